From an optimization exercise on the open Yosys and OpenROAD flow, aimed at small area; shortcuts taken in it are not production practice.
The RTL was checked by simulation tests, not by an equivalence proof against the original design.
The runs stand in the order in which they began. Some may have run side by side, so a run need not build on the results above it, and the first need not be the original design.
The series may have gaps, and a smaller design here may also do less where the tests do not look.
In runs 15 to 22 the design's own scripts or RTL, not TritonCTS, make the clock network.
The flow treats the clock pin as an ideal source. Dropping or thinning the clock tree relies on that and would not hold on a real chip.

### flow/design.v
module bcd_binario (
    input  logic [7:0] bcd,  
    output logic [3:0] bin   
);
    logic [4:0] decenas; 
    always_comb begin
        unique case (bcd [7:4])
                4'b0001 : decenas = 4'b1010;
                default : decenas = 4'b0000;
            endcase
        bin = bcd [3:0] + decenas;
    end
endmodule
module debounce (
    input  logic clk,
    input  logic rst,            
    input  logic key,            
    output logic key_pressed     
);
    parameter int N = 6;
    logic [N-1:0] reg_sat, reg_next;
    logic SAMPLE1, SAMPLE2;
    logic reg_reset;
    logic reg_add;
    logic key_stable;
    assign reg_reset = (SAMPLE1 ^ SAMPLE2);
    assign reg_add   = ~reg_sat[N-1];
    always_comb begin
        case ({reg_reset, reg_add})
            2'b00: reg_next = reg_sat;           
            2'b01: reg_next = reg_sat + 1'b1;    
            default: reg_next = {N{1'b0}};       
        endcase
    end
    always_ff @(posedge clk or negedge rst) begin
        if (!rst) begin
            SAMPLE1     <= 1'b1;
            SAMPLE2     <= 1'b1;
            reg_sat     <= '0;
            key_stable  <= 1'b1;   
            key_pressed <= 1'b1;   
        end else begin
            SAMPLE1 <= key;
            SAMPLE2 <= SAMPLE1;
            reg_sat <= reg_next;
            if (reg_sat[N-1]) begin
                key_stable <= SAMPLE2;
            end
            key_pressed <= key_stable ? 1'b1 : 1'b0;
        end
    end
endmodule
module display_bin_hex (
    input  logic [3:0] switch,
    output logic [6:0] seven  
);
    always_comb begin
        seven = 7'b1111111;
        case (switch)
            4'b0000: seven = 7'b0000001;  
            4'b0001: seven = 7'b1001111;  
            4'b0010: seven = 7'b0010010;  
            4'b0011: seven = 7'b0000110;  
            4'b0100: seven = 7'b1001100;  
            4'b0101: seven = 7'b0100100;  
            4'b0110: seven = 7'b0100000;  
            4'b0111: seven = 7'b0001111;  
            4'b1000: seven = 7'b0000000;  
            4'b1001: seven = 7'b0000100;  
            4'b1010: seven = 7'b0001000;  
            4'b1011: seven = 7'b1100000;  
            4'b1100: seven = 7'b0110001;  
            4'b1101: seven = 7'b1000010;  
            4'b1111: seven = 7'b1111111;  
            default: seven = 7'b1111111;  
        endcase
    end
endmodule
module display_7seg  (
    input  logic        clk,
    input  logic        rst,        
    input  logic [15:0] digito,     
    output logic [3:0]  anodo,      
    output logic [6:0]  seven
);
    logic [15:0] contador;
    logic [1:0]  anodo_selec;
    logic        phase;         
    logic [3:0]  data;
    logic [6:0]  seven_next;
    always_ff @(posedge clk or negedge rst) begin
        if (!rst) begin
            contador    <= 0;
            anodo_selec <= 0;
            phase       <= 1'b0;
        end else begin
            if (contador == 16'd11) begin
                contador <= 0;
                phase    <= ~phase;           
                if (phase == 1'b0) begin
                    anodo_selec <= anodo_selec + 1'b1;
                end
            end else begin
                contador <= contador + 1'b1;
            end
        end
    end
    always_ff @(posedge clk or negedge rst) begin
        if (!rst) begin
            data <= 4'd0;
        end else begin
            case (anodo_selec)
                2'b00: data <= digito[3:0];
                2'b01: data <= digito[7:4];
                2'b10: data <= digito[11:8];
                2'b11: data <= digito[15:12];
            endcase
        end
    end
    display_bin_hex u_display_bin_hex (
        .switch(data),
        .seven (seven_next)    
    );
    always_ff @(posedge clk or negedge rst) begin
        if (!rst) begin
            seven <= 7'b111_1111;  
        end else begin
            seven <= seven_next;
        end
    end
    always_ff @(posedge clk or negedge rst) begin
        if (!rst) begin
            anodo <= 4'b1111;           
        end else begin
            if (phase == 1'b0) begin
                anodo <= 4'b1111;
            end else begin
                case (anodo_selec)
                    2'b00: anodo <= 4'b1110;  
                    2'b01: anodo <= 4'b1101;  
                    2'b10: anodo <= 4'b1011;  
                    2'b11: anodo <= 4'b0111;  
                endcase
            end
        end
    end
endmodule
module teclado #(
    parameter int SCAN_DIV = 54   
)(
    input  logic clk,
    input  logic rst,            
    input  logic [3:0] filas,
    output logic [3:0] columnas,
    output logic [3:0] boton
);
    logic [1:0] contador;
    logic [$clog2(SCAN_DIV)-1:0] scan_col;
    always_ff @(posedge clk or negedge rst) begin
      if (!rst) begin
        contador <= 0;
        scan_col <= 0;
        columnas <= 4'b0111;
        boton    <= 4'b1111;
      end else begin
        if (scan_col == SCAN_DIV-1) begin
            scan_col <= 0;
            contador <= (contador == 3) ? 0: contador + 1;
        end else begin
            scan_col <= scan_col + 1;
        end        
        case(contador)
            0: columnas <= 4'b0111;
            1: columnas <= 4'b1011;
            2: columnas <= 4'b1101;
            3: columnas <= 4'b1110;
        endcase
        boton <= 4'b1111;
        case(columnas)
            4'b0111:begin
                if(filas == 4'b0111) boton <= 4'b0001;  
                if(filas == 4'b1011) boton <= 4'b0100;  
                if(filas == 4'b1101) boton <= 4'b0111;  
                if(filas == 4'b1110) boton <= 4'b1101;  
            end
            4'b1011:begin
                if(filas == 4'b0111) boton <= 4'b0010;  
                if(filas == 4'b1011) boton <= 4'b0101;  
                if(filas == 4'b1101) boton <= 4'b1000;  
                if(filas == 4'b1110) boton <= 4'b0000;  
            end
            4'b1101:begin
                if(filas == 4'b0111) boton <= 4'b0011;  
                if(filas == 4'b1011) boton <= 4'b0110;  
                if(filas == 4'b1101) boton <= 4'b1001;  
                if(filas == 4'b1110) boton <= 4'b1110;  
            end
            4'b1110:begin
                if(filas == 4'b0111) boton <= 4'b1010;  
                if(filas == 4'b1011) boton <= 4'b1011;  
                if(filas == 4'b1101) boton <= 4'b1100;  
                if(filas == 4'b1110) boton <= 4'b1101;  
            end
            default: boton <= 4'b1111;
        endcase
      end
    end
endmodule
module operacion #(
    parameter int SCAN_DIV = 500
)(
    input   logic       clk,
    input   logic       rst,
    input   logic [3:0] dividendo,
    input   logic [3:0] divisor,
    output  logic [3:0] cociente,
    output  logic [3:0] resto
);
    logic [$clog2(SCAN_DIV)-1:0] scan_div;
    logic [1:0] contador;
    logic [3:0] a_reg;  
    logic [3:0] b_reg;  
    logic [3:0] r_reg;  
    logic [3:0] q_reg;  
    logic [3:0] r_fin;  
    logic        [3:0] r_next;
    logic signed [4:0] d_next;  
    always_comb begin
        a_reg  = dividendo;
        b_reg  = divisor;
        r_next = (contador == 0) ? {3'b000, a_reg[3]}            
                                 : {r_reg[2:0], a_reg[3 - contador]};                
        d_next = $signed({1'b0, r_next}) - $signed({1'b0, b_reg});  
    end
    always_ff @(posedge clk or negedge rst) begin
        if (!rst) begin
            scan_div  <= 0;
            contador  <= 0;
            r_reg     <= 4'b0000;
            q_reg     <= 4'b0000;
            r_fin     <= 4'b0000;
        end else begin
            if (scan_div == SCAN_DIV-1) begin
            if (d_next < 0) begin
                q_reg[3 - contador] <= 1'b0;
                r_reg               <= r_next;
                if (contador == 3) r_fin <= r_next;
            end else begin
                q_reg[3 - contador] <= 1'b1;
                r_reg               <= d_next[3:0];
                if (contador == 3) r_fin <= d_next[3:0];
            end
            scan_div <= 0;
            contador <= (contador == 3) ? 0: contador + 1;
            end else begin
                scan_div <= scan_div + 1;
            end
        end
    end
    assign cociente = q_reg;
    assign resto    = r_fin;
endmodule
module top #(
    parameter int WAIT_CYCLES = 600,
    parameter int OP_CYCLES   = 400
)(
    input  logic       clk,    
    input  logic       rst,    
    output logic [3:0] anodo,  
    output logic [6:0] seven,  
    output logic [3:0] col,    
    input  logic [3:0] fil     
);
    logic [3:0] filas_debounce;
    logic [3:0] boton_press;
    debounce f0 (.clk(clk), .rst(rst), .key(fil[0]), .key_pressed(filas_debounce[0]));
    debounce f1 (.clk(clk), .rst(rst), .key(fil[1]), .key_pressed(filas_debounce[1]));
    debounce f2 (.clk(clk), .rst(rst), .key(fil[2]), .key_pressed(filas_debounce[2]));
    debounce f3 (.clk(clk), .rst(rst), .key(fil[3]), .key_pressed(filas_debounce[3]));
    teclado teclado_inst (
        .clk      (clk),
        .rst      (rst),
        .filas    (filas_debounce),
        .columnas (col),
        .boton    (boton_press)
    );
    logic [3:0] key_prev1;
    logic [3:0] key_prev2;
    logic       key_down;
    always_ff @(posedge clk or negedge rst) begin
        if (!rst) begin
            key_prev1 <= 4'b1111;
            key_prev2 <= 4'b1111;
            key_down  <= 1'b0;
        end else begin
            key_down  <= (key_prev2 == 4'b1111) &&
                         (key_prev1 == 4'b1111) &&
                         (boton_press != 4'b1111);
            key_prev2 <= key_prev1;
            key_prev1 <= boton_press;
        end
    end
    typedef enum logic [1:0] {
        STATE_INPUT_A,    
        STATE_INPUT_B,    
        STATE_WAIT,       
        STATE_OPERACION   
    } operation_state_t;
    operation_state_t current_state, next_state;
    operation_state_t prev_state;    
    logic [3:0] A0, A1;  
    logic [3:0] B0, B1;  
    localparam int WAIT_CNT_WIDTH = $clog2(WAIT_CYCLES);
    logic [WAIT_CNT_WIDTH-1:0] wait_cnt;
    logic                      wait_done;
    assign wait_done = (wait_cnt == WAIT_CYCLES-1);
    logic [3:0] a_bin, b_bin;
    logic [3:0] q_bcd, r_bcd;           
    bcd_binario dividendo (.bcd ({A1, A0}), .bin (a_bin));
    bcd_binario divisor   (.bcd ({B1, B0}), .bin (b_bin));
    operacion #(.SCAN_DIV(4)) divisor_inst (
        .clk       (clk),
        .rst       (rst),
        .dividendo (a_bin),
        .divisor   (b_bin),
        .cociente  (q_bcd),
        .resto     (r_bcd)
    );
    logic [3:0] Q_LATCH, R_LATCH;
    logic       op_latched;    
    localparam int OP_CNT_WIDTH = $clog2(OP_CYCLES);
    logic [OP_CNT_WIDTH-1:0] op_cnt;
    logic                    op_done;
    assign op_done = (op_cnt == OP_CYCLES-1);
    always_ff @(posedge clk or negedge rst) begin
        if (!rst) begin
            current_state <= STATE_INPUT_A;
            prev_state    <= STATE_INPUT_A;
            A0 <= 4'b1111; A1 <= 4'b1111;
            B0 <= 4'b1111; B1 <= 4'b1111;
            wait_cnt   <= '0;
            op_cnt     <= '0;
            op_latched <= 1'b0;
            Q_LATCH    <= 4'b1111;
            R_LATCH    <= 4'b1111;
        end else begin
            current_state <= next_state;
            case (current_state)
                STATE_WAIT: begin
                    if (!wait_done)
                        wait_cnt <= wait_cnt + 1;
                    else
                        wait_cnt <= '0;
                end
                default: begin
                    wait_cnt <= '0;
                end
            endcase
            if (current_state == STATE_OPERACION) begin
                if (!op_done) begin
                    op_cnt <= op_cnt + 1;
                end else begin
                    op_cnt <= op_cnt;
                    if (!op_latched) begin
                        Q_LATCH    <= q_bcd;
                        R_LATCH    <= r_bcd;
                        op_latched <= 1'b1;
                    end
                end
            end else begin
                op_cnt     <= '0;
                op_latched <= 1'b0;
            end
            if (key_down) begin
                unique case (current_state)
                    STATE_INPUT_A,
                    STATE_INPUT_B: begin
                        unique case (boton_press)
                            4'b1101: begin
                                A0 <= 4'b1111; A1 <= 4'b1111;
                                B0 <= 4'b1111; B1 <= 4'b1111;
                                prev_state <= STATE_INPUT_A;
                                op_latched <= 1'b0;
                                Q_LATCH    <= 4'b1111;
                                R_LATCH    <= 4'b1111;
                            end
                            4'b1110: begin
                                if (current_state == STATE_INPUT_A)
                                    prev_state <= STATE_INPUT_B;      
                                else
                                    prev_state <= STATE_OPERACION;    
                            end
                            default: begin
                                if (current_state == STATE_INPUT_A) begin
                                    A1 <= A0;
                                    A0 <= boton_press;
                                    prev_state <= STATE_INPUT_A;
                                end else begin
                                    B1 <= B0;
                                    B0 <= boton_press;
                                    prev_state <= STATE_INPUT_B;
                                end
                            end
                        endcase
                    end
                    STATE_OPERACION: begin
                        if (boton_press == 4'b1101) begin  
                            A0 <= 4'b1111; A1 <= 4'b1111;
                            B0 <= 4'b1111; B1 <= 4'b1111;
                            prev_state <= STATE_INPUT_A;
                            op_latched <= 1'b0;
                            Q_LATCH    <= 4'b1111;
                            R_LATCH    <= 4'b1111;
                        end
                    end
                    default: begin
                    end
                endcase
            end
        end
    end
    always_comb begin
        next_state = current_state;
        case (current_state)
            STATE_INPUT_A,
            STATE_INPUT_B: begin
                if (key_down)
                    next_state = STATE_WAIT;
            end
            STATE_WAIT: begin
                if (wait_done)
                    next_state = prev_state;
            end
            STATE_OPERACION: begin
                if (key_down && (boton_press == 4'b1101))
                    next_state = STATE_WAIT;
            end
            default: begin
                next_state = STATE_INPUT_A;
            end
        endcase
    end
    logic [15:0]      display_data;
    operation_state_t display_state;
    always_comb begin
        if (current_state == STATE_WAIT)
            display_state = prev_state;
        else
            display_state = current_state;
        display_data = 16'hFFFF;
        unique case (display_state)
            STATE_INPUT_A:
                display_data = {4'b1010, 4'b1111, A1, A0};
            STATE_INPUT_B:
                display_data = {4'b1011, 4'b1111, B1, B0};
            STATE_OPERACION:
                display_data = {a_bin, Q_LATCH, b_bin, R_LATCH};
            default:
                display_data = 16'hFFFF;
        endcase
    end
    display_7seg display (
        .clk   (clk),
        .rst   (rst),
        .digito(display_data),
        .anodo (anodo),
        .seven (seven)
    );
endmodule
### flow/run.sh
#!/bin/bash
# synth_recipe.tcl (not shown) runs the flow's synth.tcl, then flattens the netlist and writes it again
# the make line also repeats each setting of config.mk as NAME=value (left out here)
make -C /OpenROAD-flow-scripts/flow DESIGN_CONFIG=/design/flow/config.mk WORK_HOME=/design/flow/orfs CLKGATE_MAP_FILE= SYNTH_SCRIPT=/design/flow/synth_recipe.tcl finish
### flow/config.mk
export PLATFORM = sky130hd
export DESIGN_NAME = top
export DESIGN_NICKNAME = top
export VERILOG_FILES = /design/flow/design.v
export SDC_FILE = /design/flow/constraint.sdc
export NUM_CORES = 4
export LEC_CHECK = 0
export CAP_MARGIN = 20
export CORE_MARGIN = 2
export CORE_UTILIZATION = 40
export SLEW_MARGIN = 20
### flow/constraint.sdc
create_clock -name core_clock -period 6.0 [get_ports {clk}]
set_input_delay 1.2000 -clock core_clock [delete_from_list [all_inputs] [get_ports {clk}]]
set_output_delay 1.2000 -clock core_clock [all_outputs]
set_load 0.01 [all_outputs]
==> results of run 1 <==
[metal layers]
metal | share of wire (%) | global-route usage, % | wire length [µm]
met5 | 0 | 0 | 0
met4 | 2.0 | 5.74 | 316
met3 | 3.5 | 3.98 | 541
met2 | 47 | 24.6 | 7270
met1 | 47 | 20.5 | 7350
[through the flow]
| step | util [%] | cell area (µm²) | cells | hold WS [ns] |
|---|---|---|---|---|
| finish | 46.2 | 9010 | 1040 | 0.367 |
| global route | 46.2 | 9010 | 1040 | 0.374 |
| CTS | 46.1 | 9010 | 1040 | 0.368 |
| detailed placement | 43.2 | 8440 | 1008 | 0.357 |
| global placement | 43.2 | 8440 | 1008 | 0.355 |
| floorplan | - | 8000 | 745 | 0.352 |
[layout make-up]
class                   count  area (µm²)
repair buffers             21         211
fillers                  1830       10500
clock inverters            15         150
inverters                  28         105
clock buffers              17         425
flip-flops and latches    162        4140
well taps                 265         332
multi-input cells         532        3650
[cell usage in the layout, fill, tap and decap left out, types with 29 or more instances in the layout]
| cell type | synthesis | final |
|---|---|---|
| sky130_fd_sc_hd__dfrtp_1 | 96 | 96 |
| sky130_fd_sc_hd__nor2_1 | 81 | 81 |
| sky130_fd_sc_hd__dfstp_2 | 66 | 66 |
| sky130_fd_sc_hd__nand2_1 | 53 | 53 |
| sky130_fd_sc_hd__a21oi_1 | 40 | 40 |
| sky130_fd_sc_hd__ha_1 | 40 | 40 |
| sky130_fd_sc_hd__nand3_1 | 33 | 33 |
| sky130_fd_sc_hd__xnor2_1 | 30 | 30 |
| sky130_fd_sc_hd__o21ai_0 | 29 | 29 |
[final timing paths]
path,start,to
min reg2reg,f1.key_stable,f1.key_pressed
max,A1[0],divisor_inst.r_fin[1]
min,f1.key_stable,f1.key_pressed
max in group asynchronous,rst,f1.key_stable
min in group asynchronous,rst,f1.reg_sat[4]
max reg2reg,A1[0],divisor_inst.r_fin[1]
[critical path, stage by stage (launching register included)]
cell and delay (ns):
sky130_fd_sc_hd__dfstp_2 0.54, sky130_fd_sc_hd__nor4b_2 0.31, sky130_fd_sc_hd__ha_1 0.22, sky130_fd_sc_hd__ha_1 0.16, sky130_fd_sc_hd__xor2_1 0.19, sky130_fd_sc_hd__xnor2_1 0.18, sky130_fd_sc_hd__o22a_1 0.21, sky130_fd_sc_hd__ha_1 0.20
sky130_fd_sc_hd__fa_1 0.23, sky130_fd_sc_hd__nor2b_1 0.06, sky130_fd_sc_hd__o21ai_0 0.22, sky130_fd_sc_hd__nor2b_1 0.50, sky130_fd_sc_hd__mux2_2 0.41, sky130_fd_sc_hd__o21ai_0 0.15
[cells by family after synthesis]
group | count (synthesis)
simple gates | 260
fa+ha+maj | 41
buf+inv | 51
mux | 38
compound gates | 135
xor+xnor | 58
flops | 162
==> run notes, run 1 <==
- The main combinational cell family by area after synthesis is simple AND/OR/NAND/NOR gates.
- The clock latency on the worst-skew pair is 0.43 ns.
- During synthesis, Yosys emitted a total of 7 warnings.
- The initial antenna violation count is 0.
- Counting instances, the worst hold path has a depth of 0.
- Synthesis produced a netlist whose cell count is 745.
- Counting the buffers created by CTS gives 17.
- The slack of the worst reg-to-reg path is around 2.3 ns.
- The total overflow left after global routing is 0.
- The worst setup path is launched from a flip-flop.
- Yosys mapped a number of flops with a built-in enable equal to 0.
- Once routing completed, OpenROAD measured the worst setup slack at approximately 2.3 ns.
- The number of H-tree levels is 4.
- Cells with a size suffix above 1 make up between 10% and 20% of the layout.
- Max-cap violations in this run came to 0.
- Once the floorplan was initialized, standard cells occupied between 40% and 50% of the core.
- Buffers added to address setup during post-CTS repair amount to 0.
- The number of pins exceeding their max-slew limit in the final report is 0.
- The largest registers in the layout are display.contador: 16 flops, wait_cnt: 10 flops, op_cnt: 9 flops.
- The transition time of the tightest slew-check pin is between 0.9 and 1 ns.
- Across the routed clock network, the largest skew measured is between 0.009 and 0.01 ns.
- The final critical path takes up between 60% and 70% of the cycle.
- Before CTS, the worst setup slack after placement is between 2 and 2.5 ns.
- The placed wire-length estimate is 10600 µm.
- The final total negative setup slack is 0 ns.
- The average instance in the mapped netlist occupies about 11 µm².
- display.contador holds more flip-flops than any other register.
- The number of gates resized after CTS was 0.
- The detail route stage leaves a number of antenna-violating nets equal to 0.
- The maximum number of pins on one net before global-route repair is roughly 130.
- The area share of and/or/nand/nor cells after synthesis is between 10% and 20%.
- STA puts the critical path data required time at between 6 and 7 ns.
- The final routed wire length divided by cell count is ~15 µm.
- The first-pass GRT wire length is 27100 µm.
- The most frequently used cell type in the post-synthesis netlist is sky130_fd_sc_hd__dfrtp_1.
- Global routing consumed, over all layers together, between 10% and 20% of the routing resources.
- CTS saw between 150 and 200 sinks.
- The share of synthesized cell area in full adder, half adder and majority cells is under 10%.
- Sorting the synthesized cells by how often they occur yields 96 x sky130_fd_sc_hd__dfrtp_1, 81 x sky130_fd_sc_hd__nor2_1, 66 x sky130_fd_sc_hd__dfstp_2.
- In this run, synthesis produced a sequential element count of 162.
- The path type of the worst setup path is reg -> reg.
- After detailed routing, the number of vias per cell comes to 5.30.
- The smallest clock period supported by the final layout is computed as ~3.7 ns.
- The net count after synthesis is ~800.
- Along the worst path, the maximum fanout reaches 8.
- The number of cell rows is 51.
- The die height is between 100 and 150 µm.
- The post-cts hold buffer count is 0.
- Measured along the x axis, the die boundary spans 145 µm.
- After the first detailed-routing iteration, the DRC count stood at 296.
- The tightest slew margin relative to the limit is 35.8%.
- Setup repair after global routing left no endpoint under its margin.
- The routability congestion estimate from global placement is ~0.86.
- In the synthesized netlist, mux cells make up about 5.1% of the area.
- The run finished with no timing, DRC or antenna violations.
- The worst setup path is captured at a flip-flop.
- The final hold violation count is 0.
- The number of cells on the worst reg-to-reg path is 13.
- TritonCTS built the clock tree.
- The first detailed-routing pass took 4 iterations.
- After synthesis, the netlist uses 64 different library cells.
- The synthesized-area fraction occupied by ao, oa, aoi and oai cells is approximately 11%.
- The quantity of I/O buffers inserted on ports is 20.
- After synthesis, the cell types taking the most area are sky130_fd_sc_hd__dfrtp_1 30%, sky130_fd_sc_hd__dfstp_2 22%, sky130_fd_sc_hd__ha_1 6.3%.
- Summing the areas of all xor and xnor instances in the mapped netlist gives roughly 6.4% of the synthesized area.
- Summed over its instances, the top area cell type makes up a little under a third of the synthesized netlist area.
- The predominant post-synthesis flop cell is sky130_fd_sc_hd__dfrtp_1.
- The routed layout has about 5500 vias.
- The routed design has between 15000 and 20000 µm of wire.
- The region available for standard cell placement spans 19500 µm².
- In this run the cell area of the synthesized design comes to around 8000 µm².
- The arrival time reported for the critical path endpoint is slightly above 4 ns.
- In this run the worst hold path is classified as reg -> reg.
- For this run, design rule violations remaining after detail routing come to 0.
- The root buffer cell is sky130_fd_sc_hd__clkbuf_16.
- The I/O pin total is 21.
- In this run the deepest clock path goes through 2 buffers.
- The sequential share of the synthesized area is between 50% and 60%.
- The highest clock rate is about 0.27 GHz.
- After the last flow step, the layout net total stands at 809.
- The number of global-route vias before repair is between 5000 and 6000.
- Setup violations remaining at the end of the flow were counted as 0.
- 0 antenna diodes ended up in the layout.
- The die covers between 20000 and 25000 µm².
- The clock transition at the registers of the reported paths is 0.07 ns.
- The area growth from synthesis to layout is 12.7%.
- Of all flip-flops after synthesis, the portion carrying an async set or reset was between 90% and 100%.
- The register with the most flip-flops in the layout has 16 of them.
- The most area-hungry cell type in the Yosys netlist is sky130_fd_sc_hd__dfrtp_1.
Power of run 1 is not shown: the default activity estimate is doubtful for this run.
==> inputs of run 2 (changes only) <==
==> flow/design.v (replaced) <==
module bcd_binario (
    input  logic [7:0] bcd,  
    output logic [3:0] bin
);
    assign bin = bcd[3:0] + ((bcd[7:4] == 4'b0001) ? 4'b1010 : 4'b0000);
endmodule
module debounce (
    input  logic clk,
    input  logic rst,           
    input  logic key,           
    output logic key_stable     
);
    logic       s1, s2;
    logic [5:0] cnt;            
    always_ff @(posedge clk or negedge rst) begin
        if (!rst) begin
            s1         <= 1'b1;
            s2         <= 1'b1;
            cnt        <= '0;
            key_stable <= 1'b1;
        end else begin
            s1 <= key;
            s2 <= s1;
            if (s1 ^ s2)      cnt <= '0;
            else if (!cnt[5]) cnt <= cnt + 1'b1;
            if (cnt[5]) key_stable <= s2;
        end
    end
endmodule
module display_bin_hex (
    input  logic [3:0] switch,
    output logic [6:0] seven  
);
    always_comb begin
        case (switch)
            4'b0000: seven = 7'b0000001;  
            4'b0001: seven = 7'b1001111;  
            4'b0010: seven = 7'b0010010;  
            4'b0011: seven = 7'b0000110;  
            4'b0100: seven = 7'b1001100;  
            4'b0101: seven = 7'b0100100;  
            4'b0110: seven = 7'b0100000;  
            4'b0111: seven = 7'b0001111;  
            4'b1000: seven = 7'b0000000;  
            4'b1001: seven = 7'b0000100;  
            4'b1010: seven = 7'b0001000;  
            4'b1011: seven = 7'b1100000;  
            4'b1100: seven = 7'b0110001;  
            4'b1101: seven = 7'b1000010;  
            default: seven = 7'b1111111;  
        endcase
    end
endmodule
module display_7seg (
    input  logic       clk,
    input  logic       rst,
    input  logic [3:0] digit,     
    output logic [6:0] seven
);
    logic [3:0] d1, d2;
    always_ff @(posedge clk or negedge rst) begin
        if (!rst) begin
            d1 <= 4'd0;
            d2 <= 4'b1111;    
        end else begin
            d1 <= digit;
            d2 <= d1;
        end
    end
    display_bin_hex u_display_bin_hex (.switch(d2), .seven(seven));
endmodule
module teclado (
    input  logic       clk,
    input  logic       rst,
    input  logic [3:0] filas,      
    input  logic [1:0] col_idx,    
    output logic [3:0] boton
);
    logic       rv;
    logic [1:0] ri;
    always_ff @(posedge clk or negedge rst) begin
        if (!rst) begin
            rv    <= 1'b0;
            ri    <= 2'd0;
            boton <= 4'b1111;
        end else begin
            rv    <= (filas == 4'b0111) | (filas == 4'b1011) |
                     (filas == 4'b1101) | (filas == 4'b1110);
            ri[1] <= filas[3] & filas[2];
            ri[0] <= (filas[3] & filas[2]) ? ~filas[0] : filas[3];
            if (!rv) boton <= 4'b1111;
            else case ({col_idx, ri})
                4'b00_00: boton <= 4'b0001;  
                4'b00_01: boton <= 4'b0100;  
                4'b00_10: boton <= 4'b0111;  
                4'b00_11: boton <= 4'b1101;  
                4'b01_00: boton <= 4'b0010;  
                4'b01_01: boton <= 4'b0101;  
                4'b01_10: boton <= 4'b1000;  
                4'b01_11: boton <= 4'b0000;  
                4'b10_00: boton <= 4'b0011;  
                4'b10_01: boton <= 4'b0110;  
                4'b10_10: boton <= 4'b1001;  
                4'b10_11: boton <= 4'b1110;  
                4'b11_00: boton <= 4'b1010;  
                4'b11_01: boton <= 4'b1011;  
                4'b11_10: boton <= 4'b1100;  
                4'b11_11: boton <= 4'b1101;  
            endcase
        end
    end
endmodule
module operacion (
    input  logic [3:0] dividendo,
    input  logic [3:0] divisor,
    output logic [3:0] cociente,
    output logic [3:0] resto
);
    always_comb begin
        logic [3:0] r;
        logic [4:0] d;
        r = 4'd0;
        for (int i = 3; i >= 0; i--) begin
            r = {r[2:0], dividendo[i]};
            d = {1'b0, r} - {1'b0, divisor};
            cociente[i] = ~d[4];
            if (!d[4]) r = d[3:0];
        end
        resto = r;
    end
endmodule
module top (
    input  logic       clk,    
    input  logic       rst,    
    output logic [3:0] anodo,  
    output logic [6:0] seven,  
    output logic [3:0] col,    
    input  logic [3:0] fil     
);
    logic [2:0] m6;
    logic       p2;
    logic [3:0] m9;
    logic [1:0] sel_d;
    logic       nph_d;      
    logic [1:0] cc;
    logic       e6, e12, e54;
    assign e6  = (m6 == 3'd5);
    assign e12 = e6 & p2;
    assign e54 = e6 & (m9 == 4'd8);
    always_ff @(posedge clk or negedge rst) begin
        if (!rst) begin
            m6    <= 3'd7;
            p2    <= 1'b0;
            m9    <= 4'd0;
            sel_d <= 2'd0;
            nph_d <= 1'b1;
            cc    <= 2'd0;
        end else begin
            m6 <= e6 ? 3'd0 : m6 + 3'd1;
            if (e6) begin
                p2 <= ~p2;
                m9 <= (m9 == 4'd8) ? 4'd0 : m9 + 4'd1;
            end
            if (e12) {sel_d, nph_d} <= {sel_d, nph_d} + 3'd1;
            if (e54) cc <= cc + 2'd1;
        end
    end
    always_comb begin
        case (cc)
            2'd0: col = 4'b0111;
            2'd1: col = 4'b1011;
            2'd2: col = 4'b1101;
            2'd3: col = 4'b1110;
        endcase
        anodo = 4'b1111;
        if (!nph_d) anodo[sel_d] = 1'b0;
    end
    logic [1:0] sel;
    assign sel = sel_d + {1'b0, e12 & nph_d};
    logic [3:0] filas;
    logic [3:0] boton;
    debounce f0 (.clk(clk), .rst(rst), .key(fil[0]), .key_stable(filas[0]));
    debounce f1 (.clk(clk), .rst(rst), .key(fil[1]), .key_stable(filas[1]));
    debounce f2 (.clk(clk), .rst(rst), .key(fil[2]), .key_stable(filas[2]));
    debounce f3 (.clk(clk), .rst(rst), .key(fil[3]), .key_stable(filas[3]));
    teclado teclado_inst (
        .clk(clk), .rst(rst), .filas(filas), .col_idx(cc), .boton(boton)
    );
    logic n1, n2, key_down;
    always_ff @(posedge clk or negedge rst) begin
        if (!rst) begin
            n1       <= 1'b1;
            n2       <= 1'b1;
            key_down <= 1'b0;
        end else begin
            key_down <= n2 & n1 & (boton != 4'b1111);
            n2       <= n1;
            n1       <= (boton == 4'b1111);
        end
    end
    localparam logic [1:0] S_A = 2'd0, S_B = 2'd1, S_OP = 2'd2;
    logic [1:0] tgt;
    logic       w;
    logic [9:0] cnt;
    logic       cnt_end;
    assign cnt_end = &cnt;
    logic [3:0] P1, P0;
    logic [3:0] a_bin;     
    logic [3:0] p_bin;
    bcd_binario conv (.bcd({P1, P0}), .bin(p_bin));
    logic is_star, is_hash, go_wait;
    assign is_star = (boton == 4'b1101);
    assign is_hash = (boton == 4'b1110);
    assign go_wait = key_down & ~w & ((tgt != S_OP) | is_star);
    always_ff @(posedge clk or negedge rst) begin
        if (!rst) begin
            tgt <= S_A;
            w   <= 1'b0;
            P1  <= 4'b1111;
            P0  <= 4'b1111;
        end else begin
            if (go_wait) begin
                w <= 1'b1;
                if (is_star) begin
                    tgt <= S_A;
                    P1  <= 4'b1111;
                    P0  <= 4'b1111;
                end else if (is_hash) begin
                    if (tgt == S_A) begin
                        tgt <= S_B;
                        P1  <= 4'b1111;
                        P0  <= 4'b1111;
                    end else begin
                        tgt <= S_OP;
                    end
                end else begin
                    P1 <= P0;
                    P0 <= boton;
                end
            end else if (w & cnt_end) begin
                w <= 1'b0;
            end
        end
    end
    always_ff @(posedge clk) begin
        if (go_wait)
            cnt <= 10'd424;
        else if (w & cnt_end)
            cnt <= 10'd623;
        else if (!cnt_end)
            cnt <= cnt + 10'd1;
        if (go_wait & is_hash & (tgt == S_A))
            a_bin <= p_bin;
    end
    logic [3:0] q, r;
    logic       shown;
    operacion div (.dividendo(a_bin), .divisor(p_bin), .cociente(q), .resto(r));
    assign shown = ~w & cnt_end;
    logic [3:0] digit;
    always_comb begin
        if (tgt == S_OP) begin
            case (sel)
                2'd0: digit = shown ? r : 4'b1111;
                2'd1: digit = p_bin;
                2'd2: digit = shown ? q : 4'b1111;
                2'd3: digit = a_bin;
            endcase
        end else begin
            case (sel)
                2'd0: digit = P0;
                2'd1: digit = P1;
                2'd2: digit = 4'b1111;
                2'd3: digit = {3'b101, tgt[0]};
            endcase
        end
    end
    display_7seg display (.clk(clk), .rst(rst), .digit(digit), .seven(seven));
endmodule
==> run 2 against run 1 <==
Against the previous run:
- utilization up 0.57 points
- register-to-register slack worse by 2.0 ns
- critical path depth up 9
- synthesized cell count down 35%
- largest cell class is now multi-input combinational cells
- synthesized area down 38%
- still clean on timing, DRC and antenna
==> run notes, run 2 <==
- The run finished with no timing, DRC or antenna violations.
- The number of antenna-violating nets in the routed design is 0 (unchanged).
- The number of warnings issued by yosys came to 6 (-1).
- In the post-synthesis netlist, the biggest area contributors are sky130_fd_sc_hd__dfrtp_1 22%, sky130_fd_sc_hd__dfstp_2 18%, sky130_fd_sc_hd__ha_1 7.6%.
- The number of cell rows is 40 (-22%).
- The number of distinct library cells after synthesis was 59 (-7.8%).
- The worst setup skew after layout was 0.00822 ns (-0.00167 ns).
- The transition time of the tightest slew-check pin came to 0.951 ns (-0.0118 ns).
- The kind of cell with the highest combined delay on the critical path is compound AO/OA/AOI/OAI gates.
- The final period utilization is 95.3% (+34 points).
- The cell area after synthesis was 4930 µm² (-38%).
- The starting density of the core was 41.0% (+0.089 points).
- The number of buffer and inverter instances along the worst setup path is 0 (unchanged).
- The number of inserted diodes was 0 (unchanged).
- The die area came to 13200 µm² (-37%).
- The clock tree from TritonCTS is yes.
- The highest clock rate came to 0.175 GHz (-36%).
- The total global routing overflow was 0 (unchanged).
- The arrival time reported for the critical path endpoint is 5.93 ns (+1.90 ns).
- The synthesized area per cell is 10.1 µm² (-5.7%).
- The number of buffers inserted by post-CTS setup repair came to 0 (unchanged).
- The depth of the worst register-to-register path is 22 (+9).
- The layout net count came to 550 (-32%).
- The number of gates resized after cts is 0 (unchanged).
- The path type of the worst setup path is reg -> reg.
- The maximum cell stage delay along the critical path came to 0.55 ns (about the same).
- The number of pins exceeding their max-slew limit in the final report came to 0 (unchanged).
- The total detailed-routing wirelength is 8800 µm (-43%).
- The via count normalized by instance count is 5.27 (-0.55%).
- The hold-critical path depth was 0 (unchanged).
- The number of clock sinks is 92 (-43%).
- The worst-path cell with the longest stage delay is sky130_fd_sc_hd__dfstp_2.
- The share of flip-flops with an asynchronous set or reset came to 84.8% (-15 points).
- The number of storage elements in the synthesis netlist is 92 (-43%).
- The sequential share of the synthesized area is 47.0% (-4.8 points).
- The number of enable-type register cells in the synthesized netlist is 4 (+4).
- The predominant post-synthesis flop cell is sky130_fd_sc_hd__dfrtp_1.
- The placed wire-length estimate came to 6190 µm (-41%).
- In the synthesized netlist, the cells that appear most often are 50 x sky130_fd_sc_hd__nor2_1, 44 x sky130_fd_sc_hd__dfrtp_1, 43 x sky130_fd_sc_hd__nand2_1.
- The required time reported for the critical path endpoint is 6.21 ns (-0.13 ns).
- The maximum number of pins on one net before global-route repair is 79 (-37%).
- The biggest fanout along the worst timing path came to 4 (-4).
- The gate count of the mapped netlist is 487 (-35%).
- The first-pass GRT wire length is 15300 µm (-44%).
- The final total negative setup slack is 0 ns (unchanged).
- The I/O pin total is 21 (unchanged).
- The type of element launching the critical path is a flip-flop.
- The final routed wire length divided by cell count is 13.3 µm (-11%).
- The quantity of I/O buffers inserted on ports is 20 (unchanged).
- The CTS buffer count is 9 (-8).
- The final critical path time including I/O delays and setup is 5.72 ns (+2.03 ns).
- The total of endpoints with negative setup slack in the final report is 0 (unchanged).
- The worst setup path is captured at a flip-flop.
- The net count after synthesis was 526 (-34%).
- The count of max-cap constraint violations is 0 (unchanged).
- The number of global-route vias before repair is 3353 (-41%).
- The path class of the tightest hold or removal check is reg -> reg.
- The register with the most flip-flops is cnt.
- The commonest non-fill, non-tap cell in the layout is sky130_fd_sc_hd__nor2_1.
- The maximum number of buffers from clock root to sink is 2 (unchanged).
- The most area-hungry cell type in the Yosys netlist is sky130_fd_sc_hd__dfrtp_1.
- The clock transition at the registers of the reported paths is 0.07 ns (about the same).
- Traced cell by cell, the critical path runs through nor4b_4 > ha_1 > ha_1 > xnor2_1 > xor2_2 > nand3_1 > nand2_1 > o21ai_0 > fa_1 > a21oi_1 > or3_1 > o21bai_1 > fa_1 > a21o_1 > a21oi_2 > mux2_2 > ha_1 > a21o_1 > a21o_1 > a21oi_1 > a22oi_1 > o41a_1.
- The tree is rooted in a sky130_fd_sc_hd__clkbuf_16.
- From synthesis to final layout, the design area changed by 13.9%.
- The routability congestion estimate from global placement came to 0.848 (-1.3%).
- The initial antenna violation count is 0 (unchanged).
- Setup repair after global routing left no endpoint under its margin.
- The horizontal extent of the die was 115 µm (-21%).
- The proportion of netlist area held by the largest area contributor came to 22.3% (-7.7 points).
- The floorplan core area is 12000 µm² (-38%).
- The post-cts hold buffer count came to 0 (unchanged).
- In the layout the commonest cells are 50 x sky130_fd_sc_hd__nor2_1, 44 x sky130_fd_sc_hd__dfrtp_1, 43 x sky130_fd_sc_hd__nand2_1, 34 x sky130_fd_sc_hd__dfstp_2, 30 x sky130_fd_sc_hd__ha_1.
- The clock latency on the worst-skew pair is 0.33 ns (-0.10 ns).
- The overall track demand over capacity in global routing is 14.2% (-1.3 points).
- The number of H-tree levels is 3 (-1).
- The most frequently used cell type in the post-synthesis netlist is sky130_fd_sc_hd__nor2_1.
- The final hold violation count is 0 (unchanged).
- The critical path depth in cells is 22 (+9).
- The count of TritonRoute iterations in the first routing pass is 4 (unchanged).
- The number of flip-flops in the largest register came to 10 (-6).
- The die height is 115 µm (-21%).
- The tightest slew margin relative to the limit is 36.6% (+0.78 points).
- The proportion of layout cells with a drive suffix above 1 is 15.1% (-0.85 points).
- The DRC violations left came to 0 (unchanged).
- The number of vias in the routed layout is 3490 (-37%).
- The count of routing violations after the opening detailed-route iteration is 161 (-46%).
==> run 2: cell types whose count changed after synthesis, sizes merged, moves of 11 or more <==
cell / change
nand3: -19
a21oi: -20
mux2i: -13
dfstp: -32
xor2: -11
dfrtp: -52
xnor2: -13
nor2: -31
nor2b: -12
==> run 2: logic make-up after synthesis <==
kind of cell    synth area share [%]
simple gates                    16.3
compound gates                  13.6
flops                           47.0
buf+inv                         2.97
xor+xnor                        6.19
fa+ha+maj                       8.83
mux                             5.18
==> run 2: path summary, 6_finish.rpt <==
path	from	end	slack, ns
worst max-delay path	P1[0]	display.d1[1]	0.28
worst min-delay path	display.d1[1]	display.d2[1]	0.35
worst max register to register	P1[0]	display.d1[1]	0.28
worst min register to register	display.d1[1]	display.d2[1]	0.35
max in group asynchronous	rst	m9[2]	4.37
min in group asynchronous	rst	f2.cnt[1]	1.01
==> run 2: per-layer routing <==
metal / vias to the layer above / share of wire, % / global-route usage [%] / wire length, µm
met5: - / 0 / 0 / 0
met4: 0 / 2.2 / 6.27 / 190
met3: 18 / 2.3 / 1.95 / 206
met2: 53 / 47 / 22.6 / 4100
met1: 1666 / 49 / 19.4 / 4300
li1: 1753 / - / - / -
==> run 2: area by class of cell <==
| type | instances | area (µm²) |
|---|---|---|
| flip-flops and latches | 92 | 2310 |
| well taps | 147 | 184 |
| clock buffers | 9 | 225 |
| clock inverters | 6 | 65.1 |
| fillers | 1108 | 6400 |
| repair buffers | 24 | 228 |
| inverters | 27 | 104 |
| multi-input cells | 357 | 2490 |
==> run 2: metrics by stage <==
step | setup WS (ns) | instance area (µm²) | instances | utilization (%) | hold WS (ns)
after floorplan | 0.230 | 4930 | 487 | - | 0.333
after global placement | 0.446 | 5300 | 647 | 44.1 | 0.346
after detailed placement | 0.250 | 5300 | 647 | 44.2 | 0.337
after CTS | 0.211 | 5590 | 662 | 46.6 | 0.354
after global routing | 0.0140 | 5610 | 662 | 46.7 | 0.363
final | 0.285 | 5610 | 662 | 46.7 | 0.353
Power of run 2 is not shown: the default activity estimate is doubtful for this run.
==> inputs of run 3 (changes only) <==
--- a/flow/config.mk
+++ b/flow/config.mk
@@ -5,6 +5,7 @@
 export SDC_FILE = /design/flow/constraint.sdc
 export NUM_CORES = 4
 export LEC_CHECK = 0
+export ABC_AREA = 1
 export CAP_MARGIN = 20
 export CORE_MARGIN = 2
 export CORE_UTILIZATION = 40
==> run 3 against run 2 <==
Against the previous run:
- critical path depth up 6
- sequential cell count did not move
- cell count grew 19%
- critical path type unchanged
- register-to-register slack better by 0.31 ns
- die area up 0.66%
- via count rose by 8.6%
- still clean on timing, DRC and antenna
- sequential share of layout area decreased by 0.51 points
- clock-buffer cell count increased by 3
- worst hold slack lost 0.00092 ns
==> run notes, run 3 <==
- The run finished with no timing, DRC or antenna violations.
- The gate count of the mapped netlist is 586 (+20%).
- The net count after synthesis came to 625 (+19%).
- The commonest non-fill, non-tap cell in the layout is sky130_fd_sc_hd__inv_1.
- The final critical path time including I/O delays and setup is 5.40 ns (-0.312 ns).
- The tightest slew margin relative to the limit was 36.8% (+0.17 points).
- The clock latency on the worst-skew pair came to 0.34 ns (about the same).
- The start of the worst register-to-register path is P1[2].
- The total detailed-routing wirelength is 8860 µm (+0.62%).
- The initial antenna violation count was 0 (unchanged).
- The routability congestion estimate from global placement is 0.830 (-2.1%).
- The placed wire-length estimate was 6560 µm (+6.0%).
- The maximum number of pins on one net before global-route repair is 79 (unchanged).
- Ranked by total cell area, the synthesized netlist is headed by sky130_fd_sc_hd__dfrtp_1 22%, sky130_fd_sc_hd__dfstp_2 18%, sky130_fd_sc_hd__inv_1 8.0%.
- The number of pins exceeding their max-slew limit in the final report is 0 (unchanged).
- The number of clock sinks is 92 (unchanged).
- Clock tree synthesis selected as its root buffer the cell sky130_fd_sc_hd__clkbuf_16.
- The depth of the worst register-to-register path is 28 (+27%).
- The die area is 13300 µm² (+0.66%).
- By instance count, the cell type seen most on the critical path is sky130_fd_sc_hd__nand2_1.
- The placed standard-cell area is 5350 µm² (+0.85%).
- The critical path launch point is P1[2].
- After synthesis, the most frequently instantiated cells are 106 x sky130_fd_sc_hd__inv_1, 104 x sky130_fd_sc_hd__nand2_1, 52 x sky130_fd_sc_hd__nor2_1.
- The clock transition at the registers of the reported paths came to 0.07 ns (about the same).
- The worst setup skew after layout is 0.0101 ns (+0.00184 ns).
- The sequential share of the synthesized area is 46.6% (-0.32 points).
- The proportion of netlist area held by the largest area contributor is 22.2% (-0.15 points).
- The final routed wire length divided by cell count is 11.3 µm (-15%).
- The register with the most flip-flops in the final layout is cnt.
- The number of inserted diodes was 0 (unchanged).
- The maximum number of buffers from clock root to sink is 2 (unchanged).
- The horizontal extent of the die is 115 µm (+0.33%).
- The CTS buffer count is 9 (unchanged).
- The most frequently used cell type in the post-synthesis netlist is sky130_fd_sc_hd__inv_1.
- The number of buffer and inverter instances along the worst setup path came to 5 (+5).
- Among all stages on the critical path, the largest delay is contributed by sky130_fd_sc_hd__dfstp_2.
- The die height is 115 µm (+0.33%).
- The number of cell rows is 40 (unchanged).
- The final design area excluding fillers is 5680 µm² (+1.2%).
- The number of enable-type register cells in the synthesized netlist was 4 (unchanged).
- The predominant post-synthesis flop cell is sky130_fd_sc_hd__dfrtp_1.
- The final total negative setup slack is 0 ns (unchanged).
- The total global routing overflow is 0 (unchanged).
- The floorplan core area is 12100 µm² (+0.42%).
- The quantity of I/O buffers inserted on ports is 20 (unchanged).
- The via count normalized by instance count is 4.82 (-8.5%).
- The arrival time reported for the critical path endpoint was 5.64 ns (-0.29 ns).
- The number of flip-flops in the largest register was 10 (unchanged).
- The critical path depth in cells is 28 (+27%).
- The number of antenna-violating nets in the routed design came to 0 (unchanged).
- The number of storage elements in the synthesis netlist is 92 (unchanged).
- The transition time of the tightest slew-check pin is 0.949 ns (-0.00261 ns).
- The DRC violations left is 0 (unchanged).
- The post-cts hold buffer count is 0 (unchanged).
- The path type of the worst setup path is reg -> reg.
- The maximum cell stage delay along the critical path was 0.54 ns (about the same).
- The highest clock rate was 0.185 GHz (+5.8%).
- The number of distinct library cells after synthesis was 45 (-24%).
- The share of flip-flops with an asynchronous set or reset came to 84.8% (unchanged).
- The total of endpoints with negative setup slack in the final report was 0 (unchanged).
- The first-pass GRT wire length is 16000 µm (+5.0%).
- The most area-hungry cell type in the Yosys netlist is sky130_fd_sc_hd__dfrtp_1.
- Among cell families on the critical path, the largest total delay comes from adder cells.
- The overall track demand over capacity in global routing is 14.9% (+0.70 points).
- The class of the tightest hold or removal check is reg -> reg.
- The number of vias in the routed layout was 3790 (+8.6%).
- The count of routing violations after the opening detailed-route iteration came to 132 (-18%).
- The biggest fanout along the worst timing path came to 7 (+3).
- The share of the core filled with cells is 47.1% (+0.39 points).
- The proportion of layout cells with a drive suffix above 1 is 11.2% (-4.0 points).
- The synthesis-to-finish area growth is 14.5%.
- The slack of the worst reg-to-reg path came to 0.60 ns (+0.31 ns).
- The I/O pin total is 21 (unchanged).
- Setup repair after global routing left no endpoint under its margin.
- The final period utilization is 90.1% (-5.2 points).
- The count of TritonRoute iterations in the first routing pass is 4 (unchanged).
- The final hold violation count is 0 (unchanged).
- The required time reported for the critical path endpoint is 6.24 ns (+0.03 ns).
- The endpoint of the most critical register-to-register path is display.d1[0].
- The worst setup path is captured at a flip-flop.
- The number of warnings issued by yosys is 6 (unchanged).
- In the layout the commonest cells are 106 x sky130_fd_sc_hd__inv_1, 104 x sky130_fd_sc_hd__nand2_1, 52 x sky130_fd_sc_hd__nor2_1, 45 x sky130_fd_sc_hd__o21ai_0, 44 x sky130_fd_sc_hd__dfrtp_1.
- The synthesized area per cell is 8.47 µm² (-16%).
- The starting density of the core is 41.2% (+0.11 points).
- The layout net count came to 652 (+19%).
- The cell area after synthesis is 4960 µm² (+0.69%).
- The number of H-tree levels is 3 (unchanged).
- The critical path ends at display.d1[0].
- STA classifies the critical path startpoint as a flip-flop.
- The number of global-route vias before repair is 3828 (+14%).
- TritonCTS built the clock tree.
- The count of max-cap constraint violations was 0 (unchanged).
==> run 3: worst min-delay path by stage <==
stage	from	endpoint	slack [ns]	cells past startpoint
3_5_place_dp	display.d1[3]	display.d2[3]	0.34	0
3_3_place_gp	display.d1[3]	display.d2[3]	0.34	0
2_1_floorplan	display.d1[0]	display.d2[0]	0.33	0
6_report	display.d1[3]	display.d2[3]	0.35	0
4_1_cts	display.d1[3]	display.d2[3]	0.36	0
5_1_grt	display.d1[3]	display.d2[3]	0.36	0
==> run 3: routing by layer <==
metal | GRT usage (%) | vias up | part of all wire (%)
li1 | - | 1976 | -
met1 | 18.0 | 1768 | 46
met2 | 26.2 | 34 | 49
met3 | 2.21 | 12 | 2.4
met4 | 6.75 | 0 | 1.9
met5 | 0 | - | 0
==> run 3: layout make-up <==
cell class,instances,area (µm²)
fillers,1156,6380
flip-flops and latches,92,2310
multi-input cells,380,2220
inverters,110,415
clock buffers,12,267
well taps,168,210
repair buffers,20,198
clock inverters,4,55.1
==> run 3: logic make-up after synthesis <==
family | share of synthesized area [%]
xor+xnor | 2.47
buf+inv | 8.82
flops | 46.6
simple gates | 19.5
compound gates | 13.8
fa+ha+maj | 8.77
==> run 3: worst reg2reg max path, delay by kind of cell, from the launching register on <==
kind	cells	cell delay, ns
AND/OR/NAND/NOR	13	1.17
AO/OA/AOI/OAI	5	1.19
flip-flops	1	0.54
adder cells (fa/ha/maj)	5	1.92
buffers and inverters	5	0.50
==> run 3: timing repair <==
| action | 4_1_cts | 5_1_grt |
|---|---|---|
| gates resized for setup | 0 | 2 |
| setup endpoints to repair | 0 | 4 |
| buffers inserted | 0 | 0 |
==> run 3: metrics by stage <==
step	cells	setup WS (ns)	hold slack (ns)
2_1_floorplan	586	1.05	0.333
3_3_place_gp	770	0.692	0.340
3_5_place_dp	770	0.354	0.339
4_1_cts	786	0.315	0.355
5_1_grt	786	0.0676	0.358
6_report	786	0.597	0.352
Power of run 3 is not shown: the default activity estimate is doubtful for this run.
==> inputs of run 4 (changes only) <==
--- a/flow/config.mk
+++ b/flow/config.mk
@@ -5,8 +5,10 @@
 export SDC_FILE = /design/flow/constraint.sdc
 export NUM_CORES = 4
 export LEC_CHECK = 0
-export ABC_AREA = 1
 export CAP_MARGIN = 20
 export CORE_MARGIN = 2
 export CORE_UTILIZATION = 40
+export CTS_BUF_LIST = sky130_fd_sc_hd__clkbuf_8
+export CTS_CLUSTER_DIAMETER = 100
+export CTS_CLUSTER_SIZE = 40
 export SLEW_MARGIN = 20
==> run 4 against run 3 <==
Against the previous run:
- routed wire length shrank 2.0%
- sequential share of layout area grew 1.3 points
- utilization shrank 1.3 points
- critical endpoint is now display.d1[1]
- highest routed layer unchanged
==> run notes, run 4 <==
- The depth of the worst register-to-register path was 22 (-21%).
- The critical path ends at display.d1[1].
- The register with the most flip-flops is cnt.
- The biggest fanout along the worst timing path is 4 (-3).
- The via count normalized by instance count is 5.25 (+9.0%).
- The post-cts hold buffer count is 0 (unchanged).
- The number of vias in the routed layout was 3478 (-8.2%).
- The final design area excluding fillers is 5500 µm² (-3.1%).
- The synthesized area per cell came to 10.1 µm² (+20%).
- The critical path launch point is P1[0].
- The number of H-tree levels is 3 (unchanged).
- The CTS buffer count is 9 (unchanged).
- The number of flip-flops in the largest register came to 10 (unchanged).
- The run finished with no timing, DRC or antenna violations.
- The most frequently used cell type in the post-synthesis netlist is sky130_fd_sc_hd__nor2_1.
- The share of the core filled with cells is 45.8% (-1.3 points).
- The placed standard-cell area is 5300 µm² (-0.84%).
- The number of global-route vias before repair is 3341 (-13%).
- The final period utilization is 95.3% (+5.2 points).
- The slack of the worst reg-to-reg path was 0.28 ns (-0.31 ns).
- The routability congestion estimate from global placement is 0.848 (+2.2%).
- The most area-hungry cell type in the Yosys netlist is sky130_fd_sc_hd__dfrtp_1.
- The highest clock rate is 0.175 GHz (-5.5%).
- The number of storage elements in the synthesis netlist came to 92 (unchanged).
- The clock transition at the registers of the reported paths is 0.09 ns (+0.02 ns).
- The net count after synthesis was 526 (-16%).
- The total detailed-routing wirelength is 8680 µm (-2.0%).
- The number of distinct library cells after synthesis is 59 (+31%).
- STA classifies the critical path endpoint as a flip-flop.
- The placed wire-length estimate is 6190 µm (-5.7%).
- The smallest hold slack came to 0.359 ns (+0.00753 ns).
- The initial antenna violation count came to 0 (unchanged).
- The number of buffer and inverter instances along the worst setup path is 0 (-5).
- The die height is 115 µm (-0.33%).
- The share of flip-flops with an asynchronous set or reset is 84.8% (unchanged).
- The I/O pin total is 21 (unchanged).
- The path type of the worst setup path is reg -> reg.
- The number of cell rows is 40 (unchanged).
- The die area came to 13200 µm² (-0.66%).
- The first-pass GRT wire length was 15100 µm (-5.7%).
- The floorplan core area is 12000 µm² (-0.42%).
- The number of enable-type register cells in the synthesized netlist is 4 (unchanged).
- The startpoint identified for the worst register-to-register timing path is P1[0].
- The final hold violation count came to 0 (unchanged).
- The class of the tightest hold or removal check is reg -> reg.
- The clock tree from TritonCTS is yes.
- The quantity of I/O buffers inserted on ports is 20 (unchanged).
- In the post-synthesis netlist, the biggest area contributors are sky130_fd_sc_hd__dfrtp_1 22%, sky130_fd_sc_hd__dfstp_2 18%, sky130_fd_sc_hd__ha_1 7.6%.
- The layout net count was 550 (-16%).
- Compared with the post-synthesis result, the final layout area differs by 11.6%.
- In the layout the commonest cells are 50 x sky130_fd_sc_hd__nor2_1, 44 x sky130_fd_sc_hd__dfrtp_1, 43 x sky130_fd_sc_hd__nand2_1, 34 x sky130_fd_sc_hd__dfstp_2, 30 x sky130_fd_sc_hd__ha_1.
- The number of clock sinks came to 92 (unchanged).
- The gate count of the mapped netlist was 487 (-17%).
- The starting density of the core is 41.0% (-0.11 points).
- The tightest slew margin relative to the limit came to 28.7% (-8.0 points).
- The kind of cell with the highest combined delay along the critical path is compound AO/OA/AOI/OAI gates.
- The overall track demand over capacity in global routing was 14.1% (-0.82 points).
- The maximum cell stage delay along the critical path came to 0.56 ns (+0.02 ns).
- The required time reported for the critical path endpoint is 6.24 ns (about the same).
- The cell sitting at the root of the clock tree is a sky130_fd_sc_hd__clkbuf_8.
- The count of TritonRoute iterations in the first routing pass is 4 (unchanged).
- The most used flip-flop cell after synthesis is sky130_fd_sc_hd__dfrtp_1.
- Leaving out fill and tap cells, the most frequent cell in the layout is sky130_fd_sc_hd__nor2_1.
- The endpoint identified for the worst register-to-register timing path is display.d1[1].
- Counting instances in the post-synthesis netlist gives the leading cell types as 50 x sky130_fd_sc_hd__nor2_1, 44 x sky130_fd_sc_hd__dfrtp_1, 43 x sky130_fd_sc_hd__nand2_1.
- The clock latency on the worst-skew pair is 0.35 ns (about the same).
- The slowest stage of the critical path belongs to the cell sky130_fd_sc_hd__dfstp_2.
- The total of endpoints with negative setup slack in the final report was 0 (unchanged).
- Walking the worst path, the cells encountered are nor4b_4 > ha_1 > ha_1 > xnor2_1 > xor2_2 > nand3_1 > nand2_1 > o21ai_0 > fa_1 > a21oi_1 > or3_1 > o21bai_1 > fa_1 > a21o_1 > a21oi_2 > mux2_2 > ha_1 > a21o_1 > a21o_1 > a21oi_1 > a22oi_1 > o41a_1.
- The maximum number of pins on one net before global-route repair was 79 (unchanged).
- The DRC violations left came to 0 (unchanged).
- The cell area after synthesis was 4930 µm² (-0.68%).
- The worst setup skew after layout was 0.0125 ns (+0.00240 ns).
- The number of buffers inserted by post-CTS setup repair is 0 (unchanged).
- The arrival time reported for the critical path endpoint came to 5.95 ns (+0.31 ns).
- The proportion of netlist area held by the largest area contributor was 22.3% (+0.15 points).
- The final critical path time including I/O delays and setup was 5.72 ns (+0.313 ns).
- The number of inserted diodes is 0 (unchanged).
- The horizontal extent of the die was 115 µm (-0.33%).
- The maximum number of buffers from clock root to sink came to 2 (unchanged).
- The number of antenna-violating nets in the routed design came to 0 (unchanged).
- The transition time of the tightest slew-check pin came to 1.07 ns (+0.117 ns).
- The number of pins exceeding their max-slew limit in the final report came to 0 (unchanged).
- The final routed wire length divided by cell count is 13.1 µm (+16%).
- The sequential share of the synthesized area was 47.0% (+0.32 points).
- The critical path depth in cells was 22 (-21%).
- The number of warnings issued by yosys came to 6 (unchanged).
- The total global routing overflow is 0 (unchanged).
- The proportion of layout cells with a drive suffix above 1 is 15.0% (+3.8 points).
- STA classifies the critical path startpoint as a flip-flop.
- The count of max-cap constraint violations is 0 (unchanged).
- The count of routing violations after the opening detailed-route iteration is 181 (+37%).
run 4: changes by cell type after synthesis, sizes merged, moves of 6 or more:
cell   change
and3       +7
mux2      +10
a21oi      -9
xor2       +9
a31oi      +6
nand2     -61
nand3     -17
inv       -82
nor2b     +16
nor3      -10
o21ai     -20
xnor2     +11
mux2i     +12
run 4: cell families (layout without fill, tap and decap cells):
family | after synthesis | after routing | share of synthesized area, %
AOI/OAI and AO/OA | 102 | 102 | 13.6
buffers and inverters | 38 | 66 | 2.97
adders and majority gates | 33 | 33 | 8.83
xor gates and xnor gates | 34 | 34 | 6.19
DFF | 92 | 92 | 47.0
and+or+nand+nor | 165 | 165 | 16.3
muxes | 23 | 23 | 5.18
run 4: cell type report:
cell class	instances	area [µm²]
clock buffers	9	124
clock inverters	6	65.1
fillers	1114	6510
inverters	27	104
multi-input cells	357	2480
flip-flops and latches	92	2310
well taps	147	184
repair buffers	24	228
run 4: through the flow:
stage                     std cells  setup TNS (ns)  setup WS (ns)
after global placement          647               0          0.446
after CTS                       662               0          0.205
final                           662               0          0.284
after floorplan                 487               0          0.230
after detailed placement        647               0          0.250
after global routing            662        -0.00536       -0.00536
run 4: what timing repair did:
item / in CTS / in global routing
hold endpoints to repair: 0 / 0
resized for setup: 0 / 3
setup endpoints to repair: 0 / 4
run 4: worst register-to-register path, delay by kind of cell (launching register included):
| family | cells | cell delay (ns) |
|---|---|---|
| xor+xnor | 2 | 0.34 |
| simple gates | 4 | 0.68 |
| compound gates | 10 | 1.99 |
| flops | 1 | 0.56 |
| mux | 1 | 0.37 |
| fa+ha+maj | 5 | 1.65 |
run 4: per-layer routing:
metal,GRT usage (%),up-vias,wire length (µm)
li1,-,1748,-
met1,19.2,1654,4170
met2,22.4,64,4100
met3,2.11,12,253
met4,6.18,0,145
met5,0,-,0
run 4: how the worst min path moves through the flow:
stage                       start            end  slack [ns]  cells after the start
floorplan           display.d1[0]  display.d2[0]        0.33                      0
finish              display.d1[1]  display.d2[1]        0.36                      0
global placement    display.d1[0]  display.d2[0]        0.35                      0
global route        display.d1[1]  display.d2[1]        0.37                      0
detailed placement  display.d1[1]  display.d2[1]        0.34                      0
CTS                 display.d1[1]  display.d2[1]        0.36                      0
Power of run 4 is not shown: the default activity estimate is doubtful for this run.
==> inputs of run 5 (changes only) <==
--- a/flow/design.v
+++ b/flow/design.v
@@ -11,19 +11,21 @@
     output logic key_stable     
 );
     logic       s1, s2;
-    logic [5:0] cnt;            
+    logic [5:0] cnt;
+    logic       fb, sat;
+    assign fb  = cnt[0] ^ ~(cnt[5] | (cnt[2] & cnt[1]));
+    assign sat = cnt[5] & cnt[4] & cnt[2];
     always_ff @(posedge clk or negedge rst) begin
         if (!rst) begin
             s1         <= 1'b1;
             s2         <= 1'b1;
-            cnt        <= '0;
+            cnt        <= 6'h20;
             key_stable <= 1'b1;
         end else begin
             s1 <= key;
             s2 <= s1;
-            if (s1 ^ s2)      cnt <= '0;
-            else if (!cnt[5]) cnt <= cnt + 1'b1;
-            if (cnt[5]) key_stable <= s2;
+            cnt <= (s1 ^ s2) ? 6'h20 : {cnt[4:0], fb};
+            if (sat) key_stable <= s2;
         end
     end
 endmodule
@@ -202,8 +204,10 @@
     logic [1:0] tgt;
     logic       w;
     logic [9:0] cnt;
-    logic       cnt_end;
-    assign cnt_end = &cnt;
+    logic       cnt_hi9, cnt_end, cnt_fb;
+    assign cnt_hi9 = &cnt[8:0];
+    assign cnt_end = cnt_hi9 & cnt[9];
+    assign cnt_fb  = ~(cnt[9] ^ cnt[6]) | cnt_hi9;
     logic [3:0] P1, P0;
     logic [3:0] a_bin;     
     logic [3:0] p_bin;
@@ -244,11 +248,11 @@
     end
     always_ff @(posedge clk) begin
         if (go_wait)
-            cnt <= 10'd424;
+            cnt <= 10'h2b6;
         else if (w & cnt_end)
-            cnt <= 10'd623;
-        else if (!cnt_end)
-            cnt <= cnt + 10'd1;
+            cnt <= 10'h25c;
+        else
+            cnt <= {cnt[8:0], cnt_fb};
         if (go_wait & is_hash & (tgt == S_A))
             a_bin <= p_bin;
     end
--- a/flow/config.mk
+++ b/flow/config.mk
@@ -9,6 +9,4 @@
 export CORE_MARGIN = 2
 export CORE_UTILIZATION = 40
 export CTS_BUF_LIST = sky130_fd_sc_hd__clkbuf_8
-export CTS_CLUSTER_DIAMETER = 100
-export CTS_CLUSTER_SIZE = 40
 export SLEW_MARGIN = 20
==> run 5 against run 4 <==
Against the previous run:
- non-clock buffer count stayed put
- final area is 4.1% lower
- die area is 6.0% lower
- synthesized cell count is 10% lower
- clock skew is 0.0043 ns lower
- first-iteration DRC count is 8.3% higher
- setup slack better by 0.031 ns
- sequential cell count stayed put
- routed wire length is 11% lower
- utilization is 0.61 points higher
- largest cell class is now registers
==> run notes, run 5 <==
- The run finished with no timing, DRC or antenna violations.
- The number of pins exceeding their max-slew limit in the final report was 0 (unchanged).
- The met1 capacity usage during global routing is 16.8% (-2.4 points).
- The total area of sequential cells is 2320 µm² (+0.22%).
- The overall track demand over capacity in global routing is 13.0% (-1.0 points).
- The slack of the worst reg-to-reg path is 0.31 ns (+0.03 ns).
- The global-route layer with the greatest usage is met2.
- The number of flip-flops in the largest register is 10 (unchanged).
- The proportion of layout cells with a drive suffix above 1 is 19.0% (+4.1 points).
- In the layout the commonest cells are 45 x sky130_fd_sc_hd__nand2_1, 40 x sky130_fd_sc_hd__dfrtp_1, 38 x sky130_fd_sc_hd__dfstp_2, 26 x sky130_fd_sc_hd__inv_1, 26 x sky130_fd_sc_hd__ha_1.
- The number of warnings issued by yosys is 6 (unchanged).
- The final period utilization is 94.8% (-0.51 points).
- The gate count of the mapped netlist was 437 (-10%).
- In the post-synthesis netlist, the biggest area contributors are sky130_fd_sc_hd__dfrtp_1 22%, sky130_fd_sc_hd__dfstp_2 22%, sky130_fd_sc_hd__ha_1 7.0%.
- The count of max-cap constraint violations is 0 (unchanged).
- The endpoint of the most critical register-to-register path is display.d1[1].
- The total detailed-routing wirelength is 7750 µm (-11%).
- The slowest stage of the critical path belongs to the cell sky130_fd_sc_hd__dfstp_2.
- The cell that appears most often on the critical path is sky130_fd_sc_hd__ha_1.
- The biggest fanout along the worst timing path is 7 (+3).
- The synthesized area per cell is 10.6 µm² (+4.5%).
- The critical path launch point is P1[0].
- The number of H-tree levels is 3 (unchanged).
- The sequential share of the synthesized area is 50.2% (+3.2 points).
- The global-route track usage on met3 is 3.21% (+1.1 points).
- The number of inserted diodes was 0 (unchanged).
- The tightest slew margin relative to the limit is 34.2% (+5.5 points).
- The number of storage elements in the synthesis netlist is 92 (unchanged).
- The start of the worst register-to-register path is P1[0].
- The area of combinational cells with multiple inputs was 2220 µm² (-11%).
- The die area is 12400 µm² (-6.0%).
- The type of element launching the critical path is a flip-flop.
- The post-cts hold buffer count is 0 (unchanged).
- The final critical path time including I/O delays and setup is 5.69 ns (-0.0306 ns).
- The cell area after synthesis is 4620 µm² (-6.2%).
- The total global routing overflow is 0 (unchanged).
- The I/O pin total is 21 (unchanged).
- The number of distinct library cells after synthesis is 57 (-3.4%).
- Summed over all instances, the cell type with the most area after synthesis is sky130_fd_sc_hd__dfrtp_1.
- The most used flip-flop cell after synthesis is sky130_fd_sc_hd__dfrtp_1.
- The number of cell rows is 39 (-2.5%).
- The worst-case hold path end point is display.d2[1].
- The number of global-route vias before repair came to 3084 (-7.7%).
- The smallest hold slack is 0.361 ns (+0.00131 ns).
- The final routed wire length divided by cell count is 12.7 µm (-3.3%).
- The critical path is of the reg -> reg type.
- The number of inserted filler cells in the final layout is 1081 (-3.0%).
- The number of cells in the finished layout apart from fillers is 611 (-7.7%).
- The final hold violation count is 0 (unchanged).
- sky130_fd_sc_hd__nand2_1 is the most common cell in the netlist.
- The class of the tightest hold or removal check is reg -> reg.
- The quantity of I/O buffers inserted on ports is 20 (unchanged).
- The critical path goes through nor4b_4 > ha_1 > ha_1 > xnor2_1 > xor2_2 > inv_2 > nor2_4 > mux2i_1 > fa_1 > a21oi_2 > or3b_2 > a21oi_1 > or2_1 > ha_1 > a21o_1 > a21o_1 > o311ai_4 > ha_1 > nor2b_1 > o21ai_1 > and2_2 > mux2_2 > a21oi_1.
- The register with the most flip-flops is cnt.
- The number of antenna-violating nets in the routed design is 0 (unchanged).
- The net count after synthesis was 472 (-10%).
- The maximum number of buffers from clock root to sink is 2 (unchanged).
- The placed wire-length estimate was 5480 µm (-11%).
- The floorplan core area is 11400 µm² (-5.3%).
- Leaving out fill and tap cells, the most frequent cell in the layout is sky130_fd_sc_hd__nand2_1.
- By count the netlist is led by 45 x sky130_fd_sc_hd__nand2_1, 40 x sky130_fd_sc_hd__dfrtp_1, 38 x sky130_fd_sc_hd__dfstp_2.
- The layout net count is 498 (-9.5%).
- The CTS buffer count was 9 (unchanged).
- The total instance count after detailed placement is 594 (-8.2%).
- The number of clock sinks came to 92 (unchanged).
- The required time reported for the critical path endpoint is 6.28 ns (+0.04 ns).
- The tree is rooted in a sky130_fd_sc_hd__clkbuf_8.
- The final total negative setup slack is 0 ns (unchanged).
- From synthesis to final layout, the design area changed by 14.2%.
- The count of routing violations after the opening detailed-route iteration is 196 (+8.3%).
- The clock transition at the registers of the reported paths came to 0.10 ns (about the same).
- The setup slack after placement is 0.0266 ns (-0.223 ns).
- The DRC violations left came to 0 (unchanged).
- The met2 layer usage reported by global route came to 22.5% (+0.13 points).
- The clock latency on the worst-skew pair is 0.35 ns (about the same).
- The start point of the worst min-delay path is display.d1[1].
- The proportion of netlist area held by the largest area contributor is 21.7% (-0.68 points).
- The first-pass GRT wire length is 13700 µm (-9.4%).
- The worst setup path is captured at a flip-flop.
- The hold-critical path depth came to 0 (unchanged).
- The highest clock rate is 0.176 GHz (+0.54%).
- The maximum cell stage delay along the critical path came to 0.56 ns (about the same).
- The maximum number of pins on one net before global-route repair is 79 (unchanged).
- The clock tree from TritonCTS is yes.
- The depth of the worst register-to-register path is 23 (+4.5%).
- The slack of the critical path was 0.315 ns (+0.0306 ns).
- The share of flip-flops with an asynchronous set or reset is 84.8% (unchanged).
- The worst setup skew after layout came to 0.00818 ns (-0.00427 ns).
- The total of endpoints with negative setup slack in the final report was 0 (unchanged).
- The number of enable-type register cells in the synthesized netlist is 4 (unchanged).
- The routability congestion estimate from global placement is 0.871 (+2.7%).
- The starting density of the core is 40.7% (-0.38 points).
- The initial antenna violation count is 0 (unchanged).
- The die height is 112 µm (-3.1%).
- The via count normalized by instance count is 5.12 (-2.5%).
- The arrival time reported for the critical path endpoint is 5.97 ns (+0.02 ns).
- The transition time of the tightest slew-check pin is 0.979 ns (-0.0861 ns).
- The number of vias in the routed layout came to 3129 (-10%).
- The count of TritonRoute iterations in the first routing pass was 4 (unchanged).
- The horizontal extent of the die is 112 µm (-3.1%).
-- run 5: worst max path at each step --
stage,to,cells after the start
global placement,display.d1[1],23
finish,display.d1[1],23
floorplan,display.d1[1],23
global route,display.d1[0],24
detailed placement,display.d1[1],23
CTS,display.d1[1],23
-- run 5: layout make-up --
cell class,count,share of cell area [%]
Clock buffer,9,2.35
Clock inverter,7,2.11
Inverter,27,1.92
Multi-Input combinational cell,309,42.0
Sequential cell,92,43.9
Tap cell,143,3.39
Timing Repair Buffer,24,4.31
-- run 5: logic make-up (layout without fill, tap and decap cells) --
kind of cell	Yosys count	after routing	synth area share, %
DFF	92	92	50.2
muxes	18	18	4.44
xor gates and xnor gates	23	23	4.68
adders and majority gates	29	29	8.34
AOI/OAI and AO/OA	91	91	12.6
buffers and inverters	36	67	2.95
and+or+nand+nor	148	148	16.8
-- run 5: worst max-delay path: cells and delay by family (launching register included) --
| family | cells | cell delay [ns] |
|---|---|---|
| AND/OR/NAND/NOR | 6 | 1.35 |
| AO/OA/AOI/OAI | 7 | 1.43 |
| flip-flops | 1 | 0.56 |
| XOR/XNOR | 2 | 0.35 |
| buffers and inverters | 1 | 0.10 |
| multiplexers | 2 | 0.46 |
| adder cells (fa/ha/maj) | 5 | 1.37 |
-- run 5: through the flow --
step	util (%)	instance area, µm²
CTS	46.0	5240
finish	46.4	5280
floorplan	-	4620
global route	46.4	5280
detailed placement	43.9	4990
global placement	43.9	4990
-- run 5: routing by layer --
layer,vias up,wire length [µm]
met3,2,239
li1,1561,-
met2,49,3790
met5,-,0
met1,1517,3690
met4,0,24
-- run 5: what timing repair did --
item,in CTS,in global routing
gates resized for setup,1,8
pin swaps,0,1
setup endpoints to repair,1,4
gates cloned,0,0
buffers inserted,0,1
Power of run 5 is not shown: the default activity estimate is doubtful for this run.
==> inputs of run 6 (changes only) <==
--- a/flow/config.mk
+++ b/flow/config.mk
@@ -7,6 +7,6 @@
 export LEC_CHECK = 0
 export CAP_MARGIN = 20
 export CORE_MARGIN = 2
-export CORE_UTILIZATION = 40
+export CORE_UTILIZATION = 65
 export CTS_BUF_LIST = sky130_fd_sc_hd__clkbuf_8
 export SLEW_MARGIN = 20
==> run 6 against run 5 <==
Against the previous run:
- setup slack worse by 0.060 ns
- global-route usage rose by 9.2 points
- synthesized cell count did not move
- utilization rose by 29 points
- routed wire length is 2.6% higher
- final area is 1.8% lower
- non-clock buffer count is the same
- critical endpoint is now display.d1[0]
==> run notes, run 6 <==
- The overall track demand over capacity in global routing is 22.2% (+9.2 points).
- The final routed wire length divided by cell count is 14.1 µm (+11%).
- The number of global-route vias before repair is 2986 (-3.2%).
- The number of cell rows came to 30 (-23%).
- The maximum cell stage delay along the critical path came to 0.55 ns (about the same).
- The flow ran to the end and the layout has no timing, DRC or antenna violations.
- The share of flip-flops with an asynchronous set or reset is 84.8% (unchanged).
- The root buffer cell chosen for the clock tree is sky130_fd_sc_hd__clkbuf_8.
- The number of warnings issued by yosys is 6 (unchanged).
- The final total negative setup slack is 0 ns (unchanged).
- The sequential share of the synthesized area is 50.2% (unchanged).
- The post-cts hold buffer count is 0 (unchanged).
- The commonest non-fill, non-tap cell in the layout is sky130_fd_sc_hd__nand2_1.
- In the synthesized netlist, the cells that appear most often are 45 x sky130_fd_sc_hd__nand2_1, 40 x sky130_fd_sc_hd__dfrtp_1, 38 x sky130_fd_sc_hd__dfstp_2.
- Traced cell by cell, the critical path runs through nor4b_4 > ha_2 > ha_1 > xnor2_1 > xor2_2 > inv_2 > nor2_2 > mux2i_1 > fa_1 > a21oi_1 > or3b_2 > a21oi_2 > or2_1 > ha_1 > a21o_1 > a21o_1 > a21oi_2 > inv_1 > fa_1 > nor2b_1 > o21ai_1 > and2_2 > a311oi_1 > o31ai_1.
- The initial antenna violation count came to 0 (unchanged).
- The first-pass GRT wire length is 13400 µm (-2.2%).
- The number of clock sinks is 92 (unchanged).
- The number of pins exceeding their max-slew limit in the final report is 0 (unchanged).
- The library cells used most frequently in the layout, excluding fill and tap cells, are 45 x sky130_fd_sc_hd__nand2_1, 40 x sky130_fd_sc_hd__dfrtp_1, 38 x sky130_fd_sc_hd__dfstp_2, 26 x sky130_fd_sc_hd__inv_1.
- The worst setup skew after layout was 0.0126 ns (+0.00444 ns).
- The arrival time reported for the critical path endpoint is 5.97 ns (about the same).
- The count of max-cap constraint violations is 0 (unchanged).
- The tightest min-delay check is of the reg -> reg type.
- The maximum number of pins on one net before global-route repair came to 79 (unchanged).
- The count of routing violations after the opening detailed-route iteration is 121 (-38%).
- The starting density of the core is 67.7% (+27 points).
- The clock transition at the registers of the reported paths was 0.09 ns (about the same).
- The routability congestion estimate from global placement is 0.912 (+4.8%).
- The I/O pin total is 21 (unchanged).
- The die height is 88.3 µm (-21%).
- The transition time of the tightest slew-check pin came to 0.999 ns (+0.0197 ns).
- The share of the core filled with cells is 75.8% (+29 points).
- The clock latency on the worst-skew pair is 0.36 ns (about the same).
- The net count after synthesis is 472 (unchanged).
- The via count normalized by instance count is 5.58 (+8.9%).
- TritonCTS built the clock tree.
- The final hold violation count is 0 (unchanged).
- The number of distinct library cells after synthesis is 57 (unchanged).
- The largest individual stage delay along the critical path comes from the cell sky130_fd_sc_hd__dfstp_2.
- The final critical path time including I/O delays and setup is 5.75 ns (+0.0596 ns).
- Ranked by total cell area, the synthesized netlist is headed by sky130_fd_sc_hd__dfrtp_1 22%, sky130_fd_sc_hd__dfstp_2 22%, sky130_fd_sc_hd__ha_1 7.0%.
- The placed standard-cell area is 4930 µm² (-1.2%).
- The maximum number of buffers from clock root to sink is 2 (unchanged).
- The element type at the critical path end is a flip-flop.
- The floorplan core area is 6830 µm² (-40%).
- The die area is 7800 µm² (-37%).
- The total global routing overflow is 0 (unchanged).
- The worst setup path is launched from a flip-flop.
- The most common cell in the synthesized netlist is sky130_fd_sc_hd__nand2_1.
- The final design area excluding fillers was 5180 µm² (-1.8%).
- The layout net count is 498 (unchanged).
- The horizontal extent of the die is 88.3 µm (-21%).
- The number of enable-type register cells in the synthesized netlist is 4 (unchanged).
- The highest clock rate is 0.174 GHz (-1.0%).
- The kind of cell with the highest combined delay on the critical path is adder cells.
- The most area-hungry cell type in the Yosys netlist is sky130_fd_sc_hd__dfrtp_1.
- The cell area after synthesis came to 4620 µm² (unchanged).
- The required time reported for the critical path endpoint was 6.22 ns (-0.06 ns).
- The quantity of I/O buffers inserted on ports is 20 (unchanged).
- The placed wire-length estimate is 5590 µm (+1.9%).
- The proportion of layout cells with a drive suffix above 1 is 19.2% (+0.21 points).
- The final period utilization is 95.8% (+0.99 points).
- The synthesis-to-finish area growth is 12.1%.
- The total detailed-routing wirelength is 7950 µm (+2.6%).
- The count of TritonRoute iterations in the first routing pass was 4 (unchanged).
- The number of antenna-violating nets in the routed design is 0 (unchanged).
- For this run, the leading register cell type out of synthesis is sky130_fd_sc_hd__dfrtp_1.
- The path type of the worst setup path is reg -> reg.
- The number of storage elements in the synthesis netlist is 92 (unchanged).
- The tightest slew margin relative to the limit is 32.9% (-1.3 points).
- The number of buffer and inverter instances along the worst setup path is 2 (+1).
- The number of flip-flops in the largest register was 10 (unchanged).
- The number of vias in the routed layout is 3146 (+0.54%).
- The biggest fanout along the worst timing path is 7 (unchanged).
- The number of inserted diodes is 0 (unchanged).
- The CTS buffer count is 9 (unchanged).
- The proportion of netlist area held by the largest area contributor is 21.7% (unchanged).
- The synthesized area per cell came to 10.6 µm² (unchanged).
- The area of combinational cells with multiple inputs is 2220 µm² (+0.17%).
- Counting flops per register, the top entry is cnt.
- The DRC violations left came to 0 (unchanged).
- The gate count of the mapped netlist is 437 (unchanged).
- The total area of sequential cells is 2320 µm² (unchanged).
- The number of H-tree levels is 3 (unchanged).
- The number of inserted filler cells in the final layout is 489 (-55%).
- The total of endpoints with negative setup slack in the final report is 0 (unchanged).
run 6: cell counts after synthesis:
No cell type changed its count.
run 6: timing repair:
item                       in CTS  in global routing
cloned                          0                  0
resized for setup               1                  8
setup endpoints to repair       1                  4
buffers inserted                0                  1
run 6: metal layers:
| layer | vias up | part of all wire (%) | global-route usage (%) |
|---|---|---|---|
| li1 | 1564 | - | - |
| met1 | 1511 | 45 | 28.3 |
| met2 | 62 | 50 | 37.9 |
| met3 | 9 | 3.9 | 5.22 |
| met4 | 0 | 1.0 | 6.89 |
| met5 | - | 0 | 0 |
run 6: cells by family (layout without fill, tap and decap cells):
kind of cell             Yosys count  in the layout  synth area share [%]
multiplexers                      18             18                  4.44
flip-flops                        92             92                  50.2
AO/OA/AOI/OAI                     91             91                  12.6
adder cells (fa/ha/maj)           29             29                  8.34
buffers and inverters             36             67                  2.95
XOR/XNOR                          23             23                  4.68
AND/OR/NAND/NOR                  148            148                  16.8
run 6: cell type report:
| cell class | count | area share (%) |
|---|---|---|
| Timing Repair Buffer | 24 | 4.40 |
| Clock buffer | 9 | 2.39 |
| Tap cell | 96 | 2.32 |
| Sequential cell | 92 | 44.8 |
| Clock inverter | 7 | 1.33 |
| Inverter | 27 | 1.96 |
| Multi-Input combinational cell | 309 | 42.8 |
run 6: worst paths after layout:
check                                endpoint     startpoint  depth (start not counted)  slack (ns)
min in group asynchronous       display.d1[3]            rst                          1        0.98
worst min register to register  display.d2[2]  display.d1[2]                          0        0.36
max in group asynchronous           f3.cnt[0]            rst                          1        4.40
worst min-delay path            display.d2[2]  display.d1[2]                          0        0.36
worst max-delay path            display.d1[0]          P1[0]                         24        0.25
worst max register to register  display.d1[0]          P1[0]                         24        0.25
run 6: stage by stage:
step	cells	setup WS (ns)	hold WS, ns
CTS	563	0.0696	0.359
floorplan	437	0.300	0.333
global route	564	-0.0705	0.368
detailed placement	547	0.00710	0.337
global placement	547	0.266	0.350
finish	564	0.255	0.358
Power of run 6 is not shown: the default activity estimate is doubtful for this run.
==> inputs of run 7 (changes only) <==
--- a/flow/design.v
+++ b/flow/design.v
@@ -215,7 +215,7 @@
     logic is_star, is_hash, go_wait;
     assign is_star = (boton == 4'b1101);
     assign is_hash = (boton == 4'b1110);
-    assign go_wait = key_down & ~w & ((tgt != S_OP) | is_star);
+    assign go_wait = key_down & ~w & (~tgt[1] | is_star);
     always_ff @(posedge clk or negedge rst) begin
         if (!rst) begin
             tgt <= S_A;
@@ -230,12 +230,13 @@
                     P1  <= 4'b1111;
                     P0  <= 4'b1111;
                 end else if (is_hash) begin
-                    if (tgt == S_A) begin
+                    if (~tgt[0]) begin
                         tgt <= S_B;
                         P1  <= 4'b1111;
                         P0  <= 4'b1111;
                     end else begin
                         tgt <= S_OP;
+                        P1  <= p_bin;
                     end
                 end else begin
                     P1 <= P0;
@@ -253,30 +254,24 @@
             cnt <= 10'h25c;
         else
             cnt <= {cnt[8:0], cnt_fb};
-        if (go_wait & is_hash & (tgt == S_A))
+        if (tgt == S_A)    
             a_bin <= p_bin;
     end
     logic [3:0] q, r;
     logic       shown;
-    operacion div (.dividendo(a_bin), .divisor(p_bin), .cociente(q), .resto(r));
+    operacion div (.dividendo(a_bin), .divisor(P1), .cociente(q), .resto(r));
     assign shown = ~w & cnt_end;
+    logic       op, res;
     logic [3:0] digit;
-    always_comb begin
-        if (tgt == S_OP) begin
-            case (sel)
-                2'd0: digit = shown ? r : 4'b1111;
-                2'd1: digit = p_bin;
-                2'd2: digit = shown ? q : 4'b1111;
-                2'd3: digit = a_bin;
-            endcase
-        end else begin
-            case (sel)
-                2'd0: digit = P0;
-                2'd1: digit = P1;
-                2'd2: digit = 4'b1111;
-                2'd3: digit = {3'b101, tgt[0]};
-            endcase
-        end
+    assign op  = tgt[1];
+    assign res = op & shown;
+    always_comb begin
+        case (sel)
+            2'd0: digit = res ? r : (op ? 4'b1111 : P0);
+            2'd1: digit = P1;
+            2'd2: digit = res ? q : 4'b1111;
+            2'd3: digit = op ? a_bin : {3'b101, tgt[0]};
+        endcase
     end
     display_7seg display (.clk(clk), .rst(rst), .digit(digit), .seven(seven));
 endmodule
==> flow/flow/run.sh (new file) <==
#!/bin/bash
# Standard ORFS flow, synthesis without adder cells and with ABC's area script.
bash standard.sh ADDER_MAP_FILE= ABC_AREA=1 SYNTH_OPERATIONS_ARGS=-nofsm finish > standard_run.log 2>&1
==> flow/standard.sh (new file) <==
#!/bin/bash
# synth_recipe.tcl (not shown) runs the flow's synth.tcl, then flattens the netlist and writes it again
# the make line also repeats each setting of config.mk as NAME=value (left out here)
make -C /OpenROAD-flow-scripts/flow DESIGN_CONFIG=/design/flow/config.mk WORK_HOME=/design/flow/orfs CLKGATE_MAP_FILE= SYNTH_SCRIPT=/design/flow/synth_recipe.tcl "${@:-finish}"
--- a/flow/config.mk
+++ b/flow/config.mk
@@ -7,6 +7,6 @@
 export LEC_CHECK = 0
 export CAP_MARGIN = 20
 export CORE_MARGIN = 2
-export CORE_UTILIZATION = 65
+export CORE_UTILIZATION = 40
 export CTS_BUF_LIST = sky130_fd_sc_hd__clkbuf_8
 export SLEW_MARGIN = 20
removed: flow/run.sh
==> run 7 against run 6 <==
Against the previous run:
- utilization decreased by 29 points
- first-iteration DRC count increased by 55%
- final area decreased by 7.4%
- synthesized area decreased by 8.3%
- clock skew decreased by 0.0015 ns
- die area increased by 47%
- cell count increased by 15%
- critical endpoint is now seven[5]
- critical path depth decreased by 19
==> run notes, run 7 <==
- The run finished with no timing, DRC or antenna violations.
- Leaving out fill and tap cells, the most frequent cells in the layout are 80 x sky130_fd_sc_hd__inv_1, 76 x sky130_fd_sc_hd__nand2_1, 66 x sky130_fd_sc_hd__nor2_1, 40 x sky130_fd_sc_hd__dfrtp_1, 38 x sky130_fd_sc_hd__dfstp_2.
- By area the synthesized netlist is led by sky130_fd_sc_hd__dfrtp_1 24%, sky130_fd_sc_hd__dfstp_2 24%, sky130_fd_sc_hd__inv_1 7.1%.
- The die height is 107 µm (+21%).
- After synthesis, the most frequently instantiated cells are 80 x sky130_fd_sc_hd__inv_1, 76 x sky130_fd_sc_hd__nand2_1, 66 x sky130_fd_sc_hd__nor2_1.
- The count of routing violations after the opening detailed-route iteration is 187 (+55%).
- The post-cts hold buffer count is 0 (unchanged).
- The share of the core filled with cells is 46.5% (-29 points).
- Leaving out fill and tap cells, the most frequent cell in the layout is sky130_fd_sc_hd__inv_1.
- The worst setup skew after layout was 0.0111 ns (-0.00150 ns).
- The number of cell rows is 37 (+23%).
- The DRC violations left is 0 (unchanged).
- The final design area excluding fillers is 4800 µm² (-7.4%).
- The clock latency on the worst-skew pair is 0.37 ns (about the same).
- The final routed wire length divided by cell count is 11.6 µm (-17%).
- The count of TritonRoute iterations in the first routing pass came to 4 (unchanged).
- The number of flip-flops in the largest register was 10 (unchanged).
- The number of antenna-violating nets in the routed design is 0 (unchanged).
- The number of distinct library cells after synthesis is 43 (-25%).
- The final total negative setup slack is 0 ns (unchanged).
- The proportion of netlist area held by the largest area contributor is 23.6% (+2.0 points).
- The final hold violation count was 0 (unchanged).
- The starting density of the core is 41.1% (-27 points).
- CTS placed an instance of sky130_fd_sc_hd__clkbuf_8 at the clock tree root.
- The synthesized area per cell is 8.81 µm² (-17%).
- The I/O pin total is 21 (unchanged).
- More flip-flops sit in one register than any other, and that register is cnt.
- The die area is 11400 µm² (+47%).
- The biggest fanout along the worst timing path is 6 (-1).
- The CTS buffer count came to 9 (unchanged).
- The synthesis-to-finish area growth is 13.2%.
- The number of H-tree levels is 3 (unchanged).
- The first-pass GRT wire length is 13500 µm (+0.98%).
- The number of buffers inserted by post-CTS setup repair was 0 (unchanged).
- The overall track demand over capacity in global routing was 14.9% (-7.3 points).
- The met1 layer wirelength in the final routing was 3640 µm (+2.4%).
- The number of gates resized after cts is 0 (-1).
- The path type of the worst setup path is reg -> out.
- The cell family contributing the most delay on the critical path is buffers and inverters.
- The highest clock rate is 0.307 GHz (+76%).
- The final critical path time including I/O delays and setup is 3.26 ns (-2.49 ns).
- In the synthesized netlist the dominant register cell turns out to be sky130_fd_sc_hd__dfrtp_1.
- Setup repair after global routing left no endpoint under its margin.
- The total of endpoints with negative setup slack in the final report was 0 (unchanged).
- The sum of met3 wire segment lengths after detailed routing is 275 µm (-12%).
- The tightest slew margin relative to the limit is 38.5% (+5.6 points).
- The maximum cell stage delay along the critical path is 0.58 ns (+0.03 ns).
- The placed standard-cell area is 4600 µm² (-6.8%).
- The initial antenna violation count was 0 (unchanged).
- The number of vias in the routed layout is 3119 (-0.86%).
- The hold-critical path depth came to 0 (unchanged).
- The most numerous cell type found on the critical path is sky130_fd_sc_hd__inv_1.
- The number of warnings issued by yosys was 6 (unchanged).
- The floorplan core area was 10300 µm² (+51%).
- The total global routing overflow came to 0 (unchanged).
- The via count normalized by instance count is 4.79 (-14%).
- The number of inserted diodes is 0 (unchanged).
- The clock tree from TritonCTS is yes.
- The cell area after synthesis is 4240 µm² (-8.3%).
- sky130_fd_sc_hd__dfrtp_1 takes more of the synthesized area than any other cell.
- The number of global-route vias before repair came to 3119 (+4.5%).
- Traced cell by cell, the critical path runs through inv_1 > nor2_1 > inv_1 > o32ai_1 > clkdlybuf4s50_1.
- The depth of the worst register-to-register path is 17 (-29%).
- The sequential share of the synthesized area is 54.7% (+4.5 points).
- The gate count of the mapped netlist was 481 (+10%).
- The placed wire-length estimate is 5440 µm (-2.7%).
- The number of storage elements in the synthesis netlist came to 92 (unchanged).
- The final period utilization is 54.3% (-41 points).
- The share of flip-flops with an asynchronous set or reset is 84.8% (unchanged).
- The transition time of the tightest slew-check pin came to 0.922 ns (-0.0766 ns).
- The maximum number of pins on one net before global-route repair is 79 (unchanged).
- The type of element launching the critical path is a flip-flop.
- The clock transition at the registers of the reported paths came to 0.09 ns (about the same).
- The routability congestion estimate from global placement is 0.912 (about the same).
- The wire length on met2 came to 3530 µm (-12%).
- The number of clock sinks is 92 (unchanged).
- The detailed router used layers up to and including met4.
- The horizontal extent of the die is 107 µm (+21%).
- The number of buffer and inverter instances along the worst setup path is 3 (+1).
- The number of pins exceeding their max-slew limit in the final report is 0 (unchanged).
- The proportion of layout cells with a drive suffix above 1 is 17.5% (-1.8 points).
- The count of max-cap constraint violations is 0 (unchanged).
- The number of inserted filler cells in the final layout is 988 (+100%).
- The critical path depth in cells is 5 (-79%).
- The number of enable-type register cells in the synthesized netlist came to 4 (unchanged).
- The arrival time reported for the critical path endpoint is 2.06 ns (-3.91 ns).
- The element type at the critical path end is an output port.
- The quantity of I/O buffers inserted on ports was 20 (unchanged).
- The net count after synthesis came to 487 (+3.2%).
- The total detailed-routing wirelength is 7580 µm (-4.7%).
- The required time reported for the critical path endpoint came to 4.80 ns (-1.42 ns).
- On the critical path, the stage with the largest delay is an instance of sky130_fd_sc_hd__dfstp_2.
- The layout net count is 516 (+3.6%).
- The maximum number of buffers from clock root to sink was 2 (unchanged).
- The most frequently used cell type in the post-synthesis netlist is sky130_fd_sc_hd__inv_1.
- The class of the tightest hold or removal check is reg -> reg.
-- run 7: kinds of logic (layout without fill, tap and decap cells) --
kind of cell,after synthesis,after routing,synth area share [%]
xor+xnor,18,18,3.72
buf+inv,87,121,7.70
simple gates,212,212,23.0
flops,92,92,54.7
compound gates,68,68,9.83
mux,4,4,1.06
-- run 7: area by class of cell --
class	instances	area (µm²)	share of cell area (%)
timing repair buffer	20	198	4.12
clock inverter	7	73.8	1.54
sequential	92	2320	48.4
multi-input combinational	302	1590	33.2
clock buffer	9	124	2.58
tap	136	170	3.55
inverter	85	319	6.65
-- run 7: final timing paths --
| path | startpoint | endpoint | slack [ns] |
|---|---|---|---|
| min in group asynchronous | rst | f1.cnt[0] | 0.95 |
| worst max-delay path | display.d2[2] | seven[5] | 2.74 |
| worst min-delay path | display.d1[1] | display.d2[1] | 0.36 |
| worst max register to register | P1[1] | display.d1[2] | 3.49 |
| worst min register to register | display.d1[1] | display.d2[1] | 0.36 |
| max in group asynchronous | rst | f0.cnt[2] | 4.44 |
-- run 7: layer usage --
layer / global-route usage, % / vias up
met1: 18.8 / 1464
li1: - / 1595
met2: 24.3 / 51
met5: 0 / -
met3: 3.83 / 9
met4: 6.40 / 0
-- run 7: metrics by stage --
stage               hold slack, ns  std cells  worst slack, ns
global route                 0.368        651             2.60
global placement             0.336        635             3.17
finish                       0.359        651             2.74
detailed placement           0.340        635             3.13
floorplan                    0.333        481             3.63
CTS                          0.363        651             2.72
Power of run 7 is not shown: the default activity estimate is doubtful for this run.
==> inputs of run 8 (changes only) <==
--- a/flow/config.mk
+++ b/flow/config.mk
@@ -7,6 +7,6 @@
 export LEC_CHECK = 0
 export CAP_MARGIN = 20
 export CORE_MARGIN = 2
-export CORE_UTILIZATION = 40
+export CORE_UTILIZATION = 65
 export CTS_BUF_LIST = sky130_fd_sc_hd__clkbuf_8
 export SLEW_MARGIN = 20
==> run 8 against run 7 <==
Against the previous run:
- still clean
- highest routed layer unchanged
- sequential share of layout area is 0.56 points higher
- worst hold slack got worse by 0.0025 ns
- die area down 37%
- global-route usage up 7.7 points
==> run notes, run 8 <==
- The commonest non-fill, non-tap cell in the layout is sky130_fd_sc_hd__inv_1.
- The synthesis-to-finish area growth is 11.9%.
- More flip-flops sit in one register than any other, and that register is cnt.
- The I/O pin total is 21 (unchanged).
- The number of enable-type register cells in the synthesized netlist came to 4 (unchanged).
- The path type of the worst setup path is reg -> out.
- The number of storage elements in the synthesis netlist was 92 (unchanged).
- The via count normalized by instance count is 5.29 (+10%).
- The met2 layer usage reported by global route is 38.8% (+15 points).
- The transition time of the tightest slew-check pin is 0.924 ns (+0.00192 ns).
- The final hold violation count is 0 (unchanged).
- The required time reported for the critical path endpoint was 4.80 ns (about the same).
- The number of H-tree levels came to 3 (unchanged).
- The kind of cell with the highest combined delay on the critical path is buffers and inverters.
- The number of antenna-violating nets in the routed design is 0 (unchanged).
- The class of the tightest hold or removal check is reg -> reg.
- The clock latency on the worst-skew pair is 0.35 ns (-0.02 ns).
- The DRC violations left is 0 (unchanged).
- The number of cell rows is 29 (-22%).
- The clock transition at the registers of the reported paths was 0.08 ns (about the same).
- The die area was 7180 µm² (-37%).
- The number of vias in the routed layout is 3133 (+0.45%).
- The first-pass GRT wire length came to 13000 µm (-3.9%).
- By count the netlist is led by 80 x sky130_fd_sc_hd__inv_1, 76 x sky130_fd_sc_hd__nand2_1, 66 x sky130_fd_sc_hd__nor2_1.
- The horizontal extent of the die is 84.8 µm (-21%).
- The number of flip-flops in the largest register is 10 (unchanged).
- In the layout the commonest cells are 81 x sky130_fd_sc_hd__inv_1, 76 x sky130_fd_sc_hd__nand2_1, 66 x sky130_fd_sc_hd__nor2_1, 40 x sky130_fd_sc_hd__dfrtp_1, 38 x sky130_fd_sc_hd__dfstp_2.
- The number of warnings issued by yosys was 6 (unchanged).
- The CTS buffer count is 9 (unchanged).
- The final period utilization is 55.4% (+1.1 points).
- TritonCTS built the clock tree.
- The total detailed-routing wirelength was 7430 µm (-2.1%).
- The overall track demand over capacity in global routing is 22.6% (+7.7 points).
- The final routed wire length divided by cell count came to 12.5 µm (+7.7%).
- Among all cell types in the netlist, the one instantiated most often is sky130_fd_sc_hd__inv_1.
- The final critical path time including I/O delays and setup was 3.32 ns (+0.0642 ns).
- The type of element launching the critical path is a flip-flop.
- The slack of the critical path is 2.68 ns (-0.0642 ns).
- The total global routing overflow came to 0 (unchanged).
- The maximum number of pins on one net before global-route repair came to 79 (unchanged).
- The count of routing violations after the opening detailed-route iteration is 184 (-1.6%).
- The arrival time reported for the critical path endpoint is 2.12 ns (+0.06 ns).
- The total of endpoints with negative setup slack in the final report is 0 (unchanged).
- The share of flip-flops with an asynchronous set or reset is 84.8% (unchanged).
- The cell area after synthesis is 4240 µm² (unchanged).
- The number of inserted filler cells in the final layout is 451 (-54%).
- The floorplan core area is 6310 µm² (-39%).
- The biggest fanout along the worst timing path is 6 (unchanged).
- The starting density of the core came to 67.1% (+26 points).
- The count of max-cap constraint violations is 0 (unchanged).
- The layer flagged by global routing as most heavily used is met2.
- The maximum cell stage delay along the critical path came to 0.58 ns (about the same).
- The proportion of netlist area held by the largest area contributor was 23.6% (unchanged).
- The met1 capacity usage during global routing is 27.1% (+8.2 points).
- The number of clock sinks is 92 (unchanged).
- The number of global-route vias before repair is 3089 (-0.96%).
- The element type at the critical path end is an output port.
- The post-cts hold buffer count came to 0 (unchanged).
- The count of TritonRoute iterations in the first routing pass is 5 (+1).
- The layout net count is 516 (unchanged).
- Counting stages on the worst path, the most repeated cell is sky130_fd_sc_hd__inv_1.
- The maximum number of buffers from clock root to sink is 2 (unchanged).
- The number of gates resized after cts is 0 (unchanged).
- The net count after synthesis was 487 (unchanged).
- The run finished with no timing, DRC or antenna violations.
- The number of distinct library cells after synthesis is 43 (unchanged).
- The initial antenna violation count is 0 (unchanged).
- The most area-hungry cell type in the Yosys netlist is sky130_fd_sc_hd__dfrtp_1.
- The sequential share of the synthesized area is 54.7% (unchanged).
- The predominant post-synthesis flop cell is sky130_fd_sc_hd__dfrtp_1.
- The final total negative setup slack is 0 ns (unchanged).
- The worst-path cell with the longest stage delay is sky130_fd_sc_hd__dfstp_2.
- The critical path goes through inv_1 > nor2_1 > inv_1 > o32ai_1 > clkdlybuf4s50_1.
- The quantity of I/O buffers inserted on ports is 20 (unchanged).
- The synthesized area per cell is 8.81 µm² (unchanged).
- The gate count of the mapped netlist is 481 (unchanged).
- The number of inserted diodes is 0 (unchanged).
- The highest clock rate is 0.301 GHz (-1.9%).
- The proportion of layout cells with a drive suffix above 1 is 17.3% (-0.19 points).
- The die height came to 84.8 µm (-21%).
- The number of pins exceeding their max-slew limit in the final report is 0 (unchanged).
- The routability congestion estimate from global placement was 0.905 (-0.78%).
- The tree is rooted in a sky130_fd_sc_hd__clkbuf_8.
- The worst setup skew after layout was 0.00718 ns (-0.00395 ns).
- The global-route track usage on met3 is 5.51% (+1.7 points).
- Ranked by total cell area, the synthesized netlist is headed by sky130_fd_sc_hd__dfrtp_1 24%, sky130_fd_sc_hd__dfstp_2 24%, sky130_fd_sc_hd__inv_1 7.1%.
- The placed wire-length estimate is 5520 µm (+1.6%).
- The number of buffers inserted by post-CTS setup repair is 0 (unchanged).
- The number of buffer and inverter instances along the worst setup path was 3 (unchanged).
- The setup slack after placement is 3.10 ns (-0.0334 ns).
- Setup repair after global routing left no endpoint under its margin.
- The tightest slew margin relative to the limit was 38.4% (-0.13 points).
-- run 8: changes by cell type in the layout (fill, tap and decap cells not counted), sizes merged --
cell,change
inv,-1
bufinv,+1
clkinv,-1
clkinvlp,+1
-- run 8: final timing paths --
path / from / to / slack (ns) / cells past startpoint
hold / removal: display.d1[3] / display.d2[3] / 0.36 / 0
max in group asynchronous: rst / display.d1[3] / 4.42 / 1
min in group asynchronous: rst / f0.cnt[0] / 0.99 / 1
hold reg to reg: display.d1[3] / display.d2[3] / 0.36 / 0
setup / recovery: display.d2[2] / seven[5] / 2.68 / 5
setup reg to reg: m6[0] / display.d1[0] / 3.50 / 12
-- run 8: area by class of cell --
cell class                      count  area, µm²  area share [%]
Sequential cell                    92       2320            48.9
Timing Repair Buffer               20        198            4.17
Clock inverter                      7       92.6            1.95
Tap cell                           77       96.3            2.03
Clock buffer                        9        124            2.61
Multi-Input combinational cell    302       1590            33.6
Inverter                           85        319            6.73
-- run 8: per-layer routing --
metal | wire length, µm | share of wire [%] | up-vias
li1 | - | - | 1601
met1 | 3190 | 43 | 1459
met2 | 3850 | 52 | 61
met3 | 257 | 3.5 | 12
met4 | 124 | 1.7 | 0
met5 | 0 | 0 | -
-- run 8: through the flow --
stage                     hold slack (ns)  utilization [%]  cell area, µm²  cells
final                               0.356             75.1            4740    592
after global routing                0.369             75.1            4740    592
after floorplan                     0.333                -            4240    481
after global placement              0.336             71.7            4530    576
after CTS                           0.357             75.1            4740    592
after detailed placement            0.337             71.7            4530    576
-- run 8: kinds of logic after synthesis --
family | share of synthesized area, %
XOR/XNOR | 3.72
AO/OA/AOI/OAI | 9.83
AND/OR/NAND/NOR | 23.0
flip-flops | 54.7
multiplexers | 1.06
buffers and inverters | 7.70
Power of run 8 is not shown: the default activity estimate is doubtful for this run.
==> inputs of run 9 (changes only) <==
==> flow/flow/run.sh (replaced) <==
#!/bin/bash
# Layout flow: the standard ORFS flow (standard.sh) with three changes:
#  - synthesis maps adders as plain logic (no ha/fa cells) and runs ABC with
#    an area-oriented mapping script (flow/abc.script) instead of ORFS's;
#    everything else in synthesis is synth_recipe.tcl unchanged;
#  - the port buffers are sky130_fd_sc_hd__buf_1;
#  - CTS inserts no dummy loads.
set -uo pipefail
W=$PWD
# synthesis script: synth_recipe.tcl with the abc command's -script replaced
{
  head -n 1 synth_recipe.tcl
  cat <<EOT
proc abc {args} {
  set i [lsearch -exact \$args -script]
  if { \$i >= 0 } { lset args [expr {\$i + 1}] $W/flow/abc.script }
  yosys abc {*}\$args
}
EOT
  tail -n +2 synth_recipe.tcl
} > synth_area.tcl
bash standard.sh SYNTH_SCRIPT=$W/synth_area.tcl ADDER_MAP_FILE= \
  "BUFFER_PORTS_ARGS=-buffer_cell sky130_fd_sc_hd__buf_1" \
  "CTS_ARGS=-sink_clustering_enable -repair_clock_nets -buf_list sky130_fd_sc_hd__clkbuf_8 -dont_use_dummy_load" \
  finish > standard_run.log 2>&1
==> flow/flow/abc.script (new file) <==
strash
&get -n
&fraig -x
&put
scorr
dc2
dretime
strash
&get -n
&dch -f
&nf -R 1000
&put
--- a/flow/config.mk
+++ b/flow/config.mk
@@ -7,6 +7,6 @@
 export LEC_CHECK = 0
 export CAP_MARGIN = 20
 export CORE_MARGIN = 2
-export CORE_UTILIZATION = 65
+export CORE_UTILIZATION = 40
 export CTS_BUF_LIST = sky130_fd_sc_hd__clkbuf_8
 export SLEW_MARGIN = 20
==> run 9 against run 8 <==
Against the previous run:
- first-iteration DRC count down 9.2%
- via count down 15%
- final area down 9.6%
- critical path type is now reg -> reg
- still clean on timing, DRC and antenna
- clock-buffer cell count unchanged
- global-route usage down 8.0 points
- largest cell class unchanged
- sequential cell count unchanged
- sequential share of layout area up 5.2 points
==> run notes, run 9 <==
- The number of gates resized after cts is 0 (unchanged).
- The number of buffer and inverter instances along the worst setup path is 1 (-2).
- The cell area after synthesis came to 3910 µm² (-7.8%).
- The post-cts hold buffer count is 0 (unchanged).
- The tightest slew margin relative to the limit is 37.5% (-0.85 points).
- The net count after synthesis is 374 (-23%).
- Relative to the synthesized area, the layout overhead comes to 9.64%.
- The number of storage elements in the synthesis netlist is 92 (unchanged).
- The biggest fanout along the worst timing path is 8 (+2).
- Clock tree synthesis selected as its root buffer the cell sky130_fd_sc_hd__clkbuf_8.
- The initial antenna violation count came to 0 (unchanged).
- The arrival time reported for the critical path endpoint was 4.42 ns (+2.30 ns).
- The number of cell rows is 36 (+24%).
- The number of clock sinks came to 92 (unchanged).
- The first-pass GRT wire length came to 12000 µm (-7.8%).
- The count of max-cap constraint violations came to 0 (unchanged).
- The CTS buffer count is 9 (unchanged).
- The clock latency on the worst-skew pair is 0.35 ns (about the same).
- The number of inserted filler cells in the final layout is 938 (+110%).
- The total global routing overflow came to 0 (unchanged).
- Broken down by cell family, the worst path's largest delay share belongs to compound AO/OA/AOI/OAI gates.
- The transition time of the tightest slew-check pin is 0.937 ns (+0.0128 ns).
- The total detailed-routing wirelength is 6980 µm (-6.0%).
- The sequential share of the synthesized area is 59.3% (+4.6 points).
- The horizontal extent of the die came to 103 µm (+21%).
- The gate count of the mapped netlist is 368 (-23%).
- The final hold violation count was 0 (unchanged).
- The quantity of I/O buffers inserted on ports is 20 (unchanged).
- The starting density of the core is 40.6% (-27 points).
- The setup path with the least slack is of type reg -> reg.
- The number of global-route vias before repair is 2541 (-18%).
- The number of pins exceeding their max-slew limit in the final report is 0 (unchanged).
- In this run the worst hold path is classified as reg -> reg.
- Setup repair after global routing left no endpoint under its margin.
- The synthesized area per cell is 10.6 µm² (+21%).
- The count of routing violations after the opening detailed-route iteration was 167 (-9.2%).
- The placed wire-length estimate was 4880 µm (-12%).
- The routability congestion estimate from global placement is 0.854 (-5.6%).
- The smallest hold slack is 0.342 ns (-0.0149 ns).
- The most area-hungry cell type in the Yosys netlist is sky130_fd_sc_hd__dfrtp_1.
- The die height is 103 µm (+21%).
- The DRC violations left is 0 (unchanged).
- The proportion of netlist area held by the largest area contributor is 25.6% (+2.0 points).
- The maximum number of buffers from clock root to sink is 2 (unchanged).
- The register with the most flip-flops is cnt.
- The number of antenna-violating nets in the routed design was 0 (unchanged).
- The die area is 10600 µm² (+47%).
- The highest clock rate was 0.238 GHz (-21%).
- The maximum number of pins on one net before global-route repair came to 79 (unchanged).
- The final critical path time including I/O delays and setup is 4.20 ns (+0.876 ns).
- The final total negative setup slack is 0 ns (unchanged).
- The number of distinct library cells after synthesis is 41 (-4.7%).
- The number of vias in the routed layout is 2665 (-15%).
- Traced cell by cell, the critical path runs through clkinv_1 > o221ai_1 > o21ai_0 > maj3_1 > maj3_1 > nor2_1 > a22oi_1 > maj3_1 > nor2_1 > a211oi_1 > a21oi_1 > nand2_1 > a221oi_1 > or3_1 > nand3_1.
- The slowest stage of the critical path is the sky130_fd_sc_hd__dfstp_2 cell.
- The number of buffers inserted by post-CTS setup repair is 0 (unchanged).
- The total of endpoints with negative setup slack in the final report is 0 (unchanged).
- The I/O pin total is 21 (unchanged).
- The proportion of layout cells with a drive suffix above 1 is 12.3% (-5.0 points).
- By count the netlist is led by 42 x sky130_fd_sc_hd__nor2_1, 40 x sky130_fd_sc_hd__dfrtp_1, 38 x sky130_fd_sc_hd__dfstp_2.
- The most numerous cell type found on the critical path is sky130_fd_sc_hd__maj3_1.
- The clock transition at the registers of the reported paths came to 0.09 ns (about the same).
- The slack of the critical path is 1.80 ns (-0.876 ns).
- The share of flip-flops with an asynchronous set or reset is 84.8% (unchanged).
- After synthesis, the cell types taking the most area are sky130_fd_sc_hd__dfrtp_1 26%, sky130_fd_sc_hd__dfstp_2 26%, sky130_fd_sc_hd__dfxtp_1 5.1%.
- The number of warnings issued by yosys is 6 (unchanged).
- The placed standard-cell area is 4160 µm² (-8.0%).
- The final period utilization is 70.0% (+15 points).
- The maximum cell stage delay along the critical path is 0.61 ns (+0.03 ns).
- The layout net count is 406 (-21%).
- The setup slack after placement is 1.87 ns (-1.23 ns).
- The critical path depth in cells was 15 (+10).
- The number of enable-type register cells in the synthesized netlist is 4 (unchanged).
- The count of TritonRoute iterations in the first routing pass is 6 (+1).
- The library cell used most frequently in the layout, excluding fill and tap cells, is sky130_fd_sc_hd__nor2_1.
- By instance count, the leading cell after synthesis is sky130_fd_sc_hd__nor2_1.
- The number of flip-flops in the largest register came to 10 (unchanged).
- The final design area excluding fillers was 4290 µm² (-9.6%).
- The number of inserted diodes was 0 (unchanged).
- The required time reported for the critical path endpoint is 6.22 ns (+1.42 ns).
- The run finished with no timing, DRC or antenna violations.
- TritonCTS built the clock tree.
- The floorplan core area was 9640 µm² (+53%).
- The worst setup path is launched from a flip-flop.
- The hold-critical path depth is 0 (unchanged).
- The number of H-tree levels is 3 (unchanged).
- The worst setup skew after layout is 0.0187 ns (+0.0115 ns).
- The element type at the critical path end is a flip-flop.
- Leaving out fill and tap cells, the most frequent cells in the layout are 42 x sky130_fd_sc_hd__nor2_1, 40 x sky130_fd_sc_hd__dfrtp_1, 38 x sky130_fd_sc_hd__dfstp_2, 30 x sky130_fd_sc_hd__nand2_1.
- The depth of the worst register-to-register path is 15 (+3).
- The final routed wire length divided by cell count came to 13.1 µm (+4.8%).
- Among all flip-flop cells after synthesis, the most frequent one is sky130_fd_sc_hd__dfrtp_1.
- The via count normalized by instance count is 5.02 (-5.2%).
- The overall track demand over capacity in global routing came to 14.6% (-8.0 points).
## run 9: changes by cell type in the layout (fill, tap and decap cells not counted), moves of 11 or more
cell,before,now
sky130_fd_sc_hd__and2_0,0,18
sky130_fd_sc_hd__nand3_1,29,14
sky130_fd_sc_hd__clkdlybuf4s50_1,19,0
sky130_fd_sc_hd__xnor2_1,7,18
sky130_fd_sc_hd__nor2_1,66,42
sky130_fd_sc_hd__buf_1,0,19
sky130_fd_sc_hd__clkinv_1,1,14
sky130_fd_sc_hd__nand2_1,76,30
sky130_fd_sc_hd__inv_1,81,0
## run 9: per-stage QoR
step	std cells	util, %
detailed placement	522	43.2
CTS	531	44.5
finish	531	44.5
floorplan	368	-
global route	531	44.5
global placement	522	43.2
## run 9: cells by family after synthesis
group,after synthesis,share of synthesized area [%]
AND/OR/NAND/NOR,139,17.4
flip-flops,92,59.3
adder cells (fa/ha/maj),3,0.768
XOR/XNOR,22,4.93
buffers and inverters,14,1.34
AO/OA/AOI/OAI,89,13.7
multiplexers,9,2.53
## run 9: area by class of cell
class                   count  area, µm²  share of cell area, %
clock buffers               9        124                   2.89
inverters                  14       52.6                   1.23
multi-input cells         262       1540                   35.9
flip-flops and latches     92       2320                   54.1
well taps                 133        166                   3.88
repair buffers             21       86.3                   2.01
## run 9: metal layers
| metal | part of all wire, % | track usage (%) |
|---|---|---|
| met1 | 46 | 18.8 |
| met2 | 49 | 24.0 |
| met3 | 4.1 | 3.46 |
| met4 | 1.1 | 5.67 |
| met5 | 0 | 0 |
## run 9: final timing paths
path / endpoint / slack (ns) / startpoint
max: display.d1[0] / 1.80 / P1[1]
min: display.d2[0] / 0.34 / display.d1[0]
max reg2reg: display.d1[0] / 1.80 / P1[1]
min reg2reg: display.d2[0] / 0.34 / display.d1[0]
max in group asynchronous: display.d1[0] / 4.40 / rst
min in group asynchronous: f3.cnt[1] / 0.99 / rst
Power of run 9 is not shown: the default activity estimate is doubtful for this run.
==> inputs of run 10 (changes only) <==
--- a/flow/design.v
+++ b/flow/design.v
@@ -80,16 +80,17 @@
 );
     logic       rv;
     logic [1:0] ri;
+    always_ff @(posedge clk) begin
+        ri[1] <= filas[3] & filas[2];
+        ri[0] <= (filas[3] & filas[2]) ? ~filas[0] : filas[3];
+    end
     always_ff @(posedge clk or negedge rst) begin
         if (!rst) begin
             rv    <= 1'b0;
-            ri    <= 2'd0;
             boton <= 4'b1111;
         end else begin
             rv    <= (filas == 4'b0111) | (filas == 4'b1011) |
                      (filas == 4'b1101) | (filas == 4'b1110);
-            ri[1] <= filas[3] & filas[2];
-            ri[0] <= (filas[3] & filas[2]) ? ~filas[0] : filas[3];
             if (!rv) boton <= 4'b1111;
             else case ({col_idx, ri})
                 4'b00_00: boton <= 4'b0001;  
@@ -141,29 +142,28 @@
 );
     logic [2:0] m6;
     logic       p2;
-    logic [3:0] m9;
+    logic [3:0] m9;         
     logic [1:0] sel_d;
     logic       nph_d;      
     logic [1:0] cc;
     logic       e6, e12, e54;
-    assign e6  = (m6 == 3'd5);
+    assign e6  = m6[2] & m6[1] & ~m6[0];
     assign e12 = e6 & p2;
-    assign e54 = e6 & (m9 == 4'd8);
-    always_ff @(posedge clk or negedge rst) begin
-        if (!rst) begin
-            m6    <= 3'd7;
+    assign e54 = e6 & m9[3];
+    always_ff @(posedge clk or negedge rst) begin
+        if (!rst) begin
+            m6    <= 3'b010;
             p2    <= 1'b0;
             m9    <= 4'd0;
             sel_d <= 2'd0;
             nph_d <= 1'b1;
             cc    <= 2'd0;
         end else begin
-            m6 <= e6 ? 3'd0 : m6 + 3'd1;
+            m6 <= {m6[1:0], ~m6[2] & (m6[0] | ~m6[1])};
             if (e6) begin
-                p2 <= ~p2;
-                m9 <= (m9 == 4'd8) ? 4'd0 : m9 + 4'd1;
+                {sel_d, nph_d, p2} <= {sel_d, nph_d, p2} + 4'd1;
+                m9 <= m9[3] ? 4'd0 : m9 + 4'd1;
             end
-            if (e12) {sel_d, nph_d} <= {sel_d, nph_d} + 3'd1;
             if (e54) cc <= cc + 2'd1;
         end
     end
--- a/flow/flow/run.sh
+++ b/flow/flow/run.sh
@@ -21,5 +21,5 @@
 } > synth_area.tcl
 bash standard.sh SYNTH_SCRIPT=$W/synth_area.tcl ADDER_MAP_FILE= \
   "BUFFER_PORTS_ARGS=-buffer_cell sky130_fd_sc_hd__buf_1" \
-  "CTS_ARGS=-sink_clustering_enable -repair_clock_nets -buf_list sky130_fd_sc_hd__clkbuf_8 -dont_use_dummy_load" \
+  "CTS_ARGS=-sink_clustering_enable -repair_clock_nets -buf_list {sky130_fd_sc_hd__clkbuf_4 sky130_fd_sc_hd__clkbuf_8} -dont_use_dummy_load" \
   finish > standard_run.log 2>&1
==> flow/flow/abc.script (replaced) <==
strash
&get -n
&deepsyn -T 60
&put
strash
&get -n
&dch -f
&nf -R 1000
&put
==> run 10 against run 9 <==
Against the previous run:
- cell count fell by 6.2%
- synthesized cell count decreased by 3.3%
- sequential share of layout area rose by 1.7 points
- setup slack improved by 1.3 ns
- still clean
- worst hold slack better by 0.014 ns
- via count fell by 3.2%
- maximum frequency increased by 47%
- register-to-register slack better by 1.4 ns
- clock skew grew 0.013 ns
- global-route usage is 0.15 points lower
==> run notes, run 10 <==
- The final routed wire length divided by cell count was 13.0 µm (-0.75%).
- The DRC violations left is 0 (unchanged).
- The initial antenna violation count is 0 (unchanged).
- The commonest non-fill, non-tap cell in the layout is sky130_fd_sc_hd__nor2_1.
- The number of vias in the routed layout is 2579 (-3.2%).
- The net count after synthesis was 362 (-3.2%).
- The count of routing violations after the opening detailed-route iteration is 76 (-54%).
- The total detailed-routing wirelength is 6500 µm (-6.9%).
- The number of distinct library cells after synthesis is 36 (-12%).
- The first-pass GRT wire length is 11700 µm (-2.7%).
- The post-cts hold buffer count came to 0 (unchanged).
- By area the synthesized netlist is led by sky130_fd_sc_hd__dfrtp_1 26%, sky130_fd_sc_hd__dfstp_2 25%, sky130_fd_sc_hd__dfxtp_1 6.4%.
- The number of warnings issued by yosys is 6 (unchanged).
- The top cell types in the final layout, fill and taps aside, are 43 x sky130_fd_sc_hd__nor2_1, 40 x sky130_fd_sc_hd__dfrtp_1, 37 x sky130_fd_sc_hd__nand2_1, 36 x sky130_fd_sc_hd__dfstp_2, 23 x sky130_fd_sc_hd__a21oi_1.
- The overall track demand over capacity in global routing is 14.4% (-0.15 points).
- The final hold violation count is 0 (unchanged).
- By count the netlist is led by 43 x sky130_fd_sc_hd__nor2_1, 40 x sky130_fd_sc_hd__dfrtp_1, 37 x sky130_fd_sc_hd__nand2_1.
- The worst setup skew after layout is 0.0322 ns (+0.0135 ns).
- The count of TritonRoute iterations in the first routing pass is 6 (unchanged).
- The synthesized design spends more area on one cell type than any other, namely sky130_fd_sc_hd__dfrtp_1.
- The cell area after synthesis came to 3780 µm² (-3.3%).
- The element type at the critical path end is an output port.
- The share of flip-flops with an asynchronous set or reset came to 82.6% (-2.2 points).
- The transition time of the tightest slew-check pin was 0.848 ns (-0.0891 ns).
- The register with the most flip-flops in the final layout is cnt.
- The routability congestion estimate from global placement came to 0.839 (-1.7%).
- The number of gates resized after cts was 0 (unchanged).
- The start point of the worst min-delay path is display.d1[3].
- The synthesized area per cell is 10.6 µm² (about the same).
- The number of buffers inserted by post-CTS setup repair is 0 (unchanged).
- The maximum number of buffers from clock root to sink is 2 (unchanged).
- The root buffer cell is sky130_fd_sc_hd__clkbuf_8.
- The number of cell rows is 35 (-2.8%).
- The area growth from synthesis to layout is 9.37%.
- The slack of the worst reg-to-reg path is 3.17 ns (+1.37 ns).
- The hold-critical path depth came to 0 (unchanged).
- The horizontal extent of the die is 101 µm (-1.6%).
- The required time reported for the critical path endpoint came to 4.80 ns (-1.42 ns).
- The final critical path time including I/O delays and setup is 2.86 ns (-1.34 ns).
- The class of the tightest hold or removal check is reg -> reg.
- The final period utilization is 47.6% (-22 points).
- The die area is 10200 µm² (-3.2%).
- The number of inserted diodes was 0 (unchanged).
- The clock transition at the registers of the reported paths is 0.07 ns (-0.02 ns).
- The proportion of layout cells with a drive suffix above 1 is 12.4% (+0.092 points).
- The number of antenna-violating nets in the routed design is 0 (unchanged).
- The I/O pin total is 21 (unchanged).
- The sequential share of the synthesized area is 61.1% (+1.7 points).
- The total of endpoints with negative setup slack in the final report is 0 (unchanged).
- The biggest fanout along the worst timing path is 6 (-2).
- The starting density of the core is 41.1% (+0.54 points).
- Yosys instantiated no cell more often than sky130_fd_sc_hd__nor2_1.
- The number of H-tree levels is 3 (unchanged).
- The die height is 101 µm (-1.6%).
- The path with the worst hold slack has its endpoint at display.d2[3].
- The number of clock sinks came to 92 (unchanged).
- The count of max-cap constraint violations is 0 (unchanged).
- The path type of the worst setup path is reg -> out.
- TritonCTS built the clock tree.
- The gate count of the mapped netlist was 356 (-3.3%).
- The total global routing overflow was 0 (unchanged).
- The quantity of I/O buffers inserted on ports was 20 (unchanged).
- The predominant post-synthesis flop cell is sky130_fd_sc_hd__dfrtp_1.
- The proportion of netlist area held by the largest area contributor is 26.5% (+0.88 points).
- The depth of the worst register-to-register path came to 16 (+1).
- The CTS buffer count is 9 (unchanged).
- The number of pins exceeding their max-slew limit in the final report is 0 (unchanged).
- The endpoint identified for the worst register-to-register timing path is display.d1[1].
- The number of storage elements in the synthesis netlist was 92 (unchanged).
- The via count normalized by instance count is 5.18 (+3.2%).
- The clock latency on the worst-skew pair is 0.36 ns (about the same).
- Setup repair after global routing left no endpoint under its margin.
- The layout net count came to 395 (-2.7%).
- The tightest slew margin relative to the limit is 43.5% (+5.9 points).
- The number of flip-flops in the largest register was 10 (unchanged).
- The number of global-route vias before repair is 2567 (+1.0%).
- STA classifies the critical path startpoint as a flip-flop.
- The start of the worst register-to-register path is P1[1].
- The floorplan core area is 9200 µm² (-4.6%).
- The run finished with no timing, DRC or antenna violations.
- The final total negative setup slack was 0 ns (unchanged).
- The number of enable-type register cells in the synthesized netlist is 4 (unchanged).
- The arrival time reported for the critical path endpoint is 1.66 ns (-2.76 ns).
- The highest clock rate is 0.350 GHz (+47%).
- The placed wire-length estimate is 4630 µm (-5.2%).
- The maximum number of pins on one net before global-route repair is 40 (-49%).
==> run 10: cell types whose count changed after synthesis, moves of 4 or more <==
| cell | previous run | this run |
|---|---|---|
| sky130_fd_sc_hd__o21a_1 | 3 | 8 |
| sky130_fd_sc_hd__a21oi_1 | 27 | 23 |
| sky130_fd_sc_hd__nand2_1 | 30 | 37 |
| sky130_fd_sc_hd__o22ai_1 | 2 | 7 |
| sky130_fd_sc_hd__nand2b_1 | 9 | 16 |
| sky130_fd_sc_hd__xnor2_1 | 18 | 14 |
| sky130_fd_sc_hd__o21ai_0 | 27 | 13 |
==> run 10: per-stage QoR <==
stage                     hold slack (ns)  cell area (µm²)  cells  worst slack, ns  utilization (%)
final                               0.355             4130    498             3.14             44.9
after global routing                0.369             4130    498             2.83             44.9
after CTS                           0.361             4130    498             3.13             44.9
after detailed placement            0.342             4010    489             3.19             43.6
after global placement              0.340             4010    489             3.30             43.6
after floorplan                     0.333             3780    356             3.46                -
==> run 10: cell type report <==
| class | instances | area, µm² |
|---|---|---|
| Clock buffer | 9 | 124 |
| Fill cell | 871 | 5060 |
| Inverter | 11 | 41.3 |
| Multi-Input combinational cell | 253 | 1430 |
| Sequential cell | 92 | 2310 |
| Tap cell | 111 | 139 |
| Timing Repair Buffer | 22 | 91.3 |
==> run 10: worst max-delay path, cell delays in order, from the launching register on <==
cell and delay (ns):
sky130_fd_sc_hd__dfstp_2 0.59, sky130_fd_sc_hd__clkinv_1 0.07, sky130_fd_sc_hd__o21ai_0 0.20, sky130_fd_sc_hd__a21oi_1 0.15, sky130_fd_sc_hd__nor3_1 0.14, sky130_fd_sc_hd__buf_1 0.17
==> run 10: per-layer routing <==
metal / up-vias / part of all wire (%) / track usage (%)
met5: - / 0 / 0
met4: 0 / 1.2 / 5.20
met3: 6 / 3.5 / 4.28
met2: 36 / 49 / 24.0
met1: 1257 / 46 / 18.0
li1: 1280 / - / -
==> run 10: cell families after synthesis <==
logic type / after synthesis / synth area share (%)
AOI/OAI and AO/OA: 69 / 11.2
xor gates and xnor gates: 17 / 3.94
buffers and inverters: 11 / 1.09
DFF: 92 / 61.1
muxes: 7 / 2.05
and+or+nand+nor: 160 / 20.7
==> run 10: worst max path at each step <==
| stage | cells past startpoint | from | slack, ns | to |
|---|---|---|---|---|
| final | 5 | display.d2[3] | 3.14 | seven[4] |
| after detailed placement | 16 | P1[2] | 3.19 | display.d1[1] |
| after global placement | 16 | P1[1] | 3.30 | display.d1[1] |
| after global routing | 16 | P1[1] | 2.83 | display.d1[1] |
| after CTS | 5 | display.d2[3] | 3.13 | seven[4] |
| after floorplan | 16 | P1[1] | 3.46 | display.d1[1] |
Power of run 10 is not shown: the default activity estimate is doubtful for this run.
==> inputs of run 11 (changes only) <==
--- a/flow/flow/run.sh
+++ b/flow/flow/run.sh
@@ -21,5 +21,5 @@
 } > synth_area.tcl
 bash standard.sh SYNTH_SCRIPT=$W/synth_area.tcl ADDER_MAP_FILE= \
   "BUFFER_PORTS_ARGS=-buffer_cell sky130_fd_sc_hd__buf_1" \
-  "CTS_ARGS=-sink_clustering_enable -repair_clock_nets -buf_list {sky130_fd_sc_hd__clkbuf_4 sky130_fd_sc_hd__clkbuf_8} -dont_use_dummy_load" \
+  "CTS_ARGS=-sink_clustering_enable -repair_clock_nets -buf_list sky130_fd_sc_hd__clkbuf_8 -dont_use_dummy_load" \
   finish > standard_run.log 2>&1
==> run 11 against run 10 <==
Against the previous run:
- still clean on timing, DRC and antenna
- cell count is the same
- sequential share of layout area grew 0.19 points
- clock-buffer cell count is the same
- non-clock buffer count shrank 1
- setup slack lost 0.33 ns
- global-route usage grew 0.27 points
- first-iteration DRC count grew 51%
- die area shrank 0.23%
- worst hold slack lost 0.0098 ns
- largest cell class unchanged
==> run notes, run 11 <==
- The flow ran to the end and the layout has no timing, DRC or antenna violations.
- The arrival time reported for the critical path endpoint is 3.44 ns (+1.78 ns).
- The number of cell rows was 35 (unchanged).
- The most frequently used cell type in the post-synthesis netlist is sky130_fd_sc_hd__nor2_1.
- The final hold violation count is 0 (unchanged).
- The maximum number of pins on one net before global-route repair is 77 (+93%).
- The number of H-tree levels is 3 (unchanged).
- The number of pins exceeding their max-slew limit in the final report is 0 (unchanged).
- The tightest slew margin relative to the limit is 39.9% (-3.5 points).
- The total detailed-routing wirelength came to 6690 µm (+3.0%).
- The quantity of I/O buffers inserted on ports is 20 (unchanged).
- The number of global-route vias before repair was 2555 (-0.47%).
- The highest clock rate is 0.314 GHz (-10%).
- The cell area after synthesis is 3770 µm² (-0.23%).
- The horizontal extent of the die is 101 µm (-0.11%).
- The final period utilization is 53.1% (+5.5 points).
- The DRC violations left is 0 (unchanged).
- The maximum number of buffers from clock root to sink is 2 (unchanged).
- The number of clock sinks is 92 (unchanged).
- The placed wire-length estimate is 4680 µm (+1.1%).
- The routability congestion estimate from global placement is 0.831 (-0.95%).
- The total global routing overflow is 0 (unchanged).
- After synthesis, the most frequently instantiated cells are 53 x sky130_fd_sc_hd__nor2_1, 40 x sky130_fd_sc_hd__dfrtp_1, 36 x sky130_fd_sc_hd__dfstp_2.
- The count of routing violations after the opening detailed-route iteration is 115 (+51%).
- The critical path is of the reg -> reg type.
- The sequential share of the synthesized area is 61.2% (+0.14 points).
- The area growth from synthesis to layout is 9.26%.
- The clock transition at the registers of the reported paths is 0.07 ns (about the same).
- STA classifies the critical path startpoint as a flip-flop.
- The via count normalized by instance count was 5.19 (+0.16%).
- The CTS buffer count came to 9 (unchanged).
- The required time reported for the critical path endpoint is 6.25 ns (+1.45 ns).
- The overall track demand over capacity in global routing is 14.7% (+0.27 points).
- The worst setup skew after layout is 0.0335 ns (+0.00127 ns).
- The final total negative setup slack was 0 ns (unchanged).
- The clock latency on the worst-skew pair is 0.36 ns (about the same).
- The share of flip-flops with an asynchronous set or reset is 82.6% (unchanged).
- The number of enable-type register cells in the synthesized netlist was 4 (unchanged).
- The final critical path time including I/O delays and setup is 3.19 ns (+0.328 ns).
- In the synthesized netlist the dominant register cell turns out to be sky130_fd_sc_hd__dfrtp_1.
- STA classifies the critical path endpoint as a flip-flop.
- The count of max-cap constraint violations was 0 (unchanged).
- By area the synthesized netlist is led by sky130_fd_sc_hd__dfrtp_1 27%, sky130_fd_sc_hd__dfstp_2 25%, sky130_fd_sc_hd__dfxtp_1 6.4%.
- The number of storage elements in the synthesis netlist is 92 (unchanged).
- The net count after synthesis was 363 (+0.28%).
- The floorplan core area was 9200 µm² (unchanged).
- The number of flip-flops in the largest register is 10 (unchanged).
- The number of distinct library cells after synthesis is 38 (+5.6%).
- The register with the most flip-flops is cnt.
- The synthesized area per cell is 10.6 µm² (-0.51%).
- The class of the tightest hold or removal check is reg -> reg.
- The library cells used most frequently in the layout, excluding fill and tap cells, are 53 x sky130_fd_sc_hd__nor2_1, 40 x sky130_fd_sc_hd__dfrtp_1, 36 x sky130_fd_sc_hd__dfstp_2, 35 x sky130_fd_sc_hd__nand2_1, 25 x sky130_fd_sc_hd__a21oi_1.
- The number of buffers inserted by post-CTS setup repair is 0 (unchanged).
- The proportion of netlist area held by the largest area contributor was 26.6% (+0.062 points).
- The transition time of the tightest slew-check pin is 0.901 ns (+0.0529 ns).
- The clock tree from TritonCTS is yes.
- The biggest fanout along the worst timing path is 8 (+2).
- The die area came to 10200 µm² (-0.23%).
- The number of inserted diodes is 0 (unchanged).
- The proportion of layout cells with a drive suffix above 1 came to 12.1% (-0.26 points).
- The first-pass GRT wire length is 11500 µm (-1.3%).
- The starting density of the core came to 41.0% (-0.095 points).
- The number of antenna-violating nets in the routed design is 0 (unchanged).
- The final routed wire length divided by cell count is 13.4 µm (+3.0%).
- The root buffer cell is sky130_fd_sc_hd__clkbuf_8.
- The number of warnings issued by yosys is 6 (unchanged).
- The count of TritonRoute iterations in the first routing pass is 4 (-2).
- The post-cts hold buffer count is 0 (unchanged).
- The number of gates resized after cts is 0 (unchanged).
- The I/O pin total was 21 (unchanged).
- Setup repair after global routing left no endpoint under its margin.
- The commonest non-fill, non-tap cell in the layout is sky130_fd_sc_hd__nor2_1.
- The die height came to 101 µm (-0.11%).
- The number of vias in the routed layout is 2583 (+0.16%).
- The total of endpoints with negative setup slack in the final report is 0 (unchanged).
- The initial antenna violation count is 0 (unchanged).
- The gate count of the mapped netlist is 357 (+0.28%).
- The biggest area contributor in the post-synthesis netlist is sky130_fd_sc_hd__dfrtp_1.
- The layout net count is 395 (unchanged).
## run 11: cell types whose count changed after synthesis, moves of 2 or more
cell and delta:
sky130_fd_sc_hd__nor3_1 +2, sky130_fd_sc_hd__a21oi_1 +2, sky130_fd_sc_hd__nor2_1 +10, sky130_fd_sc_hd__nand2_1 -2
sky130_fd_sc_hd__nand2b_1 -4, sky130_fd_sc_hd__o221ai_1 -2, sky130_fd_sc_hd__o32ai_1 +2, sky130_fd_sc_hd__o21ai_0 -3
sky130_fd_sc_hd__nor2b_1 -4, sky130_fd_sc_hd__o21a_1 -2
## run 11: logic make-up (layout without fill, tap and decap cells)
| family | count (synthesis) | count (layout) | share of synthesized area, % |
|---|---|---|---|
| AO/OA/AOI/OAI | 64 | 64 | 10.4 |
| flip-flops | 92 | 92 | 61.2 |
| XOR/XNOR | 18 | 18 | 4.18 |
| multiplexers | 7 | 7 | 2.06 |
| AND/OR/NAND/NOR | 164 | 164 | 20.8 |
| buffers and inverters | 11 | 41 | 1.10 |
| adder cells (fa/ha/maj) | 1 | 1 | 0.266 |
## run 11: final cells by class
type | instances | area [µm²]
clock buffers | 9 | 124
well taps | 111 | 139
flip-flops and latches | 92 | 2310
repair buffers | 21 | 86.3
multi-input cells | 254 | 1420
inverters | 11 | 41.3
fillers | 872 | 5080
## run 11: stage by stage
step / utilization [%] / cells / cell area (µm²) / hold slack (ns) / setup WS [ns]
floorplan: - / 357 / 3770 / 0.333 / 3.26
global placement: 43.4 / 489 / 4000 / 0.337 / 2.97
detailed placement: 43.4 / 489 / 4000 / 0.342 / 2.90
CTS: 44.8 / 498 / 4120 / 0.346 / 2.84
global route: 44.8 / 498 / 4120 / 0.346 / 2.56
finish: 44.8 / 498 / 4120 / 0.345 / 2.81
## run 11: path summary, 6_finish.rpt
check | start | endpoint | slack (ns) | depth (start not counted)
worst max-delay path | P1[1] | display.d1[0] | 2.81 | 15
worst min-delay path | display.d1[0] | display.d2[0] | 0.35 | 0
worst max register to register | P1[1] | display.d1[0] | 2.81 | 15
worst min register to register | display.d1[0] | display.d2[0] | 0.35 | 0
max in group asynchronous | rst | f3.cnt[4] | 4.46 | 1
min in group asynchronous | rst | f2.cnt[2] | 0.98 | 1
## run 11: worst max-delay path, cell delays in order, from the launching register on
cell,delay [ns]
sky130_fd_sc_hd__dfstp_2,0.42
sky130_fd_sc_hd__nor3_1,0.52
sky130_fd_sc_hd__nor2_1,0.13
sky130_fd_sc_hd__o21ai_0,0.23
sky130_fd_sc_hd__nand2_1,0.08
sky130_fd_sc_hd__nand3_1,0.08
sky130_fd_sc_hd__nand2_1,0.06
sky130_fd_sc_hd__nand2_1,0.08
sky130_fd_sc_hd__xnor2_1,0.09
sky130_fd_sc_hd__maj3_1,0.39
sky130_fd_sc_hd__a21oi_1,0.13
sky130_fd_sc_hd__nor2_1,0.06
sky130_fd_sc_hd__a21oi_1,0.17
sky130_fd_sc_hd__nor2_1,0.12
sky130_fd_sc_hd__or3_1,0.35
sky130_fd_sc_hd__a31oi_1,0.16
## run 11: per-layer routing
layer / track usage [%] / wire length [µm]
met1: 17.0 / 3030
met4: 7.69 / 251
met2: 24.0 / 3180
met5: 0 / 0
met3: 5.20 / 223
Power of run 11 is not shown: the default activity estimate is doubtful for this run.
==> inputs of run 12 (changes only) <==
--- a/flow/flow/run.sh
+++ b/flow/flow/run.sh
@@ -21,5 +21,5 @@
 } > synth_area.tcl
 bash standard.sh SYNTH_SCRIPT=$W/synth_area.tcl ADDER_MAP_FILE= \
   "BUFFER_PORTS_ARGS=-buffer_cell sky130_fd_sc_hd__buf_1" \
-  "CTS_ARGS=-sink_clustering_enable -repair_clock_nets -buf_list sky130_fd_sc_hd__clkbuf_8 -dont_use_dummy_load" \
+  "CTS_ARGS=-sink_clustering_enable -repair_clock_nets -buf_list sky130_fd_sc_hd__clkbuf_16 -sink_clustering_size 50 -sink_clustering_max_diameter 300 -sink_clustering_levels 1 -dont_use_dummy_load" \
   finish > standard_run.log 2>&1
==> run 12 against run 11 <==
Against the previous run:
- still clean on timing, DRC and antenna
- via count down 0.12%
- synthesized area is the same
- maximum frequency is 0.22% higher
- critical endpoint unchanged
==> run notes, run 12 <==
- The clock latency on the worst-skew pair came to 0.34 ns (-0.02 ns).
- The number of clock sinks is 92 (unchanged).
- The number of inserted diodes is 0 (unchanged).
- The number of distinct library cells after synthesis is 38 (unchanged).
- In this run the most critical hold path is launched from display.d1[0].
- In this run the critical register-to-register path is launched from P1[1].
- The CTS buffer count came to 9 (unchanged).
- The starting density of the core was 41.0% (unchanged).
- The sum of met3 wire segment lengths after detailed routing is 230 µm (+3.1%).
- The worst register-to-register path ends at display.d1[0].
- The initial antenna violation count is 0 (unchanged).
- The horizontal extent of the die came to 101 µm (unchanged).
- The final period utilization is 53.0% (-0.12 points).
- The placed wire-length estimate is 4680 µm (unchanged).
- The DRC violations left came to 0 (unchanged).
- The number of global-route vias before repair is 2544 (-0.43%).
- The layout net count came to 395 (unchanged).
- The synthesis-to-finish area growth is 11.9%.
- The die height came to 101 µm (unchanged).
- cnt holds more flip-flops than any other register.
- The via count normalized by instance count was 5.18 (-0.12%).
- The final critical path time including I/O delays and setup is 3.18 ns (-0.00701 ns).
- The min-delay analysis places its worst path in the category reg -> reg.
- The maximum number of pins on one net before global-route repair was 77 (unchanged).
- The number of antenna-violating nets in the routed design is 0 (unchanged).
- The hold-critical path depth is 0 (unchanged).
- The maximum number of buffers from clock root to sink is 2 (unchanged).
- The proportion of layout cells with a drive suffix above 1 is 12.1% (unchanged).
- The number of enable-type register cells in the synthesized netlist was 4 (unchanged).
- The overall track demand over capacity in global routing was 14.6% (-0.088 points).
- The type of element launching the critical path is a flip-flop.
- The met1 layer wirelength in the final routing was 3130 µm (+3.3%).
- The final routed wire length divided by cell count came to 13.6 µm (+0.91%).
- The number of flip-flops in the largest register is 10 (unchanged).
- The I/O pin total was 21 (unchanged).
- The cell area after synthesis is 3770 µm² (unchanged).
- Among all flip-flop cells after synthesis, the most frequent one is sky130_fd_sc_hd__dfrtp_1.
- The arrival time reported for the critical path endpoint is 3.42 ns (-0.02 ns).
- The total of endpoints with negative setup slack in the final report came to 0 (unchanged).
- The number of gates resized after cts is 0 (unchanged).
- The worst setup skew after layout was 0.0238 ns (-0.00964 ns).
- By startpoint and endpoint, the worst setup path is classified as reg -> reg.
- The run finished with no timing, DRC or antenna violations.
- The sequential share of the synthesized area is 61.2% (unchanged).
- The worst-case hold path end point is display.d2[0].
- The commonest non-fill, non-tap cell in the layout is sky130_fd_sc_hd__nor2_1.
- TritonCTS built the clock tree.
- After detailed routing, no signal wire sits above met4.
- The gate count of the mapped netlist came to 357 (unchanged).
- The number of H-tree levels is 3 (unchanged).
- The final hold violation count came to 0 (unchanged).
- The number of pins exceeding their max-slew limit in the final report is 0 (unchanged).
- Yosys attributes the largest share of cell area to sky130_fd_sc_hd__dfrtp_1 27%, sky130_fd_sc_hd__dfstp_2 25%, sky130_fd_sc_hd__dfxtp_1 6.4%.
- The depth of the worst register-to-register path came to 15 (unchanged).
- The final total negative setup slack was 0 ns (unchanged).
- The first-pass GRT wire length is 11500 µm (about the same).
- The number of inserted filler cells in the final layout was 863 (-1.0%).
- The required time reported for the critical path endpoint is 6.24 ns (about the same).
- The post-cts hold buffer count was 0 (unchanged).
- The proportion of netlist area held by the largest area contributor was 26.6% (unchanged).
- The quantity of I/O buffers inserted on ports is 20 (unchanged).
- The total global routing overflow is 0 (unchanged).
- The total detailed-routing wirelength is 6750 µm (+0.91%).
- The number of vias in the routed layout is 2580 (-0.12%).
- Setup repair after global routing left no endpoint under its margin.
- The root buffer cell is sky130_fd_sc_hd__clkbuf_16.
- The die area is 10200 µm² (unchanged).
- The worst setup path is captured at a flip-flop.
- The library cells used most frequently in the layout, excluding fill and tap cells, are 53 x sky130_fd_sc_hd__nor2_1, 40 x sky130_fd_sc_hd__dfrtp_1, 36 x sky130_fd_sc_hd__dfstp_2, 35 x sky130_fd_sc_hd__nand2_1, 25 x sky130_fd_sc_hd__a21oi_1.
- The floorplan core area is 9200 µm² (unchanged).
- The net count after synthesis is 363 (unchanged).
- The most common cell in the synthesized netlist is sky130_fd_sc_hd__nor2_1.
- The highest clock rate was 0.315 GHz (+0.22%).
- The wire length on met2 is 3200 µm (+0.60%).
- The slack of the worst reg-to-reg path is 2.82 ns (about the same).
- The most area-hungry cell type in the Yosys netlist is sky130_fd_sc_hd__dfrtp_1.
- The count of routing violations after the opening detailed-route iteration came to 109 (-5.2%).
- The routability congestion estimate from global placement is 0.831 (unchanged).
- The biggest fanout along the worst timing path is 8 (unchanged).
- The number of buffers inserted by post-CTS setup repair is 0 (unchanged).
- By count the netlist is led by 53 x sky130_fd_sc_hd__nor2_1, 40 x sky130_fd_sc_hd__dfrtp_1, 36 x sky130_fd_sc_hd__dfstp_2.
- The count of max-cap constraint violations is 0 (unchanged).
- The share of flip-flops with an asynchronous set or reset is 82.6% (unchanged).
- The synthesized area per cell was 10.6 µm² (unchanged).
- The number of cell rows is 35 (unchanged).
- The number of storage elements in the synthesis netlist is 92 (unchanged).
- The transition time of the tightest slew-check pin is 0.919 ns (+0.0181 ns).
- The number of warnings issued by yosys was 6 (unchanged).
- The count of TritonRoute iterations in the first routing pass was 4 (unchanged).
- The clock transition at the registers of the reported paths is 0.05 ns (-0.02 ns).
- The tightest slew margin relative to the limit is 38.7% (-1.2 points).
## run 12: cell counts after synthesis
Identical to the previous run, type by type.
## run 12: cells by family after synthesis
family,share of synthesized area (%)
simple gates,20.8
buf+inv,1.10
flops,61.2
compound gates,10.4
fa+ha+maj,0.266
xor+xnor,4.18
mux,2.06
## run 12: worst max path at each step
stage | start | to | slack (ns) | depth (start not counted)
after floorplan | P1[1] | display.d1[0] | 3.26 | 15
after global placement | P1[1] | display.d1[0] | 2.97 | 15
after detailed placement | P1[1] | display.d1[0] | 2.90 | 15
after CTS | P1[1] | display.d1[0] | 2.85 | 15
after global routing | P1[1] | display.d1[0] | 2.58 | 15
final | P1[1] | display.d1[0] | 2.82 | 15
## run 12: cell type report
cell class	count	area [µm²]	area share, %
inverters	11	41.3	0.978
clock buffers	9	225	5.34
repair buffers	21	86.3	2.05
flip-flops and latches	92	2310	54.7
multi-input cells	254	1420	33.7
well taps	111	139	3.29
## run 12: stage by stage
step	instances	area [µm²]	worst slack (ns)	hold slack (ns)	utilization, %
after global routing	498	4220	2.58	0.351	45.9
final	498	4220	2.82	0.346	45.9
after detailed placement	489	4000	2.90	0.342	43.4
after floorplan	357	3770	3.26	0.333	-
after CTS	498	4220	2.85	0.348	45.9
after global placement	489	4000	2.97	0.337	43.4
## run 12: layer usage
layer	vias to the layer above	GRT usage, %
li1	1284	-
met1	1240	17.6
met2	41	23.9
met3	15	4.58
met4	0	6.86
met5	-	0
## run 12: critical path, stage by stage, from the launching register on
cell	delay (ns)
sky130_fd_sc_hd__dfstp_2	0.41
sky130_fd_sc_hd__nor3_1	0.53
sky130_fd_sc_hd__nor2_1	0.13
sky130_fd_sc_hd__o21ai_0	0.23
sky130_fd_sc_hd__nand2_1	0.08
sky130_fd_sc_hd__nand3_1	0.08
sky130_fd_sc_hd__nand2_1	0.06
sky130_fd_sc_hd__nand2_1	0.08
sky130_fd_sc_hd__xnor2_1	0.09
sky130_fd_sc_hd__maj3_1	0.39
sky130_fd_sc_hd__a21oi_1	0.13
sky130_fd_sc_hd__nor2_1	0.07
sky130_fd_sc_hd__a21oi_1	0.16
sky130_fd_sc_hd__nor2_1	0.11
sky130_fd_sc_hd__or3_1	0.35
sky130_fd_sc_hd__a31oi_1	0.16
Power of run 12 is not shown: the default activity estimate is doubtful for this run.
==> inputs of run 13 (changes only) <==
--- a/flow/design.v
+++ b/flow/design.v
@@ -81,36 +81,29 @@
     logic       rv;
     logic [1:0] ri;
     always_ff @(posedge clk) begin
+        rv    <= (filas == 4'b0111) | (filas == 4'b1011) |
+                 (filas == 4'b1101) | (filas == 4'b1110);
         ri[1] <= filas[3] & filas[2];
         ri[0] <= (filas[3] & filas[2]) ? ~filas[0] : filas[3];
-    end
-    always_ff @(posedge clk or negedge rst) begin
-        if (!rst) begin
-            rv    <= 1'b0;
-            boton <= 4'b1111;
-        end else begin
-            rv    <= (filas == 4'b0111) | (filas == 4'b1011) |
-                     (filas == 4'b1101) | (filas == 4'b1110);
-            if (!rv) boton <= 4'b1111;
-            else case ({col_idx, ri})
-                4'b00_00: boton <= 4'b0001;  
-                4'b00_01: boton <= 4'b0100;  
-                4'b00_10: boton <= 4'b0111;  
-                4'b00_11: boton <= 4'b1101;  
-                4'b01_00: boton <= 4'b0010;  
-                4'b01_01: boton <= 4'b0101;  
-                4'b01_10: boton <= 4'b1000;  
-                4'b01_11: boton <= 4'b0000;  
-                4'b10_00: boton <= 4'b0011;  
-                4'b10_01: boton <= 4'b0110;  
-                4'b10_10: boton <= 4'b1001;  
-                4'b10_11: boton <= 4'b1110;  
-                4'b11_00: boton <= 4'b1010;  
-                4'b11_01: boton <= 4'b1011;  
-                4'b11_10: boton <= 4'b1100;  
-                4'b11_11: boton <= 4'b1101;  
-            endcase
-        end
+        if (!rv) boton <= 4'b1111;
+        else case ({col_idx, ri})
+            4'b00_00: boton <= 4'b0001;  
+            4'b00_01: boton <= 4'b0100;  
+            4'b00_10: boton <= 4'b0111;  
+            4'b00_11: boton <= 4'b1101;  
+            4'b01_00: boton <= 4'b0010;  
+            4'b01_01: boton <= 4'b0101;  
+            4'b01_10: boton <= 4'b1000;  
+            4'b01_11: boton <= 4'b0000;  
+            4'b10_00: boton <= 4'b0011;  
+            4'b10_01: boton <= 4'b0110;  
+            4'b10_10: boton <= 4'b1001;  
+            4'b10_11: boton <= 4'b1110;  
+            4'b11_00: boton <= 4'b1010;  
+            4'b11_01: boton <= 4'b1011;  
+            4'b11_10: boton <= 4'b1100;  
+            4'b11_11: boton <= 4'b1101;  
+        endcase
     end
 endmodule
 module operacion (
@@ -191,15 +184,14 @@
     logic n1, n2, key_down;
     always_ff @(posedge clk or negedge rst) begin
         if (!rst) begin
-            n1       <= 1'b1;
-            n2       <= 1'b1;
+            n1       <= 1'b0;
             key_down <= 1'b0;
         end else begin
             key_down <= n2 & n1 & (boton != 4'b1111);
-            n2       <= n1;
             n1       <= (boton == 4'b1111);
         end
     end
+    always_ff @(posedge clk) n2 <= n1;
     localparam logic [1:0] S_A = 2'd0, S_B = 2'd1, S_OP = 2'd2;
     logic [1:0] tgt;
     logic       w;
--- a/flow/flow/run.sh
+++ b/flow/flow/run.sh
@@ -21,5 +21,5 @@
 } > synth_area.tcl
 bash standard.sh SYNTH_SCRIPT=$W/synth_area.tcl ADDER_MAP_FILE= \
   "BUFFER_PORTS_ARGS=-buffer_cell sky130_fd_sc_hd__buf_1" \
-  "CTS_ARGS=-sink_clustering_enable -repair_clock_nets -buf_list sky130_fd_sc_hd__clkbuf_16 -sink_clustering_size 50 -sink_clustering_max_diameter 300 -sink_clustering_levels 1 -dont_use_dummy_load" \
+  "CTS_ARGS=-sink_clustering_enable -repair_clock_nets -buf_list sky130_fd_sc_hd__clkbuf_8 -dont_use_dummy_load" \
   finish > standard_run.log 2>&1
==> flow/flow/abc.script (replaced) <==
strash
&get -n
&deepsyn -T 30
&put
strash
&get -n
&dch -f
&nf -R 1000 -p
&put
==> run 13 against run 12 <==
Against the previous run:
- critical endpoint is now display.d1[2]
- clock skew grew 0.0089 ns
- sequential share of layout area grew 0.97 points
- register-to-register slack lost 0.35 ns
- clock-buffer cell count is the same
- global-route usage shrank 0.43 points
- maximum frequency shrank 9.8%
==> run notes, run 13 <==
- The final period utilization is 58.8% (+5.8 points).
- The layout net count is 378 (-4.3%).
- Setup repair after global routing left no endpoint under its margin.
- The highest clock rate is 0.284 GHz (-9.8%).
- The number of inserted diodes is 0 (unchanged).
- The DRC violations left is 0 (unchanged).
- After synthesis, the most frequently instantiated cells are 40 x sky130_fd_sc_hd__dfrtp_1, 32 x sky130_fd_sc_hd__nand2_1, 30 x sky130_fd_sc_hd__dfstp_2.
- The placed standard-cell area is 3960 µm² (-1.0%).
- The via count normalized by instance count is 5.31 (+2.4%).
- The placed wire-length estimate is 4400 µm (-6.0%).
- The total of endpoints with negative setup slack in the final report is 0 (unchanged).
- The number of clock sinks is 92 (unchanged).
- The transition time of the tightest slew-check pin is 0.857 ns (-0.0618 ns).
- The horizontal extent of the die was 101 µm (-0.57%).
- In this run the worst hold path is classified as reg -> reg.
- The number of enable-type register cells in the synthesized netlist is 4 (unchanged).
- The synthesized area per cell is 11.0 µm² (+4.1%).
- The net count after synthesis is 345 (-5.0%).
- The number of flip-flops in the largest register was 10 (unchanged).
- The number of cell rows came to 35 (unchanged).
- By startpoint and endpoint, the worst setup path is classified as reg -> reg.
- The overall track demand over capacity in global routing is 14.2% (-0.43 points).
- The final total negative setup slack is 0 ns (unchanged).
- The number of warnings issued by yosys came to 6 (unchanged).
- The type of element launching the critical path is a flip-flop.
- The count of routing violations after the opening detailed-route iteration is 128 (+17%).
- The number of global-route vias before repair was 2439 (-4.1%).
- The most frequently used cell type in the post-synthesis netlist is sky130_fd_sc_hd__dfrtp_1.
- The gate count of the mapped netlist is 339 (-5.0%).
- The required time reported for the critical path endpoint is 6.19 ns (-0.05 ns).
- The final critical path time including I/O delays and setup is 3.53 ns (+0.346 ns).
- The worst setup skew after layout is 0.0327 ns (+0.00892 ns).
- The sequential share of the synthesized area is 60.9% (-0.27 points).
- The final design area excluding fillers is 4080 µm² (-3.4%).
- The number of distinct library cells after synthesis is 42 (+11%).
- The post-cts hold buffer count was 0 (unchanged).
- The worst-path cell with the longest stage delay is sky130_fd_sc_hd__nor3_1.
- Traced cell by cell, the critical path runs through nor3_1 > nor2_1 > o21ai_0 > a21oi_1 > a32oi_1 > nor2_1 > xnor2_1 > a21oi_1 > maj3_1 > o32ai_1 > nand2_1 > xor2_1 > o221ai_1 > o211ai_1.
- The biggest fanout along the worst timing path is 8 (unchanged).
- The die height is 101 µm (-0.57%).
- The starting density of the core is 40.7% (-0.30 points).
- The count of TritonRoute iterations in the first routing pass was 6 (+2).
- The first-pass GRT wire length is 11300 µm (-2.0%).
- The share of flip-flops with an asynchronous set or reset was 76.1% (-6.5 points).
- The floorplan core area is 9150 µm² (-0.48%).
- The flow ran to the end and the layout has no timing, DRC or antenna violations.
- The final routed wire length divided by cell count is 13.3 µm (-2.2%).
- Ranked by total cell area, the synthesized netlist is headed by sky130_fd_sc_hd__dfrtp_1 27%, sky130_fd_sc_hd__dfstp_2 21%, sky130_fd_sc_hd__dfxtp_1 9.7%.
- The initial antenna violation count is 0 (unchanged).
- The number of H-tree levels is 3 (unchanged).
- The number of storage elements in the synthesis netlist came to 92 (unchanged).
- The share of the core filled with cells is 44.6% (-1.3 points).
- The proportion of layout cells with a drive suffix above 1 is 11.4% (-0.79 points).
- Of all cell types, the one taking the most synthesized area is sky130_fd_sc_hd__dfrtp_1.
- In the layout the commonest cells are 40 x sky130_fd_sc_hd__dfrtp_1, 32 x sky130_fd_sc_hd__nand2_1, 30 x sky130_fd_sc_hd__dfstp_2, 27 x sky130_fd_sc_hd__nor2_1, 25 x sky130_fd_sc_hd__a21oi_1.
- The number of buffer and inverter instances along the worst setup path was 0 (unchanged).
- The smallest hold slack is 0.350 ns (+0.00419 ns).
- The total global routing overflow is 0 (unchanged).
- The total detailed-routing wirelength is 6380 µm (-5.5%).
- The critical path depth in cells came to 14 (-1).
- The I/O pin total came to 21 (unchanged).
- The tightest slew margin relative to the limit is 42.8% (+4.1 points).
- TritonCTS built the clock tree.
- The register with the most flip-flops is cnt.
- The kind of cell with the highest combined delay on the critical path is compound AO/OA/AOI/OAI gates.
- The maximum number of pins on one net before global-route repair is 71 (-7.8%).
- From synthesis to final layout, the design area changed by 9.51%.
- The hold-critical path depth is 0 (unchanged).
- The root buffer cell is sky130_fd_sc_hd__clkbuf_8.
- The number of pins exceeding their max-slew limit in the final report came to 0 (unchanged).
- The quantity of I/O buffers inserted on ports was 20 (unchanged).
- The slack of the worst reg-to-reg path is 2.47 ns (-0.35 ns).
- The arrival time reported for the critical path endpoint is 3.72 ns (+0.30 ns).
- The count of max-cap constraint violations is 0 (unchanged).
- The depth of the worst register-to-register path was 14 (-1).
- The clock latency on the worst-skew pair is 0.36 ns (+0.02 ns).
- The final hold violation count is 0 (unchanged).
- Leaving out fill and tap cells, the most frequent cell in the layout is sky130_fd_sc_hd__dfrtp_1.
- The number of buffers inserted by post-CTS setup repair was 0 (unchanged).
- The number of vias in the routed layout is 2552 (-1.1%).
- The clock transition at the registers of the reported paths is 0.09 ns (+0.04 ns).
- The number of antenna-violating nets in the routed design was 0 (unchanged).
- The die area came to 10100 µm² (-1.1%).
- The maximum number of buffers from clock root to sink is 2 (unchanged).
- For this run, the leading register cell type out of synthesis is sky130_fd_sc_hd__dfrtp_1.
- The proportion of netlist area held by the largest area contributor came to 26.9% (+0.32 points).
- The cell area after synthesis is 3720 µm² (-1.2%).
- The number of gates resized after cts is 0 (unchanged).
- The worst setup path is captured at a flip-flop.
- The maximum cell stage delay along the critical path came to 0.43 ns (-0.10 ns).
- The routability congestion estimate from global placement is 0.886 (+6.5%).
- The CTS buffer count is 9 (unchanged).
==> run 13: path summary, 6_finish.rpt <==
| kind | from | end |
|---|---|---|
| max reg2reg | P1[2] | display.d1[2] |
| min in group asynchronous | rst | f0.cnt[0] |
| max | P1[2] | display.d1[2] |
| min reg2reg | display.d1[3] | display.d2[3] |
| min | display.d1[3] | display.d2[3] |
| max in group asynchronous | rst | cc[0] |
==> run 13: cell type report <==
type	instances	area (µm²)
clock buffer	9	124
fill	841	5070
inverter	8	30.0
multi-input combinational	239	1430
sequential	92	2270
tap	111	139
timing repair buffer	22	91.3
==> run 13: stage by stage <==
stage               worst slack [ns]  cells
CTS                             2.55    481
floorplan                       3.03    339
detailed placement              2.62    472
global placement                2.74    472
global route                    2.12    481
finish                          2.47    481
==> run 13: cells by family (layout without fill, tap and decap cells) <==
kind of cell | Yosys count | after routing | share of synthesized area (%)
DFF | 92 | 92 | 60.9
buffers and inverters | 8 | 39 | 0.806
xor gates and xnor gates | 20 | 20 | 4.70
AOI/OAI and AO/OA | 77 | 77 | 13.0
muxes | 6 | 6 | 1.81
adders and majority gates | 1 | 1 | 0.269
and+or+nand+nor | 135 | 135 | 18.4
==> run 13: metal layers <==
metal	wire length [µm]	part of all wire [%]	global-route usage [%]
met1	3080	48	19.4
met2	2880	45	21.0
met3	319	5.0	4.09
met4	109	1.7	6.53
met5	0	0	0
==> run 13: worst reg2reg max path, delay by kind of cell, from the launching register on <==
family	cells	cell delay, ns
xor gates and xnor gates	2	0.39
and+or+nand+nor	4	0.77
DFF	1	0.42
adders and majority gates	1	0.37
AOI/OAI and AO/OA	7	1.41
Power of run 13 is not shown: the default activity estimate is doubtful for this run.
==> inputs of run 14 (changes only) <==
--- a/flow/design.v
+++ b/flow/design.v
@@ -84,25 +84,25 @@
         rv    <= (filas == 4'b0111) | (filas == 4'b1011) |
                  (filas == 4'b1101) | (filas == 4'b1110);
         ri[1] <= filas[3] & filas[2];
-        ri[0] <= (filas[3] & filas[2]) ? ~filas[0] : filas[3];
+        ri[0] <= ~(filas[3] & filas[1]);
         if (!rv) boton <= 4'b1111;
         else case ({col_idx, ri})
-            4'b00_00: boton <= 4'b0001;  
-            4'b00_01: boton <= 4'b0100;  
-            4'b00_10: boton <= 4'b0111;  
-            4'b00_11: boton <= 4'b1101;  
-            4'b01_00: boton <= 4'b0010;  
-            4'b01_01: boton <= 4'b0101;  
-            4'b01_10: boton <= 4'b1000;  
-            4'b01_11: boton <= 4'b0000;  
-            4'b10_00: boton <= 4'b0011;  
-            4'b10_01: boton <= 4'b0110;  
-            4'b10_10: boton <= 4'b1001;  
-            4'b10_11: boton <= 4'b1110;  
-            4'b11_00: boton <= 4'b1010;  
-            4'b11_01: boton <= 4'b1011;  
-            4'b11_10: boton <= 4'b1100;  
-            4'b11_11: boton <= 4'b1101;  
+            4'b00_00: boton <= 4'b0100;  
+            4'b00_01: boton <= 4'b0001;  
+            4'b00_10: boton <= 4'b1101;  
+            4'b00_11: boton <= 4'b0111;  
+            4'b01_00: boton <= 4'b0101;  
+            4'b01_01: boton <= 4'b0010;  
+            4'b01_10: boton <= 4'b0000;  
+            4'b01_11: boton <= 4'b1000;  
+            4'b10_00: boton <= 4'b0110;  
+            4'b10_01: boton <= 4'b0011;  
+            4'b10_10: boton <= 4'b1110;  
+            4'b10_11: boton <= 4'b1001;  
+            4'b11_00: boton <= 4'b1011;  
+            4'b11_01: boton <= 4'b1010;  
+            4'b11_10: boton <= 4'b1101;  
+            4'b11_11: boton <= 4'b1100;  
         endcase
     end
 endmodule
==> run 14 against run 13 <==
Against the previous run:
- register-to-register slack improved by 0.67 ns
- routed wire length decreased by 3.4%
- worst hold slack improved by 0.0057 ns
- synthesized area decreased by 0.37%
- largest cell class unchanged
- utilization increased by 0.063 points
- sequential share of layout area increased by 0.19 points
- still clean on timing, DRC and antenna
==> run notes, run 14 <==
- The number of antenna-violating nets in the routed design is 0 (unchanged).
- The DRC violations left was 0 (unchanged).
- The number of warnings issued by yosys was 6 (unchanged).
- The number of cell rows is 35 (unchanged).
- The clock transition at the registers of the reported paths is 0.08 ns (about the same).
- The element type at the critical path end is an output port.
- The maximum cell stage delay along the critical path is 0.58 ns (+0.15 ns).
- The cell area after synthesis came to 3710 µm² (-0.37%).
- By count the netlist is led by 42 x sky130_fd_sc_hd__nor2_1, 40 x sky130_fd_sc_hd__dfrtp_1, 33 x sky130_fd_sc_hd__nand2_1.
- Counting flops per register, the top entry is cnt.
- The total detailed-routing wirelength was 6170 µm (-3.4%).
- The worst-path cell with the longest stage delay is sky130_fd_sc_hd__dfstp_2.
- The number of inserted filler cells in the final layout came to 859 (+2.1%).
- The maximum number of pins on one net before global-route repair is 71 (unchanged).
- The tightest slew margin relative to the limit is 42.9% (+0.096 points).
- The number of enable-type register cells in the synthesized netlist is 4 (unchanged).
- The final design area excluding fillers is 4070 µm² (-0.34%).
- The number of buffers inserted by post-CTS setup repair is 0 (unchanged).
- The clock latency on the worst-skew pair is 0.34 ns (-0.02 ns).
- The count of TritonRoute iterations in the first routing pass is 4 (-2).
- The root buffer cell is sky130_fd_sc_hd__clkbuf_8.
- The net count after synthesis came to 356 (+3.2%).
- The class of the tightest hold or removal check is reg -> reg.
- Setup repair after global routing left no endpoint under its margin.
- Yosys instantiated no cell more often than sky130_fd_sc_hd__nor2_1.
- The initial antenna violation count is 0 (unchanged).
- The proportion of layout cells with a drive suffix above 1 is 11.0% (-0.33 points).
- The quantity of I/O buffers inserted on ports is 20 (unchanged).
- The arrival time reported for the critical path endpoint is 1.75 ns (-1.97 ns).
- The share of flip-flops with an asynchronous set or reset came to 76.1% (unchanged).
- The starting density of the core is 40.7% (+0.045 points).
- The flow ran to the end and the layout has no timing, DRC or antenna violations.
- The number of H-tree levels is 3 (unchanged).
- The placed standard-cell area came to 3940 µm² (-0.35%).
- The total global routing overflow is 0 (unchanged).
- The signal on the critical path passes through nand2b_1 > o21ai_0 > nor2b_1 > nor3_1 > buf_1.
- The library cell used most frequently in the layout, excluding fill and tap cells, is sky130_fd_sc_hd__nor2_1.
- The count of routing violations after the opening detailed-route iteration came to 153 (+20%).
- The via count normalized by instance count was 5.14 (-3.1%).
- The highest clock rate is 0.339 GHz (+20%).
- The die height is 100 µm (-0.18%).
- The type of element launching the critical path is a flip-flop.
- The routability congestion estimate from global placement is 0.866 (-2.2%).
- The count of max-cap constraint violations is 0 (unchanged).
- The final period utilization is 49.1% (-9.6 points).
- The total of endpoints with negative setup slack in the final report is 0 (unchanged).
- The layout net count is 389 (+2.9%).
- The number of pins exceeding their max-slew limit in the final report came to 0 (unchanged).
- The first-pass GRT wire length is 11000 µm (-2.4%).
- The clock tree from TritonCTS is yes.
- The number of gates resized after cts was 0 (unchanged).
- The predominant post-synthesis flop cell is sky130_fd_sc_hd__dfrtp_1.
- The transition time of the tightest slew-check pin was 0.856 ns (-0.00144 ns).
- The maximum number of buffers from clock root to sink is 2 (unchanged).
- The top cell types in the final layout, fill and taps aside, are 42 x sky130_fd_sc_hd__nor2_1, 40 x sky130_fd_sc_hd__dfrtp_1, 33 x sky130_fd_sc_hd__nand2_1, 32 x sky130_fd_sc_hd__a21oi_1, 30 x sky130_fd_sc_hd__dfstp_2.
- The die area came to 10100 µm² (-0.36%).
- The overall track demand over capacity in global routing is 13.7% (-0.49 points).
- The final routed wire length divided by cell count is 12.5 µm (-5.5%).
- The path type of the worst setup path is reg -> out.
- The post-cts hold buffer count came to 0 (unchanged).
- The most area-hungry cell type in the Yosys netlist is sky130_fd_sc_hd__dfrtp_1.
- The horizontal extent of the die is 100 µm (-0.18%).
- The number of clock sinks is 92 (unchanged).
- The CTS buffer count came to 9 (unchanged).
- The synthesized area per cell is 10.6 µm² (-3.5%).
- The number of global-route vias before repair is 2501 (+2.5%).
- The sequential share of the synthesized area is 61.2% (+0.23 points).
- The proportion of netlist area held by the largest area contributor is 27.0% (+0.10 points).
- The I/O pin total was 21 (unchanged).
- The final total negative setup slack is 0 ns (unchanged).
- Ranked by total cell area, the synthesized netlist is headed by sky130_fd_sc_hd__dfrtp_1 27%, sky130_fd_sc_hd__dfstp_2 21%, sky130_fd_sc_hd__dfxtp_1 9.7%.
- The worst setup skew after layout is 0.0137 ns (-0.0191 ns).
- The final critical path time including I/O delays and setup is 2.95 ns (-0.577 ns).
- The required time reported for the critical path endpoint is 4.80 ns (-1.39 ns).
- The biggest fanout along the worst timing path is 7 (-1).
- The final hold violation count came to 0 (unchanged).
- The number of inserted diodes is 0 (unchanged).
- The floorplan core area is 9110 µm² (-0.48%).
- The number of distinct library cells after synthesis is 41 (-2.4%).
- The number of vias in the routed layout is 2529 (-0.90%).
- The number of flip-flops in the largest register was 10 (unchanged).
- The gate count of the mapped netlist came to 350 (+3.2%).
- The synthesis-to-finish area growth is 9.54% (about the same).
- The number of storage elements in the synthesis netlist came to 92 (unchanged).
- The placed wire-length estimate is 4310 µm (-1.9%).
-- run 14: cell families after synthesis --
| kind of cell | share of synthesized area, % |
|---|---|
| buf+inv | 0.809 |
| simple gates | 19.6 |
| xor+xnor | 3.54 |
| flops | 61.2 |
| mux | 1.82 |
| compound gates | 13.1 |
-- run 14: layout make-up --
cell class | count | area, µm² | share of cell area [%]
timing repair buffer | 22 | 91.3 | 2.25
tap | 111 | 139 | 3.42
multi-input combinational | 250 | 1410 | 34.7
inverter | 8 | 30.0 | 0.739
clock buffer | 9 | 124 | 3.05
sequential | 92 | 2270 | 55.8
-- run 14: stage by stage --
step,std cells,setup slack [ns],util [%],hold slack (ns)
after global placement,483,3.14,43.3,0.334
after CTS,492,3.04,44.6,0.358
after global routing,492,2.76,44.6,0.368
after detailed placement,483,3.17,43.3,0.339
final,492,3.05,44.6,0.355
after floorplan,350,3.59,-,0.333
-- run 14: layer usage --
layer / vias to the layer above / wire, µm / GRT usage [%]
met5: - / 0 / 0
met4: 0 / 136 / 7.27
met3: 13 / 190 / 3.06
met2: 38 / 2950 / 22.7
met1: 1204 / 2890 / 16.7
li1: 1274 / - / -
-- run 14: final timing paths --
path	to	cells past startpoint	slack, ns	start
worst max-delay path	seven[4]	5	3.05	display.d2[2]
worst min-delay path	display.d2[2]	0	0.36	display.d1[2]
worst max register to register	display.d1[0]	10	3.14	m6[1]
worst min register to register	display.d2[2]	0	0.36	display.d1[2]
max in group asynchronous	sel_d[1]	2	4.38	rst
min in group asynchronous	f1.cnt[3]	2	1.05	rst
-- run 14: worst max-delay path, delay by kind of cell, from the launching register on --
family	cells	cell delay [ns]
buffers and inverters	1	0.17
AO/OA/AOI/OAI	1	0.26
AND/OR/NAND/NOR	3	0.40
flip-flops	1	0.58
Power of run 14 is not shown: the default activity estimate is doubtful for this run.
==> inputs of run 15 (changes only) <==
--- a/flow/design.v
+++ b/flow/design.v
@@ -19,15 +19,15 @@
         if (!rst) begin
             s1         <= 1'b1;
             s2         <= 1'b1;
-            cnt        <= 6'h20;
             key_stable <= 1'b1;
         end else begin
             s1 <= key;
             s2 <= s1;
-            cnt <= (s1 ^ s2) ? 6'h20 : {cnt[4:0], fb};
             if (sat) key_stable <= s2;
         end
     end
+    always_ff @(posedge clk)
+        cnt <= (s1 ^ s2) ? 6'h20 : {cnt[4:0], fb};
 endmodule
 module display_bin_hex (
     input  logic [3:0] switch,
--- a/flow/flow/run.sh
+++ b/flow/flow/run.sh
@@ -4,9 +4,11 @@
 #    an area-oriented mapping script (flow/abc.script) instead of ORFS's;
 #    everything else in synthesis is synth_recipe.tcl unchanged;
 #  - the port buffers are sky130_fd_sc_hd__buf_1;
-#  - CTS inserts no dummy loads.
+#  - the clock tree is four clock buffers driven by the clock port, one per
+#    quadrant of the flip-flops (flow/cts_pre.tcl).
 set -uo pipefail
 W=$PWD
+export MANUAL_CTS_BUF=sky130_fd_sc_hd__clkbuf_16
 # synthesis script: synth_recipe.tcl with the abc command's -script replaced
 {
   head -n 1 synth_recipe.tcl
@@ -21,5 +23,5 @@
 } > synth_area.tcl
 bash standard.sh SYNTH_SCRIPT=$W/synth_area.tcl ADDER_MAP_FILE= \
   "BUFFER_PORTS_ARGS=-buffer_cell sky130_fd_sc_hd__buf_1" \
-  "CTS_ARGS=-sink_clustering_enable -repair_clock_nets -buf_list sky130_fd_sc_hd__clkbuf_8 -dont_use_dummy_load" \
+  PRE_CTS_TCL=$W/flow/cts_pre.tcl \
   finish > standard_run.log 2>&1
==> flow/flow/cts_pre.tcl (new file) <==
# Clock tree built by hand, run as ORFS's PRE_CTS_TCL hook: the clock port
# drives four identical clock buffers, one per quadrant of the flip-flops
# (split at the median x, then at the median y of each half); each buffer is
# placed at the centre of its flip-flops. The hook replaces the
# clock_tree_synthesis command for the rest of cts.tcl, which then
# legalizes, repairs timing and writes the results as usual.
set ::manual_cts_buf sky130_fd_sc_hd__clkbuf_8
if { [info exists ::env(MANUAL_CTS_BUF)] } { set ::manual_cts_buf $::env(MANUAL_CTS_BUF) }

proc mcts_split {items axis} {
  set sorted [lsort -real -index $axis $items]
  set n [llength $sorted]
  set h [expr {$n / 2}]
  return [list [lrange $sorted 0 [expr {$h - 1}]] [lrange $sorted $h end]]
}

proc clock_tree_synthesis {args} {
  set block [ord::get_db_block]
  set db [ord::get_db]
  set clk_net [$block findNet clk]
  set items {}
  foreach it [$clk_net getITerms] {
    set inst [$it getInst]
    set bb [$inst getBBox]
    set x [expr {([$bb xMin] + [$bb xMax]) / 2.0}]
    set y [expr {([$bb yMin] + [$bb yMax]) / 2.0}]
    lappend items [list $x $y $it]
  }
  puts "manual CTS: [llength $items] sinks, buffer $::manual_cts_buf"
  set groups {}
  foreach half [mcts_split $items 0] {
    foreach q [mcts_split $half 1] { lappend groups $q }
  }
  set master [$db findMaster $::manual_cts_buf]
  set g 0
  foreach grp $groups {
    set sx 0.0; set sy 0.0
    foreach e $grp { set sx [expr {$sx + [lindex $e 0]}]; set sy [expr {$sy + [lindex $e 1]}] }
    set n [llength $grp]
    set cx [expr {int($sx / $n)}]
    set cy [expr {int($sy / $n)}]
    set inst [odb::dbInst_create $block $master clkbuf_man_$g]
    set net [odb::dbNet_create $block clknet_man_$g]
    $net setSigType CLOCK
    foreach e $grp {
      set it [lindex $e 2]
      $it disconnect
      $it connect $net
    }
    [$inst findITerm A] connect $clk_net
    [$inst findITerm X] connect $net
    $inst setLocation $cx $cy
    $inst setPlacementStatus PLACED
    puts "manual CTS: buffer $g drives $n sinks at ($cx, $cy)"
    incr g
  }
  set_propagated_clock [all_clocks]
}
==> run 15 against run 14 <==
Against the previous run:
- via count shrank 1.3%
- die area decreased by 3.0%
- register-to-register slack worse by 0.40 ns
- final area decreased by 3.5%
- sequential cell count is the same
- setup slack lost 0.31 ns
- critical path depth grew 12
- utilization grew 0.34 points
- synthesized area shrank 3.1%
- largest cell class unchanged
==> run notes, run 15 <==
- Leaving out fill and tap cells, the most frequent cell in the layout is sky130_fd_sc_hd__nand2_1.
- The total detailed-routing wirelength is 6090 µm (-1.2%).
- The final critical path time including I/O delays and setup was 3.26 ns (+0.307 ns).
- The total of endpoints with negative setup slack in the final report came to 0 (unchanged).
- The layout net count is 390 (+0.26%).
- The sequential share of the synthesized area is 59.7% (-1.5 points).
- The count of routing violations after the opening detailed-route iteration came to 109 (-29%).
- The final period utilization is 54.3% (+5.1 points).
- The quantity of I/O buffers inserted on ports is 20 (unchanged).
- In the post-synthesis netlist, the cell with the most instances is sky130_fd_sc_hd__nand2_1.
- The critical path in this run is classified as reg -> reg.
- The number of storage elements in the synthesis netlist is 92 (unchanged).
- The I/O pin total is 21 (unchanged).
- The sum of met3 wire segment lengths after detailed routing was 253 µm (+33%).
- The initial antenna violation count is 0 (unchanged).
- The number of cell rows is 34 (-2.9%).
- The maximum number of pins on one net before global-route repair came to 47 (-34%).
- The proportion of netlist area held by the largest area contributor came to 23.4% (-3.6 points).
- The proportion of layout cells with a drive suffix above 1 was 8.64% (-2.4 points).
- The tightest slew margin relative to the limit is 45.5% (+2.5 points).
- The area of combinational cells with multiple inputs is 1420 µm² (+0.89%).
- The predominant post-synthesis flop cell is sky130_fd_sc_hd__dfxtp_1.
- The biggest fanout along the worst timing path is 8 (+1).
- The number of antenna-violating nets in the routed design is 0 (unchanged).
- The number of buffers inserted by post-CTS setup repair is 0 (unchanged).
- The total global routing overflow is 0 (unchanged).
- The net count after synthesis is 362 (+1.7%).
- The floorplan core area came to 8720 µm² (-4.3%).
- The highest clock rate is 0.307 GHz (-9.4%).
- Signal routing reaches up to met4.
- The depth of the worst register-to-register path is 17 (+7).
- The horizontal extent of the die was 98.8 µm (-1.5%).
- The critical path launch point is P1[0].
- The hold-critical path depth is 0 (unchanged).
- The startpoint identified for the worst register-to-register timing path is P1[0].
- The worst hold path begins at display.d1[2].
- The clock latency on the worst-skew pair was 0.16 ns (-0.18 ns).
- The final hold violation count was 0 (unchanged).
- The clock transition at the registers of the reported paths was 0.09 ns (about the same).
- The die height is 98.8 µm (-1.5%).
- The required time reported for the critical path endpoint is 6.09 ns (+1.29 ns).
- The post-cts hold buffer count is 0 (unchanged).
- The element type at the critical path end is a flip-flop.
- The overall track demand over capacity in global routing is 12.3% (-1.4 points).
- From synthesis to final layout, the design area changed by 9.08%.
- The count of TritonRoute iterations in the first routing pass came to 4 (unchanged).
- The run finished with no timing, DRC or antenna violations.
- The cell area after synthesis was 3590 µm² (-3.1%).
- The number of inserted filler cells in the final layout is 822 (-4.3%).
- The placed standard-cell area came to 3820 µm² (-3.0%).
- The final total negative setup slack is 0 ns (unchanged).
- The first-pass GRT wire length is 10600 µm (-4.2%).
- The final routed wire length divided by cell count came to 12.4 µm (-0.81%).
- The number of distinct library cells after synthesis is 40 (-2.4%).
- The library cells used most frequently in the layout, excluding fill and tap cells, are 48 x sky130_fd_sc_hd__nand2_1, 45 x sky130_fd_sc_hd__nor2_1, 42 x sky130_fd_sc_hd__dfxtp_1, 29 x sky130_fd_sc_hd__a21oi_1, 26 x sky130_fd_sc_hd__dfstp_2.
- The number of warnings issued by yosys was 6 (unchanged).
- Setup repair after global routing left no endpoint under its margin.
- In this run the worst hold path is classified as reg -> reg.
- The transition time of the tightest slew-check pin came to 0.812 ns (-0.0441 ns).
- The met1 layer wirelength in the final routing is 2990 µm (+3.3%).
- The number of vias in the routed layout is 2495 (-1.3%).
- The number of pins exceeding their max-slew limit in the final report came to 0 (unchanged).
- The synthesized area per cell is 10.1 µm² (-4.8%).
- The slack of the worst reg-to-reg path came to 2.74 ns (-0.40 ns).
- The gate count of the mapped netlist is 356 (+1.7%).
- The arrival time reported for the critical path endpoint came to 3.35 ns (+1.60 ns).
- The worst setup path is launched from a flip-flop.
- The number of flip-flops in the largest register came to 10 (unchanged).
- The routability congestion estimate from global placement came to 0.867 (about the same).
- The count of max-cap constraint violations is 0 (unchanged).
- The placed wire-length estimate was 4350 µm (+0.84%).
- The total area of sequential cells was 2140 µm² (-5.5%).
- The wire length on met2 came to 2810 µm (-4.9%).
- The number of inserted diodes came to 0 (unchanged).
- The via count normalized by instance count is 5.09 (-0.94%).
- The DRC violations left is 0 (unchanged).
- The share of flip-flops with an asynchronous set or reset was 50.0% (-26 points).
- The worst setup skew after layout is 0.00699 ns (-0.00668 ns).
- The final design area excluding fillers is 3920 µm² (-3.5%).
- The die area is 9760 µm² (-3.0%).
- After synthesis, the cell types taking the most area are sky130_fd_sc_hd__dfxtp_1 23%, sky130_fd_sc_hd__dfstp_2 19%, sky130_fd_sc_hd__dfrtp_1 14%.
- The starting density of the core came to 41.2% (+0.48 points).
- The number of gates resized after cts is 0 (unchanged).
- In the synthesized netlist, the cells that appear most often are 48 x sky130_fd_sc_hd__nand2_1, 45 x sky130_fd_sc_hd__nor2_1, 42 x sky130_fd_sc_hd__dfxtp_1.
- The register with the most flip-flops is cnt.
- Of all cell types, the one taking the most synthesized area is sky130_fd_sc_hd__dfxtp_1.
- The number of enable-type register cells in the synthesized netlist is 4 (unchanged).
- The number of global-route vias before repair came to 2370 (-5.2%).
==> run 15: cell types whose count changed after synthesis, sizes merged, moves of 6 or more <==
cell	delta
dfxtp	+24
xnor2	+6
dfrtp	-20
nand2	+15
o21ai	-9
==> run 15: area by class of cell <==
type,instances,area share (%)
Multi-Input combinational cell,257,36.3
Inverter,7,0.670
Tap cell,108,3.45
Sequential cell,92,54.7
Buffer,4,2.55
Timing Repair Buffer,22,2.33
==> run 15: cell families after synthesis <==
| kind of cell | count (synthesis) | share of synthesized area (%) |
|---|---|---|
| AOI/OAI and AO/OA | 65 | 10.8 |
| adders and majority gates | 1 | 0.278 |
| and+or+nand+nor | 168 | 22.6 |
| muxes | 6 | 1.88 |
| xor gates and xnor gates | 17 | 4.14 |
| DFF | 92 | 59.7 |
| buffers and inverters | 7 | 0.731 |
==> run 15: metal layers <==
layer	up-vias	GRT usage [%]
met5	-	0
met4	0	0.948
met3	2	1.42
met2	48	20.5
met1	1184	18.2
li1	1261	-
==> run 15: worst paths after layout <==
path | to
worst min-delay path | display.d2[2]
worst max register to register | display.d1[0]
worst min register to register | display.d2[2]
max in group asynchronous | P0[2]
worst max-delay path | display.d1[0]
min in group asynchronous | n1
==> run 15: critical path, stage by stage, from the launching register on <==
cell and delay, ns:
sky130_fd_sc_hd__dfstp_2 0.61, sky130_fd_sc_hd__clkinv_1 0.17, sky130_fd_sc_hd__nor3_1 0.25, sky130_fd_sc_hd__nand2b_1 0.16
sky130_fd_sc_hd__nand2_1 0.06, sky130_fd_sc_hd__a21oi_1 0.24, sky130_fd_sc_hd__nor2_1 0.08, sky130_fd_sc_hd__xnor2_1 0.16
sky130_fd_sc_hd__nor2_1 0.10, sky130_fd_sc_hd__nor2_1 0.07, sky130_fd_sc_hd__maj3_1 0.36, sky130_fd_sc_hd__a21oi_1 0.15
sky130_fd_sc_hd__a31oi_1 0.08, sky130_fd_sc_hd__a21oi_1 0.19, sky130_fd_sc_hd__xnor2_1 0.13, sky130_fd_sc_hd__nor3_1 0.06
sky130_fd_sc_hd__a31oi_1 0.18, sky130_fd_sc_hd__o31a_1 0.16
==> run 15: metrics by stage <==
stage | hold WS, ns | util, % | setup slack (ns) | std cells
floorplan | 0.333 | - | 3.15 | 356
global placement | 0.337 | 43.8 | 2.87 | 486
detailed placement | 0.340 | 43.8 | 2.83 | 486
CTS | 0.363 | 45.0 | 2.78 | 490
global route | 0.373 | 45.0 | 2.47 | 490
finish | 0.358 | 45.0 | 2.74 | 490
Power of run 15 is not shown: the default activity estimate is doubtful for this run.
==> inputs of run 16 (changes only) <==
--- a/flow/flow/run.sh
+++ b/flow/flow/run.sh
@@ -9,6 +9,7 @@
 set -uo pipefail
 W=$PWD
 export MANUAL_CTS_BUF=sky130_fd_sc_hd__clkbuf_16
+export MANUAL_CTS_GROUPS=3
 # synthesis script: synth_recipe.tcl with the abc command's -script replaced
 {
   head -n 1 synth_recipe.tcl
--- a/flow/flow/cts_pre.tcl
+++ b/flow/flow/cts_pre.tcl
@@ -28,8 +28,21 @@
   }
   puts "manual CTS: [llength $items] sinks, buffer $::manual_cts_buf"
   set groups {}
-  foreach half [mcts_split $items 0] {
-    foreach q [mcts_split $half 1] { lappend groups $q }
+  set ng 4
+  if { [info exists ::env(MANUAL_CTS_GROUPS)] } { set ng $::env(MANUAL_CTS_GROUPS) }
+  if { $ng == 4 } {
+    foreach half [mcts_split $items 0] {
+      foreach q [mcts_split $half 1] { lappend groups $q }
+    }
+  } else {
+    # ng strips along x
+    set sorted [lsort -real -index 0 $items]
+    set n [llength $sorted]
+    for {set k 0} {$k < $ng} {incr k} {
+      set lo [expr {($k * $n) / $ng}]
+      set hi [expr {(($k + 1) * $n) / $ng - 1}]
+      lappend groups [lrange $sorted $lo $hi]
+    }
   }
   set master [$db findMaster $::manual_cts_buf]
   set g 0
==> run 16 against run 15 <==
Against the previous run:
- utilization shrank 0.29 points
- sequential cell count is the same
- worst hold slack improved by 0.0046 ns
- first-iteration DRC count shrank 34%
- cell count shrank 0.20%
- still clean
- routed wire length down 1.4%
- global-route usage fell by 0.12 points
- final area decreased by 0.64%
- critical path depth unchanged
- clock skew increased by 0.0040 ns
- die area unchanged
- maximum frequency down 0.41%
==> run notes, run 16 <==
- The proportion of netlist area held by the largest area contributor is 23.4% (unchanged).
- The die height is 98.8 µm (unchanged).
- The number of cells in the finished layout apart from fillers is 489 (-0.20%).
- The arrival time reported for the critical path endpoint is 3.38 ns (+0.03 ns).
- STA classifies the critical path startpoint as a flip-flop.
- The horizontal extent of the die was 98.8 µm (unchanged).
- Relative to the synthesized area, the layout overhead comes to 8.39%.
- The total of endpoints with negative setup slack in the final report is 0 (unchanged).
- The quantity of I/O buffers inserted on ports came to 20 (unchanged).
- The number of inserted diodes is 0 (unchanged).
- The layout net count came to 389 (-0.26%).
- The clock transition at the registers of the reported paths is 0.11 ns (+0.02 ns).
- The starting density of the core was 41.2% (unchanged).
- The total instance count after detailed placement is 486 (unchanged).
- The count of routing violations after the opening detailed-route iteration is 72 (-34%).
- The final period utilization is 54.5% (+0.22 points).
- The initial antenna violation count is 0 (unchanged).
- The required time reported for the critical path endpoint is 6.11 ns (+0.02 ns).
- The number of distinct library cells after synthesis came to 40 (unchanged).
- The first-pass GRT wire length came to 10500 µm (-0.65%).
- The number of enable-type register cells in the synthesized netlist was 4 (unchanged).
- The total global routing overflow was 0 (unchanged).
- The maximum number of pins on one net before global-route repair is 47 (unchanged).
- The number of global-route vias before repair is 2384 (+0.59%).
- The count of TritonRoute iterations in the first routing pass is 4 (unchanged).
- The clock latency on the worst-skew pair is 0.17 ns (about the same).
- The flow ran to the end and the layout has no timing, DRC or antenna violations.
- The element type at the critical path end is a flip-flop.
- The I/O pin total is 21 (unchanged).
- The number of storage elements in the synthesis netlist is 92 (unchanged).
- The final total negative setup slack is 0 ns (unchanged).
- The overall track demand over capacity in global routing came to 12.2% (-0.12 points).
- The placed wire-length estimate came to 4350 µm (unchanged).
- The cell area after synthesis is 3590 µm² (unchanged).
- The die area is 9760 µm² (unchanged).
- The number of cell rows was 34 (unchanged).
- The most area-hungry cell type in the Yosys netlist is sky130_fd_sc_hd__dfxtp_1.
- In this design, the largest share of critical-path delay is due to compound AO/OA/AOI/OAI gates.
- The number of vias in the routed layout is 2473 (-0.88%).
- The commonest non-fill, non-tap cell in the layout is sky130_fd_sc_hd__nand2_1.
- The highest clock rate came to 0.306 GHz (-0.41%).
- The number of flip-flops in the largest register is 10 (unchanged).
- The final critical path time including I/O delays and setup is 3.27 ns (+0.0134 ns).
- The worst setup skew after layout came to 0.0110 ns (+0.00402 ns).
- The final hold violation count is 0 (unchanged).
- The post-cts hold buffer count is 0 (unchanged).
- The number of buffers inserted by post-CTS setup repair is 0 (unchanged).
- Ranked by flip-flop count, first place goes to cnt.
- The number of antenna-violating nets in the routed design is 0 (unchanged).
- The gate count of the mapped netlist is 356 (unchanged).
- The worst hold path belongs to the class reg -> reg.
- In the layout the commonest cells are 48 x sky130_fd_sc_hd__nand2_1, 45 x sky130_fd_sc_hd__nor2_1, 42 x sky130_fd_sc_hd__dfxtp_1, 29 x sky130_fd_sc_hd__a21oi_1, 26 x sky130_fd_sc_hd__dfstp_2.
- The transition time of the tightest slew-check pin is 0.828 ns (+0.0159 ns).
- The routability congestion estimate from global placement is 0.867 (unchanged).
- The biggest fanout along the worst timing path is 8 (unchanged).
- The DRC violations left is 0 (unchanged).
- The tightest slew margin relative to the limit is 44.4% (-1.1 points).
- The synthesized area per cell is 10.1 µm² (unchanged).
- Walking the worst path, the cells encountered are clkinv_1 > nor3_1 > nand2b_1 > nand2_1 > a21oi_1 > nor2_1 > xnor2_1 > nor2_1 > nor2_1 > maj3_1 > a21oi_1 > a31oi_1 > a21oi_1 > xnor2_1 > nor3_1 > a31oi_1 > o31a_1.
- In the post-synthesis netlist, the biggest area contributors are sky130_fd_sc_hd__dfxtp_1 23%, sky130_fd_sc_hd__dfstp_2 19%, sky130_fd_sc_hd__dfrtp_1 14%.
- The net count after synthesis is 362 (unchanged).
- On the critical path, the stage with the largest delay is an instance of sky130_fd_sc_hd__dfstp_2.
- The count of max-cap constraint violations is 0 (unchanged).
- The maximum cell stage delay along the critical path came to 0.61 ns (about the same).
- The number of gates resized after cts was 0 (unchanged).
- The total detailed-routing wirelength was 6010 µm (-1.4%).
- The proportion of layout cells with a drive suffix above 1 was 8.40% (-0.24 points).
- The share of flip-flops with an asynchronous set or reset is 50.0% (unchanged).
- The floorplan core area is 8720 µm² (unchanged).
- The number of buffer and inverter instances along the worst setup path is 1 (unchanged).
- The predominant post-synthesis flop cell is sky130_fd_sc_hd__dfxtp_1.
- By startpoint and endpoint, the worst setup path is classified as reg -> reg.
- By instance count, the leading cell after synthesis is sky130_fd_sc_hd__nand2_1.
- The number of pins exceeding their max-slew limit in the final report is 0 (unchanged).
- The number of inserted filler cells in the final layout is 827 (+0.61%).
- In the synthesized netlist, the cells that appear most often are 48 x sky130_fd_sc_hd__nand2_1, 45 x sky130_fd_sc_hd__nor2_1, 42 x sky130_fd_sc_hd__dfxtp_1.
- Setup repair after global routing left no endpoint under its margin.
- The final routed wire length divided by cell count is 12.3 µm (-1.2%).
- The sequential share of the synthesized area is 59.7% (unchanged).
- The via count normalized by instance count came to 5.06 (-0.68%).
- The number of warnings issued by yosys was 6 (unchanged).
[run 16: layout make-up]
class	count	area, µm²	share of cell area, %
tap	108	135	3.47
sequential	92	2140	55.0
buffer	3	75.1	1.93
inverter	7	26.3	0.674
multi-input combinational	257	1420	36.5
timing repair buffer	22	91.3	2.34
[run 16: path summary, 6_finish.rpt]
check	slack, ns	cells after the start	endpoint	start
setup / recovery	2.73	17	display.d1[0]	P1[0]
hold / removal	0.36	0	display.d2[2]	display.d1[2]
setup reg to reg	2.73	17	display.d1[0]	P1[0]
hold reg to reg	0.36	0	display.d2[2]	display.d1[2]
max in group asynchronous	4.50	2	m6[1]	rst
min in group asynchronous	1.09	2	n1	rst
[run 16: kinds of logic (layout without fill, tap and decap cells)]
family / count (synthesis) / count (layout) / share of synthesized area, %
flip-flops: 92 / 92 / 59.7
AND/OR/NAND/NOR: 168 / 168 / 22.6
adder cells (fa/ha/maj): 1 / 1 / 0.278
buffers and inverters: 7 / 32 / 0.731
multiplexers: 6 / 6 / 1.88
AO/OA/AOI/OAI: 65 / 65 / 10.8
XOR/XNOR: 17 / 17 / 4.14
[run 16: stage by stage]
stage,hold WS [ns],instance area (µm²),utilization [%],setup slack (ns)
2_1_floorplan,0.333,3590,-,3.15
3_3_place_gp,0.337,3820,43.8,2.87
3_5_place_dp,0.340,3820,43.8,2.83
4_1_cts,0.369,3900,44.7,2.77
5_1_grt,0.379,3900,44.7,2.46
6_report,0.362,3900,44.7,2.73
[run 16: metal layers]
layer,wire length (µm),global-route usage [%],share of wire [%],vias to the layer above
met4,47,0.948,0.78,0
met5,0,0,0,-
met2,2840,21.1,47,29
li1,-,-,-,1264
met1,2940,17.6,49,1176
met3,174,0.993,2.9,4
[run 16: worst reg2reg max path: stages (launching register included)]
cell	delay, ns
sky130_fd_sc_hd__dfstp_2	0.61
sky130_fd_sc_hd__clkinv_1	0.17
sky130_fd_sc_hd__nor3_1	0.25
sky130_fd_sc_hd__nand2b_1	0.16
sky130_fd_sc_hd__nand2_1	0.06
sky130_fd_sc_hd__a21oi_1	0.24
sky130_fd_sc_hd__nor2_1	0.08
sky130_fd_sc_hd__xnor2_1	0.15
sky130_fd_sc_hd__nor2_1	0.10
sky130_fd_sc_hd__nor2_1	0.07
sky130_fd_sc_hd__maj3_1	0.36
sky130_fd_sc_hd__a21oi_1	0.15
sky130_fd_sc_hd__a31oi_1	0.09
sky130_fd_sc_hd__a21oi_1	0.19
sky130_fd_sc_hd__xnor2_1	0.13
sky130_fd_sc_hd__nor3_1	0.06
sky130_fd_sc_hd__a31oi_1	0.18
sky130_fd_sc_hd__o31a_1	0.16
Power of run 16 is not shown: the default activity estimate is doubtful for this run.
==> inputs of run 17 (changes only) <==
--- a/flow/flow/run.sh
+++ b/flow/flow/run.sh
@@ -9,7 +9,7 @@
 set -uo pipefail
 W=$PWD
 export MANUAL_CTS_BUF=sky130_fd_sc_hd__clkbuf_16
-export MANUAL_CTS_GROUPS=3
+export MANUAL_CTS_GROUPS=4
 # synthesis script: synth_recipe.tcl with the abc command's -script replaced
 {
   head -n 1 synth_recipe.tcl
==> run 17 against run 16 <==
Against the previous run:
- still clean
- first-iteration DRC count grew 51%
- utilization grew 0.29 points
- maximum frequency grew 0.41%
- synthesized area is the same
- critical path depth is the same
==> run notes, run 17 <==
- The transition time of the tightest slew-check pin is 0.812 ns (-0.0159 ns).
- The total of endpoints with negative setup slack in the final report is 0 (unchanged).
- The total global routing overflow is 0 (unchanged).
- The largest individual stage delay along the critical path comes from the cell sky130_fd_sc_hd__dfstp_2.
- The placed wire-length estimate is 4350 µm (unchanged).
- In the post-synthesis netlist, the cell with the most instances is sky130_fd_sc_hd__nand2_1.
- The start point of the worst min-delay path is display.d1[2].
- The clock transition at the registers of the reported paths is 0.09 ns (-0.02 ns).
- The net count after synthesis is 362 (unchanged).
- The element type at the critical path end is a flip-flop.
- The final critical path time including I/O delays and setup is 3.26 ns (-0.0134 ns).
- The number of pins exceeding their max-slew limit in the final report was 0 (unchanged).
- The cell area after synthesis is 3590 µm² (unchanged).
- Among cell families on the critical path, the largest total delay comes from compound AO/OA/AOI/OAI gates.
- The number of cell rows was 34 (unchanged).
- The worst register-to-register path begins at P1[0].
- The proportion of netlist area held by the largest area contributor came to 23.4% (unchanged).
- The number of global-route vias before repair came to 2370 (-0.59%).
- The final design area excluding fillers came to 3920 µm² (+0.64%).
- The layout net count is 390 (+0.26%).
- The die area is 9760 µm² (unchanged).
- The count of TritonRoute iterations in the first routing pass is 4 (unchanged).
- The clock latency on the worst-skew pair was 0.16 ns (about the same).
- The highest clock rate is 0.307 GHz (+0.41%).
- The sequential share of the synthesized area was 59.7% (unchanged).
- By count the netlist is led by 48 x sky130_fd_sc_hd__nand2_1, 45 x sky130_fd_sc_hd__nor2_1, 42 x sky130_fd_sc_hd__dfxtp_1.
- The synthesized area per cell is 10.1 µm² (unchanged).
- The maximum number of pins on one net before global-route repair is 47 (unchanged).
- The overall track demand over capacity in global routing is 12.3% (+0.12 points).
- The number of flip-flops in the largest register was 10 (unchanged).
- The synthesis-to-finish area growth is 9.08%.
- The proportion of layout cells with a drive suffix above 1 was 8.64% (+0.24 points).
- The via count normalized by instance count is 5.09 (+0.68%).
- In the layout the commonest cells are 48 x sky130_fd_sc_hd__nand2_1, 45 x sky130_fd_sc_hd__nor2_1, 42 x sky130_fd_sc_hd__dfxtp_1, 29 x sky130_fd_sc_hd__a21oi_1, 26 x sky130_fd_sc_hd__dfstp_2.
- The gate count of the mapped netlist is 356 (unchanged).
- The initial antenna violation count is 0 (unchanged).
- The biggest fanout along the worst timing path is 8 (unchanged).
- The post-cts hold buffer count is 0 (unchanged).
- The number of vias in the routed layout was 2495 (+0.89%).
- The critical path depth in cells is 17 (unchanged).
- The die height is 98.8 µm (unchanged).
- Setup repair after global routing left no endpoint under its margin.
- The worst setup skew after layout came to 0.00699 ns (-0.00402 ns).
- The commonest non-fill, non-tap cell in the layout is sky130_fd_sc_hd__nand2_1.
- In this run the worst hold path is classified as reg -> reg.
- The number of gates resized after cts is 0 (unchanged).
- The total detailed-routing wirelength was 6090 µm (+1.4%).
- The arrival time reported for the critical path endpoint is 3.35 ns (-0.03 ns).
- The final routed wire length divided by cell count came to 12.4 µm (+1.2%).
- The most area-hungry cell type in the Yosys netlist is sky130_fd_sc_hd__dfxtp_1.
- The number of buffer and inverter instances along the worst setup path came to 1 (unchanged).
- The register with the most flip-flops in the final layout is cnt.
- The type of element launching the critical path is a flip-flop.
- The floorplan core area is 8720 µm² (unchanged).
- The number of inserted filler cells in the final layout is 822 (-0.60%).
- The predominant post-synthesis flop cell is sky130_fd_sc_hd__dfxtp_1.
- The count of max-cap constraint violations was 0 (unchanged).
- The final total negative setup slack is 0 ns (unchanged).
- The number of buffers inserted by post-CTS setup repair was 0 (unchanged).
- The depth of the worst register-to-register path is 17 (unchanged).
- In this run the worst setup path begins at P1[0].
- The flow ran to the end and the layout has no timing, DRC or antenna violations.
- The routability congestion estimate from global placement was 0.867 (unchanged).
- The number of distinct library cells after synthesis came to 40 (unchanged).
- The number of enable-type register cells in the synthesized netlist was 4 (unchanged).
- The smallest hold slack is 0.358 ns (-0.00464 ns).
- The I/O pin total is 21 (unchanged).
- The final period utilization was 54.3% (-0.22 points).
- The share of flip-flops with an asynchronous set or reset came to 50.0% (unchanged).
- The tightest slew margin relative to the limit is 45.5% (+1.1 points).
- The number of storage elements in the synthesis netlist is 92 (unchanged).
- The first-pass GRT wire length is 10600 µm (+0.66%).
- The hold-critical path depth is 0 (unchanged).
- The horizontal extent of the die is 98.8 µm (unchanged).
- The number of warnings issued by yosys is 6 (unchanged).
- The placed standard-cell area is 3820 µm² (unchanged).
- The starting density of the core came to 41.2% (unchanged).
- The maximum cell stage delay along the critical path is 0.61 ns (about the same).
- The quantity of I/O buffers inserted on ports was 20 (unchanged).
- The DRC violations left is 0 (unchanged).
- After synthesis, the cell types taking the most area are sky130_fd_sc_hd__dfxtp_1 23%, sky130_fd_sc_hd__dfstp_2 19%, sky130_fd_sc_hd__dfrtp_1 14%.
- The final hold violation count is 0 (unchanged).
- The count of routing violations after the opening detailed-route iteration was 109 (+51%).
- The number of antenna-violating nets in the routed design is 0 (unchanged).
- The path type of the worst setup path is reg -> reg.
- Traced cell by cell, the critical path runs through clkinv_1 > nor3_1 > nand2b_1 > nand2_1 > a21oi_1 > nor2_1 > xnor2_1 > nor2_1 > nor2_1 > maj3_1 > a21oi_1 > a31oi_1 > a21oi_1 > xnor2_1 > nor3_1 > a31oi_1 > o31a_1.
- The number of inserted diodes is 0 (unchanged).
- The required time reported for the critical path endpoint is 6.09 ns (-0.02 ns).
## run 17: cell counts after synthesis
Identical to the previous run, type by type.
## run 17: logic make-up after synthesis
| kind of cell | Yosys count | synth area share (%) |
|---|---|---|
| simple gates | 168 | 22.6 |
| flops | 92 | 59.7 |
| compound gates | 65 | 10.8 |
| xor+xnor | 17 | 4.14 |
| buf+inv | 7 | 0.731 |
| mux | 6 | 1.88 |
| fa+ha+maj | 1 | 0.278 |
## run 17: worst paths after layout
check / endpoint / slack (ns)
worst max-delay path: display.d1[0] / 2.74
worst min-delay path: display.d2[2] / 0.36
worst max register to register: display.d1[0] / 2.74
worst min register to register: display.d2[2] / 0.36
max in group asynchronous: P0[2] / 4.48
min in group asynchronous: n1 / 1.12
## run 17: per-stage QoR
stage	setup slack, ns	std cells	utilization (%)
6_report	2.74	490	45.0
5_1_grt	2.47	490	45.0
4_1_cts	2.78	490	45.0
3_5_place_dp	2.83	486	43.8
3_3_place_gp	2.87	486	43.8
2_1_floorplan	3.15	356	-
## run 17: per-layer routing
layer / share of wire, % / vias up / global-route usage, %
met2: 46 / 48 / 20.5
met5: 0 / - / 0
met1: 49 / 1184 / 18.2
met3: 4.2 / 2 / 1.42
met4: 0.76 / 0 / 0.948
li1: - / 1261 / -
## run 17: layout make-up
cell class,count,area [µm²],area share (%)
Multi-Input combinational cell,257,1420,36.3
Timing Repair Buffer,22,91.3,2.33
Sequential cell,92,2140,54.7
Tap cell,108,135,3.45
Inverter,7,26.3,0.670
Buffer,4,100,2.55
## run 17: worst register-to-register path: cells and delay by family (launching register included)
kind                       cells  cell delay [ns]
DFF                            1             0.61
buffers and inverters          1             0.17
xor gates and xnor gates       2             0.29
and+or+nand+nor                7             0.78
AOI/OAI and AO/OA              6             1.00
adders and majority gates      1             0.36
Power of run 17 is not shown: the default activity estimate is doubtful for this run.
==> inputs of run 18 (changes only) <==
--- a/flow/design.v
+++ b/flow/design.v
@@ -142,12 +142,12 @@
     logic       e6, e12, e54;
     assign e6  = m6[2] & m6[1] & ~m6[0];
     assign e12 = e6 & p2;
-    assign e54 = e6 & m9[3];
+    assign e54 = e6 & m9[3] & m9[2];
     always_ff @(posedge clk or negedge rst) begin
         if (!rst) begin
             m6    <= 3'b010;
             p2    <= 1'b0;
-            m9    <= 4'd0;
+            m9    <= 4'b1000;
             sel_d <= 2'd0;
             nph_d <= 1'b1;
             cc    <= 2'd0;
@@ -155,17 +155,17 @@
             m6 <= {m6[1:0], ~m6[2] & (m6[0] | ~m6[1])};
             if (e6) begin
                 {sel_d, nph_d, p2} <= {sel_d, nph_d, p2} + 4'd1;
-                m9 <= m9[3] ? 4'd0 : m9 + 4'd1;
+                m9 <= {m9[2:0], ~m9[1] & ~(m9[3] ^ m9[0])};
             end
-            if (e54) cc <= cc + 2'd1;
+            if (e54) cc <= {cc[0], ~cc[1]};    
         end
     end
     always_comb begin
         case (cc)
-            2'd0: col = 4'b0111;
-            2'd1: col = 4'b1011;
-            2'd2: col = 4'b1101;
-            2'd3: col = 4'b1110;
+            2'b00: col = 4'b0111;
+            2'b01: col = 4'b1011;
+            2'b11: col = 4'b1101;
+            2'b10: col = 4'b1110;
         endcase
         anodo = 4'b1111;
         if (!nph_d) anodo[sel_d] = 1'b0;
@@ -179,7 +179,7 @@
     debounce f2 (.clk(clk), .rst(rst), .key(fil[2]), .key_stable(filas[2]));
     debounce f3 (.clk(clk), .rst(rst), .key(fil[3]), .key_stable(filas[3]));
     teclado teclado_inst (
-        .clk(clk), .rst(rst), .filas(filas), .col_idx(cc), .boton(boton)
+        .clk(clk), .rst(rst), .filas(filas), .col_idx({cc[1], cc[1] ^ cc[0]}), .boton(boton)
     );
     logic n1, n2, key_down;
     always_ff @(posedge clk or negedge rst) begin
@@ -229,6 +229,7 @@
                     end else begin
                         tgt <= S_OP;
                         P1  <= p_bin;
+                        P0  <= 4'b1111;
                     end
                 end else begin
                     P1 <= P0;
@@ -259,7 +260,7 @@
     assign res = op & shown;
     always_comb begin
         case (sel)
-            2'd0: digit = res ? r : (op ? 4'b1111 : P0);
+            2'd0: digit = res ? r : P0;
             2'd1: digit = P1;
             2'd2: digit = res ? q : 4'b1111;
             2'd3: digit = op ? a_bin : {3'b101, tgt[0]};
--- a/flow/flow/run.sh
+++ b/flow/flow/run.sh
@@ -4,12 +4,12 @@
 #    an area-oriented mapping script (flow/abc.script) instead of ORFS's;
 #    everything else in synthesis is synth_recipe.tcl unchanged;
 #  - the port buffers are sky130_fd_sc_hd__buf_1;
-#  - the clock tree is four clock buffers driven by the clock port, one per
-#    quadrant of the flip-flops (flow/cts_pre.tcl).
+#  - the clock tree is three clock buffers driven by the clock port, each
+#    driving a third of the flip-flops (split along x; flow/cts_pre.tcl).
 set -uo pipefail
 W=$PWD
 export MANUAL_CTS_BUF=sky130_fd_sc_hd__clkbuf_16
-export MANUAL_CTS_GROUPS=4
+export MANUAL_CTS_GROUPS=3
 # synthesis script: synth_recipe.tcl with the abc command's -script replaced
 {
   head -n 1 synth_recipe.tcl
--- a/flow/flow/cts_pre.tcl
+++ b/flow/flow/cts_pre.tcl
@@ -1,6 +1,7 @@
 # Clock tree built by hand, run as ORFS's PRE_CTS_TCL hook: the clock port
-# drives four identical clock buffers, one per quadrant of the flip-flops
-# (split at the median x, then at the median y of each half); each buffer is
+# drives MANUAL_CTS_GROUPS identical clock buffers (MANUAL_CTS_BUF). With 4
+# groups, one per quadrant of the flip-flops (split at the median x, then at
+# the median y of each half); otherwise equal strips along x. Each buffer is
 # placed at the centre of its flip-flops. The hook replaces the
 # clock_tree_synthesis command for the rest of cts.tcl, which then
 # legalizes, repairs timing and writes the results as usual.
==> run 18 against run 17 <==
Against the previous run:
- global-route usage is 0.30 points higher
- setup slack worse by 0.47 ns
- sequential share of layout area is 0.31 points higher
- critical path type unchanged
- critical path depth stayed put
- clock skew is 0.0019 ns higher
- register-to-register slack worse by 0.47 ns
- cell count is 0.20% lower
- first-iteration DRC count is 38% lower
- maximum frequency is 13% lower
- utilization is 0.23 points lower
- die area is 0.13% higher
- synthesized cell count stayed put
==> run notes, run 18 <==
- The flow ran to the end and the layout has no timing, DRC or antenna violations.
- The overall track demand over capacity in global routing is 12.6% (+0.30 points).
- The I/O pin total is 21 (unchanged).
- The worst register-to-register path begins at P1[1].
- In the post-synthesis netlist, the biggest area contributors are sky130_fd_sc_hd__dfxtp_1 23%, sky130_fd_sc_hd__dfstp_2 20%, sky130_fd_sc_hd__dfrtp_1 13%.
- The total global routing overflow is 0 (unchanged).
- The final critical path time including I/O delays and setup is 3.73 ns (+0.474 ns).
- Setup repair after global routing left no endpoint under its margin.
- The most frequently used cell type in the post-synthesis netlist is sky130_fd_sc_hd__nor2_1.
- The number of vias in the routed layout is 2470 (-1.0%).
- The synthesized area per cell is 10.1 µm² (+0.14%).
- The layout net count is 389 (-0.26%).
- The biggest fanout along the worst timing path was 9 (+1).
- The wire length on met2 is 3010 µm (+7.2%).
- The number of cell rows is 34 (unchanged).
- The worst setup skew after layout is 0.00893 ns (+0.00194 ns).
- The most critical setup path has its endpoint at display.d1[1].
- The placed standard-cell area is 3830 µm² (+0.13%).
- The type of element launching the critical path is a flip-flop.
- The placed wire-length estimate came to 4350 µm (about the same).
- The maximum number of pins on one net before global-route repair is 47 (unchanged).
- The predominant post-synthesis flop cell is sky130_fd_sc_hd__dfxtp_1.
- The starting density of the core is 41.3% (+0.057 points).
- The clock transition at the registers of the reported paths is 0.11 ns (+0.02 ns).
- The post-cts hold buffer count was 0 (unchanged).
- The final hold violation count is 0 (unchanged).
- The number of storage elements in the synthesis netlist is 92 (unchanged).
- The final routed wire length divided by cell count is 12.3 µm (-1.4%).
- The die height is 98.9 µm (about the same).
- The sum of met3 wire segment lengths after detailed routing is 187 µm (-26%).
- The proportion of netlist area held by the largest area contributor was 23.4% (-0.033 points).
- The highest clock rate is 0.268 GHz (-13%).
- The slack of the worst reg-to-reg path is 2.27 ns (-0.47 ns).
- The arrival time reported for the critical path endpoint was 3.79 ns (+0.44 ns).
- The number of flip-flops in the largest register was 10 (unchanged).
- The depth of the worst register-to-register path is 17 (unchanged).
- The largest total area in the synthesized netlist belongs to sky130_fd_sc_hd__dfxtp_1.
- The met1 layer wirelength in the final routing is 2740 µm (-8.1%).
- The top routing layer in use is met4.
- The number of buffers inserted by post-CTS setup repair is 0 (unchanged).
- The path type of the worst setup path is reg -> reg.
- In the layout the commonest cells are 43 x sky130_fd_sc_hd__nor2_1, 42 x sky130_fd_sc_hd__dfxtp_1, 37 x sky130_fd_sc_hd__nand2_1, 27 x sky130_fd_sc_hd__dfstp_2, 25 x sky130_fd_sc_hd__a21oi_1.
- The final period utilization is 62.2% (+7.9 points).
- The number of enable-type register cells in the synthesized netlist is 4 (unchanged).
- The total detailed-routing wirelength came to 5990 µm (-1.6%).
- The tightest slew margin relative to the limit is 54.0% (+8.5 points).
- The commonest non-fill, non-tap cell in the layout is sky130_fd_sc_hd__nor2_1.
- The net count after synthesis is 362 (unchanged).
- The proportion of layout cells with a drive suffix above 1 is 8.66% (+0.023 points).
- The element type at the critical path end is a flip-flop.
- The smallest hold slack came to 0.366 ns (+0.00882 ns).
- The number of gates resized after cts is 0 (unchanged).
- The final design area excluding fillers is 3900 µm² (-0.51%).
- By count the netlist is led by 43 x sky130_fd_sc_hd__nor2_1, 42 x sky130_fd_sc_hd__dfxtp_1, 37 x sky130_fd_sc_hd__nand2_1.
- The share of the core filled with cells came to 44.7% (-0.23 points).
- The DRC violations left is 0 (unchanged).
- The sequential share of the synthesized area came to 59.6% (about the same).
- The worst register-to-register path ends at display.d1[1].
- The quantity of I/O buffers inserted on ports is 20 (unchanged).
- The floorplan core area is 8720 µm² (unchanged).
- The count of max-cap constraint violations is 0 (unchanged).
- The number of distinct library cells after synthesis is 39 (-2.5%).
- The count of routing violations after the opening detailed-route iteration is 68 (-38%).
- The die area is 9770 µm² (+0.13%).
- The clock latency on the worst-skew pair came to 0.17 ns (about the same).
- The total of endpoints with negative setup slack in the final report is 0 (unchanged).
- The number of inserted filler cells in the final layout came to 848 (+3.2%).
- The horizontal extent of the die is 98.9 µm (about the same).
- The number of global-route vias before repair came to 2367 (-0.13%).
- The share of flip-flops with an asynchronous set or reset was 50.0% (unchanged).
- The transition time of the tightest slew-check pin is 0.685 ns (-0.127 ns).
- The required time reported for the critical path endpoint came to 6.06 ns (-0.03 ns).
- The number of inserted diodes is 0 (unchanged).
- The final total negative setup slack is 0 ns (unchanged).
- The number of warnings issued by yosys is 6 (unchanged).
- The worst hold path belongs to the class reg -> reg.
- The first-pass GRT wire length is 10800 µm (+2.4%).
- The count of TritonRoute iterations in the first routing pass is 4 (unchanged).
- The via count normalized by instance count is 5.05 (-0.80%).
- The initial antenna violation count is 0 (unchanged).
- The number of pins exceeding their max-slew limit in the final report is 0 (unchanged).
- The routability congestion estimate from global placement is 0.880 (+1.5%).
- The gate count of the mapped netlist is 356 (unchanged).
- The register with the most flip-flops is cnt.
- The number of antenna-violating nets in the routed design is 0 (unchanged).
- The cell area after synthesis is 3600 µm² (+0.14%).
- The synthesis-to-finish area growth is 8.38%.
- The critical path launch point is P1[1].
==> run 18: layer usage <==
layer	vias to the layer above	global-route usage, %
met5	-	0
met4	0	0.948
met3	4	0.780
met2	30	23.5
met1	1177	16.9
li1	1259	-
==> run 18: stage by stage <==
stage | cells | worst slack, ns
global route | 489 | 1.83
global placement | 486 | 2.45
CTS | 489 | 2.28
finish | 489 | 2.27
detailed placement | 486 | 2.29
floorplan | 356 | 2.72
==> run 18: area by class of cell <==
| cell class | count | area [µm²] | share of cell area [%] |
|---|---|---|---|
| tap | 108 | 135 | 3.46 |
| sequential | 92 | 2150 | 55.0 |
| multi-input combinational | 244 | 1380 | 35.3 |
| inverter | 20 | 75.1 | 1.92 |
| buffer | 3 | 75.1 | 1.92 |
| timing repair buffer | 22 | 91.3 | 2.34 |
==> run 18: how the worst min path moves through the flow <==
stage	startpoint	endpoint	cells after the start
finish	display.d1[2]	display.d2[2]	0
global route	display.d1[2]	display.d2[2]	0
CTS	display.d1[2]	display.d2[2]	0
detailed placement	display.d1[2]	display.d2[2]	0
global placement	display.d1[2]	display.d2[2]	0
floorplan	display.d1[0]	display.d2[0]	0
==> run 18: critical path, stage by stage (launching register included) <==
cell	delay [ns]
sky130_fd_sc_hd__dfstp_2	0.64
sky130_fd_sc_hd__clkinv_1	0.15
sky130_fd_sc_hd__o21ai_0	0.33
sky130_fd_sc_hd__a21oi_1	0.11
sky130_fd_sc_hd__a21oi_1	0.19
sky130_fd_sc_hd__nor2_1	0.06
sky130_fd_sc_hd__a211oi_1	0.36
sky130_fd_sc_hd__nand2_1	0.10
sky130_fd_sc_hd__a22oi_1	0.24
sky130_fd_sc_hd__clkinv_1	0.11
sky130_fd_sc_hd__maj3_1	0.38
sky130_fd_sc_hd__clkinv_1	0.08
sky130_fd_sc_hd__maj3_1	0.18
sky130_fd_sc_hd__a21oi_1	0.06
sky130_fd_sc_hd__or2_0	0.28
sky130_fd_sc_hd__and3_1	0.18
sky130_fd_sc_hd__nor3_1	0.12
sky130_fd_sc_hd__nor3_1	0.06
==> run 18: logic make-up (layout without fill, tap and decap cells) <==
logic type	after synthesis	in the layout	synth area share, %
compound gates	72	72	12.1
xor+xnor	14	14	3.41
fa+ha+maj	2	2	0.556
buf+inv	20	45	2.09
flops	92	92	59.6
mux	9	9	2.82
simple gates	147	147	19.5
Power of run 18 is not shown: the default activity estimate is doubtful for this run.
==> inputs of run 19 (changes only) <==
--- a/flow/design.v
+++ b/flow/design.v
@@ -10,24 +10,22 @@
     input  logic key,           
     output logic key_stable     
 );
-    logic       s1, s2;
+    logic       s2;
     logic [5:0] cnt;
     logic       fb, sat;
     assign fb  = cnt[0] ^ ~(cnt[5] | (cnt[2] & cnt[1]));
     assign sat = cnt[5] & cnt[4] & cnt[2];
     always_ff @(posedge clk or negedge rst) begin
         if (!rst) begin
-            s1         <= 1'b1;
             s2         <= 1'b1;
             key_stable <= 1'b1;
         end else begin
-            s1 <= key;
-            s2 <= s1;
+            s2 <= key;
             if (sat) key_stable <= s2;
         end
     end
     always_ff @(posedge clk)
-        cnt <= (s1 ^ s2) ? 6'h20 : {cnt[4:0], fb};
+        cnt <= (key ^ s2) ? 6'h20 : {cnt[4:0], fb};
 endmodule
 module display_bin_hex (
     input  logic [3:0] switch,
@@ -78,13 +76,18 @@
     input  logic [1:0] col_idx,    
     output logic [3:0] boton
 );
-    logic       rv;
-    logic [1:0] ri;
+    logic       rv1, rv;
+    logic [1:0] ri1, ri;
+    always_ff @(posedge clk or negedge rst) begin
+        if (!rst) rv1 <= 1'b0;
+        else      rv1 <= (filas == 4'b0111) | (filas == 4'b1011) |
+                         (filas == 4'b1101) | (filas == 4'b1110);
+    end
     always_ff @(posedge clk) begin
-        rv    <= (filas == 4'b0111) | (filas == 4'b1011) |
-                 (filas == 4'b1101) | (filas == 4'b1110);
-        ri[1] <= filas[3] & filas[2];
-        ri[0] <= ~(filas[3] & filas[1]);
+        ri1[1] <= filas[3] & filas[2];
+        ri1[0] <= ~(filas[3] & filas[1]);
+        rv     <= rv1;
+        ri     <= ri1;
         if (!rv) boton <= 4'b1111;
         else case ({col_idx, ri})
             4'b00_00: boton <= 4'b0100;  
==> run 19 against run 18 <==
Against the previous run:
- still clean on timing, DRC and antenna
- via count fell by 2.6%
- cell count shrank 4.5%
- worst hold slack worse by 0.030 ns
- global-route usage shrank 0.48 points
- register-to-register slack improved by 0.07 ns
- final area fell by 2.2%
- clock skew shrank 0.0040 ns
- largest cell class unchanged
==> run notes, run 19 <==
- Routed signal wires occupy layers up through met4.
- The number of storage elements in the synthesis netlist is 91 (-1.1%).
- The number of distinct library cells after synthesis came to 38 (-2.6%).
- The die height was 97.8 µm (-1.1%).
- The top cell types in the final layout, fill and taps aside, are 44 x sky130_fd_sc_hd__dfxtp_1, 30 x sky130_fd_sc_hd__nand2_1, 26 x sky130_fd_sc_hd__o21ai_0, 25 x sky130_fd_sc_hd__nor2_1.
- The synthesis-to-finish area growth is 8.43% (about the same).
- The register with the most flip-flops is cnt.
- The synthesized area per cell was 10.5 µm² (+3.9%).
- The initial antenna violation count was 0 (unchanged).
- The total global routing overflow is 0 (unchanged).
- The number of cell rows is 34 (unchanged).
- The smallest hold slack is 0.336 ns (-0.0299 ns).
- The transition time of the tightest slew-check pin is 0.580 ns (-0.105 ns).
- The net count after synthesis is 341 (-5.8%).
- The final hold violation count is 0 (unchanged).
- The proportion of netlist area held by the largest area contributor came to 25.0% (+1.7 points).
- The count of routing violations after the opening detailed-route iteration is 61 (-10%).
- The overall track demand over capacity in global routing was 12.2% (-0.48 points).
- The path type of the worst setup path is reg -> reg.
- The number of antenna-violating nets in the routed design is 0 (unchanged).
- The sum of met3 wire segment lengths after detailed routing is 156 µm (-17%).
- The cell area after synthesis is 3520 µm² (-2.3%).
- The number of cells in the finished layout apart from fillers came to 467 (-4.5%).
- The number of vias in the routed layout is 2405 (-2.6%).
- The quantity of I/O buffers inserted on ports was 20 (unchanged).
- The biggest fanout along the worst timing path is 8 (-1).
- The starting density of the core is 40.7% (-0.54 points).
- The wire length on met2 is 2840 µm (-5.6%).
- The clock latency on the worst-skew pair is 0.17 ns (about the same).
- Leaving out fill and tap cells, the most frequent cell in the layout is sky130_fd_sc_hd__dfxtp_1.
- The required time reported for the critical path endpoint came to 6.05 ns (about the same).
- The placed standard-cell area is 3740 µm² (-2.3%).
- The total detailed-routing wirelength is 5840 µm (-2.5%).
- The number of inserted diodes is 0 (unchanged).
- The proportion of layout cells with a drive suffix above 1 is 7.80% (-0.86 points).
- The path class of the tightest hold or removal check is reg -> reg.
- The number of global-route vias before repair is 2226 (-6.0%).
- The final routed wire length divided by cell count is 12.5 µm (+2.1%).
- The number of inserted filler cells in the final layout is 844 (-0.47%).
- The number of enable-type register cells in the synthesized netlist came to 4 (unchanged).
- The number of gates resized after cts is 0 (unchanged).
- The sequential share of the synthesized area is 59.9% (+0.24 points).
- The clock transition at the registers of the reported paths came to 0.11 ns (about the same).
- The maximum number of pins on one net before global-route repair is 44 (-6.4%).
- The area of combinational cells with multiple inputs was 1380 µm² (-0.27%).
- The met1 layer wirelength in the final routing came to 2760 µm (+0.62%).
- The layout net count is 367 (-5.7%).
- For this run, the leading register cell type out of synthesis is sky130_fd_sc_hd__dfxtp_1.
- The final total negative setup slack is 0 ns (unchanged).
- The number of flip-flops in the largest register came to 10 (unchanged).
- The count of TritonRoute iterations in the first routing pass came to 4 (unchanged).
- The floorplan core area is 8640 µm² (-0.98%).
- The die area is 9560 µm² (-2.2%).
- The tightest slew margin relative to the limit was 61.1% (+7.0 points).
- The arrival time reported for the critical path endpoint is 3.71 ns (-0.08 ns).
- The worst setup skew after layout was 0.00497 ns (-0.00397 ns).
- The placed wire-length estimate came to 4290 µm (-1.4%).
- The DRC violations left is 0 (unchanged).
- The post-cts hold buffer count is 0 (unchanged).
- Of all cell types, the one taking the most synthesized area is sky130_fd_sc_hd__dfxtp_1.
- The count of max-cap constraint violations is 0 (unchanged).
- By area the synthesized netlist is led by sky130_fd_sc_hd__dfxtp_1 25%, sky130_fd_sc_hd__dfstp_2 17%, sky130_fd_sc_hd__dfrtp_1 14%.
- The first-pass GRT wire length is 10300 µm (-4.7%).
- The routability congestion estimate from global placement is 0.877 (-0.33%).
- The horizontal extent of the die was 97.8 µm (-1.1%).
- The via count normalized by instance count is 5.15 (+2.0%).
- The final period utilization came to 61.0% (-1.2 points).
- STA classifies the critical path endpoint as a flip-flop.
- The highest clock rate is 0.273 GHz (+2.0%).
- The final design area excluding fillers is 3810 µm² (-2.2%).
- Sorting the synthesized cells by how often they occur yields 44 x sky130_fd_sc_hd__dfxtp_1, 30 x sky130_fd_sc_hd__nand2_1, 26 x sky130_fd_sc_hd__o21ai_0.
- The number of warnings issued by yosys is 6 (unchanged).
- The total of endpoints with negative setup slack in the final report is 0 (unchanged).
- The slack of the worst reg-to-reg path is 2.34 ns (+0.07 ns).
- The total instance count after detailed placement is 464 (-4.5%).
- The number of pins exceeding their max-slew limit in the final report is 0 (unchanged).
- By instance count, the leading cell after synthesis is sky130_fd_sc_hd__dfxtp_1.
- The total area of sequential cells is 2110 µm² (-1.9%).
- The run finished with no timing, DRC or antenna violations.
- The gate count of the mapped netlist was 335 (-5.9%).
- The final critical path time including I/O delays and setup is 3.66 ns (-0.0725 ns).
- Setup repair after global routing left no endpoint under its margin.
- The I/O pin total is 21 (unchanged).
- The share of flip-flops with an asynchronous set or reset is 47.3% (-2.7 points).
- The number of buffers inserted by post-CTS setup repair is 0 (unchanged).
- The type of element launching the critical path is a flip-flop.
==> run 19: through the flow <==
stage / util, % / setup WS, ns
2_1_floorplan: - / 2.87
3_3_place_gp: 43.3 / 2.60
3_5_place_dp: 43.3 / 2.43
4_1_cts: 44.1 / 2.39
6_report: 44.2 / 2.34
5_1_grt: 44.2 / 1.98
==> run 19: cell type report <==
type	count	area share [%]
sequential	91	55.2
tap	108	3.54
timing repair buffer	21	2.26
multi-input combinational	234	36.0
buffer	3	1.97
inverter	10	0.984
==> run 19: path summary, 6_finish.rpt <==
path	start	end	cells after the start
max in group asynchronous	rst	f0.key_stable	1
min in group asynchronous	rst	p2	1
setup reg to reg	P1[1]	display.d1[1]	16
setup / recovery	P1[1]	display.d1[1]	16
hold reg to reg	teclado_inst.ri1[1]	teclado_inst.ri[1]	0
hold / removal	teclado_inst.ri1[1]	teclado_inst.ri[1]	0
==> run 19: critical path, stage by stage (launching register included) <==
cell	delay, ns
sky130_fd_sc_hd__dfstp_2	0.63
sky130_fd_sc_hd__clkinv_1	0.13
sky130_fd_sc_hd__o21ai_0	0.37
sky130_fd_sc_hd__nand2_1	0.11
sky130_fd_sc_hd__a31oi_1	0.19
sky130_fd_sc_hd__a21oi_1	0.07
sky130_fd_sc_hd__a211oi_1	0.30
sky130_fd_sc_hd__a41o_1	0.16
sky130_fd_sc_hd__and2_0	0.18
sky130_fd_sc_hd__xnor2_1	0.17
sky130_fd_sc_hd__maj3_1	0.26
sky130_fd_sc_hd__nor2_1	0.07
sky130_fd_sc_hd__o21ai_0	0.30
sky130_fd_sc_hd__nand2_1	0.17
sky130_fd_sc_hd__and3_1	0.20
sky130_fd_sc_hd__o21ai_0	0.14
sky130_fd_sc_hd__nand3_1	0.09
==> run 19: routing by layer <==
metal	GRT usage (%)	vias up
li1	-	1216
met1	16.9	1140
met2	21.5	39
met3	0.716	10
met4	1.92	0
met5	0	-
==> run 19: kinds of logic (layout without fill, tap and decap cells) <==
logic type / count (synthesis) / after routing / share of synthesized area [%]
flip-flops: 91 / 91 / 59.9
multiplexers: 9 / 9 / 2.88
AO/OA/AOI/OAI: 78 / 78 / 13.3
buffers and inverters: 10 / 34 / 1.07
AND/OR/NAND/NOR: 131 / 131 / 18.8
XOR/XNOR: 15 / 15 / 3.73
adder cells (fa/ha/maj): 1 / 1 / 0.285
Power of run 19 is not shown: the default activity estimate is doubtful for this run.
==> inputs of run 20 (changes only) <==
--- a/flow/design.v
+++ b/flow/design.v
@@ -11,10 +11,11 @@
     output logic key_stable     
 );
     logic       s2;
-    logic [5:0] cnt;
+    logic [5:0] y, v;
     logic       fb, sat;
-    assign fb  = cnt[0] ^ ~(cnt[5] | (cnt[2] & cnt[1]));
-    assign sat = cnt[5] & cnt[4] & cnt[2];
+    assign v   = y ^ 6'h2a;
+    assign fb  = v[5] ? (v[4] & (~v[2] | v[0])) : (~v[4] | v[2]);
+    assign sat = v[5] & v[4] & v[0];
     always_ff @(posedge clk or negedge rst) begin
         if (!rst) begin
             s2         <= 1'b1;
@@ -25,7 +26,7 @@
         end
     end
     always_ff @(posedge clk)
-        cnt <= (key ^ s2) ? 6'h20 : {cnt[4:0], fb};
+        y <= (key ^ s2) ? 6'h00 : ({v[4:0], fb} ^ 6'h2a);
 endmodule
 module display_bin_hex (
     input  logic [3:0] switch,
@@ -140,7 +141,7 @@
     logic       p2;
     logic [3:0] m9;         
     logic [1:0] sel_d;
-    logic       nph_d;      
+    logic       ph_d;       
     logic [1:0] cc;
     logic       e6, e12, e54;
     assign e6  = m6[2] & m6[1] & ~m6[0];
@@ -152,12 +153,16 @@
             p2    <= 1'b0;
             m9    <= 4'b1000;
             sel_d <= 2'd0;
-            nph_d <= 1'b1;
+            ph_d  <= 1'b0;
             cc    <= 2'd0;
         end else begin
             m6 <= {m6[1:0], ~m6[2] & (m6[0] | ~m6[1])};
             if (e6) begin
-                {sel_d, nph_d, p2} <= {sel_d, nph_d, p2} + 4'd1;
+                p2   <= ~p2;
+                if (p2) begin
+                    ph_d <= ~ph_d;
+                    if (!ph_d) sel_d <= sel_d + 2'd1;
+                end
                 m9 <= {m9[2:0], ~m9[1] & ~(m9[3] ^ m9[0])};
             end
             if (e54) cc <= {cc[0], ~cc[1]};    
@@ -171,10 +176,10 @@
             2'b10: col = 4'b1110;
         endcase
         anodo = 4'b1111;
-        if (!nph_d) anodo[sel_d] = 1'b0;
+        if (ph_d) anodo[sel_d] = 1'b0;
     end
     logic [1:0] sel;
-    assign sel = sel_d + {1'b0, e12 & nph_d};
+    assign sel = sel_d + {1'b0, e12 & ~ph_d};
     logic [3:0] filas;
     logic [3:0] boton;
     debounce f0 (.clk(clk), .rst(rst), .key(fil[0]), .key_stable(filas[0]));
@@ -203,7 +208,10 @@
     assign cnt_hi9 = &cnt[8:0];
     assign cnt_end = cnt_hi9 & cnt[9];
     assign cnt_fb  = ~(cnt[9] ^ cnt[6]) | cnt_hi9;
+    logic [3:0] nP1, nP0;    
     logic [3:0] P1, P0;
+    assign P1 = ~nP1;
+    assign P0 = ~nP0;
     logic [3:0] a_bin;     
     logic [3:0] p_bin;
     bcd_binario conv (.bcd({P1, P0}), .bin(p_bin));
@@ -215,28 +223,28 @@
         if (!rst) begin
             tgt <= S_A;
             w   <= 1'b0;
-            P1  <= 4'b1111;
-            P0  <= 4'b1111;
+            nP1 <= 4'b0000;
+            nP0 <= 4'b0000;
         end else begin
             if (go_wait) begin
                 w <= 1'b1;
                 if (is_star) begin
                     tgt <= S_A;
-                    P1  <= 4'b1111;
-                    P0  <= 4'b1111;
+                    nP1 <= 4'b0000;
+                    nP0 <= 4'b0000;
                 end else if (is_hash) begin
                     if (~tgt[0]) begin
                         tgt <= S_B;
-                        P1  <= 4'b1111;
-                        P0  <= 4'b1111;
+                        nP1 <= 4'b0000;
+                        nP0 <= 4'b0000;
                     end else begin
                         tgt <= S_OP;
-                        P1  <= p_bin;
-                        P0  <= 4'b1111;
+                        nP1 <= ~p_bin;
+                        nP0 <= 4'b0000;
                     end
                 end else begin
-                    P1 <= P0;
-                    P0 <= boton;
+                    nP1 <= nP0;
+                    nP0 <= ~boton;
                 end
             end else if (w & cnt_end) begin
                 w <= 1'b0;
==> run 20 against run 19 <==
Against the previous run:
- critical path depth fell by 4
- die area fell by 0.48%
- still clean
- critical endpoint is now display.d1[0]
- maximum frequency rose by 32%
- synthesized cell count rose by 6.9%
- first-iteration DRC count rose by 77%
- routed wire length fell by 3.1%
- setup slack improved by 0.88 ns
- largest cell class unchanged
- register-to-register slack improved by 0.88 ns
==> run notes, run 20 <==
- The flow ran to the end and the layout has no timing, DRC or antenna violations.
- The worst setup path is launched from a flip-flop.
- The post-cts hold buffer count was 0 (unchanged).
- The routability congestion estimate from global placement came to 0.880 (+0.42%).
- Ranked by instance count, the synthesized netlist is headed by 59 x sky130_fd_sc_hd__nand2_1, 57 x sky130_fd_sc_hd__nor2_1, 44 x sky130_fd_sc_hd__dfxtp_1.
- The number of cell rows came to 34 (unchanged).
- In this design, the critical path's most frequently occurring cell is sky130_fd_sc_hd__nand2_1.
- The die area is 9520 µm² (-0.48%).
- The overall track demand over capacity in global routing came to 12.1% (-0.034 points).
- In the synthesized netlist the dominant register cell turns out to be sky130_fd_sc_hd__dfxtp_1.
- The quantity of I/O buffers inserted on ports is 20 (unchanged).
- The number of storage elements in the synthesis netlist is 91 (unchanged).
- The synthesis-to-finish area growth is 8.40% (about the same).
- The starting density of the core was 40.7% (about the same).
- The path class of the tightest hold or removal check is reg -> reg.
- The proportion of netlist area held by the largest area contributor is 25.2% (+0.13 points).
- The DRC violations left is 0 (unchanged).
- The gate count of the mapped netlist is 358 (+6.9%).
- The number of inserted diodes is 0 (unchanged).
- The total of endpoints with negative setup slack in the final report is 0 (unchanged).
- The count of max-cap constraint violations is 0 (unchanged).
- The register with the most flip-flops is cnt.
- The count of TritonRoute iterations in the first routing pass is 4 (unchanged).
- The number of vias in the routed layout is 2496 (+3.8%).
- Setup repair after global routing left no endpoint under its margin.
- The number of gates resized after cts is 0 (unchanged).
- The number of global-route vias before repair is 2341 (+5.2%).
- The number of enable-type register cells in the synthesized netlist is 4 (unchanged).
- The maximum cell stage delay along the critical path is 0.53 ns (-0.10 ns).
- The number of pins exceeding their max-slew limit in the final report is 0 (unchanged).
- The layout net count is 390 (+6.3%).
- The floorplan core area came to 8590 µm² (-0.49%).
- The maximum number of pins on one net before global-route repair is 44 (unchanged).
- The start of the worst register-to-register path is m6[1].
- The final critical path time including I/O delays and setup is 2.78 ns (-0.876 ns).
- The initial antenna violation count is 0 (unchanged).
- The share of flip-flops with an asynchronous set or reset was 47.3% (unchanged).
- The top cell types in the final layout, fill and taps aside, are 59 x sky130_fd_sc_hd__nand2_1, 57 x sky130_fd_sc_hd__nor2_1, 44 x sky130_fd_sc_hd__dfxtp_1, 29 x sky130_fd_sc_hd__dfrtp_1, 21 x sky130_fd_sc_hd__o21ai_0.
- The number of distinct library cells after synthesis is 40 (+5.3%).
- In the post-synthesis netlist, the biggest area contributors are sky130_fd_sc_hd__dfxtp_1 25%, sky130_fd_sc_hd__dfrtp_1 21%, sky130_fd_sc_hd__dfstp_2 11%.
- The library cell used most frequently in the layout, excluding fill and tap cells, is sky130_fd_sc_hd__nand2_1.
- The proportion of layout cells with a drive suffix above 1 is 4.97% (-2.8 points).
- The horizontal extent of the die is 97.6 µm (-0.24%).
- The critical path launch point is m6[1].
- The largest total area in the synthesized netlist belongs to sky130_fd_sc_hd__dfxtp_1.
- The biggest fanout along the worst timing path is 7 (-1).
- The sequential share of the synthesized area is 59.8% (about the same).
- In this design, the largest share of critical-path delay is due to simple AND/OR/NAND/NOR gates.
- The transition time of the tightest slew-check pin is 0.613 ns (+0.0334 ns).
- The worst-path cell with the longest stage delay is sky130_fd_sc_hd__dfstp_2.
- The final routed wire length divided by cell count was 11.5 µm (-7.7%).
- The required time reported for the critical path endpoint is 6.11 ns (+0.06 ns).
- The number of buffers inserted by post-CTS setup repair came to 0 (unchanged).
- STA classifies the critical path endpoint as a flip-flop.
- The net count after synthesis is 364 (+6.7%).
- The number of antenna-violating nets in the routed design is 0 (unchanged).
- Walking the worst path, the cells encountered are nor2b_1 > and2_0 > nand2_1 > nor2_1 > nand2_1 > xnor2_1 > nor2_1 > nand2_1 > a21oi_1 > a211oi_1 > o31ai_1 > a31oi_1.
- The arrival time reported for the critical path endpoint is 2.89 ns (-0.82 ns).
- The final period utilization was 46.3% (-15 points).
- The total global routing overflow was 0 (unchanged).
- The final hold violation count is 0 (unchanged).
- The I/O pin total came to 21 (unchanged).
- The first-pass GRT wire length came to 10200 µm (-0.60%).
- The startpoint identified for the worst hold timing path is teclado_inst.ri1[0].
- The synthesized area per cell is 9.78 µm² (-6.9%).
- The placed wire-length estimate is 4170 µm (-2.7%).
- The tightest slew margin relative to the limit is 59.0% (-2.1 points).
- The number of flip-flops in the largest register is 10 (unchanged).
- The final total negative setup slack is 0 ns (unchanged).
- The number of warnings issued by yosys is 6 (unchanged).
- The clock latency on the worst-skew pair is 0.17 ns (about the same).
- The count of routing violations after the opening detailed-route iteration came to 108 (+77%).
- The total detailed-routing wirelength is 5660 µm (-3.1%).
- The path type of the worst setup path is reg -> reg.
- The worst setup skew after layout is 0.0120 ns (+0.00703 ns).
- The highest clock rate was 0.360 GHz (+32%).
- The via count normalized by instance count is 5.09 (-1.1%).
- The die height is 97.6 µm (-0.24%).
- The cell area after synthesis is 3500 µm² (-0.50%).
- The number of buffer and inverter instances along the worst setup path came to 0 (-1).
- The clock transition at the registers of the reported paths came to 0.11 ns (about the same).
- The most common cell in the synthesized netlist is sky130_fd_sc_hd__nand2_1.
-- run 20: cell types whose count changed after synthesis, sizes merged, moves of 7 or more --
cell and change:
nor2 +32, a21oi -7, and2 -13, dfstp -9, nand2 +29, dfrtp +9
-- run 20: layer usage --
layer | vias to the layer above | GRT usage [%] | routed length, µm
li1 | 1271 | - | -
met1 | 1168 | 16.0 | 2560
met2 | 48 | 22.3 | 2800
met3 | 9 | 0.791 | 228
met4 | 0 | 1.82 | 76
met5 | - | 0 | 0
-- run 20: final timing paths --
kind | end | slack, ns | cells after the start
worst min register to register | teclado_inst.ri[0] | 0.34 | 0
worst min-delay path | teclado_inst.ri[0] | 0.34 | 0
min in group asynchronous | n1 | 1.09 | 2
worst max-delay path | display.d1[0] | 3.22 | 12
max in group asynchronous | m6[1] | 4.52 | 2
worst max register to register | display.d1[0] | 3.22 | 12
-- run 20: cell families (layout without fill, tap and decap cells) --
family / Yosys count / in the layout / synth area share [%]
multiplexers: 5 / 5 / 1.61
AND/OR/NAND/NOR: 175 / 175 / 22.3
XOR/XNOR: 20 / 20 / 5.00
flip-flops: 91 / 91 / 59.8
AO/OA/AOI/OAI: 60 / 60 / 10.5
buffers and inverters: 7 / 31 / 0.751
-- run 20: final cells by class --
class / count / area, µm²
buffer: 3 / 75.1
fill: 838 / 4800
inverter: 7 / 26.3
multi-input combinational: 260 / 1380
sequential: 91 / 2090
tap: 108 / 135
timing repair buffer: 21 / 83.8
-- run 20: stage by stage --
step / worst slack, ns / cells / util [%] / cell area, µm² / hold slack [ns]
2_1_floorplan: 3.56 / 358 / - / 3500 / 0.310
3_3_place_gp: 3.19 / 487 / 43.3 / 3720 / 0.311
3_5_place_dp: 3.20 / 487 / 43.3 / 3720 / 0.314
4_1_cts: 3.19 / 490 / 44.2 / 3790 / 0.340
5_1_grt: 2.87 / 490 / 44.2 / 3790 / 0.356
6_report: 3.22 / 490 / 44.2 / 3790 / 0.337
-- run 20: worst register-to-register path, stage by stage (launching register included) --
cell and delay (ns):
sky130_fd_sc_hd__dfstp_2 0.53, sky130_fd_sc_hd__nor2b_1 0.18, sky130_fd_sc_hd__and2_0 0.29, sky130_fd_sc_hd__nand2_1 0.13, sky130_fd_sc_hd__nor2_1 0.16, sky130_fd_sc_hd__nand2_1 0.09
sky130_fd_sc_hd__xnor2_1 0.43, sky130_fd_sc_hd__nor2_1 0.19, sky130_fd_sc_hd__nand2_1 0.11, sky130_fd_sc_hd__a21oi_1 0.07, sky130_fd_sc_hd__a211oi_1 0.29, sky130_fd_sc_hd__o31ai_1 0.12
sky130_fd_sc_hd__a31oi_1 0.14
Power of run 20 is not shown: the default activity estimate is doubtful for this run.
==> inputs of run 21 (changes only) <==
==> flow/flow/abc.script (replaced) <==
strash
&get -n
&deepsyn -I 3 -J 50
&put
strash
&get -n
&dch -f
&nf -R 1000 -p
&dch -f
&nf -R 1000 -p
&put
==> run 21 against run 20 <==
Against the previous run:
- still clean on timing, DRC and antenna
- utilization is essentially flat
- routed wire length grew 5.7%
- critical path depth grew 4
- sequential cell count is the same
- maximum frequency shrank 23%
- final area grew 0.59%
- synthesized cell count shrank 1.7%
- die area grew 0.42%
- global-route usage grew 0.27 points
- cell count shrank 1.0%
==> run notes, run 21 <==
- The floorplan core area was 8640 µm² (+0.50%).
- The number of vias in the routed layout is 2481 (-0.60%).
- The gate count of the mapped netlist is 352 (-1.7%).
- The starting density of the core is 40.7% (about the same).
- The required time reported for the critical path endpoint was 6.11 ns (about the same).
- The register with the most flip-flops is cnt.
- The number of warnings issued by yosys is 6 (unchanged).
- The I/O pin total is 21 (unchanged).
- The maximum cell stage delay along the critical path is 0.52 ns (about the same).
- The number of buffer and inverter instances along the worst setup path is 1 (+1).
- The layout net count was 385 (-1.3%).
- The most area-hungry cell type in the Yosys netlist is sky130_fd_sc_hd__dfxtp_1.
- The tightest slew margin relative to the limit is 60.0% (+0.98 points).
- The worst setup path is captured at a flip-flop.
- The transition time of the tightest slew-check pin is 0.599 ns (-0.0143 ns).
- The final routed wire length divided by cell count came to 12.3 µm (+6.8%).
- The number of antenna-violating nets in the routed design is 0 (unchanged).
- The proportion of layout cells with a drive suffix above 1 is 5.31% (+0.33 points).
- The final total negative setup slack is 0 ns (unchanged).
- The DRC violations left was 0 (unchanged).
- The highest clock rate came to 0.276 GHz (-23%).
- The arrival time reported for the critical path endpoint came to 3.73 ns (+0.84 ns).
- The post-cts hold buffer count is 0 (unchanged).
- The total global routing overflow came to 0 (unchanged).
- By area the synthesized netlist is led by sky130_fd_sc_hd__dfxtp_1 25%, sky130_fd_sc_hd__dfrtp_1 21%, sky130_fd_sc_hd__dfstp_2 10%.
- The synthesized area per cell is 9.99 µm² (+2.1%).
- The cell that appears most often on the critical path is sky130_fd_sc_hd__a21oi_1.
- The net count after synthesis was 358 (-1.6%).
- The number of buffers inserted by post-CTS setup repair is 0 (unchanged).
- The initial antenna violation count came to 0 (unchanged).
- The worst setup skew after layout was 0.00833 ns (-0.00367 ns).
- The routability congestion estimate from global placement is 0.916 (+4.0%).
- The share of flip-flops with an asynchronous set or reset came to 47.3% (unchanged).
- The clock transition at the registers of the reported paths is 0.11 ns (about the same).
- Among all stages on the critical path, the largest delay is contributed by sky130_fd_sc_hd__edfxtp_1.
- Setup repair after global routing left no endpoint under its margin.
- The placed wire-length estimate is 4380 µm (+4.9%).
- The via count normalized by instance count is 5.12 (+0.42%).
- The path type of the worst setup path is reg -> reg.
- The number of cell rows was 34 (unchanged).
- The quantity of I/O buffers inserted on ports was 20 (unchanged).
- The overall track demand over capacity in global routing is 12.4% (+0.27 points).
- In the synthesized netlist the dominant register cell turns out to be sky130_fd_sc_hd__dfxtp_1.
- The die height is 97.8 µm (+0.21%).
- The final hold violation count was 0 (unchanged).
- The kind of cell with the highest combined delay on the critical path is compound AO/OA/AOI/OAI gates.
- In this run the worst hold path is classified as reg -> reg.
- The count of TritonRoute iterations in the first routing pass is 4 (unchanged).
- The number of global-route vias before repair came to 2362 (+0.90%).
- The first-pass GRT wire length came to 10400 µm (+1.8%).
- The number of gates resized after cts is 0 (unchanged).
- After synthesis, the most frequently instantiated cells are 50 x sky130_fd_sc_hd__nand2_1, 50 x sky130_fd_sc_hd__nor2_1, 44 x sky130_fd_sc_hd__dfxtp_1.
- The total detailed-routing wirelength is 5980 µm (+5.7%).
- The clock latency on the worst-skew pair is 0.17 ns (about the same).
- The number of inserted diodes is 0 (unchanged).
- The cell area after synthesis is 3520 µm² (+0.43%).
- The final period utilization is 60.5% (+14 points).
- The total of endpoints with negative setup slack in the final report is 0 (unchanged).
- The number of pins exceeding their max-slew limit in the final report is 0 (unchanged).
- The final critical path time including I/O delays and setup was 3.63 ns (+0.848 ns).
- The count of routing violations after the opening detailed-route iteration was 91 (-16%).
- The number of storage elements in the synthesis netlist is 91 (unchanged).
- The count of max-cap constraint violations is 0 (unchanged).
- In the layout the commonest cells are 50 x sky130_fd_sc_hd__nor2_1, 50 x sky130_fd_sc_hd__nand2_1, 44 x sky130_fd_sc_hd__dfxtp_1, 29 x sky130_fd_sc_hd__dfrtp_1, 23 x sky130_fd_sc_hd__o21ai_0.
- The sequential share of the synthesized area is 59.6% (-0.26 points).
- The proportion of netlist area held by the largest area contributor was 25.1% (-0.11 points).
- The horizontal extent of the die is 97.8 µm (+0.21%).
- Compared with the post-synthesis result, the final layout area differs by 8.58%.
- The number of enable-type register cells in the synthesized netlist is 4 (unchanged).
- STA classifies the critical path startpoint as a flip-flop.
- The critical path goes through o211ai_1 > o21ai_0 > o21ai_0 > a21oi_1 > or2_0 > nor3b_1 > xor2_1 > clkinv_1 > maj3_1 > o21a_1 > a31oi_1 > a21oi_1 > xor2_1 > nor4b_1 > a21oi_1 > a21oi_1.
- The number of inserted filler cells in the final layout is 837 (-0.12%).
- The number of flip-flops in the largest register is 10 (unchanged).
- The number of distinct library cells after synthesis is 39 (-2.5%).
- The maximum number of pins on one net before global-route repair is 44 (unchanged).
- The die area is 9560 µm² (+0.42%).
- The run finished with no timing, DRC or antenna violations.
- The biggest fanout along the worst timing path is 8 (+1).
## run 21: cell types whose count changed after synthesis, moves of 3 or more
cell	before	now
sky130_fd_sc_hd__nor2_1	57	50
sky130_fd_sc_hd__nor3b_1	0	6
sky130_fd_sc_hd__nand2b_1	6	9
sky130_fd_sc_hd__nand3_1	16	11
sky130_fd_sc_hd__a31oi_1	1	4
sky130_fd_sc_hd__nand2_1	59	50
sky130_fd_sc_hd__o211ai_1	0	3
sky130_fd_sc_hd__a21o_1	0	3
## run 21: layer usage
| metal | vias up | wire, µm | GRT usage, % | share of wire (%) |
|---|---|---|---|---|
| li1 | 1261 | - | - | - |
| met1 | 1180 | 2790 | 16.2 | 47 |
| met2 | 36 | 2950 | 23.2 | 49 |
| met3 | 4 | 181 | 1.07 | 3.0 |
| met4 | 0 | 58 | 1.39 | 0.97 |
| met5 | - | 0 | 0 | 0 |
## run 21: metrics by stage
step	setup slack, ns	cell area (µm²)	cells	hold WS [ns]	util [%]
after global placement	2.51	3740	482	0.317	43.3
final	2.37	3820	485	0.338	44.2
after global routing	2.02	3820	485	0.353	44.2
after floorplan	2.79	3520	352	0.310	-
after detailed placement	2.43	3740	482	0.313	43.3
after CTS	2.40	3820	485	0.342	44.2
## run 21: area by class of cell
cell class,count,area [µm²],area share (%)
inverters,8,30.0,0.787
multi-input cells,253,1390,36.4
repair buffers,22,91.3,2.39
flip-flops and latches,91,2090,54.9
plain buffers,3,75.1,1.97
well taps,108,135,3.54
## run 21: final timing paths
path                                          start                  to  slack [ns]  cells past startpoint
min in group asynchronous                       rst              nP0[0]        1.09                      2
max in group asynchronous                       rst               m6[1]        4.54                      2
worst max-delay path                       a_bin[3]       display.d1[0]        2.37                     16
worst min register to register  teclado_inst.ri1[0]  teclado_inst.ri[0]        0.34                      0
worst min-delay path            teclado_inst.ri1[0]  teclado_inst.ri[0]        0.34                      0
worst max register to register             a_bin[3]       display.d1[0]        2.37                     16
## run 21: cell families after synthesis
| logic type | share of synthesized area (%) |
|---|---|
| AOI/OAI and AO/OA | 11.6 |
| adders and majority gates | 0.285 |
| DFF | 59.6 |
| buffers and inverters | 0.854 |
| muxes | 1.60 |
| and+or+nand+nor | 21.4 |
| xor gates and xnor gates | 4.73 |
## run 21: worst reg2reg max path, cell delays in order (launching register included)
cell	delay, ns
sky130_fd_sc_hd__edfxtp_1	0.52
sky130_fd_sc_hd__o211ai_1	0.24
sky130_fd_sc_hd__o21ai_0	0.15
sky130_fd_sc_hd__o21ai_0	0.25
sky130_fd_sc_hd__a21oi_1	0.11
sky130_fd_sc_hd__or2_0	0.28
sky130_fd_sc_hd__nor3b_1	0.23
sky130_fd_sc_hd__xor2_1	0.19
sky130_fd_sc_hd__clkinv_1	0.13
sky130_fd_sc_hd__maj3_1	0.39
sky130_fd_sc_hd__o21a_1	0.11
sky130_fd_sc_hd__a31oi_1	0.26
sky130_fd_sc_hd__a21oi_1	0.09
sky130_fd_sc_hd__xor2_1	0.18
sky130_fd_sc_hd__nor4b_1	0.24
sky130_fd_sc_hd__a21oi_1	0.07
sky130_fd_sc_hd__a21oi_1	0.12
Power of run 21 is not shown: the default activity estimate is doubtful for this run.
==> inputs of run 22 (changes only) <==
==> flow/flow/abc.script (replaced) <==
strash
&get -n
&fraig -x
&put
scorr
dc2
strash
&get -n
&deepsyn -I 10 -J 50
&put
strash
&get -n
&dch -f
&nf -R 1000 -p
&put
==> run 22 against run 21 <==
Against the previous run:
- still clean
- via count grew 0.20%
- utilization decreased by 0.10 points
- clock skew grew 0.0074 ns
- sequential cell count unchanged
- final area fell by 0.72%
- worst hold slack got worse by 0.0020 ns
- register-to-register slack better by 0.50 ns
- die area decreased by 0.55%
- critical path depth is 1 lower
==> run notes, run 22 <==
- The quantity of I/O buffers inserted on ports was 20 (unchanged).
- The final hold violation count is 0 (unchanged).
- The number of enable-type register cells in the synthesized netlist is 4 (unchanged).
- The initial antenna violation count is 0 (unchanged).
- The share of flip-flops with an asynchronous set or reset is 47.3% (unchanged).
- The number of pins exceeding their max-slew limit in the final report is 0 (unchanged).
- Ranked by instance count, the synthesized netlist is headed by 45 x sky130_fd_sc_hd__nor2_1, 44 x sky130_fd_sc_hd__dfxtp_1, 44 x sky130_fd_sc_hd__nand2_1.
- The number of flip-flops in the largest register came to 10 (unchanged).
- The clock transition at the registers of the reported paths came to 0.11 ns (about the same).
- The placed wire-length estimate is 4270 µm (-2.6%).
- By instance count, the cell type seen most on the critical path is sky130_fd_sc_hd__o21ai_0.
- The DRC violations left came to 0 (unchanged).
- The total detailed-routing wirelength was 5800 µm (-3.0%).
- The die height was 97.5 µm (-0.28%).
- The overall track demand over capacity in global routing is 12.1% (-0.29 points).
- STA classifies the critical path startpoint as a flip-flop.
- The total global routing overflow is 0 (unchanged).
- The first-pass GRT wire length is 10400 µm (-0.40%).
- Setup repair after global routing left no endpoint under its margin.
- The synthesized area per cell is 10.1 µm² (+1.2%).
- The sequential share of the synthesized area is 59.9% (+0.34 points).
- The number of cell rows is 34 (unchanged).
- The number of global-route vias before repair is 2299 (-2.7%).
- The smallest hold slack is 0.336 ns (-0.00198 ns).
- The number of gates resized after cts is 0 (unchanged).
- The count of routing violations after the opening detailed-route iteration is 94 (+3.3%).
- The element type at the critical path end is a flip-flop.
- The layout net count is 378 (-1.8%).
- The die area is 9500 µm² (-0.55%).
- The proportion of netlist area held by the largest area contributor is 25.2% (+0.14 points).
- The number of distinct library cells after synthesis was 38 (-2.6%).
- The floorplan core area is 8590 µm² (-0.49%).
- The worst setup skew after layout is 0.0157 ns (+0.00735 ns).
- The transition time of the tightest slew-check pin was 0.814 ns (+0.215 ns).
- The arrival time reported for the critical path endpoint came to 3.21 ns (-0.52 ns).
- The number of warnings issued by yosys was 6 (unchanged).
- The starting density of the core is 40.7% (about the same).
- The number of antenna-violating nets in the routed design is 0 (unchanged).
- The critical path is of the reg -> reg type.
- The final routed wire length divided by cell count is 12.1 µm (-1.6%).
- The maximum cell stage delay along the critical path came to 0.54 ns (+0.02 ns).
- The required time reported for the critical path endpoint is 6.08 ns (-0.03 ns).
- The flow ran to the end and the layout has no timing, DRC or antenna violations.
- The total of endpoints with negative setup slack in the final report was 0 (unchanged).
- The horizontal extent of the die came to 97.5 µm (-0.28%).
- The synthesis-to-finish area growth is 8.41%.
- The most frequently used cell type in the post-synthesis netlist is sky130_fd_sc_hd__nor2_1.
- The library cell used most frequently in the layout, excluding fill and tap cells, is sky130_fd_sc_hd__nor2_1.
- The setup slack after placement is 2.94 ns (+0.511 ns).
- The top cell types in the final layout, fill and taps aside, are 45 x sky130_fd_sc_hd__nor2_1, 44 x sky130_fd_sc_hd__nand2_1, 44 x sky130_fd_sc_hd__dfxtp_1, 29 x sky130_fd_sc_hd__dfrtp_1, 24 x sky130_fd_sc_hd__o21ai_0.
- cnt holds more flip-flops than any other register.
- The number of buffers inserted by post-CTS setup repair was 0 (unchanged).
- The final period utilization came to 52.2% (-8.3 points).
- The highest clock rate is 0.319 GHz (+16%).
- The predominant post-synthesis flop cell is sky130_fd_sc_hd__dfxtp_1.
- The worst-path cell with the longest stage delay is sky130_fd_sc_hd__dfrtp_1.
- Summed over all instances, the cell type with the most area after synthesis is sky130_fd_sc_hd__dfxtp_1.
- The number of vias in the routed layout came to 2486 (+0.20%).
- The slack of the worst reg-to-reg path is 2.87 ns (+0.50 ns).
- The post-cts hold buffer count was 0 (unchanged).
- The cell area after synthesis came to 3500 µm² (-0.57%).
- The tightest slew margin relative to the limit is 45.6% (-14 points).
- The number of storage elements in the synthesis netlist is 91 (unchanged).
- The number of inserted diodes was 0 (unchanged).
- The proportion of layout cells with a drive suffix above 1 is 5.14% (-0.17 points).
- Traced cell by cell, the critical path runs through nand2b_1 > nand2b_1 > a21oi_1 > a21o_1 > nor2_1 > a21oi_1 > nor2_1 > xnor2_1 > o21ai_0 > maj3_1 > o21ai_0 > o21ai_0 > nand3b_1 > xnor2_1 > a221oi_1.
- The count of TritonRoute iterations in the first routing pass is 6 (+2).
- The final total negative setup slack is 0 ns (unchanged).
- The I/O pin total is 21 (unchanged).
- The final critical path time including I/O delays and setup was 3.13 ns (-0.496 ns).
- The net count after synthesis is 352 (-1.7%).
- The gate count of the mapped netlist is 346 (-1.7%).
- The via count normalized by instance count is 5.20 (+1.7%).
- The class of the tightest hold or removal check is reg -> reg.
- The count of max-cap constraint violations came to 0 (unchanged).
- Ranked by total cell area, the synthesized netlist is headed by sky130_fd_sc_hd__dfxtp_1 25%, sky130_fd_sc_hd__dfrtp_1 21%, sky130_fd_sc_hd__dfstp_2 11%.
- The clock latency on the worst-skew pair is 0.17 ns (about the same).
- The maximum number of pins on one net before global-route repair is 44 (unchanged).
- The slack of the critical path is 2.87 ns (+0.496 ns).
- The routability congestion estimate from global placement is 0.841 (-8.2%).
- The biggest fanout along the worst timing path is 13 (+5).
## run 22: cell types whose count changed after synthesis, moves of 3 or more
cell / change
sky130_fd_sc_hd__nand2_1: -6
sky130_fd_sc_hd__nor2_1: -5
sky130_fd_sc_hd__a31oi_1: -4
sky130_fd_sc_hd__nand4_1: +3
sky130_fd_sc_hd__xor2_1: -3
## run 22: final timing paths
| path | start | endpoint | cells after the start |
|---|---|---|---|
| worst min-delay path | teclado_inst.ri1[0] | teclado_inst.ri[0] | 0 |
| worst min register to register | teclado_inst.ri1[0] | teclado_inst.ri[0] | 0 |
| worst max-delay path | nP1[0] | display.d1[1] | 15 |
| max in group asynchronous | rst | m6[1] | 2 |
| worst max register to register | nP1[0] | display.d1[1] | 15 |
| min in group asynchronous | rst | nP0[2] | 2 |
## run 22: final cells by class
cell class / instances / area, µm²
fillers: 834 / 4800
flip-flops and latches: 91 / 2090
multi-input cells: 246 / 1370
well taps: 108 / 135
repair buffers: 21 / 83.8
plain buffers: 3 / 75.1
inverters: 9 / 33.8
## run 22: critical path: cells and delay by family, from the launching register on
family | cells | cell delay (ns)
and+or+nand+nor | 5 | 0.65
xor gates and xnor gates | 2 | 0.29
adders and majority gates | 1 | 0.39
AOI/OAI and AO/OA | 7 | 1.16
DFF | 1 | 0.54
## run 22: cells by family (layout without fill, tap and decap cells)
kind of cell / after synthesis / after routing / synth area share, %
AO/OA/AOI/OAI: 72 / 72 / 13.0
flip-flops: 91 / 91 / 59.9
multiplexers: 4 / 4 / 1.29
adder cells (fa/ha/maj): 1 / 1 / 0.286
buffers and inverters: 9 / 33 / 0.966
AND/OR/NAND/NOR: 152 / 152 / 20.3
XOR/XNOR: 17 / 17 / 4.26
## run 22: per-layer routing
| layer | routed length (µm) | track usage, % | part of all wire, % | vias up |
|---|---|---|---|---|
| li1 | - | - | - | 1257 |
| met1 | 2770 | 17.4 | 48 | 1186 |
| met2 | 2790 | 21.1 | 48 | 37 |
| met3 | 194 | 0.935 | 3.3 | 6 |
| met4 | 51 | 0.855 | 0.88 | 0 |
| met5 | 0 | 0 | 0 | - |
## run 22: stage by stage
stage | std cells | cell area, µm² | util, %
after global placement | 475 | 3710 | 43.2
final | 478 | 3790 | 44.1
after CTS | 478 | 3790 | 44.1
after detailed placement | 475 | 3710 | 43.2
after global routing | 478 | 3790 | 44.1
after floorplan | 346 | 3500 | -
Power of run 22 is not shown: the default activity estimate is doubtful for this run.

afterwards: timing with drivers on the ports:
In the flow no input, the clock included, has a driving cell. The finished layouts below were timed again as built, in two steps.
Step 1, drivers: a clkbuf_16 drives clk and a buf_2 each remaining input, both assumed.
Step 2 also shifts input and output timing later by t, the mid clock arrival at the registers, as if the neighbouring blocks saw the same clock.
a / b / c = ideal ports / drivers / drivers and shift; a / b = the first two.
| run | t (ns) | setup WS [ns] | slew at the worst register clock pin (ns) |
|---|---|---|---|
| run 1 | 0.472 | 2.316 / 2.316 / 2.316 | 0.07 / 0.07 |
| run 2 | 0.366 | 0.285 / 0.285 / 0.285 | 0.07 / 0.07 |
| run 3 | 0.372 | 0.597 / 0.597 / 0.597 | 0.07 / 0.07 |
| run 4 | 0.379 | 0.284 / 0.284 / 0.284 | 0.09 / 0.09 |
| run 5 | 0.378 | 0.315 / 0.315 / 0.315 | 0.10 / 0.10 |
| run 6 | 0.384 | 0.255 / 0.255 / 0.255 | 0.10 / 0.10 |
| run 7 | 0.394 | 2.742 / 2.710 / 3.104 | 0.10 / 0.10 |
| run 8 | 0.373 | 2.678 / 2.646 / 3.019 | 0.09 / 0.09 |
| run 9 | 0.366 | 1.802 / 1.802 / 1.802 | 0.09 / 0.09 |
| run 10 | 0.373 | 3.141 / 3.108 / 3.170 | 0.10 / 0.10 |
| run 11 | 0.379 | 2.813 / 2.813 / 2.813 | 0.09 / 0.09 |
| run 12 | 0.361 | 2.821 / 2.821 / 2.821 | 0.07 / 0.07 |
| run 13 | 0.372 | 2.475 / 2.475 / 2.475 | 0.09 / 0.09 |
| run 14 | 0.366 | 3.051 / 3.021 / 3.138 | 0.08 / 0.08 |
| run 15 | 0.226 | 2.744 / 2.744 / 2.744 | 0.09 / 0.09 |
| run 16 | 0.227 | 2.730 / 2.730 / 2.730 | 0.11 / 0.11 |
| run 17 | 0.226 | 2.744 / 2.744 / 2.744 | 0.09 / 0.09 |
| run 18 | 0.222 | 2.270 / 2.270 / 2.270 | 0.11 / 0.11 |
| run 19 | 0.225 | 2.343 / 2.343 / 2.343 | 0.11 / 0.11 |
| run 20 | 0.225 | 3.219 / 3.219 / 3.219 | 0.11 / 0.11 |
| run 21 | 0.224 | 2.371 / 2.371 / 2.371 | 0.11 / 0.11 |
| run 22 | 0.223 | 2.867 / 2.867 / 2.867 | 0.11 / 0.11 |
After both steps every run listed still meets setup and hold.
